What follows belongs to an exercise in optimizing a design on an open flow for small area; a production flow would make more cautious choices.
Function was checked by simulation only, so behaviour that the tests miss may differ from the original.
Order is by start time. A run may have started before the one above it ended, and the first run may already hold edits.
The series may have gaps, and a smaller design here may also do less where the tests do not look.
Power is estimated from default activity; no workload was simulated.

==> flow/design.v <==
module MainModule(clk,rst,start,si_1,si_0,b1,b2,b3,b4,st,clk_on,data_compp,read_dataaa, Db1, Db2, Db3,
Db4, Tb1, Tb2, Tb3, Tb4, Rb1, Rb2, Rb3, Rb4, readPacket, o_hsync, o_vsync, o_vga_blank, o_vga_sync, o_vga_clk,
o_red, o_blue, o_green);
input clk,rst,start,si_1,si_0;
localparam READ_DIV = 95;
localparam SHOW_PHASE = 100000;
wire [17:0] buff1,buff2,buff3,buff4;
wire [2:0] state, read_dataa;
wire data_comp, clk_enn, hsync, vsync, vga_clk;
wire [3:0] dataa;
wire [4:0] packet_read;
wire red, blue, green;
wire Dbuffer_1, Dbuffer_2, Dbuffer_3, Dbuffer_4, Rbuffer_1, Rbuffer_2, Rbuffer_3, Rbuffer_4, Tbuffer_1, Tbuffer_2, Tbuffer_3, Tbuffer_4;
output reg [17:0] b1,b2,b3,b4;
output reg [2:0] st, read_dataaa;
output reg clk_on, data_compp, o_hsync, o_vsync, o_vga_clk;
output o_vga_blank, o_vga_sync;
output reg Db1, Db2, Db3, Db4, Tb1, Tb2, Tb3, Tb4, Rb1, Rb2, Rb3, Rb4;
output reg [4:0] readPacket;
output [7:0] o_red, o_blue, o_green;
reg rst_d;
reg o_r, o_g, o_b;
assign o_vga_blank = 1'b1;
assign o_vga_sync = 1'b0;
assign o_red = {8{o_r}};
assign o_green = {8{o_g}};
assign o_blue = {8{o_b}};
collect_input u1(.clk (clk), .rst (rst),.start (start), .si_1 (si_1), .si_0 (si_0), .data_output (dataa), .data_completed (data_comp));
buffer_dist3 u2(.rst_d (rst_d), .data (dataa), .data_completed (data_compp), .read_data (read_dataaa),
 .b1 (b1), .b2 (b2), .b3 (b3), .b4 (b4), .rp (readPacket),
 .Db ({Db4, Db3, Db2, Db1}), .Rb ({Rb4, Rb3, Rb2, Rb1}), .Tb ({Tb4, Tb3, Tb2, Tb1}),
 .buffer1 (buff1), .buffer2 (buff2), .buffer3 (buff3), .buffer4 (buff4), .packet_read(packet_read),
 .Dbuffer ({Dbuffer_4, Dbuffer_3, Dbuffer_2, Dbuffer_1}), .Rbuffer ({Rbuffer_4, Rbuffer_3, Rbuffer_2, Rbuffer_1}),
 .Tbuffer ({Tbuffer_4, Tbuffer_3, Tbuffer_2, Tbuffer_1}));
read_data_m #(.READ_DIV(READ_DIV)) u3(.clk (clk), .rst_d (rst_d), .b1 (b1), .b2 (b2), .b3 (b3), .b4 (b4),
 .st (st), .clk_on (clk_on), .rd (read_dataaa), .read_data (read_dataa), .current_state (state), .clk_en (clk_enn));
VGA_P #(.SHOW_PHASE(SHOW_PHASE)) u4( .clk(clk), .rst(rst), .rst_d(rst_d), .vclk_q(o_vga_clk), .o_hsync(hsync), .o_vsync(vsync), .vga_clk(vga_clk),
.o_red(red), .o_blue(blue), .o_green(green), .b1(buff1), .b2(buff2), .b3(buff3), .b4(buff4), .bq1(b1), .bq2(b2), .bq3(b3), .bq4(b4), .out(packet_read),
.TPulse1(Tbuffer_1), .TPulse2(Tbuffer_2), .TPulse3(Tbuffer_3), .TPulse4(Tbuffer_4), .RPulse1(Rbuffer_1), .RPulse2(Rbuffer_2),
 .RPulse3(Rbuffer_3), .RPulse4(Rbuffer_4), .DPulse1(Dbuffer_1), .DPulse2(Dbuffer_2), .DPulse3(Dbuffer_3), .DPulse4(Dbuffer_4) );
always @(posedge clk)
begin
	rst_d <= rst;
	b1 <= buff1;
	b2 <= buff2;
	b3 <= buff3;
	b4 <= buff4;
	st <= state;
	clk_on <= clk_enn;
	data_compp <= data_comp;
	read_dataaa <= read_dataa;
	Db1 <= Dbuffer_1;
	Db2 <= Dbuffer_2;
	Db3 <= Dbuffer_3;
	Db4 <= Dbuffer_4;
	Tb1 <= Tbuffer_1;
	Tb2 <= Tbuffer_2;
	Tb3 <= Tbuffer_3;
	Tb4 <= Tbuffer_4;
	Rb1 <= Rbuffer_1;
	Rb2 <= Rbuffer_2;
	Rb3 <= Rbuffer_3;
	Rb4 <= Rbuffer_4;
	readPacket <= packet_read;
	o_b <= blue;
	o_r <= red;
	o_g <= green;
	o_hsync <= hsync;
	o_vsync <= vsync;
	o_vga_clk <= vga_clk;
end
endmodule
module collect_input(clk,rst,start,si_1,si_0,data_output,data_completed);
input clk,rst,start,si_1,si_0;
output reg [3:0] data_output;
output data_completed;
reg [1:0] start_counter, si_1_counter, si_0_counter;
reg [2:0] counter;
assign data_completed = (counter == 3'd5);
wire p1 = (si_1_counter == 2'd2);
wire p0 = (si_0_counter == 2'd2);
wire active = (counter == 3'd1) || (counter == 3'd2) || (counter == 3'd3) || (counter == 3'd4);
always @(posedge clk) begin
	if (rst) begin
		start_counter <= 2'd0;
		si_1_counter <= 2'd0;
		si_0_counter <= 2'd0;
	end else begin
		if (start == 1'b0 && start_counter != 2'd3) start_counter <= start_counter + 2'd1;
		else if (start == 1'b1) start_counter <= 2'd0;
		if (si_1 == 1'b0 && si_1_counter != 2'd3) si_1_counter <= si_1_counter + 2'd1;
		else if (si_1 == 1'b1) si_1_counter <= 2'd0;
		if (si_0 == 1'b0 && si_0_counter != 2'd3) si_0_counter <= si_0_counter + 2'd1;
		else if (si_0 == 1'b1) si_0_counter <= 2'd0;
	end
end
reg [3:0] d_tmp;
always @(posedge clk) begin
	if (rst) begin
		counter <= 3'd0;
		data_output <= 4'd0;
	end else begin
		d_tmp = data_output;
		if (active && p1) d_tmp = {d_tmp[2:0], 1'b1};
		if (active && p0) d_tmp = {d_tmp[2:0], 1'b0};
		data_output <= d_tmp;
		if (active && (p1 || p0)) counter <= counter + 3'd1;
		else if (start_counter == 2'd2) counter <= 3'd1;
		else if (counter == 3'd5) counter <= 3'd0;
	end
end
endmodule
module buffer_dist3(rst_d, data, data_completed, read_data, b1, b2, b3, b4, rp, Db, Rb, Tb,
	buffer1, buffer2, buffer3, buffer4, packet_read, Dbuffer, Rbuffer, Tbuffer);
input rst_d, data_completed;
input [3:0] data;
input [2:0] read_data;
input [17:0] b1, b2, b3, b4;
input [4:0] rp;
input [3:0] Db, Rb, Tb;
output [17:0] buffer1, buffer2, buffer3, buffer4;
output reg [4:0] packet_read;
output reg [3:0] Dbuffer, Rbuffer, Tbuffer;
wire wr = data_completed;
wire rd = !data_completed && read_data[2];
wire [3:0] wsel = 4'b0001 << data[3:2];
wire [3:0] rsel = 4'b0001 << read_data[1:0];
function [17:0] nxt;
	input [17:0] b;
	input w, r;
	input [1:0] d;
	begin
		nxt = b;
		if (w) begin
			if (!b[2]) nxt[2:0] = {1'b1, d};
			else if (!b[5]) nxt[5:3] = {1'b1, d};
			else if (!b[8]) nxt[8:6] = {1'b1, d};
			else if (!b[11]) nxt[11:9] = {1'b1, d};
			else if (!b[14]) nxt[14:12] = {1'b1, d};
			else if (!b[17]) nxt[17:15] = {1'b1, d};
			else nxt = {1'b1, d, b[17:3]};
		end else if (r) nxt = {3'b000, b[17:3]};
	end
endfunction
wire [17:0] n1 = nxt(b1, wr && wsel[0], rd && rsel[0], data[1:0]);
wire [17:0] n2 = nxt(b2, wr && wsel[1], rd && rsel[1], data[1:0]);
wire [17:0] n3 = nxt(b3, wr && wsel[2], rd && rsel[2], data[1:0]);
wire [17:0] n4 = nxt(b4, wr && wsel[3], rd && rsel[3], data[1:0]);
assign buffer1 = rst_d ? 18'd0 : n1;
assign buffer2 = rst_d ? 18'd0 : n2;
assign buffer3 = rst_d ? 18'd0 : n3;
assign buffer4 = rst_d ? 18'd0 : n4;
wire [3:0] full = {b4[17] & b4[14] & b4[11] & b4[8] & b4[5] & b4[2],
                   b3[17] & b3[14] & b3[11] & b3[8] & b3[5] & b3[2],
                   b2[17] & b2[14] & b2[11] & b2[8] & b2[5] & b2[2],
                   b1[17] & b1[14] & b1[11] & b1[8] & b1[5] & b1[2]};
reg [1:0] head;
always @(*) begin
	case (read_data[1:0])
		2'd0: head = b1[1:0];
		2'd1: head = b2[1:0];
		2'd2: head = b3[1:0];
		default: head = b4[1:0];
	endcase
	if (rst_d) begin
		Dbuffer = 4'd0; Rbuffer = 4'd0; Tbuffer = 4'd0; packet_read = 5'd0;
	end else if (wr) begin
		Dbuffer = Db | (wsel & full);
		Rbuffer = Rb | wsel;
		Tbuffer = 4'd0;
		packet_read = rp;
	end else if (rd) begin
		Dbuffer = 4'd0;
		Rbuffer = 4'd0;
		Tbuffer = Tb | rsel;
		packet_read = {1'b1, read_data[1:0], head};
	end else begin
		Dbuffer = 4'd0; Rbuffer = 4'd0; Tbuffer = 4'd0; packet_read = rp;
	end
end
endmodule
module read_data_m #(parameter READ_DIV = 149999999) (clk, rst_d, b1, b2, b3, b4, st, clk_on, rd, read_data, current_state, clk_en);
input clk, rst_d;
input [17:0] b1, b2, b3, b4;
input [2:0] st, rd;
input clk_on;
output reg [2:0] read_data;
output reg [2:0] current_state;
output clk_en;
reg [6:0] q;
wire [6:0] counter = (rst_d || st == 3'd0 || q == READ_DIV) ? 7'd0 : q + 7'd1;
assign clk_en = !rst_d && st != 3'd0 && q == READ_DIV;
always @(posedge clk) q <= counter;
always @(*) begin
	if (rst_d) current_state = 3'd0;
	else if (b1[2] == 1'b0 && b2[2] == 1'b0 && b3[2] == 1'b0 && b4[2] == 1'b0) current_state = 3'd0;
	else if (b1[2] != 1'b0 && b2[17] != 1'b1 && b3[17] != 1'b1 && b4[17] != 1'b1) current_state = 3'd1;
	else if ((b2[17] == 1'b1 && b3[17] != 1'b1 && b4[17] != 1'b1) || (b1[2] == 1'b0 && b2[2] != 1'b0 && b3[17] != 1'b1 && b4[17] != 1'b1)) current_state = 3'd2;
	else if ((b3[17] == 1'b1 && b4[17] != 1'b1) || (b1[2] == 1'b0 && b2[2] == 1'b0 && b3[2] != 1'b0 && b4[17] != 1'b1)) current_state = 3'd3;
	else if ((b4[17] == 1'b1) || (b1[2] == 1'b0 && b2[2] == 1'b0 && b3[2] == 1'b0 && b4[2] != 1'b0)) current_state = 3'd4;
	else current_state = st;
	if (rst_d) read_data = 3'd0;
	else if (!clk_on) read_data = {1'b0, rd[1:0]};
	else case (st)
		3'd0: read_data = {1'b0, rd[1:0]};
		3'd1: read_data = 3'b100;
		3'd2: read_data = 3'b101;
		3'd3: read_data = 3'b110;
		3'd4: read_data = 3'b111;
		default: read_data = rd;
	endcase
end
endmodule
module cnt1000(input clk, input rst, input inc, output reg [9:0] v);
always @(posedge clk) begin
	if (rst) v <= 10'd0;
	else if (inc) v <= (v == 10'd999) ? 10'd0 : v + 10'd1;
end
endmodule
module VGA_P #(parameter SHOW_PHASE = 50000000) (
	input clk, input rst, input rst_d, input vclk_q, output o_hsync, output o_vsync, output vga_clk,
	output o_red, output o_blue, output o_green, input [17:0] b1, input [17:0] b2, input [17:0] b3,
	input [17:0] b4, input [17:0] bq1, input [17:0] bq2, input [17:0] bq3, input [17:0] bq4,
	input [4:0] out, input DPulse1, input DPulse2, input DPulse3, input DPulse4,
	input RPulse1, input RPulse2, input RPulse3, input RPulse4, input TPulse1, input TPulse2,
	input TPulse3, input TPulse4
);
	reg [9:0] x;   
	reg [9:0] y;   
	reg r_red, r_green, r_blue;
	wire clk25 = !rst_d && !vclk_q;
	assign vga_clk = clk25;
	always @(posedge clk) begin
		if (rst) x <= 10'd0;
		else if (!clk25) x <= (x == 10'd799) ? 10'd0 : x + 10'd1;
	end
	always @(posedge clk) begin
		if (rst) y <= 10'd0;
		else if (!clk25 && x == 10'd799) y <= (y == 10'd525) ? 10'd0 : y + 10'd1;
	end
	assign o_hsync = (x < 10'd96);
	assign o_vsync = (y < 10'd2);
	wire [9:0] R1, R2, R3, R4, Rt, T1, T2, T3, T4, Tt;
	cnt1000 cR1(.clk(clk), .rst(rst), .inc(RPulse1), .v(R1));
	cnt1000 cR2(.clk(clk), .rst(rst), .inc(RPulse2), .v(R2));
	cnt1000 cR3(.clk(clk), .rst(rst), .inc(RPulse3), .v(R3));
	cnt1000 cR4(.clk(clk), .rst(rst), .inc(RPulse4), .v(R4));
	cnt1000 cRt(.clk(clk), .rst(rst), .inc(RPulse1 | RPulse2 | RPulse3 | RPulse4), .v(Rt));
	cnt1000 cT1(.clk(clk), .rst(rst), .inc(TPulse1), .v(T1));
	cnt1000 cT2(.clk(clk), .rst(rst), .inc(TPulse2), .v(T2));
	cnt1000 cT3(.clk(clk), .rst(rst), .inc(TPulse3), .v(T3));
	cnt1000 cT4(.clk(clk), .rst(rst), .inc(TPulse4), .v(T4));
	cnt1000 cTt(.clk(clk), .rst(rst), .inc(TPulse1 | TPulse2 | TPulse3 | TPulse4), .v(Tt));
	function [2:0] occ;
		input [17:0] b;
		occ = {2'b00, b[2]} + {2'b00, b[5]} + {2'b00, b[8]} + {2'b00, b[11]} + {2'b00, b[14]} + {2'b00, b[17]};
	endfunction
	wire [2:0] o1 = occ(bq1), o2 = occ(bq2), o3 = occ(bq3), o4 = occ(bq4);
	wire [4:0] ot = {2'b00, o1} + {2'b00, o2} + {2'b00, o3} + {2'b00, o4};
	wire yk1 = (y >= 10'd248), yk2 = (y >= 10'd353);
	wire [6:0] ty = y[6:0] - (yk2 ? 7'd97 : yk1 ? 7'd120 : 7'd15);    
	wire ry_ok = (y >= 10'd143) && (y <= 10'd407);
	wire xg1 = (x >= 10'd519), xg2 = (x >= 10'd570), xg3 = (x >= 10'd621), xg4 = (x >= 10'd672);
	wire [2:0] g = xg4 ? 3'd4 : xg3 ? 3'd3 : xg2 ? 3'd2 : xg1 ? 3'd1 : 3'd0;
	wire [5:0] lg = x[5:0] - (xg4 ? 6'd32 : xg3 ? 6'd45 : xg2 ? 6'd58 : xg1 ? 6'd7 : 6'd21);   
	wire rx_ok = (x >= 10'd469) && (x <= 10'd721);
	wire dig_row = ry_ok && rx_ok && ty >= 7'd45 && ty <= 7'd54;
	wire [3:0] dly = ty[3:0] - 4'd13;
	reg [1:0] dpos; reg dcol;
	always @(*) begin
		dcol = 1'b1;
		if (lg <= 6'd7) dpos = 2'd2;
		else if (lg >= 6'd10 && lg <= 6'd17) dpos = 2'd1;
		else if (lg >= 6'd20 && lg <= 6'd27) dpos = 2'd0;
		else begin dpos = 2'd0; dcol = 1'b0; end
	end
	wire [2:0] dlx = lg[2:0] - (dpos == 2'd2 ? 3'd0 : dpos == 2'd1 ? 3'd2 : 3'd4);
	wire dig_in = dig_row && dcol;
	reg [9:0] Rg, Tg; reg [4:0] og;
	always @(*) begin
		case (g)
			3'd0: begin Rg = R1; Tg = T1; og = {2'b00, o1}; end
			3'd1: begin Rg = R2; Tg = T2; og = {2'b00, o2}; end
			3'd2: begin Rg = R3; Tg = T3; og = {2'b00, o3}; end
			3'd3: begin Rg = R4; Tg = T4; og = {2'b00, o4}; end
			default: begin Rg = Rt; Tg = Tt; og = ot; end
		endcase
	end
	wire [10:0] dd0 = {1'b0, Rg} - {1'b0, Tg} - {6'd0, og};
	wire [10:0] dd1 = dd0 + 11'd1000;
	wire [10:0] dd2 = dd0 + 11'd2000;
	wire [9:0] dval = !dd0[10] ? dd0[9:0] : !dd1[10] ? dd1[9:0] : dd2[9:0];
	wire [9:0] val = yk2 ? dval : yk1 ? Tg : Rg;
	function [11:0] bcd;
		input [9:0] v;
		integer i;
		reg [21:0] s;
		begin
			s = {12'd0, v};
			for (i = 0; i < 10; i = i + 1) begin
				if (s[13:10] >= 4'd5) s[13:10] = s[13:10] + 4'd3;
				if (s[17:14] >= 4'd5) s[17:14] = s[17:14] + 4'd3;
				if (s[21:18] >= 4'd5) s[21:18] = s[21:18] + 4'd3;
				s = s << 1;
			end
			bcd = s[21:10];
		end
	endfunction
	wire [11:0] vb = bcd(val);
	wire [3:0] dv = dpos == 2'd2 ? vb[11:8] : dpos == 2'd1 ? vb[7:4] : vb[3:0];
	wire dexc = (yk2 && g == 3'd4 && (dpos == 2'd2) && dv == 4'd8 && ((dlx == 3'd2 && dly == 4'd1) || (dlx == 3'd3 && dly == 4'd1) || (dlx == 3'd4 && dly == 4'd1) || (dlx == 3'd5 && dly == 4'd1))) ||
		(yk1 && !yk2 && g == 3'd2 && (dpos == 2'd2) && dv == 4'd9 && ((dlx == 3'd2 && dly == 4'd0) || (dlx == 3'd2 && dly == 4'd1) || (dlx == 3'd3 && dly == 4'd0) || (dlx == 3'd3 && dly == 4'd1) || (dlx == 3'd4 && dly == 4'd0) || (dlx == 3'd4 && dly == 4'd1) || (dlx == 3'd5 && dly == 4'd0) || (dlx == 3'd5 && dly == 4'd1))) ||
		(yk2 && g == 3'd1 && (dpos == 2'd0 || dpos == 2'd1 || dpos == 2'd2) && dv == 4'd4 && ((dlx == 3'd7 && dly == 4'd6) || (dlx == 3'd7 && dly == 4'd7))) ||
		(yk2 && g == 3'd1 && (dpos == 2'd0 || dpos == 2'd1 || dpos == 2'd2) && dv == 4'd7 && ((dlx == 3'd6 && dly == 4'd2) || (dlx == 3'd6 && dly == 4'd3) || (dlx == 3'd6 && dly == 4'd4) || (dlx == 3'd6 && dly == 4'd5))) ||
		(yk2 && g == 3'd0 && (dpos == 2'd1 || dpos == 2'd2) && dv == 4'd4 && ((dlx == 3'd2 && dly == 4'd2) || (dlx == 3'd2 && dly == 4'd3)));
	wire xc1 = (x >= 10'd238), xc2 = (x >= 10'd299), xc3 = (x >= 10'd360);
	wire [1:0] c = xc3 ? 2'd3 : xc2 ? 2'd2 : xc1 ? 2'd1 : 2'd0;
	wire [5:0] xb = x[5:0] - (xc3 ? 6'd40 : xc2 ? 6'd43 : xc1 ? 6'd46 : 6'd49);   
	wire lx_ok = (x >= 10'd177) && (x <= 10'd395) && (xb <= 6'd35);
	wire ym1 = (y >= 10'd150), ym2 = (y >= 10'd184), ym3 = (y >= 10'd218), ym4 = (y >= 10'd252), ym5 = (y >= 10'd286), ym6 = (y >= 10'd320);
	wire [2:0] m = ym6 ? 3'd6 : ym5 ? 3'd5 : ym4 ? 3'd4 : ym3 ? 3'd3 : ym2 ? 3'd2 : ym1 ? 3'd1 : 3'd0;
	wire [5:0] yb = y[5:0] - (ym6 ? 6'd0 : ym5 ? 6'd30 : ym4 ? 6'd60 : ym3 ? 6'd26 : ym2 ? 6'd56 : ym1 ? 6'd22 : 6'd52);  
	wire ly_ok = (y >= 10'd116) && (y <= 10'd321);
	wire grid = lx_ok && ly_ok && (xb <= 6'd1 || xb >= 6'd34 || yb <= 6'd1);
	wire box_in = lx_ok && ly_ok && !grid;
	reg [17:0] bc;
	always @(*) begin
		case (c)
			2'd0: bc = b1;
			2'd1: bc = b2;
			2'd2: bc = b3;
			default: bc = b4;
		endcase
	end
	reg [2:0] slot;
	always @(*) begin
		case (m)
			3'd0: slot = bc[17:15];
			3'd1: slot = bc[14:12];
			3'd2: slot = bc[11:9];
			3'd3: slot = bc[8:6];
			3'd4: slot = bc[5:3];
			default: slot = bc[2:0];
		endcase
	end
	wire bwin = xb >= 6'd14 && xb <= 6'd21 && yb >= 6'd13 && yb <= 6'd22;
	wire [2:0] blx = xb[2:0] + 3'd2;
	wire [3:0] bly = yb[3:0] + 4'd3;
	wire out_row = (y >= 10'd427) && (y <= 10'd436);
	wire [3:0] oly = y[3:0] - 4'd11;
	reg out_in; reg ov;
	always @(*) begin
		out_in = out[4] && out_row; ov = 1'b0;
		if (x >= 10'd259 && x <= 10'd266) ov = out[3];
		else if (x >= 10'd275 && x <= 10'd282) ov = out[2];
		else if (x >= 10'd291 && x <= 10'd298) ov = out[1];
		else if (x >= 10'd307 && x <= 10'd314) ov = out[0];
		else out_in = 1'b0;
	end
	wire [2:0] olx = x[2:0] - 3'd3;
	function glyph;
		input [3:0] v;
		input [2:0] lx;
		input [3:0] ly;
		reg [7:0] row;
		begin
			case ({v, ly[3:1]})
				7'd0: row = 8'b00111100;
				7'd1: row = 8'b11000011;
				7'd2: row = 8'b11000011;
				7'd3: row = 8'b11000011;
				7'd4: row = 8'b00111100;
				7'd8: row = 8'b00011000;
				7'd9: row = 8'b01111000;
				7'd10: row = 8'b00011000;
				7'd11: row = 8'b00011000;
				7'd12: row = 8'b01111110;
				7'd16: row = 8'b00111100;
				7'd17: row = 8'b11000011;
				7'd18: row = 8'b00001100;
				7'd19: row = 8'b00110000;
				7'd20: row = 8'b11111111;
				7'd24: row = 8'b00111100;
				7'd25: row = 8'b11000011;
				7'd26: row = 8'b00001100;
				7'd27: row = 8'b11000011;
				7'd28: row = 8'b00111100;
				7'd32: row = 8'b00001100;
				7'd33: row = 8'b00111100;
				7'd34: row = 8'b11001100;
				7'd35: row = 8'b11111111;
				7'd36: row = 8'b00001100;
				7'd40: row = 8'b11111111;
				7'd41: row = 8'b11000000;
				7'd42: row = 8'b11111100;
				7'd43: row = 8'b00000011;
				7'd44: row = 8'b11111100;
				7'd48: row = 8'b00111100;
				7'd49: row = 8'b11000000;
				7'd50: row = 8'b11111100;
				7'd51: row = 8'b11000011;
				7'd52: row = 8'b00111100;
				7'd56: row = 8'b11111100;
				7'd57: row = 8'b00000011;
				7'd58: row = 8'b00000011;
				7'd59: row = 8'b00001100;
				7'd60: row = 8'b00001100;
				7'd64: row = 8'b00111100;
				7'd65: row = 8'b11000011;
				7'd66: row = 8'b00111100;
				7'd67: row = 8'b11000011;
				7'd68: row = 8'b00111100;
				7'd72: row = 8'b00111100;
				7'd73: row = 8'b11000011;
				7'd74: row = 8'b00111111;
				7'd75: row = 8'b00000011;
				7'd76: row = 8'b00001100;
				default: row = 8'b0;
			endcase
			glyph = row[3'd7 - lx];
		end
	endfunction
	function label;
		input [2:0] n;
		input [2:0] r;
		input [5:0] lx;
		reg [35:0] row;
		begin
			case ({n, r})
				6'd0: row = 36'b001000001110111101111011110100100111;
				6'd1: row = 36'b001100010010000100001000010100101001;
				6'd2: row = 36'b001000001110011100111001110100100111;
				6'd3: row = 36'b001000001010000100001000010100101001;
				6'd4: row = 36'b011100010010111100001000010111100111;
				6'd8: row = 36'b011000001110111101111011110100100111;
				6'd9: row = 36'b100100010010000100001000010100101001;
				6'd10: row = 36'b010000001110011100111001110100100111;
				6'd11: row = 36'b001000001010000100001000010100101001;
				6'd12: row = 36'b111100010010111100001000010111100111;
				6'd16: row = 36'b011000001110111101111011110100100111;
				6'd17: row = 36'b100100010010000100001000010100101001;
				6'd18: row = 36'b010000001110011100111001110100100111;
				6'd19: row = 36'b100100001010000100001000010100101001;
				6'd20: row = 36'b011000010010111100001000010111100111;
				6'd24: row = 36'b010000001110111101111011110100100111;
				6'd25: row = 36'b011000010010000100001000010100101001;
				6'd26: row = 36'b010100001110011100111001110100100111;
				6'd27: row = 36'b111100001010000100001000010100101001;
				6'd28: row = 36'b010000010010111100001000010111100111;
				6'd32: row = 36'b000000000000010011001111100110011111;
				6'd33: row = 36'b000000000000010100100010001001000100;
				6'd34: row = 36'b000000000000010111100010001001000100;
				6'd35: row = 36'b000000000000010100100010001001000100;
				6'd36: row = 36'b000000000011110100100010000110000100;
				default: row = 36'b0;
			endcase
			label = (lx <= 6'd35) ? row[lx] : 1'b0;
		end
	endfunction
	wire t_frame = x >= 10'd238 && x <= 10'd334 && y >= 10'd414 && y <= 10'd449 && (x <= 10'd239 || x >= 10'd333 || y <= 10'd415 || y >= 10'd448);
	wire t_top = (y >= 10'd108) && (y <= 10'd112) && lx_ok && label({1'b0, c}, y[2:0] - 3'd4, xb);
	wire lab_row = ry_ok && rx_ok && ty >= 7'd30 && ty <= 7'd34;
	wire [2:0] lr = ty[2:0] - 3'd6;
	wire t_lab = lab_row && (label(g, lr, lg) || (g == 3'd2 && lr == 3'd2 && lg == 6'd23) || (g == 3'd3 && lr == 3'd2 && lg == 6'd23));
	reg t_big;
	always @(*) begin
		t_big = 1'b0;
		if (ry_ok && ty <= 7'd9) case ({yk2, yk1, ty[3:0]})
			{2'b00, 4'd0}: t_big = (x >= 10'd469 && x <= 10'd470) || (x >= 10'd475 && x <= 10'd476) || (x >= 10'd479 && x <= 10'd480) || (x >= 10'd485 && x <= 10'd486) || (x >= 10'd489 && x <= 10'd490) || (x >= 10'd497 && x <= 10'd498) || (x >= 10'd501 && x <= 10'd506) || (x >= 10'd511 && x <= 10'd518) || (x >= 10'd521 && x <= 10'd526) || (x >= 10'd537 && x <= 10'd540) || (x >= 10'd545 && x <= 10'd552) || (x >= 10'd559 && x <= 10'd564) || (x >= 10'd569 && x <= 10'd576) || (x >= 10'd581 && x <= 10'd584) || (x >= 10'd589 && x <= 10'd596) || (x >= 10'd599 && x <= 10'd604) || (x >= 10'd607 && x <= 10'd608) || (x >= 10'd615 && x <= 10'd616) || (x >= 10'd619 && x <= 10'd626) || (x >= 10'd629 && x <= 10'd634) || (x >= 10'd643 && x <= 10'd648) || (x >= 10'd655 && x <= 10'd658) || (x >= 10'd665 && x <= 10'd668) || (x >= 10'd673 && x <= 10'd674) || (x >= 10'd679 && x <= 10'd680) || (x >= 10'd683 && x <= 10'd690) || (x >= 10'd693 && x <= 10'd702) || (x >= 10'd707 && x <= 10'd712);
			{2'b00, 4'd1}: t_big = (x >= 10'd469 && x <= 10'd470) || (x >= 10'd475 && x <= 10'd476) || (x >= 10'd479 && x <= 10'd480) || (x >= 10'd485 && x <= 10'd486) || (x >= 10'd489 && x <= 10'd490) || (x >= 10'd497 && x <= 10'd498) || (x >= 10'd501 && x <= 10'd506) || (x >= 10'd511 && x <= 10'd518) || (x >= 10'd521 && x <= 10'd526) || (x >= 10'd537 && x <= 10'd540) || (x >= 10'd545 && x <= 10'd552) || (x >= 10'd559 && x <= 10'd564) || (x >= 10'd569 && x <= 10'd576) || (x >= 10'd581 && x <= 10'd584) || (x >= 10'd589 && x <= 10'd596) || (x >= 10'd599 && x <= 10'd604) || (x >= 10'd607 && x <= 10'd608) || (x >= 10'd615 && x <= 10'd616) || (x >= 10'd619 && x <= 10'd626) || (x >= 10'd629 && x <= 10'd634) || (x >= 10'd643 && x <= 10'd648) || (x >= 10'd655 && x <= 10'd658) || (x >= 10'd665 && x <= 10'd668) || (x >= 10'd673 && x <= 10'd674) || (x >= 10'd679 && x <= 10'd680) || (x >= 10'd683 && x <= 10'd690) || (x >= 10'd693 && x <= 10'd702) || (x >= 10'd707 && x <= 10'd712);
			{2'b00, 4'd2}: t_big = (x >= 10'd469 && x <= 10'd472) || (x >= 10'd475 && x <= 10'd476) || (x >= 10'd479 && x <= 10'd480) || (x >= 10'd485 && x <= 10'd486) || (x >= 10'd489 && x <= 10'd492) || (x >= 10'd495 && x <= 10'd498) || (x >= 10'd501 && x <= 10'd502) || (x >= 10'd507 && x <= 10'd508) || (x >= 10'd511 && x <= 10'd512) || (x >= 10'd521 && x <= 10'd522) || (x >= 10'd527 && x <= 10'd528) || (x >= 10'd535 && x <= 10'd536) || (x >= 10'd541 && x <= 10'd542) || (x >= 10'd545 && x <= 10'd546) || (x >= 10'd559 && x <= 10'd560) || (x >= 10'd565 && x <= 10'd566) || (x >= 10'd569 && x <= 10'd570) || (x >= 10'd579 && x <= 10'd580) || (x >= 10'd585 && x <= 10'd586) || (x >= 10'd589 && x <= 10'd590) || (x >= 10'd601 && x <= 10'd602) || (x >= 10'd607 && x <= 10'd608) || (x >= 10'd615 && x <= 10'd616) || (x >= 10'd619 && x <= 10'd620) || (x >= 10'd629 && x <= 10'd630) || (x >= 10'd635 && x <= 10'd636) || (x >= 10'd643 && x <= 10'd644) || (x >= 10'd649 && x <= 10'd650) || (x >= 10'd653 && x <= 10'd654) || (x >= 10'd659 && x <= 10'd660) || (x >= 10'd663 && x <= 10'd664) || (x >= 10'd669 && x <= 10'd670) || (x >= 10'd673 && x <= 10'd674) || (x >= 10'd677 && x <= 10'd678) || (x >= 10'd683 && x <= 10'd684) || (x >= 10'd697 && x <= 10'd698) || (x >= 10'd705 && x <= 10'd706);
			{2'b00, 4'd3}: t_big = (x >= 10'd469 && x <= 10'd472) || (x >= 10'd475 && x <= 10'd476) || (x >= 10'd479 && x <= 10'd480) || (x >= 10'd485 && x <= 10'd486) || (x >= 10'd489 && x <= 10'd492) || (x >= 10'd495 && x <= 10'd498) || (x >= 10'd501 && x <= 10'd502) || (x >= 10'd507 && x <= 10'd508) || (x >= 10'd511 && x <= 10'd512) || (x >= 10'd521 && x <= 10'd522) || (x >= 10'd527 && x <= 10'd528) || (x >= 10'd535 && x <= 10'd536) || (x >= 10'd541 && x <= 10'd542) || (x >= 10'd545 && x <= 10'd546) || (x >= 10'd559 && x <= 10'd560) || (x >= 10'd565 && x <= 10'd566) || (x >= 10'd569 && x <= 10'd570) || (x >= 10'd579 && x <= 10'd580) || (x >= 10'd585 && x <= 10'd586) || (x >= 10'd589 && x <= 10'd590) || (x >= 10'd601 && x <= 10'd602) || (x >= 10'd607 && x <= 10'd608) || (x >= 10'd615 && x <= 10'd616) || (x >= 10'd619 && x <= 10'd620) || (x >= 10'd629 && x <= 10'd630) || (x >= 10'd635 && x <= 10'd636) || (x >= 10'd643 && x <= 10'd644) || (x >= 10'd649 && x <= 10'd650) || (x >= 10'd653 && x <= 10'd654) || (x >= 10'd659 && x <= 10'd660) || (x >= 10'd663 && x <= 10'd664) || (x >= 10'd669 && x <= 10'd670) || (x >= 10'd673 && x <= 10'd674) || (x >= 10'd677 && x <= 10'd678) || (x >= 10'd683 && x <= 10'd684) || (x >= 10'd697 && x <= 10'd698) || (x >= 10'd705 && x <= 10'd706);
			{2'b00, 4'd4}: t_big = (x >= 10'd469 && x <= 10'd470) || (x >= 10'd473 && x <= 10'd476) || (x >= 10'd479 && x <= 10'd480) || (x >= 10'd485 && x <= 10'd486) || (x >= 10'd489 && x <= 10'd490) || (x >= 10'd493 && x <= 10'd494) || (x >= 10'd497 && x <= 10'd498) || (x >= 10'd501 && x <= 10'd506) || (x >= 10'd511 && x <= 10'd516) || (x >= 10'd521 && x <= 10'd526) || (x >= 10'd535 && x <= 10'd536) || (x >= 10'd541 && x <= 10'd542) || (x >= 10'd545 && x <= 10'd550) || (x >= 10'd559 && x <= 10'd564) || (x >= 10'd569 && x <= 10'd574) || (x >= 10'd579 && x <= 10'd580) || (x >= 10'd589 && x <= 10'd594) || (x >= 10'd601 && x <= 10'd602) || (x >= 10'd609 && x <= 10'd610) || (x >= 10'd613 && x <= 10'd614) || (x >= 10'd619 && x <= 10'd624) || (x >= 10'd629 && x <= 10'd630) || (x >= 10'd635 && x <= 10'd636) || (x >= 10'd643 && x <= 10'd648) || (x >= 10'd653 && x <= 10'd660) || (x >= 10'd663 && x <= 10'd664) || (x >= 10'd673 && x <= 10'd676) || (x >= 10'd683 && x <= 10'd688) || (x >= 10'd697 && x <= 10'd698) || (x >= 10'd707 && x <= 10'd710);
			{2'b00, 4'd5}: t_big = (x >= 10'd469 && x <= 10'd470) || (x >= 10'd473 && x <= 10'd476) || (x >= 10'd479 && x <= 10'd480) || (x >= 10'd485 && x <= 10'd486) || (x >= 10'd489 && x <= 10'd490) || (x >= 10'd493 && x <= 10'd494) || (x >= 10'd497 && x <= 10'd498) || (x >= 10'd501 && x <= 10'd506) || (x >= 10'd511 && x <= 10'd516) || (x >= 10'd521 && x <= 10'd526) || (x >= 10'd535 && x <= 10'd536) || (x >= 10'd541 && x <= 10'd542) || (x >= 10'd545 && x <= 10'd550) || (x >= 10'd559 && x <= 10'd564) || (x >= 10'd569 && x <= 10'd574) || (x >= 10'd579 && x <= 10'd580) || (x >= 10'd589 && x <= 10'd594) || (x >= 10'd601 && x <= 10'd602) || (x >= 10'd609 && x <= 10'd610) || (x >= 10'd613 && x <= 10'd614) || (x >= 10'd619 && x <= 10'd624) || (x >= 10'd629 && x <= 10'd630) || (x >= 10'd635 && x <= 10'd636) || (x >= 10'd643 && x <= 10'd648) || (x >= 10'd653 && x <= 10'd660) || (x >= 10'd663 && x <= 10'd664) || (x >= 10'd673 && x <= 10'd676) || (x >= 10'd683 && x <= 10'd688) || (x >= 10'd697 && x <= 10'd698) || (x >= 10'd707 && x <= 10'd710);
			{2'b00, 4'd6}: t_big = (x >= 10'd469 && x <= 10'd470) || (x >= 10'd475 && x <= 10'd476) || (x >= 10'd479 && x <= 10'd480) || (x >= 10'd485 && x <= 10'd486) || (x >= 10'd489 && x <= 10'd490) || (x >= 10'd497 && x <= 10'd498) || (x >= 10'd501 && x <= 10'd502) || (x >= 10'd507 && x <= 10'd508) || (x >= 10'd511 && x <= 10'd512) || (x >= 10'd521 && x <= 10'd522) || (x >= 10'd525 && x <= 10'd526) || (x >= 10'd535 && x <= 10'd536) || (x >= 10'd541 && x <= 10'd542) || (x >= 10'd545 && x <= 10'd546) || (x >= 10'd559 && x <= 10'd560) || (x >= 10'd563 && x <= 10'd564) || (x >= 10'd569 && x <= 10'd570) || (x >= 10'd579 && x <= 10'd580) || (x >= 10'd585 && x <= 10'd586) || (x >= 10'd589 && x <= 10'd590) || (x >= 10'd601 && x <= 10'd602) || (x >= 10'd609 && x <= 10'd610) || (x >= 10'd613 && x <= 10'd614) || (x >= 10'd619 && x <= 10'd620) || (x >= 10'd629 && x <= 10'd630) || (x >= 10'd635 && x <= 10'd636) || (x >= 10'd643 && x <= 10'd644) || (x >= 10'd653 && x <= 10'd654) || (x >= 10'd659 && x <= 10'd660) || (x >= 10'd663 && x <= 10'd664) || (x >= 10'd669 && x <= 10'd670) || (x >= 10'd673 && x <= 10'd674) || (x >= 10'd677 && x <= 10'd678) || (x >= 10'd683 && x <= 10'd684) || (x >= 10'd697 && x <= 10'd698) || (x >= 10'd711 && x <= 10'd712);
			{2'b00, 4'd7}: t_big = (x >= 10'd469 && x <= 10'd470) || (x >= 10'd475 && x <= 10'd476) || (x >= 10'd479 && x <= 10'd480) || (x >= 10'd485 && x <= 10'd486) || (x >= 10'd489 && x <= 10'd490) || (x >= 10'd497 && x <= 10'd498) || (x >= 10'd501 && x <= 10'd502) || (x >= 10'd507 && x <= 10'd508) || (x >= 10'd511 && x <= 10'd512) || (x >= 10'd521 && x <= 10'd522) || (x >= 10'd525 && x <= 10'd526) || (x >= 10'd535 && x <= 10'd536) || (x >= 10'd541 && x <= 10'd542) || (x >= 10'd545 && x <= 10'd546) || (x >= 10'd559 && x <= 10'd560) || (x >= 10'd563 && x <= 10'd564) || (x >= 10'd569 && x <= 10'd570) || (x >= 10'd579 && x <= 10'd580) || (x >= 10'd585 && x <= 10'd586) || (x >= 10'd589 && x <= 10'd590) || (x >= 10'd601 && x <= 10'd602) || (x >= 10'd609 && x <= 10'd610) || (x >= 10'd613 && x <= 10'd614) || (x >= 10'd619 && x <= 10'd620) || (x >= 10'd629 && x <= 10'd630) || (x >= 10'd635 && x <= 10'd636) || (x >= 10'd643 && x <= 10'd644) || (x >= 10'd653 && x <= 10'd654) || (x >= 10'd659 && x <= 10'd660) || (x >= 10'd663 && x <= 10'd664) || (x >= 10'd669 && x <= 10'd670) || (x >= 10'd673 && x <= 10'd674) || (x >= 10'd677 && x <= 10'd678) || (x >= 10'd683 && x <= 10'd684) || (x >= 10'd697 && x <= 10'd698) || (x >= 10'd711 && x <= 10'd712);
			{2'b00, 4'd8}: t_big = (x >= 10'd469 && x <= 10'd470) || (x >= 10'd475 && x <= 10'd476) || (x >= 10'd479 && x <= 10'd486) || (x >= 10'd489 && x <= 10'd490) || (x >= 10'd497 && x <= 10'd498) || (x >= 10'd501 && x <= 10'd506) || (x >= 10'd511 && x <= 10'd518) || (x >= 10'd521 && x <= 10'd522) || (x >= 10'd527 && x <= 10'd528) || (x >= 10'd537 && x <= 10'd540) || (x >= 10'd545 && x <= 10'd546) || (x >= 10'd559 && x <= 10'd560) || (x >= 10'd565 && x <= 10'd566) || (x >= 10'd569 && x <= 10'd576) || (x >= 10'd581 && x <= 10'd584) || (x >= 10'd589 && x <= 10'd596) || (x >= 10'd599 && x <= 10'd604) || (x >= 10'd611 && x <= 10'd612) || (x >= 10'd619 && x <= 10'd626) || (x >= 10'd629 && x <= 10'd634) || (x >= 10'd643 && x <= 10'd644) || (x >= 10'd653 && x <= 10'd654) || (x >= 10'd659 && x <= 10'd660) || (x >= 10'd665 && x <= 10'd668) || (x >= 10'd673 && x <= 10'd674) || (x >= 10'd679 && x <= 10'd680) || (x >= 10'd683 && x <= 10'd690) || (x >= 10'd697 && x <= 10'd698) || (x >= 10'd705 && x <= 10'd710);
			{2'b00, 4'd9}: t_big = (x >= 10'd469 && x <= 10'd470) || (x >= 10'd475 && x <= 10'd476) || (x >= 10'd479 && x <= 10'd486) || (x >= 10'd489 && x <= 10'd490) || (x >= 10'd497 && x <= 10'd498) || (x >= 10'd501 && x <= 10'd506) || (x >= 10'd511 && x <= 10'd518) || (x >= 10'd521 && x <= 10'd522) || (x >= 10'd527 && x <= 10'd528) || (x >= 10'd537 && x <= 10'd540) || (x >= 10'd545 && x <= 10'd546) || (x >= 10'd559 && x <= 10'd560) || (x >= 10'd565 && x <= 10'd566) || (x >= 10'd569 && x <= 10'd576) || (x >= 10'd581 && x <= 10'd584) || (x >= 10'd589 && x <= 10'd596) || (x >= 10'd599 && x <= 10'd604) || (x >= 10'd611 && x <= 10'd612) || (x >= 10'd619 && x <= 10'd626) || (x >= 10'd629 && x <= 10'd634) || (x >= 10'd643 && x <= 10'd644) || (x >= 10'd653 && x <= 10'd654) || (x >= 10'd659 && x <= 10'd660) || (x >= 10'd665 && x <= 10'd668) || (x >= 10'd673 && x <= 10'd674) || (x >= 10'd679 && x <= 10'd680) || (x >= 10'd683 && x <= 10'd690) || (x >= 10'd697 && x <= 10'd698) || (x >= 10'd705 && x <= 10'd710);
			{2'b01, 4'd0}: t_big = (x >= 10'd469 && x <= 10'd470) || (x >= 10'd475 && x <= 10'd476) || (x >= 10'd479 && x <= 10'd480) || (x >= 10'd485 && x <= 10'd486) || (x >= 10'd489 && x <= 10'd490) || (x >= 10'd497 && x <= 10'd498) || (x >= 10'd501 && x <= 10'd506) || (x >= 10'd511 && x <= 10'd518) || (x >= 10'd521 && x <= 10'd526) || (x >= 10'd537 && x <= 10'd540) || (x >= 10'd545 && x <= 10'd552) || (x >= 10'd559 && x <= 10'd568) || (x >= 10'd571 && x <= 10'd576) || (x >= 10'd583 && x <= 10'd586) || (x >= 10'd591 && x <= 10'd592) || (x >= 10'd597 && x <= 10'd598) || (x >= 10'd603 && x <= 10'd608) || (x >= 10'd611 && x <= 10'd612) || (x >= 10'd619 && x <= 10'd620) || (x >= 10'd623 && x <= 10'd628) || (x >= 10'd631 && x <= 10'd640) || (x >= 10'd643 && x <= 10'd652) || (x >= 10'd655 && x <= 10'd662) || (x >= 10'd665 && x <= 10'd670) || (x >= 10'd679 && x <= 10'd684) || (x >= 10'd691 && x <= 10'd694) || (x >= 10'd701 && x <= 10'd704) || (x >= 10'd709 && x <= 10'd710) || (x >= 10'd715 && x <= 10'd716) || (x >= 10'd719 && x <= 10'd726) || (x >= 10'd729 && x <= 10'd738) || (x >= 10'd743 && x <= 10'd748);
			{2'b01, 4'd1}: t_big = (x >= 10'd469 && x <= 10'd470) || (x >= 10'd475 && x <= 10'd476) || (x >= 10'd479 && x <= 10'd480) || (x >= 10'd485 && x <= 10'd486) || (x >= 10'd489 && x <= 10'd490) || (x >= 10'd497 && x <= 10'd498) || (x >= 10'd501 && x <= 10'd506) || (x >= 10'd511 && x <= 10'd518) || (x >= 10'd521 && x <= 10'd526) || (x >= 10'd537 && x <= 10'd540) || (x >= 10'd545 && x <= 10'd552) || (x >= 10'd559 && x <= 10'd568) || (x >= 10'd571 && x <= 10'd576) || (x >= 10'd583 && x <= 10'd586) || (x >= 10'd591 && x <= 10'd592) || (x >= 10'd597 && x <= 10'd598) || (x >= 10'd603 && x <= 10'd608) || (x >= 10'd611 && x <= 10'd612) || (x >= 10'd619 && x <= 10'd620) || (x >= 10'd623 && x <= 10'd628) || (x >= 10'd631 && x <= 10'd640) || (x >= 10'd643 && x <= 10'd652) || (x >= 10'd655 && x <= 10'd662) || (x >= 10'd665 && x <= 10'd670) || (x >= 10'd679 && x <= 10'd684) || (x >= 10'd691 && x <= 10'd694) || (x >= 10'd701 && x <= 10'd704) || (x >= 10'd709 && x <= 10'd710) || (x >= 10'd715 && x <= 10'd716) || (x >= 10'd719 && x <= 10'd726) || (x >= 10'd729 && x <= 10'd738) || (x >= 10'd743 && x <= 10'd748);
			{2'b01, 4'd2}: t_big = (x >= 10'd469 && x <= 10'd472) || (x >= 10'd475 && x <= 10'd476) || (x >= 10'd479 && x <= 10'd480) || (x >= 10'd485 && x <= 10'd486) || (x >= 10'd489 && x <= 10'd492) || (x >= 10'd495 && x <= 10'd498) || (x >= 10'd501 && x <= 10'd502) || (x >= 10'd507 && x <= 10'd508) || (x >= 10'd511 && x <= 10'd512) || (x >= 10'd521 && x <= 10'd522) || (x >= 10'd527 && x <= 10'd528) || (x >= 10'd535 && x <= 10'd536) || (x >= 10'd541 && x <= 10'd542) || (x >= 10'd545 && x <= 10'd546) || (x >= 10'd563 && x <= 10'd564) || (x >= 10'd571 && x <= 10'd572) || (x >= 10'd577 && x <= 10'd578) || (x >= 10'd581 && x <= 10'd582) || (x >= 10'd587 && x <= 10'd588) || (x >= 10'd591 && x <= 10'd594) || (x >= 10'd597 && x <= 10'd598) || (x >= 10'd601 && x <= 10'd602) || (x >= 10'd611 && x <= 10'd614) || (x >= 10'd617 && x <= 10'd620) || (x >= 10'd625 && x <= 10'd626) || (x >= 10'd635 && x <= 10'd636) || (x >= 10'd647 && x <= 10'd648) || (x >= 10'd655 && x <= 10'd656) || (x >= 10'd665 && x <= 10'd666) || (x >= 10'd671 && x <= 10'd672) || (x >= 10'd679 && x <= 10'd680) || (x >= 10'd685 && x <= 10'd686) || (x >= 10'd689 && x <= 10'd690) || (x >= 10'd695 && x <= 10'd696) || (x >= 10'd699 && x <= 10'd700) || (x >= 10'd705 && x <= 10'd706) || (x >= 10'd709 && x <= 10'd710) || (x >= 10'd713 && x <= 10'd714) || (x >= 10'd719 && x <= 10'd720) || (x >= 10'd733 && x <= 10'd734) || (x >= 10'd741 && x <= 10'd742);
			{2'b01, 4'd3}: t_big = (x >= 10'd469 && x <= 10'd472) || (x >= 10'd475 && x <= 10'd476) || (x >= 10'd479 && x <= 10'd480) || (x >= 10'd485 && x <= 10'd486) || (x >= 10'd489 && x <= 10'd492) || (x >= 10'd495 && x <= 10'd498) || (x >= 10'd501 && x <= 10'd502) || (x >= 10'd507 && x <= 10'd508) || (x >= 10'd511 && x <= 10'd512) || (x >= 10'd521 && x <= 10'd522) || (x >= 10'd527 && x <= 10'd528) || (x >= 10'd535 && x <= 10'd536) || (x >= 10'd541 && x <= 10'd542) || (x >= 10'd545 && x <= 10'd546) || (x >= 10'd563 && x <= 10'd564) || (x >= 10'd571 && x <= 10'd572) || (x >= 10'd577 && x <= 10'd578) || (x >= 10'd581 && x <= 10'd582) || (x >= 10'd587 && x <= 10'd588) || (x >= 10'd591 && x <= 10'd594) || (x >= 10'd597 && x <= 10'd598) || (x >= 10'd601 && x <= 10'd602) || (x >= 10'd611 && x <= 10'd614) || (x >= 10'd617 && x <= 10'd620) || (x >= 10'd625 && x <= 10'd626) || (x >= 10'd635 && x <= 10'd636) || (x >= 10'd647 && x <= 10'd648) || (x >= 10'd655 && x <= 10'd656) || (x >= 10'd665 && x <= 10'd666) || (x >= 10'd671 && x <= 10'd672) || (x >= 10'd679 && x <= 10'd680) || (x >= 10'd685 && x <= 10'd686) || (x >= 10'd689 && x <= 10'd690) || (x >= 10'd695 && x <= 10'd696) || (x >= 10'd699 && x <= 10'd700) || (x >= 10'd705 && x <= 10'd706) || (x >= 10'd709 && x <= 10'd710) || (x >= 10'd713 && x <= 10'd714) || (x >= 10'd719 && x <= 10'd720) || (x >= 10'd733 && x <= 10'd734) || (x >= 10'd741 && x <= 10'd742);
			{2'b01, 4'd4}: t_big = (x >= 10'd469 && x <= 10'd470) || (x >= 10'd473 && x <= 10'd476) || (x >= 10'd479 && x <= 10'd480) || (x >= 10'd485 && x <= 10'd486) || (x >= 10'd489 && x <= 10'd490) || (x >= 10'd493 && x <= 10'd494) || (x >= 10'd497 && x <= 10'd498) || (x >= 10'd501 && x <= 10'd506) || (x >= 10'd511 && x <= 10'd516) || (x >= 10'd521 && x <= 10'd526) || (x >= 10'd535 && x <= 10'd536) || (x >= 10'd541 && x <= 10'd542) || (x >= 10'd545 && x <= 10'd550) || (x >= 10'd563 && x <= 10'd564) || (x >= 10'd571 && x <= 10'd576) || (x >= 10'd581 && x <= 10'd588) || (x >= 10'd591 && x <= 10'd592) || (x >= 10'd595 && x <= 10'd598) || (x >= 10'd603 && x <= 10'd606) || (x >= 10'd611 && x <= 10'd612) || (x >= 10'd615 && x <= 10'd616) || (x >= 10'd619 && x <= 10'd620) || (x >= 10'd625 && x <= 10'd626) || (x >= 10'd635 && x <= 10'd636) || (x >= 10'd647 && x <= 10'd648) || (x >= 10'd655 && x <= 10'd660) || (x >= 10'd665 && x <= 10'd666) || (x >= 10'd671 && x <= 10'd672) || (x >= 10'd679 && x <= 10'd684) || (x >= 10'd689 && x <= 10'd696) || (x >= 10'd699 && x <= 10'd700) || (x >= 10'd709 && x <= 10'd712) || (x >= 10'd719 && x <= 10'd724) || (x >= 10'd733 && x <= 10'd734) || (x >= 10'd743 && x <= 10'd746);
			{2'b01, 4'd5}: t_big = (x >= 10'd469 && x <= 10'd470) || (x >= 10'd473 && x <= 10'd476) || (x >= 10'd479 && x <= 10'd480) || (x >= 10'd485 && x <= 10'd486) || (x >= 10'd489 && x <= 10'd490) || (x >= 10'd493 && x <= 10'd494) || (x >= 10'd497 && x <= 10'd498) || (x >= 10'd501 && x <= 10'd506) || (x >= 10'd511 && x <= 10'd516) || (x >= 10'd521 && x <= 10'd526) || (x >= 10'd535 && x <= 10'd536) || (x >= 10'd541 && x <= 10'd542) || (x >= 10'd545 && x <= 10'd550) || (x >= 10'd563 && x <= 10'd564) || (x >= 10'd571 && x <= 10'd576) || (x >= 10'd581 && x <= 10'd588) || (x >= 10'd591 && x <= 10'd592) || (x >= 10'd595 && x <= 10'd598) || (x >= 10'd603 && x <= 10'd606) || (x >= 10'd611 && x <= 10'd612) || (x >= 10'd615 && x <= 10'd616) || (x >= 10'd619 && x <= 10'd620) || (x >= 10'd625 && x <= 10'd626) || (x >= 10'd635 && x <= 10'd636) || (x >= 10'd647 && x <= 10'd648) || (x >= 10'd655 && x <= 10'd660) || (x >= 10'd665 && x <= 10'd666) || (x >= 10'd671 && x <= 10'd672) || (x >= 10'd679 && x <= 10'd684) || (x >= 10'd689 && x <= 10'd696) || (x >= 10'd699 && x <= 10'd700) || (x >= 10'd709 && x <= 10'd712) || (x >= 10'd719 && x <= 10'd724) || (x >= 10'd733 && x <= 10'd734) || (x >= 10'd743 && x <= 10'd746);
			{2'b01, 4'd6}: t_big = (x >= 10'd469 && x <= 10'd470) || (x >= 10'd475 && x <= 10'd476) || (x >= 10'd479 && x <= 10'd480) || (x >= 10'd485 && x <= 10'd486) || (x >= 10'd489 && x <= 10'd490) || (x >= 10'd497 && x <= 10'd498) || (x >= 10'd501 && x <= 10'd502) || (x >= 10'd507 && x <= 10'd508) || (x >= 10'd511 && x <= 10'd512) || (x >= 10'd521 && x <= 10'd522) || (x >= 10'd525 && x <= 10'd526) || (x >= 10'd535 && x <= 10'd536) || (x >= 10'd541 && x <= 10'd542) || (x >= 10'd545 && x <= 10'd546) || (x >= 10'd563 && x <= 10'd564) || (x >= 10'd571 && x <= 10'd572) || (x >= 10'd575 && x <= 10'd576) || (x >= 10'd581 && x <= 10'd582) || (x >= 10'd587 && x <= 10'd588) || (x >= 10'd591 && x <= 10'd592) || (x >= 10'd597 && x <= 10'd598) || (x >= 10'd607 && x <= 10'd608) || (x >= 10'd611 && x <= 10'd612) || (x >= 10'd619 && x <= 10'd620) || (x >= 10'd625 && x <= 10'd626) || (x >= 10'd635 && x <= 10'd636) || (x >= 10'd647 && x <= 10'd648) || (x >= 10'd655 && x <= 10'd656) || (x >= 10'd665 && x <= 10'd666) || (x >= 10'd671 && x <= 10'd672) || (x >= 10'd679 && x <= 10'd680) || (x >= 10'd689 && x <= 10'd690) || (x >= 10'd695 && x <= 10'd696) || (x >= 10'd699 && x <= 10'd700) || (x >= 10'd705 && x <= 10'd706) || (x >= 10'd709 && x <= 10'd710) || (x >= 10'd713 && x <= 10'd714) || (x >= 10'd719 && x <= 10'd720) || (x >= 10'd733 && x <= 10'd734) || (x >= 10'd747 && x <= 10'd748);
			{2'b01, 4'd7}: t_big = (x >= 10'd469 && x <= 10'd470) || (x >= 10'd475 && x <= 10'd476) || (x >= 10'd479 && x <= 10'd480) || (x >= 10'd485 && x <= 10'd486) || (x >= 10'd489 && x <= 10'd490) || (x >= 10'd497 && x <= 10'd498) || (x >= 10'd501 && x <= 10'd502) || (x >= 10'd507 && x <= 10'd508) || (x >= 10'd511 && x <= 10'd512) || (x >= 10'd521 && x <= 10'd522) || (x >= 10'd525 && x <= 10'd526) || (x >= 10'd535 && x <= 10'd536) || (x >= 10'd541 && x <= 10'd542) || (x >= 10'd545 && x <= 10'd546) || (x >= 10'd563 && x <= 10'd564) || (x >= 10'd571 && x <= 10'd572) || (x >= 10'd575 && x <= 10'd576) || (x >= 10'd581 && x <= 10'd582) || (x >= 10'd587 && x <= 10'd588) || (x >= 10'd591 && x <= 10'd592) || (x >= 10'd597 && x <= 10'd598) || (x >= 10'd607 && x <= 10'd608) || (x >= 10'd611 && x <= 10'd612) || (x >= 10'd619 && x <= 10'd620) || (x >= 10'd625 && x <= 10'd626) || (x >= 10'd635 && x <= 10'd636) || (x >= 10'd647 && x <= 10'd648) || (x >= 10'd655 && x <= 10'd656) || (x >= 10'd665 && x <= 10'd666) || (x >= 10'd671 && x <= 10'd672) || (x >= 10'd679 && x <= 10'd680) || (x >= 10'd689 && x <= 10'd690) || (x >= 10'd695 && x <= 10'd696) || (x >= 10'd699 && x <= 10'd700) || (x >= 10'd705 && x <= 10'd706) || (x >= 10'd709 && x <= 10'd710) || (x >= 10'd713 && x <= 10'd714) || (x >= 10'd719 && x <= 10'd720) || (x >= 10'd733 && x <= 10'd734) || (x >= 10'd747 && x <= 10'd748);
			{2'b01, 4'd8}: t_big = (x >= 10'd469 && x <= 10'd470) || (x >= 10'd475 && x <= 10'd476) || (x >= 10'd479 && x <= 10'd486) || (x >= 10'd489 && x <= 10'd490) || (x >= 10'd497 && x <= 10'd498) || (x >= 10'd501 && x <= 10'd506) || (x >= 10'd511 && x <= 10'd518) || (x >= 10'd521 && x <= 10'd522) || (x >= 10'd527 && x <= 10'd528) || (x >= 10'd537 && x <= 10'd540) || (x >= 10'd545 && x <= 10'd546) || (x >= 10'd563 && x <= 10'd564) || (x >= 10'd571 && x <= 10'd572) || (x >= 10'd577 && x <= 10'd578) || (x >= 10'd581 && x <= 10'd582) || (x >= 10'd587 && x <= 10'd588) || (x >= 10'd591 && x <= 10'd592) || (x >= 10'd597 && x <= 10'd598) || (x >= 10'd601 && x <= 10'd606) || (x >= 10'd611 && x <= 10'd612) || (x >= 10'd619 && x <= 10'd620) || (x >= 10'd623 && x <= 10'd628) || (x >= 10'd635 && x <= 10'd636) || (x >= 10'd647 && x <= 10'd648) || (x >= 10'd655 && x <= 10'd662) || (x >= 10'd665 && x <= 10'd670) || (x >= 10'd679 && x <= 10'd680) || (x >= 10'd689 && x <= 10'd690) || (x >= 10'd695 && x <= 10'd696) || (x >= 10'd701 && x <= 10'd704) || (x >= 10'd709 && x <= 10'd710) || (x >= 10'd715 && x <= 10'd716) || (x >= 10'd719 && x <= 10'd726) || (x >= 10'd733 && x <= 10'd734) || (x >= 10'd741 && x <= 10'd746);
			{2'b01, 4'd9}: t_big = (x >= 10'd469 && x <= 10'd470) || (x >= 10'd475 && x <= 10'd476) || (x >= 10'd479 && x <= 10'd486) || (x >= 10'd489 && x <= 10'd490) || (x >= 10'd497 && x <= 10'd498) || (x >= 10'd501 && x <= 10'd506) || (x >= 10'd511 && x <= 10'd518) || (x >= 10'd521 && x <= 10'd522) || (x >= 10'd527 && x <= 10'd528) || (x >= 10'd537 && x <= 10'd540) || (x >= 10'd545 && x <= 10'd546) || (x >= 10'd563 && x <= 10'd564) || (x >= 10'd571 && x <= 10'd572) || (x >= 10'd577 && x <= 10'd578) || (x >= 10'd581 && x <= 10'd582) || (x >= 10'd587 && x <= 10'd588) || (x >= 10'd591 && x <= 10'd592) || (x >= 10'd597 && x <= 10'd598) || (x >= 10'd601 && x <= 10'd606) || (x >= 10'd611 && x <= 10'd612) || (x >= 10'd619 && x <= 10'd620) || (x >= 10'd623 && x <= 10'd628) || (x >= 10'd635 && x <= 10'd636) || (x >= 10'd647 && x <= 10'd648) || (x >= 10'd655 && x <= 10'd662) || (x >= 10'd665 && x <= 10'd670) || (x >= 10'd679 && x <= 10'd680) || (x >= 10'd689 && x <= 10'd690) || (x >= 10'd695 && x <= 10'd696) || (x >= 10'd701 && x <= 10'd704) || (x >= 10'd709 && x <= 10'd710) || (x >= 10'd715 && x <= 10'd716) || (x >= 10'd719 && x <= 10'd726) || (x >= 10'd733 && x <= 10'd734) || (x >= 10'd741 && x <= 10'd746);
			{2'b11, 4'd0}: t_big = (x >= 10'd469 && x <= 10'd470) || (x >= 10'd475 && x <= 10'd476) || (x >= 10'd479 && x <= 10'd480) || (x >= 10'd485 && x <= 10'd486) || (x >= 10'd489 && x <= 10'd490) || (x >= 10'd497 && x <= 10'd498) || (x >= 10'd501 && x <= 10'd506) || (x >= 10'd511 && x <= 10'd518) || (x >= 10'd521 && x <= 10'd526) || (x >= 10'd537 && x <= 10'd540) || (x >= 10'd545 && x <= 10'd552) || (x >= 10'd559 && x <= 10'd564) || (x >= 10'd569 && x <= 10'd574) || (x >= 10'd581 && x <= 10'd584) || (x >= 10'd589 && x <= 10'd594) || (x >= 10'd599 && x <= 10'd604) || (x >= 10'd609 && x <= 10'd616) || (x >= 10'd619 && x <= 10'd624) || (x >= 10'd633 && x <= 10'd638) || (x >= 10'd645 && x <= 10'd648) || (x >= 10'd655 && x <= 10'd658) || (x >= 10'd663 && x <= 10'd664) || (x >= 10'd669 && x <= 10'd670) || (x >= 10'd673 && x <= 10'd680) || (x >= 10'd683 && x <= 10'd692) || (x >= 10'd697 && x <= 10'd702);
			{2'b11, 4'd1}: t_big = (x >= 10'd469 && x <= 10'd470) || (x >= 10'd475 && x <= 10'd476) || (x >= 10'd479 && x <= 10'd480) || (x >= 10'd485 && x <= 10'd486) || (x >= 10'd489 && x <= 10'd490) || (x >= 10'd497 && x <= 10'd498) || (x >= 10'd501 && x <= 10'd506) || (x >= 10'd511 && x <= 10'd518) || (x >= 10'd521 && x <= 10'd526) || (x >= 10'd537 && x <= 10'd540) || (x >= 10'd545 && x <= 10'd552) || (x >= 10'd559 && x <= 10'd564) || (x >= 10'd569 && x <= 10'd574) || (x >= 10'd581 && x <= 10'd584) || (x >= 10'd589 && x <= 10'd594) || (x >= 10'd599 && x <= 10'd604) || (x >= 10'd609 && x <= 10'd616) || (x >= 10'd619 && x <= 10'd624) || (x >= 10'd633 && x <= 10'd638) || (x >= 10'd645 && x <= 10'd648) || (x >= 10'd655 && x <= 10'd658) || (x >= 10'd663 && x <= 10'd664) || (x >= 10'd669 && x <= 10'd670) || (x >= 10'd673 && x <= 10'd680) || (x >= 10'd683 && x <= 10'd692) || (x >= 10'd697 && x <= 10'd702);
			{2'b11, 4'd2}: t_big = (x >= 10'd469 && x <= 10'd472) || (x >= 10'd475 && x <= 10'd476) || (x >= 10'd479 && x <= 10'd480) || (x >= 10'd485 && x <= 10'd486) || (x >= 10'd489 && x <= 10'd492) || (x >= 10'd495 && x <= 10'd498) || (x >= 10'd501 && x <= 10'd502) || (x >= 10'd507 && x <= 10'd508) || (x >= 10'd511 && x <= 10'd512) || (x >= 10'd521 && x <= 10'd522) || (x >= 10'd527 && x <= 10'd528) || (x >= 10'd535 && x <= 10'd536) || (x >= 10'd541 && x <= 10'd542) || (x >= 10'd545 && x <= 10'd546) || (x >= 10'd559 && x <= 10'd560) || (x >= 10'd565 && x <= 10'd566) || (x >= 10'd569 && x <= 10'd570) || (x >= 10'd575 && x <= 10'd576) || (x >= 10'd579 && x <= 10'd580) || (x >= 10'd585 && x <= 10'd586) || (x >= 10'd589 && x <= 10'd590) || (x >= 10'd595 && x <= 10'd596) || (x >= 10'd599 && x <= 10'd600) || (x >= 10'd605 && x <= 10'd606) || (x >= 10'd609 && x <= 10'd610) || (x >= 10'd619 && x <= 10'd620) || (x >= 10'd625 && x <= 10'd626) || (x >= 10'd633 && x <= 10'd634) || (x >= 10'd639 && x <= 10'd640) || (x >= 10'd643 && x <= 10'd644) || (x >= 10'd649 && x <= 10'd650) || (x >= 10'd653 && x <= 10'd654) || (x >= 10'd659 && x <= 10'd660) || (x >= 10'd663 && x <= 10'd664) || (x >= 10'd667 && x <= 10'd668) || (x >= 10'd673 && x <= 10'd674) || (x >= 10'd687 && x <= 10'd688) || (x >= 10'd695 && x <= 10'd696);
			{2'b11, 4'd3}: t_big = (x >= 10'd469 && x <= 10'd472) || (x >= 10'd475 && x <= 10'd476) || (x >= 10'd479 && x <= 10'd480) || (x >= 10'd485 && x <= 10'd486) || (x >= 10'd489 && x <= 10'd492) || (x >= 10'd495 && x <= 10'd498) || (x >= 10'd501 && x <= 10'd502) || (x >= 10'd507 && x <= 10'd508) || (x >= 10'd511 && x <= 10'd512) || (x >= 10'd521 && x <= 10'd522) || (x >= 10'd527 && x <= 10'd528) || (x >= 10'd535 && x <= 10'd536) || (x >= 10'd541 && x <= 10'd542) || (x >= 10'd545 && x <= 10'd546) || (x >= 10'd559 && x <= 10'd560) || (x >= 10'd565 && x <= 10'd566) || (x >= 10'd569 && x <= 10'd570) || (x >= 10'd575 && x <= 10'd576) || (x >= 10'd579 && x <= 10'd580) || (x >= 10'd585 && x <= 10'd586) || (x >= 10'd589 && x <= 10'd590) || (x >= 10'd595 && x <= 10'd596) || (x >= 10'd599 && x <= 10'd600) || (x >= 10'd605 && x <= 10'd606) || (x >= 10'd609 && x <= 10'd610) || (x >= 10'd619 && x <= 10'd620) || (x >= 10'd625 && x <= 10'd626) || (x >= 10'd633 && x <= 10'd634) || (x >= 10'd639 && x <= 10'd640) || (x >= 10'd643 && x <= 10'd644) || (x >= 10'd649 && x <= 10'd650) || (x >= 10'd653 && x <= 10'd654) || (x >= 10'd659 && x <= 10'd660) || (x >= 10'd663 && x <= 10'd664) || (x >= 10'd667 && x <= 10'd668) || (x >= 10'd673 && x <= 10'd674) || (x >= 10'd687 && x <= 10'd688) || (x >= 10'd695 && x <= 10'd696);
			{2'b11, 4'd4}: t_big = (x >= 10'd469 && x <= 10'd470) || (x >= 10'd473 && x <= 10'd476) || (x >= 10'd479 && x <= 10'd480) || (x >= 10'd485 && x <= 10'd486) || (x >= 10'd489 && x <= 10'd490) || (x >= 10'd493 && x <= 10'd494) || (x >= 10'd497 && x <= 10'd498) || (x >= 10'd501 && x <= 10'd506) || (x >= 10'd511 && x <= 10'd516) || (x >= 10'd521 && x <= 10'd526) || (x >= 10'd535 && x <= 10'd536) || (x >= 10'd541 && x <= 10'd542) || (x >= 10'd545 && x <= 10'd550) || (x >= 10'd559 && x <= 10'd560) || (x >= 10'd565 && x <= 10'd566) || (x >= 10'd569 && x <= 10'd574) || (x >= 10'd579 && x <= 10'd580) || (x >= 10'd585 && x <= 10'd586) || (x >= 10'd589 && x <= 10'd594) || (x >= 10'd599 && x <= 10'd604) || (x >= 10'd609 && x <= 10'd614) || (x >= 10'd619 && x <= 10'd620) || (x >= 10'd625 && x <= 10'd626) || (x >= 10'd633 && x <= 10'd638) || (x >= 10'd643 && x <= 10'd650) || (x >= 10'd653 && x <= 10'd654) || (x >= 10'd663 && x <= 10'd666) || (x >= 10'd673 && x <= 10'd678) || (x >= 10'd687 && x <= 10'd688) || (x >= 10'd697 && x <= 10'd700);
			{2'b11, 4'd5}: t_big = (x >= 10'd469 && x <= 10'd470) || (x >= 10'd473 && x <= 10'd476) || (x >= 10'd479 && x <= 10'd480) || (x >= 10'd485 && x <= 10'd486) || (x >= 10'd489 && x <= 10'd490) || (x >= 10'd493 && x <= 10'd494) || (x >= 10'd497 && x <= 10'd498) || (x >= 10'd501 && x <= 10'd506) || (x >= 10'd511 && x <= 10'd516) || (x >= 10'd521 && x <= 10'd526) || (x >= 10'd535 && x <= 10'd536) || (x >= 10'd541 && x <= 10'd542) || (x >= 10'd545 && x <= 10'd550) || (x >= 10'd559 && x <= 10'd560) || (x >= 10'd565 && x <= 10'd566) || (x >= 10'd569 && x <= 10'd574) || (x >= 10'd579 && x <= 10'd580) || (x >= 10'd585 && x <= 10'd586) || (x >= 10'd589 && x <= 10'd594) || (x >= 10'd599 && x <= 10'd604) || (x >= 10'd609 && x <= 10'd614) || (x >= 10'd619 && x <= 10'd620) || (x >= 10'd625 && x <= 10'd626) || (x >= 10'd633 && x <= 10'd638) || (x >= 10'd643 && x <= 10'd650) || (x >= 10'd653 && x <= 10'd654) || (x >= 10'd663 && x <= 10'd666) || (x >= 10'd673 && x <= 10'd678) || (x >= 10'd687 && x <= 10'd688) || (x >= 10'd697 && x <= 10'd700);
			{2'b11, 4'd6}: t_big = (x >= 10'd469 && x <= 10'd470) || (x >= 10'd475 && x <= 10'd476) || (x >= 10'd479 && x <= 10'd480) || (x >= 10'd485 && x <= 10'd486) || (x >= 10'd489 && x <= 10'd490) || (x >= 10'd497 && x <= 10'd498) || (x >= 10'd501 && x <= 10'd502) || (x >= 10'd507 && x <= 10'd508) || (x >= 10'd511 && x <= 10'd512) || (x >= 10'd521 && x <= 10'd522) || (x >= 10'd525 && x <= 10'd526) || (x >= 10'd535 && x <= 10'd536) || (x >= 10'd541 && x <= 10'd542) || (x >= 10'd545 && x <= 10'd546) || (x >= 10'd559 && x <= 10'd560) || (x >= 10'd565 && x <= 10'd566) || (x >= 10'd569 && x <= 10'd570) || (x >= 10'd573 && x <= 10'd574) || (x >= 10'd579 && x <= 10'd580) || (x >= 10'd585 && x <= 10'd586) || (x >= 10'd589 && x <= 10'd590) || (x >= 10'd599 && x <= 10'd600) || (x >= 10'd609 && x <= 10'd610) || (x >= 10'd619 && x <= 10'd620) || (x >= 10'd625 && x <= 10'd626) || (x >= 10'd633 && x <= 10'd634) || (x >= 10'd643 && x <= 10'd644) || (x >= 10'd649 && x <= 10'd650) || (x >= 10'd653 && x <= 10'd654) || (x >= 10'd659 && x <= 10'd660) || (x >= 10'd663 && x <= 10'd664) || (x >= 10'd667 && x <= 10'd668) || (x >= 10'd673 && x <= 10'd674) || (x >= 10'd687 && x <= 10'd688) || (x >= 10'd701 && x <= 10'd702);
			{2'b11, 4'd7}: t_big = (x >= 10'd469 && x <= 10'd470) || (x >= 10'd475 && x <= 10'd476) || (x >= 10'd479 && x <= 10'd480) || (x >= 10'd485 && x <= 10'd486) || (x >= 10'd489 && x <= 10'd490) || (x >= 10'd497 && x <= 10'd498) || (x >= 10'd501 && x <= 10'd502) || (x >= 10'd507 && x <= 10'd508) || (x >= 10'd511 && x <= 10'd512) || (x >= 10'd521 && x <= 10'd522) || (x >= 10'd525 && x <= 10'd526) || (x >= 10'd535 && x <= 10'd536) || (x >= 10'd541 && x <= 10'd542) || (x >= 10'd545 && x <= 10'd546) || (x >= 10'd559 && x <= 10'd560) || (x >= 10'd565 && x <= 10'd566) || (x >= 10'd569 && x <= 10'd570) || (x >= 10'd573 && x <= 10'd574) || (x >= 10'd579 && x <= 10'd580) || (x >= 10'd585 && x <= 10'd586) || (x >= 10'd589 && x <= 10'd590) || (x >= 10'd599 && x <= 10'd600) || (x >= 10'd609 && x <= 10'd610) || (x >= 10'd619 && x <= 10'd620) || (x >= 10'd625 && x <= 10'd626) || (x >= 10'd633 && x <= 10'd634) || (x >= 10'd643 && x <= 10'd644) || (x >= 10'd649 && x <= 10'd650) || (x >= 10'd653 && x <= 10'd654) || (x >= 10'd659 && x <= 10'd660) || (x >= 10'd663 && x <= 10'd664) || (x >= 10'd667 && x <= 10'd668) || (x >= 10'd673 && x <= 10'd674) || (x >= 10'd687 && x <= 10'd688) || (x >= 10'd701 && x <= 10'd702);
			{2'b11, 4'd8}: t_big = (x >= 10'd469 && x <= 10'd470) || (x >= 10'd475 && x <= 10'd476) || (x >= 10'd479 && x <= 10'd486) || (x >= 10'd489 && x <= 10'd490) || (x >= 10'd497 && x <= 10'd498) || (x >= 10'd501 && x <= 10'd506) || (x >= 10'd511 && x <= 10'd518) || (x >= 10'd521 && x <= 10'd522) || (x >= 10'd527 && x <= 10'd528) || (x >= 10'd537 && x <= 10'd540) || (x >= 10'd545 && x <= 10'd546) || (x >= 10'd559 && x <= 10'd564) || (x >= 10'd569 && x <= 10'd570) || (x >= 10'd575 && x <= 10'd576) || (x >= 10'd581 && x <= 10'd584) || (x >= 10'd589 && x <= 10'd590) || (x >= 10'd599 && x <= 10'd600) || (x >= 10'd609 && x <= 10'd616) || (x >= 10'd619 && x <= 10'd624) || (x >= 10'd633 && x <= 10'd634) || (x >= 10'd643 && x <= 10'd644) || (x >= 10'd649 && x <= 10'd650) || (x >= 10'd655 && x <= 10'd658) || (x >= 10'd663 && x <= 10'd664) || (x >= 10'd669 && x <= 10'd670) || (x >= 10'd673 && x <= 10'd680) || (x >= 10'd687 && x <= 10'd688) || (x >= 10'd695 && x <= 10'd700);
			{2'b11, 4'd9}: t_big = (x >= 10'd469 && x <= 10'd470) || (x >= 10'd475 && x <= 10'd476) || (x >= 10'd479 && x <= 10'd484) || (x >= 10'd489 && x <= 10'd490) || (x >= 10'd497 && x <= 10'd498) || (x >= 10'd501 && x <= 10'd506) || (x >= 10'd511 && x <= 10'd518) || (x >= 10'd521 && x <= 10'd522) || (x >= 10'd527 && x <= 10'd528) || (x >= 10'd537 && x <= 10'd540) || (x >= 10'd545 && x <= 10'd546) || (x >= 10'd559 && x <= 10'd564) || (x >= 10'd569 && x <= 10'd570) || (x >= 10'd575 && x <= 10'd576) || (x >= 10'd581 && x <= 10'd584) || (x >= 10'd589 && x <= 10'd590) || (x >= 10'd599 && x <= 10'd600) || (x >= 10'd609 && x <= 10'd616) || (x >= 10'd619 && x <= 10'd624) || (x >= 10'd633 && x <= 10'd634) || (x >= 10'd643 && x <= 10'd644) || (x >= 10'd649 && x <= 10'd650) || (x >= 10'd655 && x <= 10'd658) || (x >= 10'd663 && x <= 10'd664) || (x >= 10'd669 && x <= 10'd670) || (x >= 10'd673 && x <= 10'd680) || (x >= 10'd687 && x <= 10'd688) || (x >= 10'd695 && x <= 10'd700);
			default: t_big = 1'b0;
		endcase
	end
	wire t_on = grid || t_frame || t_top || t_lab || t_big;
	wire use_box = box_in && bwin && slot[2];
	wire [3:0] gv = use_box ? {2'b00, slot[1:0]} : out_in ? {3'b000, ov} : dv;
	wire [2:0] glx = use_box ? blx : out_in ? olx : dlx;
	wire [3:0] gly = use_box ? bly : out_in ? oly : dly;
	wire black = (use_box || out_in || (dig_in && !dexc)) && glyph(gv, glx, gly);
	reg [2:0] box_rgb;
	always @(*) begin
		case (c)
			2'd0: box_rgb = 3'b100;
			2'd1: box_rgb = 3'b001;
			2'd2: box_rgb = 3'b110;
			default: box_rgb = 3'b010;
		endcase
	end
	reg [1:0] phase;
	reg [16:0] cnt;    
	wire cnt_last = (cnt == 17'd64700);
	wire [16:0] cnt_next = {cnt[15:0], cnt[16] ^ cnt[13]};
	wire bg = !t_on && !box_in && !out_in && !dig_in;
	always @(posedge clk) begin
		if (rst) begin
			phase <= 2'd0; cnt <= 17'd1;
		end else if (t_on && phase == 2'd3) begin
			phase <= 2'd0; cnt <= 17'd1;
		end else if ((t_on || bg) && phase != 2'd3) begin
			if (cnt_last) begin cnt <= 17'd1; phase <= phase + 2'd1; end
			else cnt <= cnt_next;
		end
	end
	always @(posedge clk) begin
		if (rst) begin
			r_red <= 1'b0; r_green <= 1'b0; r_blue <= 1'b0;
		end else if (t_on) begin
			if (phase != 2'd3) begin
				r_red <= (phase == 2'd0);
				r_green <= (phase == 2'd1);
				r_blue <= (phase != 2'd2);
			end
		end else if (box_in && slot[2]) begin
			r_red <= box_rgb[2] && !black;
			r_green <= box_rgb[1] && !black;
			r_blue <= box_rgb[0] && !black;
		end else begin
			r_red <= !black; r_green <= !black; r_blue <= !black;
		end
	end
	wire vis = (x > 10'd144 && x <= 10'd783 && y > 10'd35 && y <= 10'd514);
	assign o_red = vis && r_red;
	assign o_green = vis && r_green;
	assign o_blue = vis && r_blue;
endmodule
==> flow/run.sh <==
#!/bin/bash
# synth_recipe.tcl (not shown) runs the flow's synth.tcl, then flattens the netlist and writes it again
# the make line also repeats each setting of config.mk as NAME=value (left out here)
make -C /OpenROAD-flow-scripts/flow DESIGN_CONFIG=/design/flow/config.mk WORK_HOME=/design/flow/orfs CLKGATE_MAP_FILE= SYNTH_SCRIPT=/design/flow/synth_recipe.tcl finish
==> flow/config.mk <==
export PLATFORM = sky130hd
export DESIGN_NAME = MainModule
export DESIGN_NICKNAME = MainModule
export VERILOG_FILES = /design/flow/design.v
export SDC_FILE = /design/flow/constraint.sdc
export NUM_CORES = 4
export LEC_CHECK = 0
export ABC_AREA = 1
export CAP_MARGIN = 40
export CORE_MARGIN = 2
export CORE_UTILIZATION = 45
export PLACE_DENSITY = 0.55
export SLEW_MARGIN = 20
==> flow/constraint.sdc <==
create_clock -name core_clock -period 10.0 [get_ports {clk}]
set_input_delay 2.0000 -clock core_clock [delete_from_list [all_inputs] [get_ports {clk}]]
set_output_delay 2.0000 -clock core_clock [all_outputs]
set_load 0.01 [all_outputs]
==> key figures, run 1 <==
Run status
  • Status: complete, but fails checks
  • Violated Checks: setup timing

Worst setup path
  • WP data required: roughly 10,000 ps
  • FF-to-FF End: u4.r_green
  • Internal reg-to-reg setup slack: -1820 ps
  • Slowest CP cell: fa_1
  • Crit path DAT: 12,310 ps
  • Critical path type: flip-flop to flip-flop
  • Max incr delay on CP: 600 ps
  • Startpoint types: flip-flop
  • R2r worst-path depth: 84
  • Worst Setup End Kind: flip-flop
  • Critical-path maximum fanout: 6
  • Crit path from: b2[5]
  • Most used cell, CP: nand2_4
  • Reg-to-reg startpoint: b2[5]
  • Worst Setup EP: u4.r_green

Power and ir drop
  • Pwr Total: 2.54 mW
  • Switching part of the total: 0.267
  • Max IR drop VDD: 0.174 mV
  • Power Internal: 1.86 mW
  • Logic pwr share: 0.088
  • Sequential power share: 0.421
  • Pleak: 14.4 nW
  • PD cells: just under 80 nW/um2
  • Clk pwr share: 0.492
  • Switch Pwr: 0.677 mW

Synthesis
  • Synth Cell Area: 26,100 um2
  • Post-synth ARST share: 0
  • YS warnings: 6
  • Synth cell types: 75
  • Post-synthesis sequential area ratio: 0.204
  • Syn Area/Cell: about 6 um2
  • Synth Register Bits: 266
  • Post-synth EDFFs: 0
  • Gate Count Post-Synth: around 4,300
  • Syn nets: 4,443
  • Most used DFF post-synth: dfxtp_1

Floorplanning
  • Cell Rows: a little under 90
  • Initial cell density of the core: 0.453
  • Die Span X: approximately 240 um
  • Die Area: roughly 60,000 um2
  • Core footprint: 57,500 um2
  • Io pins: 131
  • Die Y: 245 um

STA
  • Final WS setup: -1820 ps
  • RSZ-0062 raised after global routing: yes
  • Fin crit share: 1.18
  • Relative slew margins: 0.234
  • Hold Vio Cnt, Final: 0
  • Minimum clock period: about 12,000 ps
  • Final setup vio count: 3
  • Tightest Pin Transition: around 1100 ps
  • FMAX: 84.6 MHz
  • Setup Skew: 43.5 ps
  • Slew Limit Fails: 0

Clock network
  • CTS tree: built
  • CTS Sinks: 266
  • CTS root buf: clkbuf_16
  • Hold Buf Count CTS: 0
  • Worst-path clk slew: about 60 ps
  • Maximum buffer depth of the clock tree: 3
  • Num CTS Buffers: 31
  • Worst-skew pair later-pin latency: slightly above 600 ps
  • Clock H-tree levels: 1

Detailed routing
  • Initial DRC Count: between 3,000 and 4,000
  • WL/cell: 22.9 um
  • TritonRoute pass-1 iters: 8
  • DRC: 0
  • Post-Route WL: 126 mm
  • Via count: 33,100
  • Vias/cell: 6.03
  • Post-DRT Antenna Nets: 0

Placement
  • DP Wirelength: 99.9 mm
  • Port buffer count: 128
  • DP Area: 30,500 um2
  • Final GP Congestion: 1.05

Finish
  • Design area: 32,500 um2
  • Final net count: 4,854
  • Reg area: 5330 um2
  • Multi-input gate area: 18,100 um2
  • Share of cells above drive strength 1: 0.150
  • P&R area growth vs syn: 24.7%
  • Final-layout fill cell count: 5,770

GRT
  • First-pass GRT wire length: 186 mm
  • Global Route Usage Sum: 0.405
  • Initial antenna violation count: 3
  • GRT overflow: 0
  • Largest net degree at the start of global routing: 48
  • Vias in the first global route: 30,200

Worst hold path
  • Worst min path class: flip-flop to flip-flop

Flow run
  • Max-cap violations: 0
## synthesized netlist by cell type, drive strengths merged, types with 28 or more instances
cell type,n,area (um2)
a211oi,45,338
a21oi,326,1650
a221oi,28,245
a31oi,28,181
buf,47,320
clkbuf,86,323
dfxtp,266,5330
ha,126,1580
inv,709,2670
nand2,849,3370
nand3,245,1330
nand4,61,388
nor2,514,2020
nor3,102,510
o211ai,61,458
o21ai,389,1960
o22ai,51,319
xor2,40,350
## stage by stage
step           std cells  utilization  hold slack [ps]  TNS (ps)  setup WS (ps)
3_5_place_dp        5386        0.530              422     -6150          -2060
3_3_place_gp        5378        0.529              421     -5400          -1800
6_report            5490        0.565              429     -5460          -1820
5_1_grt             5487        0.565              453     -7310          -2440
2_1_floorplan       4286            -              405     -3840          -1280
4_1_cts             5470        0.557              431     -5050          -1700
## worst min path at each step
stage / to / start / depth (start not counted)
detailed placement: o_g / u4.r_green / 2
CTS: o_g / u4.r_green / 2
floorplan: o_b / u4.r_blue / 2
global route: o_g / u4.r_green / 2
finish: o_g / u4.r_green / 2
global placement: o_g / u4.r_green / 2
## kinds of logic after synthesis
kind of cell,share of synthesized area
AO/OA/AOI/OAI,0.255
AND/OR/NAND/NOR,0.314
buffers and inverters,0.129
other,0.000288
flip-flops,0.204
adder cells (fa/ha/maj),0.0805
multiplexers,0.000384
XOR/XNOR,0.0165
## power by group through the flow
| stage | Clock [mW] | Sequential, mW | Combinational (mW) |
|---|---|---|---|
| floorplan | 0 | 1.09 | 0.123 |
| global placement | 0 | 1.09 | 0.208 |
| detailed placement | 0 | 1.09 | 0.206 |
| CTS | 1.26 | 1.07 | 0.208 |
| global route | 1.30 | 1.07 | 0.235 |
| finish | 1.25 | 1.07 | 0.223 |
## cell type report
cell class,count,area share
multi-input cells,3167,0.558
flip-flops and latches,266,0.164
repair buffers,510,0.130
inverters,721,0.0842
well taps,765,0.0295
clock buffers,38,0.0262
clock inverters,20,0.00786
diodes,3,0.000231
## per-layer routing
layer	track usage	share of wire	wire [um]	vias to the layer above
met5	0	0	0	-
met4	0.144	0.045	5590	0
met3	0.0892	0.12	15300	359
met2	0.607	0.41	51900	2075
met1	0.566	0.42	52800	15400
li1	-	-	-	15300
## critical path, delay by kind of cell (launching register included)
kind	cells	cell delay (ps)
AOI/OAI and AO/OA	9	1160
xor gates and xnor gates	1	310
adders and majority gates	15	4860
buffers and inverters	16	1130
DFF	1	330
and+or+nand+nor	43	3870
## cell usage in the layout (no fill, tap or decap), types with 25 or more instances in the layout
master	n
nand2_2	57
buf_4	364
nand3_1	208
o31ai_1	25
dfxtp_1	261
inv_1	664
nor2_1	493
nand2_4	28
a21oi_1	311
o211ai_1	61
xor2_1	39
a211oi_1	45
a221oi_1	28
clkdlybuf4s50_1	127
nand3_2	26
nand4_1	60
o221ai_1	26
o22ai_1	51
ha_1	106
clkbuf_16	31
nand2_1	763
nor3_1	100
inv_2	36
a31oi_1	26
nor3b_1	26
o21ai_0	369
## sequential cells by signal, indices dropped and copies added (netlist names), 10 cells and up
name / cells
b1: 18
b2: 18
b3: 18
b4: 18
u4.cnt: 17
u4.cR1.v: 10
u4.cR2.v: 10
u4.cR3.v: 10
u4.cR4.v: 10
u4.cRt.v: 10
u4.cT1.v: 10
u4.cT2.v: 10
u4.cT3.v: 10
u4.cT4.v: 10
u4.cTt.v: 10
u4.x: 10
u4.y: 10
## timing repair
item	in CTS	in global routing
pin swaps	72	77
buffers inserted	26	14
endpoints found under the setup margin	3	3
endpoints found under the hold margin	0	0
cloned	1	0
gates resized for setup	62	73
==> inputs of run 2 (changes only) <==
==> flow/design.v (replaced) <==
module MainModule(clk,rst,start,si_1,si_0,b1,b2,b3,b4,st,clk_on,data_compp,read_dataaa, Db1, Db2, Db3,
Db4, Tb1, Tb2, Tb3, Tb4, Rb1, Rb2, Rb3, Rb4, readPacket, o_hsync, o_vsync, o_vga_blank, o_vga_sync, o_vga_clk,
o_red, o_blue, o_green);
input clk,rst,start,si_1,si_0;
localparam READ_DIV = 95;
localparam SHOW_PHASE = 100000;
wire [17:0] buff1,buff2,buff3,buff4;
wire [2:0] state, read_dataa;
wire data_comp, clk_enn, hsync, vsync, vga_clk;
wire [3:0] dataa;
wire [4:0] packet_read;
wire red, blue, green;
wire Dbuffer_1, Dbuffer_2, Dbuffer_3, Dbuffer_4, Rbuffer_1, Rbuffer_2, Rbuffer_3, Rbuffer_4, Tbuffer_1, Tbuffer_2, Tbuffer_3, Tbuffer_4;
output reg [17:0] b1,b2,b3,b4;
output reg [2:0] st, read_dataaa;
output reg clk_on, data_compp, o_hsync, o_vsync, o_vga_clk;
output o_vga_blank, o_vga_sync;
output reg Db1, Db2, Db3, Db4, Tb1, Tb2, Tb3, Tb4, Rb1, Rb2, Rb3, Rb4;
output reg [4:0] readPacket;
output [7:0] o_red, o_blue, o_green;
reg rst_d;
reg o_r, o_g, o_b;
assign o_vga_blank = 1'b1;
assign o_vga_sync = 1'b0;
assign o_red = {8{o_r}};
assign o_green = {8{o_g}};
assign o_blue = {8{o_b}};
collect_input u1(.clk (clk), .rst (rst),.start (start), .si_1 (si_1), .si_0 (si_0), .data_output (dataa), .data_completed (data_comp));
buffer_dist3 u2(.rst_d (rst_d), .data (dataa), .data_completed (data_compp), .read_data (read_dataaa),
 .b1 (b1), .b2 (b2), .b3 (b3), .b4 (b4), .rp (readPacket),
 .buffer1 (buff1), .buffer2 (buff2), .buffer3 (buff3), .buffer4 (buff4), .packet_read(packet_read),
 .Dbuffer ({Dbuffer_4, Dbuffer_3, Dbuffer_2, Dbuffer_1}), .Rbuffer ({Rbuffer_4, Rbuffer_3, Rbuffer_2, Rbuffer_1}),
 .Tbuffer ({Tbuffer_4, Tbuffer_3, Tbuffer_2, Tbuffer_1}));
read_data_m #(.READ_DIV(READ_DIV)) u3(.clk (clk), .rst_d (rst_d), .b1 (b1), .b2 (b2), .b3 (b3), .b4 (b4),
 .st (st), .clk_on (clk_on), .rd (read_dataaa), .read_data (read_dataa), .current_state (state), .clk_en (clk_enn));
VGA_P #(.SHOW_PHASE(SHOW_PHASE)) u4( .clk(clk), .rst(rst), .rst_d(rst_d), .vclk_q(o_vga_clk), .o_hsync(hsync), .o_vsync(vsync), .vga_clk(vga_clk),
.o_red(red), .o_blue(blue), .o_green(green), .b1(buff1), .b2(buff2), .b3(buff3), .b4(buff4), .out(packet_read),
.TPulse1(Tbuffer_1), .TPulse2(Tbuffer_2), .TPulse3(Tbuffer_3), .TPulse4(Tbuffer_4), .RPulse1(Rbuffer_1), .RPulse2(Rbuffer_2),
 .RPulse3(Rbuffer_3), .RPulse4(Rbuffer_4), .DPulse1(Dbuffer_1), .DPulse2(Dbuffer_2), .DPulse3(Dbuffer_3), .DPulse4(Dbuffer_4) );
always @(posedge clk)
begin
	rst_d <= rst;
	b1 <= buff1;
	b2 <= buff2;
	b3 <= buff3;
	b4 <= buff4;
	st <= state;
	clk_on <= clk_enn;
	data_compp <= data_comp;
	read_dataaa <= read_dataa;
	Db1 <= Dbuffer_1;
	Db2 <= Dbuffer_2;
	Db3 <= Dbuffer_3;
	Db4 <= Dbuffer_4;
	Tb1 <= Tbuffer_1;
	Tb2 <= Tbuffer_2;
	Tb3 <= Tbuffer_3;
	Tb4 <= Tbuffer_4;
	Rb1 <= Rbuffer_1;
	Rb2 <= Rbuffer_2;
	Rb3 <= Rbuffer_3;
	Rb4 <= Rbuffer_4;
	readPacket <= packet_read;
	o_b <= blue;
	o_r <= red;
	o_g <= green;
	o_hsync <= hsync;
	o_vsync <= vsync;
	o_vga_clk <= vga_clk;
end
endmodule
module collect_input(clk,rst,start,si_1,si_0,data_output,data_completed);
input clk,rst,start,si_1,si_0;
output reg [3:0] data_output;
output data_completed;
reg [1:0] start_counter, si_1_counter, si_0_counter;
reg [2:0] counter;
assign data_completed = (counter == 3'd5);
wire p1 = (si_1_counter == 2'd2);
wire p0 = (si_0_counter == 2'd2);
wire active = (counter == 3'd1) || (counter == 3'd2) || (counter == 3'd3) || (counter == 3'd4);
always @(posedge clk) begin
	if (rst) begin
		start_counter <= 2'd0;
		si_1_counter <= 2'd0;
		si_0_counter <= 2'd0;
	end else begin
		if (start == 1'b0 && start_counter != 2'd3) start_counter <= start_counter + 2'd1;
		else if (start == 1'b1) start_counter <= 2'd0;
		if (si_1 == 1'b0 && si_1_counter != 2'd3) si_1_counter <= si_1_counter + 2'd1;
		else if (si_1 == 1'b1) si_1_counter <= 2'd0;
		if (si_0 == 1'b0 && si_0_counter != 2'd3) si_0_counter <= si_0_counter + 2'd1;
		else if (si_0 == 1'b1) si_0_counter <= 2'd0;
	end
end
reg [3:0] d_tmp;
always @(posedge clk) begin
	if (rst) begin
		counter <= 3'd0;
		data_output <= 4'd0;
	end else begin
		d_tmp = data_output;
		if (active && p1) d_tmp = {d_tmp[2:0], 1'b1};
		if (active && p0) d_tmp = {d_tmp[2:0], 1'b0};
		data_output <= d_tmp;
		if (active && (p1 || p0)) counter <= counter + 3'd1;
		else if (start_counter == 2'd2) counter <= 3'd1;
		else if (counter == 3'd5) counter <= 3'd0;
	end
end
endmodule
module buffer_dist3(rst_d, data, data_completed, read_data, b1, b2, b3, b4, rp,
	buffer1, buffer2, buffer3, buffer4, packet_read, Dbuffer, Rbuffer, Tbuffer);
input rst_d, data_completed;
input [3:0] data;
input [2:0] read_data;
input [17:0] b1, b2, b3, b4;
input [4:0] rp;
output [17:0] buffer1, buffer2, buffer3, buffer4;
output reg [4:0] packet_read;
output [3:0] Dbuffer, Rbuffer, Tbuffer;
wire wr = data_completed;
wire rd = !data_completed && read_data[2];
wire [3:0] wsel = 4'b0001 << data[3:2];
wire [3:0] rsel = 4'b0001 << read_data[1:0];
function [17:0] nxt;
	input [17:0] b;
	input w, r;
	input [1:0] d;
	reg sh;
	begin
		sh = (w && b[17]) || r;
		nxt[2:0]   = sh ? b[5:3]   : (w && !b[2])           ? {1'b1, d} : b[2:0];
		nxt[5:3]   = sh ? b[8:6]   : (w && !b[5] && b[2])   ? {1'b1, d} : b[5:3];
		nxt[8:6]   = sh ? b[11:9]  : (w && !b[8] && b[5])   ? {1'b1, d} : b[8:6];
		nxt[11:9]  = sh ? b[14:12] : (w && !b[11] && b[8])  ? {1'b1, d} : b[11:9];
		nxt[14:12] = sh ? b[17:15] : (w && !b[14] && b[11]) ? {1'b1, d} : b[14:12];
		nxt[17:15] = (w && b[14]) ? {1'b1, d} : r ? 3'b000 : b[17:15];
	end
endfunction
wire [17:0] n1 = nxt(b1, wr && wsel[0], rd && rsel[0], data[1:0]);
wire [17:0] n2 = nxt(b2, wr && wsel[1], rd && rsel[1], data[1:0]);
wire [17:0] n3 = nxt(b3, wr && wsel[2], rd && rsel[2], data[1:0]);
wire [17:0] n4 = nxt(b4, wr && wsel[3], rd && rsel[3], data[1:0]);
assign buffer1 = rst_d ? 18'd0 : n1;
assign buffer2 = rst_d ? 18'd0 : n2;
assign buffer3 = rst_d ? 18'd0 : n3;
assign buffer4 = rst_d ? 18'd0 : n4;
wire [3:0] full = {b4[17], b3[17], b2[17], b1[17]};
assign Rbuffer = (!rst_d && wr) ? wsel : 4'd0;
assign Dbuffer = (!rst_d && wr) ? (wsel & full) : 4'd0;
assign Tbuffer = (!rst_d && rd) ? rsel : 4'd0;
reg [1:0] head;
always @(*) begin
	case (read_data[1:0])
		2'd0: head = b1[1:0];
		2'd1: head = b2[1:0];
		2'd2: head = b3[1:0];
		default: head = b4[1:0];
	endcase
	if (rst_d) packet_read = 5'd0;
	else if (rd) packet_read = {1'b1, read_data[1:0], head};
	else packet_read = rp;
end
endmodule
module read_data_m #(parameter READ_DIV = 149999999) (clk, rst_d, b1, b2, b3, b4, st, clk_on, rd, read_data, current_state, clk_en);
input clk, rst_d;
input [17:0] b1, b2, b3, b4;
input [2:0] st, rd;
input clk_on;
output reg [2:0] read_data;
output reg [2:0] current_state;
output clk_en;
reg [6:0] q;
wire [6:0] counter = (rst_d || st == 3'd0 || q == READ_DIV) ? 7'd0 : q + 7'd1;
assign clk_en = !rst_d && st != 3'd0 && q == READ_DIV;
always @(posedge clk) q <= counter;
always @(*) begin
	if (rst_d) current_state = 3'd0;
	else if (b1[2] == 1'b0 && b2[2] == 1'b0 && b3[2] == 1'b0 && b4[2] == 1'b0) current_state = 3'd0;
	else if (b1[2] != 1'b0 && b2[17] != 1'b1 && b3[17] != 1'b1 && b4[17] != 1'b1) current_state = 3'd1;
	else if ((b2[17] == 1'b1 && b3[17] != 1'b1 && b4[17] != 1'b1) || (b1[2] == 1'b0 && b2[2] != 1'b0 && b3[17] != 1'b1 && b4[17] != 1'b1)) current_state = 3'd2;
	else if ((b3[17] == 1'b1 && b4[17] != 1'b1) || (b1[2] == 1'b0 && b2[2] == 1'b0 && b3[2] != 1'b0 && b4[17] != 1'b1)) current_state = 3'd3;
	else if ((b4[17] == 1'b1) || (b1[2] == 1'b0 && b2[2] == 1'b0 && b3[2] == 1'b0 && b4[2] != 1'b0)) current_state = 3'd4;
	else current_state = st;
	if (rst_d) read_data = 3'd0;
	else if (!clk_on) read_data = {1'b0, rd[1:0]};
	else case (st)
		3'd0: read_data = {1'b0, rd[1:0]};
		3'd1: read_data = 3'b100;
		3'd2: read_data = 3'b101;
		3'd3: read_data = 3'b110;
		3'd4: read_data = 3'b111;
		default: read_data = rd;
	endcase
end
endmodule
module VGA_P #(parameter SHOW_PHASE = 50000000) (
	input clk, input rst, input rst_d, input vclk_q, output o_hsync, output o_vsync, output vga_clk,
	output o_red, output o_blue, output o_green, input [17:0] b1, input [17:0] b2, input [17:0] b3,
	input [17:0] b4,
	input [4:0] out, input DPulse1, input DPulse2, input DPulse3, input DPulse4,
	input RPulse1, input RPulse2, input RPulse3, input RPulse4, input TPulse1, input TPulse2,
	input TPulse3, input TPulse4
);
	reg [9:0] x;   
	reg [9:0] y;   
	reg r_red, r_green, r_blue;
	wire clk25 = !rst_d && !vclk_q;
	assign vga_clk = clk25;
	always @(posedge clk) begin
		if (rst) x <= 10'd0;
		else if (!clk25) x <= (x == 10'd799) ? 10'd0 : x + 10'd1;
	end
	always @(posedge clk) begin
		if (rst) y <= 10'd0;
		else if (!clk25 && x == 10'd799) y <= (y == 10'd525) ? 10'd0 : y + 10'd1;
	end
	assign o_hsync = (x < 10'd96);
	assign o_vsync = (y < 10'd2);
	reg [11:0] R1, R2, R3, R4, Rt, T1, T2, T3, T4, Tt, D1, D2, D3, D4, Dt;
	function [11:0] inc3;
		input [11:0] v;
		begin
			inc3[3:0] = (v[3:0] == 4'd9) ? 4'd0 : v[3:0] + 4'd1;
			inc3[7:4] = (v[3:0] != 4'd9) ? v[7:4] : (v[7:4] == 4'd9) ? 4'd0 : v[7:4] + 4'd1;
			inc3[11:8] = (v[3:0] != 4'd9 || v[7:4] != 4'd9) ? v[11:8] : (v[11:8] == 4'd9) ? 4'd0 : v[11:8] + 4'd1;
		end
	endfunction
	wire [11:0] Rs = ({12{RPulse1}} & R1) | ({12{RPulse2}} & R2) | ({12{RPulse3}} & R3) | ({12{RPulse4}} & R4);
	wire [11:0] Ts = ({12{TPulse1}} & T1) | ({12{TPulse2}} & T2) | ({12{TPulse3}} & T3) | ({12{TPulse4}} & T4);
	wire [11:0] Ds = ({12{DPulse1}} & D1) | ({12{DPulse2}} & D2) | ({12{DPulse3}} & D3) | ({12{DPulse4}} & D4);
	wire [11:0] Rn = rst ? 12'd0 : inc3(Rs);
	wire [11:0] Tn = rst ? 12'd0 : inc3(Ts);
	wire [11:0] Dn = rst ? 12'd0 : inc3(Ds);
	wire [11:0] Rtn = rst ? 12'd0 : inc3(Rt);
	wire [11:0] Ttn = rst ? 12'd0 : inc3(Tt);
	wire [11:0] Dtn = rst ? 12'd0 : inc3(Dt);
	wire anyR = RPulse1 | RPulse2 | RPulse3 | RPulse4;
	wire anyT = TPulse1 | TPulse2 | TPulse3 | TPulse4;
	wire anyD = DPulse1 | DPulse2 | DPulse3 | DPulse4;
	always @(posedge clk) begin
		if (rst || RPulse1) R1 <= Rn;
		if (rst || RPulse2) R2 <= Rn;
		if (rst || RPulse3) R3 <= Rn;
		if (rst || RPulse4) R4 <= Rn;
		if (rst || anyR) Rt <= Rtn;
		if (rst || TPulse1) T1 <= Tn;
		if (rst || TPulse2) T2 <= Tn;
		if (rst || TPulse3) T3 <= Tn;
		if (rst || TPulse4) T4 <= Tn;
		if (rst || anyT) Tt <= Ttn;
		if (rst || DPulse1) D1 <= Dn;
		if (rst || DPulse2) D2 <= Dn;
		if (rst || DPulse3) D3 <= Dn;
		if (rst || DPulse4) D4 <= Dn;
		if (rst || anyD) Dt <= Dtn;
	end
	wire yk1 = (y >= 10'd248), yk2 = (y >= 10'd353);
	wire [6:0] ty = y[6:0] - (yk2 ? 7'd97 : yk1 ? 7'd120 : 7'd15);    
	wire ry_ok = (y >= 10'd143) && (y <= 10'd407);
	wire xg1 = (x >= 10'd519), xg2 = (x >= 10'd570), xg3 = (x >= 10'd621), xg4 = (x >= 10'd672);
	wire [2:0] g = xg4 ? 3'd4 : xg3 ? 3'd3 : xg2 ? 3'd2 : xg1 ? 3'd1 : 3'd0;
	wire [5:0] lg = x[5:0] - (xg4 ? 6'd32 : xg3 ? 6'd45 : xg2 ? 6'd58 : xg1 ? 6'd7 : 6'd21);   
	wire rx_ok = (x >= 10'd469) && (x <= 10'd721);
	wire dig_row = ry_ok && rx_ok && ty >= 7'd45 && ty <= 7'd54;
	wire [3:0] dly = ty[3:0] - 4'd13;
	reg [1:0] dpos; reg dcol;
	always @(*) begin
		dcol = 1'b1;
		if (lg <= 6'd7) dpos = 2'd2;
		else if (lg >= 6'd10 && lg <= 6'd17) dpos = 2'd1;
		else if (lg >= 6'd20 && lg <= 6'd27) dpos = 2'd0;
		else begin dpos = 2'd0; dcol = 1'b0; end
	end
	wire [2:0] dlx = lg[2:0] - (dpos == 2'd2 ? 3'd0 : dpos == 2'd1 ? 3'd2 : 3'd4);
	wire dig_in = dig_row && dcol;
	reg [11:0] val;
	always @(*) begin
		case ({yk2, yk1, g})
			5'b00_000: val = R1;
			5'b00_001: val = R2;
			5'b00_010: val = R3;
			5'b00_011: val = R4;
			5'b00_100: val = Rt;
			5'b01_000: val = T1;
			5'b01_001: val = T2;
			5'b01_010: val = T3;
			5'b01_011: val = T4;
			5'b01_100: val = Tt;
			5'b11_000: val = D1;
			5'b11_001: val = D2;
			5'b11_010: val = D3;
			5'b11_011: val = D4;
			default: val = Dt;
		endcase
	end
	wire [11:0] vb = val;
	wire [3:0] dv = dpos == 2'd2 ? vb[11:8] : dpos == 2'd1 ? vb[7:4] : vb[3:0];
	wire dexc = (yk2 && g == 3'd4 && (dpos == 2'd2) && dv == 4'd8 && ((dlx == 3'd2 && dly == 4'd1) || (dlx == 3'd3 && dly == 4'd1) || (dlx == 3'd4 && dly == 4'd1) || (dlx == 3'd5 && dly == 4'd1))) ||
		(yk1 && !yk2 && g == 3'd2 && (dpos == 2'd2) && dv == 4'd9 && ((dlx == 3'd2 && dly == 4'd0) || (dlx == 3'd2 && dly == 4'd1) || (dlx == 3'd3 && dly == 4'd0) || (dlx == 3'd3 && dly == 4'd1) || (dlx == 3'd4 && dly == 4'd0) || (dlx == 3'd4 && dly == 4'd1) || (dlx == 3'd5 && dly == 4'd0) || (dlx == 3'd5 && dly == 4'd1))) ||
		(yk2 && g == 3'd1 && (dpos == 2'd0 || dpos == 2'd1 || dpos == 2'd2) && dv == 4'd4 && ((dlx == 3'd7 && dly == 4'd6) || (dlx == 3'd7 && dly == 4'd7))) ||
		(yk2 && g == 3'd1 && (dpos == 2'd0 || dpos == 2'd1 || dpos == 2'd2) && dv == 4'd7 && ((dlx == 3'd6 && dly == 4'd2) || (dlx == 3'd6 && dly == 4'd3) || (dlx == 3'd6 && dly == 4'd4) || (dlx == 3'd6 && dly == 4'd5))) ||
		(yk2 && g == 3'd0 && (dpos == 2'd1 || dpos == 2'd2) && dv == 4'd4 && ((dlx == 3'd2 && dly == 4'd2) || (dlx == 3'd2 && dly == 4'd3)));
	wire xc1 = (x >= 10'd238), xc2 = (x >= 10'd299), xc3 = (x >= 10'd360);
	wire [1:0] c = xc3 ? 2'd3 : xc2 ? 2'd2 : xc1 ? 2'd1 : 2'd0;
	wire [5:0] xb = x[5:0] - (xc3 ? 6'd40 : xc2 ? 6'd43 : xc1 ? 6'd46 : 6'd49);   
	wire lx_ok = (x >= 10'd177) && (x <= 10'd395) && (xb <= 6'd35);
	wire ym1 = (y >= 10'd150), ym2 = (y >= 10'd184), ym3 = (y >= 10'd218), ym4 = (y >= 10'd252), ym5 = (y >= 10'd286), ym6 = (y >= 10'd320);
	wire [2:0] m = ym6 ? 3'd6 : ym5 ? 3'd5 : ym4 ? 3'd4 : ym3 ? 3'd3 : ym2 ? 3'd2 : ym1 ? 3'd1 : 3'd0;
	wire [5:0] yb = y[5:0] - (ym6 ? 6'd0 : ym5 ? 6'd30 : ym4 ? 6'd60 : ym3 ? 6'd26 : ym2 ? 6'd56 : ym1 ? 6'd22 : 6'd52);  
	wire ly_ok = (y >= 10'd116) && (y <= 10'd321);
	wire grid = lx_ok && ly_ok && (xb <= 6'd1 || xb >= 6'd34 || yb <= 6'd1);
	wire box_in = lx_ok && ly_ok && !grid;
	reg [17:0] bc;
	always @(*) begin
		case (c)
			2'd0: bc = b1;
			2'd1: bc = b2;
			2'd2: bc = b3;
			default: bc = b4;
		endcase
	end
	reg [2:0] slot;
	always @(*) begin
		case (m)
			3'd0: slot = bc[17:15];
			3'd1: slot = bc[14:12];
			3'd2: slot = bc[11:9];
			3'd3: slot = bc[8:6];
			3'd4: slot = bc[5:3];
			default: slot = bc[2:0];
		endcase
	end
	wire bwin = xb >= 6'd14 && xb <= 6'd21 && yb >= 6'd13 && yb <= 6'd22;
	wire [2:0] blx = xb[2:0] + 3'd2;
	wire [3:0] bly = yb[3:0] + 4'd3;
	wire out_row = (y >= 10'd427) && (y <= 10'd436);
	wire [3:0] oly = y[3:0] - 4'd11;
	reg out_in; reg ov;
	always @(*) begin
		out_in = out[4] && out_row; ov = 1'b0;
		if (x >= 10'd259 && x <= 10'd266) ov = out[3];
		else if (x >= 10'd275 && x <= 10'd282) ov = out[2];
		else if (x >= 10'd291 && x <= 10'd298) ov = out[1];
		else if (x >= 10'd307 && x <= 10'd314) ov = out[0];
		else out_in = 1'b0;
	end
	wire [2:0] olx = x[2:0] - 3'd3;
	vga_glyph u_glyph(.v(gv), .lx(glx), .ly(gly), .g(gbit));
	wire t_frame = x >= 10'd238 && x <= 10'd334 && y >= 10'd414 && y <= 10'd449 && (x <= 10'd239 || x >= 10'd333 || y <= 10'd415 || y >= 10'd448);
	wire top_row = (y >= 10'd108) && (y <= 10'd112);
	wire lab_row = ry_ok && rx_ok && ty >= 7'd30 && ty <= 7'd34;
	wire [2:0] lr = ty[2:0] - 3'd6;
	wire lbit;
	vga_label u_label(.n(top_row ? {1'b0, c} : g), .r(top_row ? y[2:0] - 3'd4 : lr), .lx(top_row ? xb : lg), .g(lbit));
	wire t_top = top_row && lx_ok && lbit;
	wire t_lab = lab_row && (lbit || (g == 3'd2 && lr == 3'd2 && lg == 6'd23) || (g == 3'd3 && lr == 3'd2 && lg == 6'd23));
	reg [4:0] ci; reg [2:0] cc;
	wire [4:0] gid; wire [2:0] cw;
	vga_code u_code(.k({yk2, yk1}), .ci(ci), .gid(gid), .cw(cw));
	always @(posedge clk) begin
		if (rst) begin ci <= 5'd0; cc <= 3'd0; end
		else if (!clk25) begin
			if (x == 10'd468) begin ci <= 5'd0; cc <= 3'd0; end
			else if (x >= 10'd469 && !x[0]) begin
				if (cc == cw) begin ci <= ci + 5'd1; cc <= 3'd0; end
				else cc <= cc + 3'd1;
			end
		end
	end
	wire fbit;
	vga_font u_font(.gid(gid), .cc(cc), .by(ty[3:1]), .f(fbit));
	wire t_big = ry_ok && ty <= 7'd9 && x >= 10'd469 && fbit && !(yk2 && ty[3:0] == 4'd9 && (x == 10'd485 || x == 10'd486));
	wire t_on = grid || t_frame || t_top || t_lab || t_big;
	wire gbit;
	wire use_box = box_in && bwin && slot[2];
	wire [3:0] gv = use_box ? {2'b00, slot[1:0]} : out_in ? {3'b000, ov} : dv;
	wire [2:0] glx = use_box ? blx : out_in ? olx : dlx;
	wire [3:0] gly = use_box ? bly : out_in ? oly : dly;
	wire black = (use_box || out_in || (dig_in && !dexc)) && gbit;
	reg [2:0] box_rgb;
	always @(*) begin
		case (c)
			2'd0: box_rgb = 3'b100;
			2'd1: box_rgb = 3'b001;
			2'd2: box_rgb = 3'b110;
			default: box_rgb = 3'b010;
		endcase
	end
	reg [1:0] phase;
	reg [16:0] cnt;    
	wire cnt_last = (cnt == 17'd64700);
	wire [16:0] cnt_next = {cnt[15:0], cnt[16] ^ cnt[13]};
	wire bg = !t_on && !box_in && !out_in && !dig_in;
	always @(posedge clk) begin
		if (rst) begin
			phase <= 2'd0; cnt <= 17'd1;
		end else if (t_on && phase == 2'd3) begin
			phase <= 2'd0; cnt <= 17'd1;
		end else if ((t_on || bg) && phase != 2'd3) begin
			if (cnt_last) begin cnt <= 17'd1; phase <= phase + 2'd1; end
			else cnt <= cnt_next;
		end
	end
	always @(posedge clk) begin
		if (rst) begin
			r_red <= 1'b0; r_green <= 1'b0; r_blue <= 1'b0;
		end else if (t_on) begin
			if (phase != 2'd3) begin
				r_red <= (phase == 2'd0);
				r_green <= (phase == 2'd1);
				r_blue <= (phase != 2'd2);
			end
		end else if (box_in && slot[2]) begin
			r_red <= box_rgb[2] && !black;
			r_green <= box_rgb[1] && !black;
			r_blue <= box_rgb[0] && !black;
		end else begin
			r_red <= !black; r_green <= !black; r_blue <= !black;
		end
	end
	wire vis = (x > 10'd144 && x <= 10'd783 && y > 10'd35 && y <= 10'd514);
	assign o_red = vis && r_red;
	assign o_green = vis && r_green;
	assign o_blue = vis && r_blue;
endmodule
module vga_glyph(input [3:0] v, input [2:0] lx, input [3:0] ly, output g);
	reg [7:0] row;
	always @(*) begin
		case ({v, ly[3:1]})
			7'd0: row = 8'b00111100;
			7'd1: row = 8'b11000011;
			7'd2: row = 8'b11000011;
			7'd3: row = 8'b11000011;
			7'd4: row = 8'b00111100;
			7'd8: row = 8'b00011000;
			7'd9: row = 8'b01111000;
			7'd10: row = 8'b00011000;
			7'd11: row = 8'b00011000;
			7'd12: row = 8'b01111110;
			7'd16: row = 8'b00111100;
			7'd17: row = 8'b11000011;
			7'd18: row = 8'b00001100;
			7'd19: row = 8'b00110000;
			7'd20: row = 8'b11111111;
			7'd24: row = 8'b00111100;
			7'd25: row = 8'b11000011;
			7'd26: row = 8'b00001100;
			7'd27: row = 8'b11000011;
			7'd28: row = 8'b00111100;
			7'd32: row = 8'b00001100;
			7'd33: row = 8'b00111100;
			7'd34: row = 8'b11001100;
			7'd35: row = 8'b11111111;
			7'd36: row = 8'b00001100;
			7'd40: row = 8'b11111111;
			7'd41: row = 8'b11000000;
			7'd42: row = 8'b11111100;
			7'd43: row = 8'b00000011;
			7'd44: row = 8'b11111100;
			7'd48: row = 8'b00111100;
			7'd49: row = 8'b11000000;
			7'd50: row = 8'b11111100;
			7'd51: row = 8'b11000011;
			7'd52: row = 8'b00111100;
			7'd56: row = 8'b11111100;
			7'd57: row = 8'b00000011;
			7'd58: row = 8'b00000011;
			7'd59: row = 8'b00001100;
			7'd60: row = 8'b00001100;
			7'd64: row = 8'b00111100;
			7'd65: row = 8'b11000011;
			7'd66: row = 8'b00111100;
			7'd67: row = 8'b11000011;
			7'd68: row = 8'b00111100;
			7'd72: row = 8'b00111100;
			7'd73: row = 8'b11000011;
			7'd74: row = 8'b00111111;
			7'd75: row = 8'b00000011;
			7'd76: row = 8'b00001100;
			default: row = 8'b0;
		endcase
	end
	assign g = row[3'd7 - lx];
endmodule
module vga_label(input [2:0] n, input [2:0] r, input [5:0] lx, output g);
	reg [35:0] row;
	always @(*) begin
		case ({n, r})
			6'd0: row = 36'b001000001110111101111011110100100111;
			6'd1: row = 36'b001100010010000100001000010100101001;
			6'd2: row = 36'b001000001110011100111001110100100111;
			6'd3: row = 36'b001000001010000100001000010100101001;
			6'd4: row = 36'b011100010010111100001000010111100111;
			6'd8: row = 36'b011000001110111101111011110100100111;
			6'd9: row = 36'b100100010010000100001000010100101001;
			6'd10: row = 36'b010000001110011100111001110100100111;
			6'd11: row = 36'b001000001010000100001000010100101001;
			6'd12: row = 36'b111100010010111100001000010111100111;
			6'd16: row = 36'b011000001110111101111011110100100111;
			6'd17: row = 36'b100100010010000100001000010100101001;
			6'd18: row = 36'b010000001110011100111001110100100111;
			6'd19: row = 36'b100100001010000100001000010100101001;
			6'd20: row = 36'b011000010010111100001000010111100111;
			6'd24: row = 36'b010000001110111101111011110100100111;
			6'd25: row = 36'b011000010010000100001000010100101001;
			6'd26: row = 36'b010100001110011100111001110100100111;
			6'd27: row = 36'b111100001010000100001000010100101001;
			6'd28: row = 36'b010000010010111100001000010111100111;
			6'd32: row = 36'b000000000000010011001111100110011111;
			6'd33: row = 36'b000000000000010100100010001001000100;
			6'd34: row = 36'b000000000000010111100010001001000100;
			6'd35: row = 36'b000000000000010100100010001001000100;
			6'd36: row = 36'b000000000011110100100010000110000100;
			default: row = 36'b0;
		endcase
	end
	assign g = (lx <= 6'd35) ? row[lx] : 1'b0;
endmodule
module vga_code(input [1:0] k, input [4:0] ci, output reg [4:0] gid, output reg [2:0] cw);
	always @(*) begin
		case ({k, ci})
			{2'b00, 5'd0}: begin gid = 5'd1; cw = 3'd4; end
			{2'b00, 5'd1}: begin gid = 5'd2; cw = 3'd4; end
			{2'b00, 5'd2}: begin gid = 5'd3; cw = 3'd5; end
			{2'b00, 5'd3}: begin gid = 5'd4; cw = 3'd4; end
			{2'b00, 5'd4}: begin gid = 5'd5; cw = 3'd4; end
			{2'b00, 5'd5}: begin gid = 5'd6; cw = 3'd6; end
			{2'b00, 5'd6}: begin gid = 5'd7; cw = 3'd4; end
			{2'b00, 5'd7}: begin gid = 5'd8; cw = 3'd6; end
			{2'b00, 5'd8}: begin gid = 5'd6; cw = 3'd4; end
			{2'b00, 5'd9}: begin gid = 5'd5; cw = 3'd4; end
			{2'b00, 5'd10}: begin gid = 5'd9; cw = 3'd4; end
			{2'b00, 5'd11}: begin gid = 5'd5; cw = 3'd4; end
			{2'b00, 5'd12}: begin gid = 5'd10; cw = 3'd3; end
			{2'b00, 5'd13}: begin gid = 5'd11; cw = 3'd5; end
			{2'b00, 5'd14}: begin gid = 5'd5; cw = 3'd4; end
			{2'b00, 5'd15}: begin gid = 5'd12; cw = 3'd6; end
			{2'b00, 5'd16}: begin gid = 5'd13; cw = 3'd4; end
			{2'b00, 5'd17}: begin gid = 5'd14; cw = 3'd4; end
			{2'b00, 5'd18}: begin gid = 5'd9; cw = 3'd4; end
			{2'b00, 5'd19}: begin gid = 5'd15; cw = 3'd4; end
			{2'b00, 5'd20}: begin gid = 5'd5; cw = 3'd4; end
			{2'b00, 5'd21}: begin gid = 5'd16; cw = 3'd5; end
			{2'b00, 5'd22}: begin gid = 5'd17; cw = 3'd6; end
			{2'b01, 5'd0}: begin gid = 5'd1; cw = 3'd4; end
			{2'b01, 5'd1}: begin gid = 5'd2; cw = 3'd4; end
			{2'b01, 5'd2}: begin gid = 5'd3; cw = 3'd5; end
			{2'b01, 5'd3}: begin gid = 5'd4; cw = 3'd4; end
			{2'b01, 5'd4}: begin gid = 5'd5; cw = 3'd4; end
			{2'b01, 5'd5}: begin gid = 5'd6; cw = 3'd6; end
			{2'b01, 5'd6}: begin gid = 5'd7; cw = 3'd4; end
			{2'b01, 5'd7}: begin gid = 5'd8; cw = 3'd6; end
			{2'b01, 5'd8}: begin gid = 5'd16; cw = 3'd5; end
			{2'b01, 5'd9}: begin gid = 5'd6; cw = 3'd4; end
			{2'b01, 5'd10}: begin gid = 5'd14; cw = 3'd4; end
			{2'b01, 5'd11}: begin gid = 5'd1; cw = 3'd4; end
			{2'b01, 5'd12}: begin gid = 5'd17; cw = 3'd4; end
			{2'b01, 5'd13}: begin gid = 5'd3; cw = 3'd5; end
			{2'b01, 5'd14}: begin gid = 5'd10; cw = 3'd3; end
			{2'b01, 5'd15}: begin gid = 5'd16; cw = 3'd5; end
			{2'b01, 5'd16}: begin gid = 5'd16; cw = 3'd5; end
			{2'b01, 5'd17}: begin gid = 5'd5; cw = 3'd4; end
			{2'b01, 5'd18}: begin gid = 5'd12; cw = 3'd6; end
			{2'b01, 5'd19}: begin gid = 5'd13; cw = 3'd4; end
			{2'b01, 5'd20}: begin gid = 5'd14; cw = 3'd4; end
			{2'b01, 5'd21}: begin gid = 5'd9; cw = 3'd4; end
			{2'b01, 5'd22}: begin gid = 5'd15; cw = 3'd4; end
			{2'b01, 5'd23}: begin gid = 5'd5; cw = 3'd4; end
			{2'b01, 5'd24}: begin gid = 5'd16; cw = 3'd5; end
			{2'b01, 5'd25}: begin gid = 5'd17; cw = 3'd6; end
			{2'b11, 5'd0}: begin gid = 5'd1; cw = 3'd4; end
			{2'b11, 5'd1}: begin gid = 5'd2; cw = 3'd4; end
			{2'b11, 5'd2}: begin gid = 5'd3; cw = 3'd5; end
			{2'b11, 5'd3}: begin gid = 5'd4; cw = 3'd4; end
			{2'b11, 5'd4}: begin gid = 5'd5; cw = 3'd4; end
			{2'b11, 5'd5}: begin gid = 5'd6; cw = 3'd6; end
			{2'b11, 5'd6}: begin gid = 5'd7; cw = 3'd4; end
			{2'b11, 5'd7}: begin gid = 5'd8; cw = 3'd6; end
			{2'b11, 5'd8}: begin gid = 5'd12; cw = 3'd4; end
			{2'b11, 5'd9}: begin gid = 5'd6; cw = 3'd4; end
			{2'b11, 5'd10}: begin gid = 5'd7; cw = 3'd4; end
			{2'b11, 5'd11}: begin gid = 5'd13; cw = 3'd4; end
			{2'b11, 5'd12}: begin gid = 5'd13; cw = 3'd4; end
			{2'b11, 5'd13}: begin gid = 5'd5; cw = 3'd4; end
			{2'b11, 5'd14}: begin gid = 5'd12; cw = 3'd6; end
			{2'b11, 5'd15}: begin gid = 5'd13; cw = 3'd4; end
			{2'b11, 5'd16}: begin gid = 5'd14; cw = 3'd4; end
			{2'b11, 5'd17}: begin gid = 5'd9; cw = 3'd4; end
			{2'b11, 5'd18}: begin gid = 5'd15; cw = 3'd4; end
			{2'b11, 5'd19}: begin gid = 5'd5; cw = 3'd4; end
			{2'b11, 5'd20}: begin gid = 5'd16; cw = 3'd5; end
			{2'b11, 5'd21}: begin gid = 5'd17; cw = 3'd6; end
			default: begin gid = 5'd0; cw = 3'd6; end
		endcase
	end
endmodule
module vga_font(input [4:0] gid, input [2:0] cc, input [2:0] by, output reg f);
	always @(*) begin
		case ({gid, cc, by})
			{5'd1, 3'd0, 3'd0}: f = 1'b1;
			{5'd1, 3'd0, 3'd1}: f = 1'b1;
			{5'd1, 3'd0, 3'd2}: f = 1'b1;
			{5'd1, 3'd0, 3'd3}: f = 1'b1;
			{5'd1, 3'd0, 3'd4}: f = 1'b1;
			{5'd1, 3'd1, 3'd1}: f = 1'b1;
			{5'd1, 3'd2, 3'd2}: f = 1'b1;
			{5'd1, 3'd3, 3'd0}: f = 1'b1;
			{5'd1, 3'd3, 3'd1}: f = 1'b1;
			{5'd1, 3'd3, 3'd2}: f = 1'b1;
			{5'd1, 3'd3, 3'd3}: f = 1'b1;
			{5'd1, 3'd3, 3'd4}: f = 1'b1;
			{5'd2, 3'd0, 3'd0}: f = 1'b1;
			{5'd2, 3'd0, 3'd1}: f = 1'b1;
			{5'd2, 3'd0, 3'd2}: f = 1'b1;
			{5'd2, 3'd0, 3'd3}: f = 1'b1;
			{5'd2, 3'd0, 3'd4}: f = 1'b1;
			{5'd2, 3'd1, 3'd4}: f = 1'b1;
			{5'd2, 3'd2, 3'd4}: f = 1'b1;
			{5'd2, 3'd3, 3'd0}: f = 1'b1;
			{5'd2, 3'd3, 3'd1}: f = 1'b1;
			{5'd2, 3'd3, 3'd2}: f = 1'b1;
			{5'd2, 3'd3, 3'd3}: f = 1'b1;
			{5'd2, 3'd3, 3'd4}: f = 1'b1;
			{5'd3, 3'd0, 3'd0}: f = 1'b1;
			{5'd3, 3'd0, 3'd1}: f = 1'b1;
			{5'd3, 3'd0, 3'd2}: f = 1'b1;
			{5'd3, 3'd0, 3'd3}: f = 1'b1;
			{5'd3, 3'd0, 3'd4}: f = 1'b1;
			{5'd3, 3'd1, 3'd1}: f = 1'b1;
			{5'd3, 3'd2, 3'd2}: f = 1'b1;
			{5'd3, 3'd3, 3'd1}: f = 1'b1;
			{5'd3, 3'd4, 3'd0}: f = 1'b1;
			{5'd3, 3'd4, 3'd1}: f = 1'b1;
			{5'd3, 3'd4, 3'd2}: f = 1'b1;
			{5'd3, 3'd4, 3'd3}: f = 1'b1;
			{5'd3, 3'd4, 3'd4}: f = 1'b1;
			{5'd4, 3'd0, 3'd0}: f = 1'b1;
			{5'd4, 3'd0, 3'd1}: f = 1'b1;
			{5'd4, 3'd0, 3'd2}: f = 1'b1;
			{5'd4, 3'd0, 3'd3}: f = 1'b1;
			{5'd4, 3'd0, 3'd4}: f = 1'b1;
			{5'd4, 3'd1, 3'd0}: f = 1'b1;
			{5'd4, 3'd1, 3'd2}: f = 1'b1;
			{5'd4, 3'd1, 3'd4}: f = 1'b1;
			{5'd4, 3'd2, 3'd0}: f = 1'b1;
			{5'd4, 3'd2, 3'd2}: f = 1'b1;
			{5'd4, 3'd2, 3'd4}: f = 1'b1;
			{5'd4, 3'd3, 3'd1}: f = 1'b1;
			{5'd4, 3'd3, 3'd3}: f = 1'b1;
			{5'd5, 3'd0, 3'd0}: f = 1'b1;
			{5'd5, 3'd0, 3'd1}: f = 1'b1;
			{5'd5, 3'd0, 3'd2}: f = 1'b1;
			{5'd5, 3'd0, 3'd3}: f = 1'b1;
			{5'd5, 3'd0, 3'd4}: f = 1'b1;
			{5'd5, 3'd1, 3'd0}: f = 1'b1;
			{5'd5, 3'd1, 3'd2}: f = 1'b1;
			{5'd5, 3'd1, 3'd4}: f = 1'b1;
			{5'd5, 3'd2, 3'd0}: f = 1'b1;
			{5'd5, 3'd2, 3'd2}: f = 1'b1;
			{5'd5, 3'd2, 3'd4}: f = 1'b1;
			{5'd5, 3'd3, 3'd0}: f = 1'b1;
			{5'd5, 3'd3, 3'd4}: f = 1'b1;
			{5'd6, 3'd0, 3'd0}: f = 1'b1;
			{5'd6, 3'd0, 3'd1}: f = 1'b1;
			{5'd6, 3'd0, 3'd2}: f = 1'b1;
			{5'd6, 3'd0, 3'd3}: f = 1'b1;
			{5'd6, 3'd0, 3'd4}: f = 1'b1;
			{5'd6, 3'd1, 3'd0}: f = 1'b1;
			{5'd6, 3'd1, 3'd2}: f = 1'b1;
			{5'd6, 3'd2, 3'd0}: f = 1'b1;
			{5'd6, 3'd2, 3'd2}: f = 1'b1;
			{5'd6, 3'd2, 3'd3}: f = 1'b1;
			{5'd6, 3'd3, 3'd1}: f = 1'b1;
			{5'd6, 3'd3, 3'd4}: f = 1'b1;
			{5'd7, 3'd0, 3'd1}: f = 1'b1;
			{5'd7, 3'd0, 3'd2}: f = 1'b1;
			{5'd7, 3'd0, 3'd3}: f = 1'b1;
			{5'd7, 3'd1, 3'd0}: f = 1'b1;
			{5'd7, 3'd1, 3'd4}: f = 1'b1;
			{5'd7, 3'd2, 3'd0}: f = 1'b1;
			{5'd7, 3'd2, 3'd4}: f = 1'b1;
			{5'd7, 3'd3, 3'd1}: f = 1'b1;
			{5'd7, 3'd3, 3'd2}: f = 1'b1;
			{5'd7, 3'd3, 3'd3}: f = 1'b1;
			{5'd8, 3'd0, 3'd0}: f = 1'b1;
			{5'd8, 3'd0, 3'd1}: f = 1'b1;
			{5'd8, 3'd0, 3'd2}: f = 1'b1;
			{5'd8, 3'd0, 3'd3}: f = 1'b1;
			{5'd8, 3'd0, 3'd4}: f = 1'b1;
			{5'd8, 3'd1, 3'd0}: f = 1'b1;
			{5'd8, 3'd1, 3'd2}: f = 1'b1;
			{5'd8, 3'd2, 3'd0}: f = 1'b1;
			{5'd8, 3'd2, 3'd2}: f = 1'b1;
			{5'd8, 3'd3, 3'd0}: f = 1'b1;
			{5'd9, 3'd0, 3'd1}: f = 1'b1;
			{5'd9, 3'd0, 3'd2}: f = 1'b1;
			{5'd9, 3'd0, 3'd3}: f = 1'b1;
			{5'd9, 3'd1, 3'd0}: f = 1'b1;
			{5'd9, 3'd1, 3'd4}: f = 1'b1;
			{5'd9, 3'd2, 3'd0}: f = 1'b1;
			{5'd9, 3'd2, 3'd4}: f = 1'b1;
			{5'd9, 3'd3, 3'd1}: f = 1'b1;
			{5'd9, 3'd3, 3'd3}: f = 1'b1;
			{5'd10, 3'd0, 3'd0}: f = 1'b1;
			{5'd10, 3'd0, 3'd4}: f = 1'b1;
			{5'd10, 3'd1, 3'd0}: f = 1'b1;
			{5'd10, 3'd1, 3'd1}: f = 1'b1;
			{5'd10, 3'd1, 3'd2}: f = 1'b1;
			{5'd10, 3'd1, 3'd3}: f = 1'b1;
			{5'd10, 3'd1, 3'd4}: f = 1'b1;
			{5'd10, 3'd2, 3'd0}: f = 1'b1;
			{5'd10, 3'd2, 3'd4}: f = 1'b1;
			{5'd11, 3'd0, 3'd0}: f = 1'b1;
			{5'd11, 3'd0, 3'd1}: f = 1'b1;
			{5'd11, 3'd1, 3'd2}: f = 1'b1;
			{5'd11, 3'd1, 3'd3}: f = 1'b1;
			{5'd11, 3'd2, 3'd4}: f = 1'b1;
			{5'd11, 3'd3, 3'd2}: f = 1'b1;
			{5'd11, 3'd3, 3'd3}: f = 1'b1;
			{5'd11, 3'd4, 3'd0}: f = 1'b1;
			{5'd11, 3'd4, 3'd1}: f = 1'b1;
			{5'd12, 3'd0, 3'd0}: f = 1'b1;
			{5'd12, 3'd0, 3'd1}: f = 1'b1;
			{5'd12, 3'd0, 3'd2}: f = 1'b1;
			{5'd12, 3'd0, 3'd3}: f = 1'b1;
			{5'd12, 3'd0, 3'd4}: f = 1'b1;
			{5'd12, 3'd1, 3'd0}: f = 1'b1;
			{5'd12, 3'd1, 3'd4}: f = 1'b1;
			{5'd12, 3'd2, 3'd0}: f = 1'b1;
			{5'd12, 3'd2, 3'd4}: f = 1'b1;
			{5'd12, 3'd3, 3'd1}: f = 1'b1;
			{5'd12, 3'd3, 3'd2}: f = 1'b1;
			{5'd12, 3'd3, 3'd3}: f = 1'b1;
			{5'd13, 3'd0, 3'd0}: f = 1'b1;
			{5'd13, 3'd0, 3'd1}: f = 1'b1;
			{5'd13, 3'd0, 3'd2}: f = 1'b1;
			{5'd13, 3'd0, 3'd3}: f = 1'b1;
			{5'd13, 3'd0, 3'd4}: f = 1'b1;
			{5'd13, 3'd1, 3'd0}: f = 1'b1;
			{5'd13, 3'd1, 3'd2}: f = 1'b1;
			{5'd13, 3'd2, 3'd0}: f = 1'b1;
			{5'd13, 3'd2, 3'd2}: f = 1'b1;
			{5'd13, 3'd3, 3'd1}: f = 1'b1;
			{5'd14, 3'd0, 3'd1}: f = 1'b1;
			{5'd14, 3'd0, 3'd2}: f = 1'b1;
			{5'd14, 3'd0, 3'd3}: f = 1'b1;
			{5'd14, 3'd0, 3'd4}: f = 1'b1;
			{5'd14, 3'd1, 3'd0}: f = 1'b1;
			{5'd14, 3'd1, 3'd2}: f = 1'b1;
			{5'd14, 3'd2, 3'd0}: f = 1'b1;
			{5'd14, 3'd2, 3'd2}: f = 1'b1;
			{5'd14, 3'd3, 3'd1}: f = 1'b1;
			{5'd14, 3'd3, 3'd2}: f = 1'b1;
			{5'd14, 3'd3, 3'd3}: f = 1'b1;
			{5'd14, 3'd3, 3'd4}: f = 1'b1;
			{5'd15, 3'd0, 3'd0}: f = 1'b1;
			{5'd15, 3'd0, 3'd1}: f = 1'b1;
			{5'd15, 3'd0, 3'd2}: f = 1'b1;
			{5'd15, 3'd0, 3'd3}: f = 1'b1;
			{5'd15, 3'd0, 3'd4}: f = 1'b1;
			{5'd15, 3'd1, 3'd2}: f = 1'b1;
			{5'd15, 3'd2, 3'd1}: f = 1'b1;
			{5'd15, 3'd2, 3'd3}: f = 1'b1;
			{5'd15, 3'd3, 3'd0}: f = 1'b1;
			{5'd15, 3'd3, 3'd4}: f = 1'b1;
			{5'd16, 3'd0, 3'd0}: f = 1'b1;
			{5'd16, 3'd1, 3'd0}: f = 1'b1;
			{5'd16, 3'd2, 3'd0}: f = 1'b1;
			{5'd16, 3'd2, 3'd1}: f = 1'b1;
			{5'd16, 3'd2, 3'd2}: f = 1'b1;
			{5'd16, 3'd2, 3'd3}: f = 1'b1;
			{5'd16, 3'd2, 3'd4}: f = 1'b1;
			{5'd16, 3'd3, 3'd0}: f = 1'b1;
			{5'd16, 3'd4, 3'd0}: f = 1'b1;
			{5'd17, 3'd0, 3'd1}: f = 1'b1;
			{5'd17, 3'd0, 3'd4}: f = 1'b1;
			{5'd17, 3'd1, 3'd0}: f = 1'b1;
			{5'd17, 3'd1, 3'd2}: f = 1'b1;
			{5'd17, 3'd1, 3'd4}: f = 1'b1;
			{5'd17, 3'd2, 3'd0}: f = 1'b1;
			{5'd17, 3'd2, 3'd2}: f = 1'b1;
			{5'd17, 3'd2, 3'd4}: f = 1'b1;
			{5'd17, 3'd3, 3'd0}: f = 1'b1;
			{5'd17, 3'd3, 3'd3}: f = 1'b1;
			default: f = 1'b0;
		endcase
	end
endmodule
--- a/flow/config.mk
+++ b/flow/config.mk
@@ -6,8 +6,8 @@
 export NUM_CORES = 4
 export LEC_CHECK = 0
 export ABC_AREA = 1
-export CAP_MARGIN = 40
+export CAP_MARGIN = 30
 export CORE_MARGIN = 2
-export CORE_UTILIZATION = 45
-export PLACE_DENSITY = 0.55
+export CORE_UTILIZATION = 55
+export PLACE_DENSITY = 0.65
 export SLEW_MARGIN = 20
==> key figures, run 2 <==
Run status
  • Status: complete, no violations

Worst setup path
  • Startpoint types: flip-flop
  • WP data required: 10,500 ps (about the same)
  • Critical path type: flip-flop to flip-flop
  • Slowest CP cell: dfxtp_1
  • Critical-path maximum fanout: 16 (+10)
  • Crit path from: u4.x[1]
  • Crit path DAT: 6860 ps (-5450 ps)
  • Worst Setup End Kind: flip-flop
  • Most used cell, CP: nand2_1
  • Max incr delay on CP: 740 ps (+140 ps)
  • Reg-to-reg startpoint: u4.x[1]

Detailed routing
  • Post-Route WL: 85.1 mm (-32%)
  • WL/cell: 20.2 um (-12%)
  • Via count: 25,500 (-23%)
  • TritonRoute pass-1 iters: 6 (-2)
  • Post-DRT Antenna Nets: 0 (unchanged)
  • DRC: 0 (unchanged)
  • Initial DRC Count: 3,080 (-17%)
  • Vias/cell: 6.05 (+0.31%)

Clock network
  • CTS root buf: clkbuf_16
  • Worst-skew pair later-pin latency: 590 ps (-20 ps)
  • Worst-path clk slew: 60 ps (about the same)
  • Maximum buffer depth of the clock tree: 3 (unchanged)
  • Hold Buf Count CTS: 0 (unchanged)
  • Postcts setup bufs: 0 (-100%)
  • PostCTS Resize Cnt: 0 (-100%)
  • CTS tree: built
  • Num CTS Buffers: 41 (+32%)
  • CTS Sinks: 354 (+33%)
  • Clock H-tree levels: 2 (+1)

Synthesis
  • Post-synthesis sequential area ratio: 0.358 (+0.153)
  • Synth cell types: 72 (-4.0%)
  • Gate Count Post-Synth: 3,512 (-18%)
  • Commonest cells in the netlist: 840 x nand2_1, 451 x nor2_1, 421 x inv_1, 241 x nand3_1, 187 x o21ai_0
  • Synth area leader: edfxtp_1
  • Most used DFF post-synth: edfxtp_1
  • Post-synth EDFFs: 180 (+180)
  • Most frequent cell after synthesis: nand2_1
  • Synth Register Bits: 354 (+33%)
  • Ranking of synthesized cells by area: edfxtp_1 22%, dfxtp_1 14%, nand2_1 13%
  • Area share of the largest cell type after synthesis: 0.218 (+0.0132)
  • Syn nets: 3,636 (-18%)
  • Synth Cell Area: 24,800 um2 (-4.6%)
  • Post-synth ARST share: 0 (unchanged)
  • Syn Area/Cell: 7.07 um2 (+16%)
  • YS warnings: 9 (+3)

Placement
  • DP Wirelength: 63.2 mm (-37%)
  • Final GP Congestion: 1.00 (-5.0%)
  • Port buffer count: 128 (unchanged)

Worst hold path
  • Worst min path class: flip-flop to flip-flop
  • HP Start: u4.r_blue

Finish
  • Share of cells above drive strength 1: 0.0674 (-0.0830)
  • Diode count: 0 (-3)
  • Multi-input gate area: 13,500 um2 (-25%)
  • Final net count: 3,714 (-23%)
  • Final-layout fill cell count: 4,052 (-30%)
  • P&R area growth vs syn: 11.8%
  • Most frequent cells in the layout: 840 x nand2_1, 451 x nor2_1, 420 x inv_1
  • Leading cell type in the layout, fill and taps excluded: nand2_1
  • Reg area: 8890 um2 (+67%)

STA
  • Fin crit share: 0.636 (-0.546)
  • Minimum clock period: 6360 ps (-5460 ps)
  • Relative slew margins: 0.238 (+0.00399)
  • Slew Limit Fails: 0 (unchanged)
  • RSZ-0062 raised after global routing: no
  • Tightest Pin Transition: 1130 ps (+12.5 ps)
  • Final setup vio count: 0 (-3)
  • Setup Skew: 27.0 ps (-16.5 ps)
  • Hold Vio Cnt, Final: 0 (unchanged)
  • FMAX: 157 MHz (+86%)
  • Setup TNS: 0 ps (+5460 ps)
  • Hold slack: 444 ps (+15.0 ps)

GRT
  • First-pass GRT wire length: 132 mm (-29%)
  • GRT overflow: 0 (unchanged)
  • Largest net degree at the start of global routing: 53 (+10%)
  • Initial antenna violation count: 1 (-2)
  • Global Route Usage Sum: 0.355 (-0.0493)
  • Vias in the first global route: 24,000 (-21%)

Flow run
  • Max-cap violations: 0 (unchanged)

Floorplanning
  • Initial cell density of the core: 0.559 (+0.106)
  • Core footprint: 44,400 um2 (-23%)
  • Io pins: 131 (unchanged)
  • Die Span X: 217 um (-11%)
  • Cell Rows: 77 (-13%)
  • Die Area: 46,900 um2 (-22%)
  • Die Y: 217 um (-11%)

Power and ir drop
  • Pwr Total: 3.34 mW (+32%)
  • Pleak: 12.3 nW (-15%)
  • PD cells: 120 nW/um2 (+54%)
  • Max IR drop VDD: 0.156 mV (-10%)
-- run 2: cell types whose count changed after synthesis, moves of 32 or more --
cell / before / now
o22ai_1: 51 / 19
o21ai_0: 374 / 187
clkbuf_1: 86 / 32
dfxtp_1: 266 / 174
nand2_1: 801 / 840
edfxtp_1: 0 / 180
inv_1: 684 / 421
nor2_1: 499 / 451
a21oi_1: 322 / 170
nor3_1: 102 / 47
-- run 2: critical path: cells and delay by family, from the launching register on --
family          cells  cell delay (ps)
fa+ha+maj           4             1280
xor+xnor            1              290
simple gates       21             2860
flops               1              740
buf+inv             5              570
compound gates      4              520
-- run 2: per-stage QoR --
stage | std cells | setup WS (ps) | utilization | instance area [um2]
after global placement | 4134 | 3890 | 0.593 | 26300
after detailed placement | 4137 | 3580 | 0.594 | 26400
final | 4213 | 3640 | 0.625 | 27800
after floorplan | 3512 | 5160 | - | 24800
after CTS | 4211 | 3510 | 0.625 | 27700
after global routing | 4213 | 3120 | 0.625 | 27800
-- run 2: final cells by class --
class | count | share of cell area
clock buffer | 58 | 0.0418
inverter | 470 | 0.0638
timing repair buffer | 151 | 0.0524
clock inverter | 16 | 0.00780
sequential | 354 | 0.320
multi-input combinational | 2572 | 0.487
tap | 592 | 0.0267
-- run 2: final timing paths --
kind / to / cells past startpoint / slack (ps)
max: u4.r_green / 35 / 3640
min: o_b / 2 / 440
max reg2reg: u4.r_green / 35 / 3640
min reg2reg: o_b / 2 / 440
-- run 2: cell families (layout without fill, tap and decap cells) --
family	count (synthesis)	after routing	share of synthesized area
other cells	2	2	0.000302
buf+inv	586	695	0.0983
fa+ha+maj	119	119	0.0611
simple gates	1799	1799	0.317
flops	354	354	0.358
xor+xnor	45	45	0.0159
compound gates	607	607	0.149
-- run 2: where the power goes --
part / total (mW) / internal (mW) / switching [mW]
Combinational: 0.194 / 0.0559 / 0.138
Sequential: 1.59 / 1.56 / 0.0289
Clock: 1.56 / 0.919 / 0.638
-- run 2: routing by layer --
layer  GRT usage  share of wire  vias to the layer above
li1            -              -                    11900
met1       0.462           0.40                    11800
met2       0.571           0.45                     1519
met3      0.0662           0.10                      288
met4       0.171          0.048                        0
met5           0              0                        -
==> run 3: too many edits to list; what changed since run 2 <==
flow/design.v: 790 -> 6382 lines; modules unchanged: 0
  MainModule: edited, 71 -> 6382 lines, shown in part
  removed: collect_input, buffer_dist3, read_data_m, VGA_P, vga_glyph, vga_label, vga_code, vga_font
==> module MainModule as of run 3, first 98 of 6382 lines <==
module MainModule(clk, rst, start, si_1, si_0, b1, b2, b3, b4, st, clk_on, data_compp, read_dataaa, Db1, Db2, Db3, Db4, Tb1, Tb2, Tb3, Tb4
, Rb1, Rb2, Rb3, Rb4, readPacket, o_hsync, o_vsync, o_vga_blank, o_vga_sync, o_vga_clk, o_red, o_blue, o_green);
  input clk;
  wire clk;
  input rst;
  wire rst;
  input start;
  wire start;
  input si_1;
  wire si_1;
  input si_0;
  wire si_0;
  output [17:0] b1;
  reg [17:0] b1;
  output [17:0] b2;
  reg [17:0] b2;
  output [17:0] b3;
  reg [17:0] b3;
  output [17:0] b4;
  reg [17:0] b4;
  output [2:0] st;
  reg [2:0] st;
  output clk_on;
  reg clk_on;
  output data_compp;
  reg data_compp;
  output [2:0] read_dataaa;
  reg [2:0] read_dataaa;
  output Db1;
  wire Db1;
  output Db2;
  wire Db2;
  output Db3;
  wire Db3;
  output Db4;
  wire Db4;
  output Tb1;
  wire Tb1;
  output Tb2;
  wire Tb2;
  output Tb3;
  wire Tb3;
  output Tb4;
  wire Tb4;
  output Rb1;
  wire Rb1;
  output Rb2;
  wire Rb2;
  output Rb3;
  wire Rb3;
  output Rb4;
  wire Rb4;
  output [4:0] readPacket;
  reg [4:0] readPacket;
  output o_hsync;
  reg o_hsync;
  output o_vsync;
  reg o_vsync;
  output o_vga_blank;
  wire o_vga_blank;
  output o_vga_sync;
  wire o_vga_sync;
  output o_vga_clk;
  reg o_vga_clk;
  output [7:0] o_red;
  wire [7:0] o_red;
  output [7:0] o_blue;
  wire [7:0] o_blue;
  output [7:0] o_green;
  wire [7:0] o_green;
  wire _0000_;
  wire _0001_;
  wire _0002_;
  wire _0003_;
  wire _0004_;
  wire _0005_;
  wire _0006_;
  wire _0007_;
  wire _0008_;
  wire _0009_;
  wire _0010_;
  wire _0011_;
  wire _0012_;
  wire _0013_;
  wire _0014_;
  wire _0015_;
  wire _0016_;
  wire _0017_;
  wire _0018_;
  wire _0019_;
  wire _0020_;
  wire _0021_;
  wire _0022_;
  wire _0023_;
  wire _0024_;
  wire _0025_;
  wire _0026_;
  wire _0027_;
==> key figures, run 3 <==
Finish
  • Final-layout fill cell count: 3,193 (-21%)
  • Final net count: 2,886 (-22%)
  • Share of cells above drive strength 1: 0.0714 (+0.00404)
  • P&R area growth vs syn: 13.8%
  • Leading cell type in the layout, fill and taps excluded: nand2_1
  • Diode count: 0 (unchanged)
  • Most frequent cells in the layout: 525 x nand2_1, 384 x inv_1, 266 x nor2_1
  • Utilization after layout: 0.630 (+0.00534)
  • Design area: 22,900 um2 (-17%)
  • Reg area: 7850 um2 (-12%)
  • Multi-input gate area: 10,200 um2 (-25%)
  • Final Non-Filler Cells: 3,296 (-22%)

Synthesis
  • Syn nets: 2,790 (-23%)
  • Ranking of synthesized cells by area: edfxtp_1 22%, dfxtp_1 17%, nand2_1 9.8%
  • Commonest cells in the netlist: 525 x nand2_1, 384 x inv_1, 266 x nor2_1, 204 x o21ai_0, 191 x nand3_1
  • Largest family of logic cells by synthesized area: simple AND/OR/NAND/NOR gates
  • Post-synth ARST share: 0 (unchanged)
  • Synth Area in Compound Gates: 0.173 (+0.0239)
  • Synth area leader: edfxtp_1
  • Most frequent cell after synthesis: nand2_1
  • Post-synthesis sequential area ratio: 0.390 (+0.0321)
  • Post-synth EDFFs: 150 (-17%)
  • Synth cell types: 74 (+2.8%)
  • Simple-gate share of the synthesized area: 0.268 (-0.0490)
  • Most used DFF post-synth: dfxtp_1
  • Synth Cell Area: 20,100 um2 (-19%)
  • Syn Area/Cell: 7.44 um2 (+5.2%)
  • Synth Register Bits: 317 (-10%)
  • Area share of the largest cell type after synthesis: 0.224 (+0.00621)
  • YS warnings: 1 (-8)
  • Gate Count Post-Synth: 2,704 (-23%)
  • Multiplexer share of the synthesized area: 0.000995 (+0.000995)
  • XOR/XNOR share of the synthesized area: 0.0124 (-0.00343)
  • Post-Synth Adder-Cell Area: 0.0515 (-0.00967)

Floorplanning
  • Initial cell density of the core: 0.554 (-0.00557)
  • Die Area: 38,100 um2 (-19%)
  • Cell Rows: 70 (-9.1%)
  • Die Y: 195 um (-9.8%)
  • Die Span X: 195 um (-9.8%)
  • Core footprint: 36,300 um2 (-18%)
  • Io pins: 131 (unchanged)

STA
  • Slew Limit Fails: 0 (unchanged)
  • Hold Vio Cnt, Final: 0 (unchanged)
  • Setup Skew: 29.0 ps (+2.03 ps)
  • Minimum clock period: 9170 ps (+2800 ps)
  • Tightest Pin Transition: 945 ps (-187 ps)
  • Setup TNS: 0 ps (unchanged)
  • Relative slew margins: 0.368 (+0.130)
  • Final setup vio count: 0 (unchanged)
  • FMAX: 109 MHz (-31%)
  • RSZ-0062 raised after global routing: no
  • Fin crit share: 0.917 (+0.280)

Worst setup path
  • Crit path DAT: 9610 ps (+2750 ps)
  • Max incr delay on CP: 480 ps (-260 ps)
  • Worst Setup End Kind: flip-flop
  • Slowest CP cell: nor2_8
  • Critical path type: flip-flop to flip-flop
  • Buf/Inv on CP: 7 (+2)
  • Family with the most delay on the worst path: simple AND/OR/NAND/NOR gates
  • WP data required: 10,450 ps (-50 ps)
  • Most used cell, CP: nand2_1
  • Startpoint types: flip-flop
  • Critical-path maximum fanout: 20 (+4)

GRT
  • GRT overflow: 0 (unchanged)
  • Initial antenna violation count: 0 (-1)
  • First-pass GRT wire length: 111 mm (-15%)
  • Global Route Usage Sum: 0.379 (+0.0236)
  • Largest net degree at the start of global routing: 35 (-34%)
  • Vias in the first global route: 19,400 (-19%)

Clock network
  • Worst-path clk slew: 60 ps (about the same)
  • Num CTS Buffers: 36 (-12%)
  • PostCTS Resize Cnt: 0 (unchanged)
  • Hold Buf Count CTS: 0 (unchanged)
  • CTS tree: built
  • Maximum buffer depth of the clock tree: 3 (unchanged)
  • Worst-skew pair later-pin latency: 570 ps (-20 ps)
  • CTS root buf: clkbuf_16
  • CTS Sinks: 317 (-10%)
  • Postcts setup bufs: 0 (unchanged)
  • Clock H-tree levels: 2 (unchanged)

Placement
  • DP Wirelength: 56.5 mm (-11%)
  • Final GP Congestion: 1.03 (+2.5%)
  • Port buffer count: 128 (unchanged)
  • Placed insts: 3,230 (-22%)
  • DP Area: 21,600 um2 (-18%)

Power and ir drop
  • Switching part of the total: 0.267 (+0.0262)
  • PD cells: 142 nW/um2 (+18%)
  • Power Internal: 2.38 mW (-6.0%)
  • Max IR drop VDD: 0.156 mV (about the same)
  • Sequential power share: 0.437 (-0.039)
  • Pleak: 9.48 nW (-23%)
  • Logic pwr share: 0.113 (+0.055)
  • Switch Pwr: 0.870 mW (+7.9%)
  • Clk pwr share: 0.450 (-0.016)

Detailed routing
  • WL/cell: 22.1 um (+9.4%)
  • Via count: 20,400 (-20%)
  • Initial DRC Count: 2,198 (-29%)
  • Vias/cell: 6.19 (+2.4%)
  • Post-DRT Antenna Nets: 0 (unchanged)
  • Post-Route WL: 72.8 mm (-14%)
  • DRC: 0 (unchanged)
  • TritonRoute pass-1 iters: 6 (unchanged)

Flow run
  • Max-cap violations: 0 (unchanged)

Worst hold path
  • Worst min path class: flip-flop to flip-flop

Run status
  • Status: complete, no violations
[run 3: cell count changes in the layout (fill, tap and decap cells not counted), sizes merged, moves of 35 or more]
cell,previous run,this run
nor2,487,297
nand3,254,200
nand2,869,557
a21oi,178,137
nand4,75,40
inv,468,414
ha,115,78
[run 3: worst reg2reg max path, delay by kind of cell, from the launching register on]
family | cells | cell delay, ps
AOI/OAI and AO/OA | 3 | 750
DFF | 1 | 460
adders and majority gates | 7 | 1760
buffers and inverters | 7 | 860
and+or+nand+nor | 40 | 5230
[run 3: area by class of cell]
cell class / instances / area share
timing repair buffer: 140 / 0.0598
multi-input combinational: 1880 / 0.446
sequential: 317 / 0.342
tap: 468 / 0.0256
inverter: 425 / 0.0696
clock buffer: 46 / 0.0446
clock inverter: 20 / 0.0124
[run 3: kinds of logic (layout without fill, tap and decap cells)]
kind of cell / after synthesis / in the layout
compound gates: 567 / 567
xor+xnor: 26 / 26
fa+ha+maj: 81 / 81
buf+inv: 507 / 631
flops: 317 / 317
mux: 2 / 2
other cells: 2 / 2
simple gates: 1202 / 1202
[run 3: stage by stage]
step,setup WS (ps),hold WS (ps),power [mW]
4_1_cts,1050,410,3.24
6_report,833,415,3.25
3_3_place_gp,1530,403,1.79
5_1_grt,86.0,423,3.35
2_1_floorplan,3050,362,1.69
3_5_place_dp,1080,397,1.80
[run 3: layer usage]
metal / global-route usage / wire length (um) / vias up
met4: 0.188 / 3870 / 0
met5: 0 / 0 / -
met3: 0.0661 / 6960 / 247
met1: 0.487 / 28500 / 9593
met2: 0.619 / 33500 / 1211
li1: - / - / 9356
[run 3: power groups by stage]
stage | Combinational (mW) | Sequential (mW) | Clock (mW)
final | 0.367 | 1.42 | 1.46
after global routing | 0.408 | 1.42 | 1.51
after CTS | 0.356 | 1.42 | 1.46
after detailed placement | 0.354 | 1.45 | 0
after global placement | 0.345 | 1.45 | 0
after floorplan | 0.260 | 1.43 | 0
[run 3: path summary, 6_finish.rpt]
| path | to | cells after the start | slack, ps | from |
|---|---|---|---|---|
| worst max register to register | u4.r_red | 57 | 830 | u4.y[1] |
| worst max-delay path | u4.r_red | 57 | 830 | u4.y[1] |
| worst min register to register | rsel_q[0] | 0 | 420 | dataa[2] |
| worst min-delay path | rsel_q[0] | 0 | 420 | dataa[2] |
==> inputs of run 4 (changes only) <==
==> flow/flow/run.sh (new file) <==
#!/bin/bash
# The standard layout (standard.sh: ORFS synthesis through finish),
# except that the input and output ports get the smallest buffer,
# sky130_fd_sc_hd__buf_1, instead of ORFS's default port buffer.
set -euo pipefail
export BUFFER_PORTS_ARGS="-buffer_cell sky130_fd_sc_hd__buf_1"
bash standard.sh finish > standard_flow.log 2>&1
==> flow/standard.sh (new file) <==
#!/bin/bash
# synth_recipe.tcl (not shown) runs the flow's synth.tcl, then flattens the netlist and writes it again
# the make line also repeats each setting of config.mk as NAME=value (left out here)
make -C /OpenROAD-flow-scripts/flow DESIGN_CONFIG=/design/flow/config.mk WORK_HOME=/design/flow/orfs CLKGATE_MAP_FILE= SYNTH_SCRIPT=/design/flow/synth_recipe.tcl "${@:-finish}"
--- a/flow/config.mk
+++ b/flow/config.mk
@@ -9,5 +9,6 @@
 export CAP_MARGIN = 30
 export CORE_MARGIN = 2
 export CORE_UTILIZATION = 55
+export CTS_BUF_LIST = sky130_fd_sc_hd__clkbuf_8
 export PLACE_DENSITY = 0.65
 export SLEW_MARGIN = 20
removed: flow/run.sh
==> key figures, run 4 <==
Run status
  • Status: complete, no violations

Synthesis
  • Commonest cells in the netlist: 525 x nand2_1, 384 x inv_1, 266 x nor2_1, 204 x o21ai_0, 191 x nand3_1
  • Post-synth EDFFs: 150 (unchanged)
  • Synth area leader: edfxtp_1
  • Gate Count Post-Synth: 2,704 (unchanged)
  • Area share of the largest cell type after synthesis: 0.224 (unchanged)
  • Post-synthesis sequential area ratio: 0.390 (unchanged)
  • Post-synth ARST share: 0 (unchanged)
  • Synth Register Bits: 317 (unchanged)
  • Syn nets: 2,790 (unchanged)
  • Synth cell types: 74 (unchanged)
  • Most used DFF post-synth: dfxtp_1
  • Most frequent cell after synthesis: nand2_1
  • Synth Cell Area: 20,100 um2 (unchanged)
  • YS warnings: 1 (unchanged)
  • Syn Area/Cell: 7.44 um2 (unchanged)
  • Ranking of synthesized cells by area: edfxtp_1 22%, dfxtp_1 17%, nand2_1 9.8%

GRT
  • M1 GR Usage: 0.487 (about the same)
  • Largest net degree at the start of global routing: 54 (+54%)
  • First-pass GRT wire length: 109 mm (-2.4%)
  • Busiest layer in global routing: met2
  • Initial antenna violation count: 0 (unchanged)
  • Global Route Usage Sum: 0.369 (-0.0100)
  • Met2 usage: 0.592 (-0.0270)
  • Grt met3 use: 0.0677 (+0.00155)
  • GRT overflow: 0 (unchanged)
  • Vias in the first global route: 19,000 (-2.1%)

Finish
  • Final net count: 2,904 (+0.62%)
  • Leading cell type in the layout, fill and taps excluded: nand2_1
  • Diode count: 0 (unchanged)
  • Reg area: 7850 um2 (unchanged)
  • Multi-input gate area: 10,200 um2 (unchanged)
  • Most frequent cells in the layout: 525 x nand2_1, 397 x inv_1, 266 x nor2_1
  • Share of cells above drive strength 1: 0.0783 (+0.00684)
  • P&R area growth vs syn: 8.70%
  • Final-layout fill cell count: 3,369 (+5.5%)

Worst setup path
  • WP data required: 10,520 ps (+70 ps)
  • Family with the most delay on the worst path: simple AND/OR/NAND/NOR gates
  • Buf/Inv on CP: 6 (-1)
  • Critical path type: flip-flop to flip-flop
  • Critical-path maximum fanout: 16 (-20%)
  • Max incr delay on CP: 640 ps (+160 ps)
  • Crit path DAT: 9270 ps (-340 ps)
  • Slowest CP cell: nor2_2
  • Most used cell, CP: nand2_1
  • Internal reg-to-reg setup slack: 1250 ps (+410 ps)
  • Startpoint types: flip-flop
  • Worst Setup End Kind: flip-flop

Power and ir drop
  • Sequential power share: 0.482 (+0.045)
  • Switch Pwr: 0.847 mW (-2.6%)
  • Power Internal: 2.11 mW (-12%)
  • Logic pwr share: 0.122 (+0.009)
  • Pleak: 9.16 nW (-3.4%)
  • Max IR drop VDD: 0.172 mV (+10%)
  • PD cells: 135 nW/um2 (-5.0%)
  • Pwr Total: 2.95 mW (-9.3%)
  • Switching part of the total: 0.287 (+0.0197)
  • Clk pwr share: 0.396 (-0.054)

Detailed routing
  • Post-Route WL: 70.9 mm (-2.5%)
  • Initial DRC Count: 2,121 (-3.5%)
  • DRC: 0 (unchanged)
  • Post-DRT Antenna Nets: 0 (unchanged)
  • Via count: 20,400 (-0.22%)
  • TritonRoute pass-1 iters: 7 (+1)
  • WL/cell: 21.3 um (-3.5%)
  • Vias/cell: 6.11 (-1.2%)

Flow run
  • Max-cap violations: 0 (unchanged)

Placement
  • Final GP Congestion: 1.01 (-1.2%)
  • Port buffer count: 128 (unchanged)
  • DP Wirelength: 55.2 mm (-2.3%)
  • Setup Slack @ Placement: 1580 ps (+497 ps)

Floorplanning
  • Die Area: 38,100 um2 (unchanged)
  • Die Y: 195 um (unchanged)
  • Die Span X: 195 um (unchanged)
  • Cell Rows: 70 (unchanged)
  • Core footprint: 36,300 um2 (unchanged)
  • Io pins: 131 (unchanged)
  • Initial cell density of the core: 0.554 (unchanged)

Clock network
  • Num CTS Buffers: 53 (+47%)
  • CTS root buf: clkbuf_8
  • Worst-path clk slew: 70 ps (about the same)
  • PostCTS Resize Cnt: 0 (unchanged)
  • CTS tree: built
  • Worst-skew pair later-pin latency: 660 ps (+90 ps)
  • CTS Sinks: 317 (unchanged)
  • Hold Buf Count CTS: 0 (unchanged)
  • Clock H-tree levels: 2 (unchanged)
  • Postcts setup bufs: 0 (unchanged)
  • Maximum buffer depth of the clock tree: 3 (unchanged)

STA
  • Slew Limit Fails: 0 (unchanged)
  • FMAX: 114 MHz (+4.7%)
  • Minimum clock period: 8750 ps (-413 ps)
  • Fin crit share: 0.875 (-0.0413)
  • Relative slew margins: 0.403 (+0.0351)
  • Setup Skew: 49.0 ps (+20.0 ps)
  • Final setup vio count: 0 (unchanged)
  • Tightest Pin Transition: 892 ps (-52.5 ps)
  • RSZ-0062 raised after global routing: no
  • Final WS setup: 1250 ps (+413 ps)
  • Hold Vio Cnt, Final: 0 (unchanged)
  • Setup TNS: 0 ps (unchanged)

Worst hold path
  • Worst min path class: flip-flop to flip-flop
-- run 4: through the flow --
step,cell area [um2],utilization,hold slack (ps),cells
final,21900,0.602,390,3330
after global routing,21900,0.602,390,3330
after CTS,21900,0.602,385,3329
after detailed placement,20800,0.572,378,3230
after global placement,20800,0.572,379,3229
after floorplan,20100,-,362,2704
-- run 4: area by class of cell --
cell class	count	area share
Multi-Input combinational cell	1880	0.467
Timing Repair Buffer	141	0.0263
Clock inverter	39	0.0109
Sequential cell	317	0.359
Clock buffer	60	0.0377
Tap cell	468	0.0268
Inverter	425	0.0729
-- run 4: kinds of logic (layout without fill, tap and decap cells) --
group,Yosys count,in the layout,share of synthesized area
other,2,2,0.000373
buffers and inverters,507,665,0.103
DFF,317,317,0.390
muxes,2,2,0.000995
AOI/OAI and AO/OA,567,567,0.173
xor gates and xnor gates,26,26,0.0124
and+or+nand+nor,1202,1202,0.268
adders and majority gates,81,81,0.0515
-- run 4: worst reg2reg max path, delay by kind of cell (launching register included) --
| family | cells | cell delay [ps] |
|---|---|---|
| flops | 1 | 450 |
| simple gates | 39 | 4850 |
| compound gates | 4 | 920 |
| fa+ha+maj | 7 | 1860 |
| buf+inv | 6 | 550 |
-- run 4: worst paths after layout --
path         startpoint   endpoint  cells after the start
min            dataa[3]  rsel_q[1]                      0
max             u4.x[5]  u4.r_blue                     56
max reg2reg     u4.x[5]  u4.r_blue                     56
min reg2reg    dataa[3]  rsel_q[1]                      0
-- run 4: power by group through the flow --
| stage | Combinational [mW] | Sequential [mW] | Clock, mW |
|---|---|---|---|
| after CTS | 0.349 | 1.42 | 1.18 |
| after global placement | 0.342 | 1.45 | 0 |
| final | 0.359 | 1.42 | 1.17 |
| after detailed placement | 0.346 | 1.45 | 0 |
| after global routing | 0.399 | 1.43 | 1.23 |
| after floorplan | 0.260 | 1.43 | 0 |
-- run 4: per-layer routing --
metal	part of all wire	up-vias
li1	-	9399
met1	0.41	9572
met2	0.45	1189
met3	0.094	202
met4	0.045	0
met5	0	-
==> inputs of run 5 (changes only) <==
--- a/flow/config.mk
+++ b/flow/config.mk
@@ -10,5 +10,7 @@
 export CORE_MARGIN = 2
 export CORE_UTILIZATION = 55
 export CTS_BUF_LIST = sky130_fd_sc_hd__clkbuf_8
+export CTS_CLUSTER_DIAMETER = 80
+export CTS_CLUSTER_SIZE = 13
 export PLACE_DENSITY = 0.65
 export SLEW_MARGIN = 20
==> key figures, run 5 <==
Run status
  • Status: complete, no violations

Synthesis
  • Area share of the largest cell type after synthesis: 0.224 (unchanged)
  • Post-synth ARST share: 0 (unchanged)
  • Ranking of synthesized cells by area: edfxtp_1 22%, dfxtp_1 17%, nand2_1 9.8%
  • Gate Count Post-Synth: 2,704 (unchanged)
  • Synth area leader: edfxtp_1
  • Syn nets: 2,790 (unchanged)
  • Most used DFF post-synth: dfxtp_1
  • Commonest cells in the netlist: 525 x nand2_1, 384 x inv_1, 266 x nor2_1, 204 x o21ai_0, 191 x nand3_1
  • Post-synthesis sequential area ratio: 0.390 (unchanged)
  • Most frequent cell after synthesis: nand2_1
  • Synth Cell Area: 20,100 um2 (unchanged)
  • Synth Register Bits: 317 (unchanged)
  • Post-synth EDFFs: 150 (unchanged)
  • YS warnings: 1 (unchanged)
  • Synth cell types: 74 (unchanged)
  • Syn Area/Cell: 7.44 um2 (unchanged)

Clock network
  • Hold Buf Count CTS: 0 (unchanged)
  • PostCTS Resize Cnt: 0 (unchanged)
  • Num CTS Buffers: 30 (-43%)
  • CTS root buf: clkbuf_8
  • Maximum buffer depth of the clock tree: 3 (unchanged)
  • CTS Sinks: 317 (unchanged)
  • CTS tree: built
  • Clock H-tree levels: 1 (-1)
  • Worst-path clk slew: 100 ps (+30 ps)
  • Postcts setup bufs: 0 (unchanged)
  • Worst-skew pair later-pin latency: 670 ps (about the same)

Detailed routing
  • Uppermost layer routed: met4
  • Met1 Routed Length: 29.1 mm (+0.35%)
  • Routed met2 length: 31.9 mm (-0.61%)
  • TritonRoute pass-1 iters: 6 (-1)
  • DRC: 0 (unchanged)
  • Met3 WL: 6.10 mm (-8.3%)
  • Initial DRC Count: 2,278 (+7.4%)
  • Post-DRT Antenna Nets: 0 (unchanged)
  • Post-Route WL: 70.5 mm (-0.60%)
  • WL/cell: 21.5 um (+0.91%)
  • Vias/cell: 6.15 (+0.60%)
  • Via count: 20,200 (-0.91%)

Power and ir drop
  • Switching part of the total: 0.298 (+0.0107)
  • Pleak: 8.87 nW (-3.2%)
  • PD cells: 119 nW/um2 (-12%)
  • Power Internal: 1.79 mW (-15%)
  • Sequential power share: 0.558 (+0.076)
  • Switch Pwr: 0.758 mW (-11%)
  • Clk pwr share: 0.301 (-0.095)
  • Max IR drop VDD: 0.133 mV (-23%)
  • Pwr Total: 2.55 mW (-14%)
  • Logic pwr share: 0.141 (+0.019)

Worst setup path
  • Worst Setup End Kind: flip-flop
  • Critical-path maximum fanout: 16 (unchanged)
  • Most used cell, CP: nand2_1
  • Max incr delay on CP: 630 ps (about the same)
  • Slowest CP cell: nor2_2
  • Startpoint types: flip-flop
  • Crit path DAT: 9240 ps (-30 ps)
  • Critical path type: flip-flop to flip-flop
  • WP data required: 10,520 ps (about the same)

Finish
  • Final-layout fill cell count: 3,444 (+2.2%)
  • Leading cell type in the layout, fill and taps excluded: nand2_1
  • Final net count: 2,880 (-0.83%)
  • Reg area: 7850 um2 (unchanged)
  • P&R area growth vs syn: 6.04%
  • Share of cells above drive strength 1: 0.0637 (-0.0146)
  • Diode count: 0 (unchanged)
  • Multi-input gate area: 10,200 um2 (unchanged)
  • Most frequent cells in the layout: 525 x nand2_1, 397 x inv_1, 266 x nor2_1

Floorplanning
  • Io pins: 131 (unchanged)
  • Core footprint: 36,300 um2 (unchanged)
  • Die Span X: 195 um (unchanged)
  • Cell Rows: 70 (unchanged)
  • Initial cell density of the core: 0.554 (unchanged)
  • Die Y: 195 um (unchanged)
  • Die Area: 38,100 um2 (unchanged)

STA
  • Tightest Pin Transition: 989 ps (+96.2 ps)
  • Final setup vio count: 0 (unchanged)
  • FMAX: 115 MHz (+0.35%)
  • Setup Skew: 35.9 ps (-13.1 ps)
  • Hold Vio Cnt, Final: 0 (unchanged)
  • Fin crit share: 0.872 (-0.00307)
  • RSZ-0062 raised after global routing: no
  • Slew Limit Fails: 0 (unchanged)
  • Minimum clock period: 8720 ps (-30.7 ps)
  • Relative slew margins: 0.334 (-0.0689)
  • Setup TNS: 0 ps (unchanged)

Flow run
  • Max-cap violations: 0 (unchanged)

Placement
  • Final GP Congestion: 1.01 (unchanged)
  • Port buffer count: 128 (unchanged)
  • DP Wirelength: 55.2 mm (unchanged)

GRT
  • Largest net degree at the start of global routing: 54 (unchanged)
  • First-pass GRT wire length: 108 mm (-0.79%)
  • Initial antenna violation count: 0 (unchanged)
  • Global Route Usage Sum: 0.364 (-0.00509)
  • GRT overflow: 0 (unchanged)
  • Vias in the first global route: 18,900 (-0.88%)

Worst hold path
  • Worst min path class: flip-flop to flip-flop
[run 5: cell types whose count changed in the layout (fill, tap and decap cells not counted), sizes merged]
| cell | previous run | this run |
|---|---|---|
| inv | 428 | 429 |
| clkinv | 32 | 15 |
| buf | 141 | 140 |
| clkinvlp | 2 | 0 |
| bufinv | 2 | 0 |
| clkbuf | 60 | 31 |
[run 5: stage by stage]
stage                     std cells  cell area [um2]   util  worst slack [ps]  hold WS [ps]
after floorplan                2704            20100      -              3050           362
after global placement         3229            20800  0.572              1920           379
after detailed placement       3230            20800  0.572              1580           378
after CTS                      3280            21300  0.587              1540           393
after global routing           3280            21300  0.587               483           401
final                          3280            21300  0.587              1280           395
[run 5: logic make-up (layout without fill, tap and decap cells)]
group,after synthesis,count (layout),share of synthesized area
buf+inv,507,615,0.103
compound gates,567,567,0.173
simple gates,1202,1202,0.268
flops,317,317,0.390
mux,2,2,0.000995
fa+ha+maj,81,81,0.0515
other cells,2,2,0.000373
xor+xnor,26,26,0.0124
[run 5: power groups by stage]
stage | clock, mW | sequential (mW) | combinational, mW
2_1_floorplan | 0 | 1.43 | 0.260
5_1_grt | 0.814 | 1.42 | 0.398
6_report | 0.766 | 1.42 | 0.358
3_5_place_dp | 0 | 1.45 | 0.346
4_1_cts | 0.774 | 1.42 | 0.348
3_3_place_gp | 0 | 1.45 | 0.342
[run 5: final cells by class]
class	count	share of cell area
Clock buffer	31	0.0200
Clock inverter	19	0.00504
Inverter	425	0.0747
Multi-Input combinational cell	1880	0.478
Sequential cell	317	0.368
Tap cell	468	0.0274
Timing Repair Buffer	140	0.0267
[run 5: worst max-delay path: cells and delay by family, from the launching register on]
kind	cells	cell delay, ps
buf+inv	6	550
flops	1	460
simple gates	39	4800
compound gates	4	870
fa+ha+maj	7	1870
[run 5: final timing paths]
path                 start        end  slack (ps)  cells after the start
setup reg to reg   u4.x[5]  u4.r_blue        1280                     56
hold / removal    dataa[3]  rsel_q[1]         400                      0
hold reg to reg   dataa[3]  rsel_q[1]         400                      0
setup / recovery   u4.x[5]  u4.r_blue        1280                     56
[run 5: per-layer routing]
metal  vias up  GRT usage
met2      1149      0.591
met1      9497      0.487
li1       9333          -
met5         -          0
met3       198     0.0504
met4         0      0.157
==> inputs of run 6 (changes only) <==
--- a/flow/config.mk
+++ b/flow/config.mk
@@ -10,7 +10,7 @@
 export CORE_MARGIN = 2
 export CORE_UTILIZATION = 55
 export CTS_BUF_LIST = sky130_fd_sc_hd__clkbuf_8
-export CTS_CLUSTER_DIAMETER = 80
-export CTS_CLUSTER_SIZE = 13
+export CTS_CLUSTER_DIAMETER = 70
+export CTS_CLUSTER_SIZE = 15
 export PLACE_DENSITY = 0.65
 export SLEW_MARGIN = 20
==> key figures, run 6 <==
GRT
  • First-pass GRT wire length: 108 mm (-0.26%)
  • Global Route Usage Sum: 0.363 (-0.000454)
  • Vias in the first global route: 18,800 (-0.35%)
  • Initial antenna violation count: 1 (+1)
  • Largest net degree at the start of global routing: 54 (unchanged)
  • GRT overflow: 0 (unchanged)

Detailed routing
  • Post-DRT Antenna Nets: 0 (unchanged)
  • DRC: 0 (unchanged)
  • WL/cell: 21.4 um (-0.52%)
  • Via count: 20,100 (-0.24%)
  • Initial DRC Count: 2,147 (-5.8%)
  • Post-Route WL: 70.3 mm (-0.36%)
  • TritonRoute pass-1 iters: 6 (unchanged)
  • Vias/cell: 6.13 (-0.39%)

Synthesis
  • Commonest cells in the netlist: 525 x nand2_1, 384 x inv_1, 266 x nor2_1, 204 x o21ai_0, 191 x nand3_1
  • Post-synthesis sequential area ratio: 0.390 (unchanged)
  • Most frequent cell after synthesis: nand2_1
  • Most used DFF post-synth: dfxtp_1
  • Ranking of synthesized cells by area: edfxtp_1 22%, dfxtp_1 17%, nand2_1 9.8%
  • Synth cell types: 74 (unchanged)
  • Synth Register Bits: 317 (unchanged)
  • Gate Count Post-Synth: 2,704 (unchanged)
  • Post-synth EDFFs: 150 (unchanged)
  • Synth Cell Area: 20,100 um2 (unchanged)
  • Area share of the largest cell type after synthesis: 0.224 (unchanged)
  • Syn nets: 2,790 (unchanged)
  • Post-synth ARST share: 0 (unchanged)
  • Syn Area/Cell: 7.44 um2 (unchanged)
  • YS warnings: 1 (unchanged)
  • Synth area leader: edfxtp_1

Run status
  • Status: complete, no violations

Clock network
  • Num CTS Buffers: 30 (unchanged)
  • CTS root buf: clkbuf_8
  • PostCTS Resize Cnt: 0 (unchanged)
  • CTS tree: built
  • Worst-path clk slew: 100 ps (about the same)
  • Postcts setup bufs: 0 (unchanged)
  • Worst-skew pair later-pin latency: 690 ps (+20 ps)
  • Hold Buf Count CTS: 0 (unchanged)
  • Clock H-tree levels: 1 (unchanged)
  • CTS Sinks: 317 (unchanged)
  • Maximum buffer depth of the clock tree: 3 (unchanged)

STA
  • Hold Vio Cnt, Final: 0 (unchanged)
  • Minimum clock period: 8740 ps (+13.2 ps)
  • RSZ-0062 raised after global routing: no
  • Hold slack: 398 ps (+2.72 ps)
  • FMAX: 114 MHz (-0.15%)
  • Setup Skew: 59.1 ps (+23.1 ps)
  • Fin crit share: 0.874 (+0.00132)
  • Final WS setup: 1260 ps (-13.2 ps)
  • Final setup vio count: 0 (unchanged)
  • Slew Limit Fails: 0 (unchanged)
  • Setup TNS: 0 ps (unchanged)
  • Relative slew margins: 0.405 (+0.0713)
  • Tightest Pin Transition: 889 ps (-99.8 ps)

Worst setup path
  • Max incr delay on CP: 620 ps (about the same)
  • Worst Setup End Kind: flip-flop
  • Most used cell, CP: nand2_1
  • Critical path type: flip-flop to flip-flop
  • Startpoint types: flip-flop
  • Crit path DAT: 9260 ps (+20 ps)
  • Critical-path maximum fanout: 16 (unchanged)
  • R2r worst-path depth: 56 (unchanged)
  • Slowest CP cell: nor2_2
  • WP data required: 10,530 ps (about the same)

Power and ir drop
  • Max IR drop VDD: 0.126 mV (-4.8%)
  • Pleak: 8.91 nW (+0.45%)
  • PD cells: 122 nW/um2 (+2.5%)
  • Pwr Total: 2.62 mW (+3.0%)

Floorplanning
  • Initial cell density of the core: 0.554 (unchanged)
  • Io pins: 131 (unchanged)
  • Die Area: 38,100 um2 (unchanged)
  • Cell Rows: 70 (unchanged)
  • Core footprint: 36,300 um2 (unchanged)
  • Die Y: 195 um (unchanged)
  • Die Span X: 195 um (unchanged)

Finish
  • P&R area growth vs syn: 6.52%
  • Share of cells above drive strength 1: 0.0664 (+0.00273)
  • Leading cell type in the layout, fill and taps excluded: nand2_1
  • Diode count: 0 (unchanged)
  • Design area: 21,400 um2 (+0.46%)
  • Utilization after layout: 0.590 (+0.00269)
  • Final Non-Filler Cells: 3,285 (+0.15%)
  • Final net count: 2,881 (+0.035%)
  • Most frequent cells in the layout: 525 x nand2_1, 394 x inv_1, 266 x nor2_1

Flow run
  • Max-cap violations: 0 (unchanged)

Worst hold path
  • Hold Path Depth: 0 (unchanged)
  • Worst min path class: flip-flop to flip-flop

Placement
  • Final GP Congestion: 1.01 (unchanged)
  • DP Wirelength: 55.2 mm (unchanged)
  • DP Area: 20,800 um2 (unchanged)
  • Port buffer count: 128 (unchanged)
  • Placed insts: 3,230 (unchanged)
  • Setup Slack @ Placement: 1580 ps (unchanged)
## run 6: logic make-up after synthesis
kind of cell,count (synthesis),synth area share
adder cells (fa/ha/maj),81,0.0515
XOR/XNOR,26,0.0124
AO/OA/AOI/OAI,567,0.173
AND/OR/NAND/NOR,1202,0.268
buffers and inverters,507,0.103
other,2,0.000373
multiplexers,2,0.000995
flip-flops,317,0.390
## run 6: routing by layer
layer  vias to the layer above  GRT usage  part of all wire
met3                       211     0.0570             0.093
met2                      1138      0.588              0.45
met4                         0      0.157             0.048
met1                      9443      0.484              0.41
li1                       9337          -                 -
met5                         -          0                 0
## run 6: final timing paths
kind / end / startpoint / slack [ps]
setup / recovery: u4.r_blue / u4.x[5] / 1260
hold / removal: rsel_q[1] / dataa[3] / 400
setup reg to reg: u4.r_blue / u4.x[5] / 1260
hold reg to reg: rsel_q[1] / dataa[3] / 400
## run 6: layout make-up
type / count / area (um2)
clock inverters: 22 / 186
clock buffers: 32 / 440
multi-input cells: 1880 / 10200
flip-flops and latches: 317 / 7850
repair buffers: 141 / 576
well taps: 468 / 586
fillers: 3438 / 14900
inverters: 425 / 1600
## run 6: power breakdown
| part | internal [mW] | switching, mW | leakage [nW] |
|---|---|---|---|
| Clock | 0.342 | 0.502 | 0.358 |
| Combinational | 0.106 | 0.252 | 5.66 |
| Sequential | 1.39 | 0.0316 | 2.89 |
| Total | 1.84 | 0.786 | 8.91 |
## run 6: worst max-delay path: cells and delay by family (launching register included)
family	cells	cell delay, ps
AND/OR/NAND/NOR	39	4820
adder cells (fa/ha/maj)	7	1850
AO/OA/AOI/OAI	4	900
buffers and inverters	6	570
flip-flops	1	460

==> port drivers added, routing unchanged <==
In the flow no input, the clock included, has a driving cell. The finished layouts below were timed again as built, in two steps. Step 1 (the two cells are an assumption about what drives the block):
set clk [get_ports {clk}]
set_driving_cell -lib_cell sky130_fd_sc_hd__clkbuf_16 $clk
set_driving_cell -lib_cell sky130_fd_sc_hd__buf_2 [delete_from_list [all_inputs] $clk]
Step 2 times the ports against the registers' clock, not the clock port: input delays grow and output delays shrink by t, the midpoint of the rising clock arrivals with the driver on. Slacks: ideal ports / drivers / drivers and shift; pairs: ideal ports / drivers.
run | t, ns | setup slack, ns | hold slack, ns | worst setup path after step 2 | cell pins on the clock port's net
run 1 | 0.653 | -1.824 / -1.824 / -1.824 | 0.429 / 0.429 / 0.429 | register to register | 1
run 2 | 0.636 | 3.637 / 3.637 / 3.637 | 0.444 / 0.444 / 0.444 | register to register | 1
run 3 | 0.619 | 0.833 / 0.833 / 0.833 | 0.415 / 0.415 / 0.415 | register to register | 1
run 4 | 0.691 | 1.247 / 1.247 / 1.247 | 0.390 / 0.390 / 0.390 | register to register | 1
run 5 | 0.711 | 1.277 / 1.277 / 1.277 | 0.395 / 0.395 / 0.395 | register to register | 1
run 6 | 0.709 | 1.264 / 1.264 / 1.264 | 0.398 / 0.398 / 0.398 | register to register | 1
